Context: an optimization exercise on an open-source flow, tuned for small area. The choices shown serve that exercise and are no tape-out recipe.
Function was checked by simulation only, so behaviour that the tests miss may differ from the original.
The runs stand in the order in which they began. Some may have run side by side, so a run need not build on the results above it, and the first need not be the original design.
Some runs may be left out. An edit can pass the tests and still lose a function that they never use.

[design/flow/design.v]
module ilog2_32(
	input 	[31:0]	data_in,
	output 	[4:0]	pos_out
);
wire [4:0]  data_chk;
wire [15:0] data_1;	
wire [7:0]  data_2;
wire [3:0]  data_3;
wire [1:0]  data_4;
assign data_chk[4] = |data_in[31:16]; 
assign data_chk[3] = |data_1[15:8];
assign data_chk[2] = |data_2[7:4];
assign data_chk[1] = |data_3[3:2];
assign data_chk[0] = |data_4[1]; 
assign	data_1	= (data_chk[4]) ? data_in[31:16] : data_in[15:0];  
assign	data_2 	= (data_chk[3]) ? data_1[15:8] 	: data_1[7:0];		 
assign	data_3 	= (data_chk[2]) ? data_2[7:4] : data_2[3:0];		 
assign	data_4 	= (data_chk[1]) ? data_3[3:2] : data_3[1:0];		 
assign 	pos_out = data_chk;
endmodule
module compute_sc(
    input   clock,
    input   resetn,
    input   ivalid,
    output  oready,
    output reg  ovalid,
    input   iready,
    input   [63:0]  a_x,
    input   [31:0]  a_y,
    input   [63:0]  ri,
    input   [31:0]  qi,
	input	[31:0]  q_span,
    input   [31:0]  avg_qspan,
    input   [31:0]  max_dist_x,
    input   [31:0]  max_dist_y,
    input   [31:0]  bw,
    output reg [31:0]  data_return
);
wire    [63:0]  dr;
wire    [31:0]  dq;
wire    [31:0]  dd_pre;
wire    [31:0]  dd;
wire direct_return;
wire direct_return_0, direct_return_1, direct_return_2;
wire branch_extra;
wire    [31:0]  min_d;
wire    [31:0]  sc;
wire    [4:0]   c_log;
wire    [15:0]  c_lin;
wire    [31:0]  c_lin_pre;
wire	  [31:0]	 c_lin_final;
wire	  			 c_lin_round;
wire    [31:0]  branch_data_part;
wire    [31:0]  branch_data;
reg     [31:0]  dr_stage_0;
reg     [31:0]  dq_stage_0;
reg     [31:0]  max_dist_x_stage_0;
reg     [31:0]  max_dist_y_stage_0;
reg     [31:0]  bw_stage_0;
reg     [7:0]   n_segs_stage_0;
reg     [7:0]   q_span_stage_0;
reg     [31:0]  avg_qspan_stage_0;
reg             data_valid_stage_0;
reg				 branch_extra_stage_0;
reg     [31:0]  dd_stage_1;
reg             direct_return_0_stage_1;
reg             direct_return_1_stage_1;
reg     [31:0]  min_d_stage_1;
reg     [31:0]  bw_stage_1;
reg     [7:0]   q_span_stage_1;
reg     [31:0]  avg_qspan_stage_1;
reg             data_valid_stage_1;
reg     [31:0]  sc_stage_2;
reg             direct_return_stage_2;
reg     [4:0]   c_log_stage_2;
reg     [31:0]  c_lin_pre_stage_2;
reg             data_valid_stage_2;
reg     [31:0]  sc_stage_3;
reg     [31:0]  branch_data_part_stage_3;
reg             direct_return_stage_3;
reg             data_valid_stage_3;
assign dr = ri - a_x;   
assign dq = qi - a_y;  
assign branch_extra = (ri > (a_x + max_dist_x));
always @(posedge clock or negedge resetn) begin
    if(~resetn)begin
        dr_stage_0 <= 32'b0;
        dq_stage_0 <= 32'b0;
        max_dist_x_stage_0 <= 32'b0;
        max_dist_y_stage_0 <= 32'b0;
        bw_stage_0 <= 32'b0;
        q_span_stage_0 <= 8'b0;
        avg_qspan_stage_0 <= 32'b0;
        data_valid_stage_0 <= 1'b0;
		  branch_extra_stage_0 <= 1'b0;
    end
    else begin
        dr_stage_0 <= dr[31:0];
        dq_stage_0 <= dq;
        max_dist_x_stage_0 <= max_dist_x;
        max_dist_y_stage_0 <= max_dist_y;
        bw_stage_0 <= bw;
        q_span_stage_0 <= q_span[7:0];
        avg_qspan_stage_0 <= avg_qspan;
        data_valid_stage_0 <= ivalid;
		  branch_extra_stage_0 <= branch_extra;
    end
end
assign dd_pre = dr_stage_0[31:0] - dq_stage_0;
assign dd = dd_pre[31]?((~dd_pre)+1):dd_pre; 
assign direct_return_0 = ((dr_stage_0[31]!=1) && (dr_stage_0[31:0]>max_dist_y_stage_0)) || (|(dr_stage_0)==1'b0) || branch_extra_stage_0;
assign direct_return_1 = (dq_stage_0[31]==1 || |(dq_stage_0)==0  || dq_stage_0 > max_dist_x_stage_0 || (dq_stage_0 > max_dist_y_stage_0));
assign min_d = dd_pre[31]?dr_stage_0[31:0]:dq_stage_0;
always @(posedge clock or negedge resetn) begin
    if(~resetn)begin
        dd_stage_1 <= 32'b0;
        direct_return_0_stage_1 <= 1'b0;
        direct_return_1_stage_1 <= 1'b0;
        min_d_stage_1 <= 32'b0;
        bw_stage_1 <= 32'b0;
        q_span_stage_1 <= 8'b0;
        avg_qspan_stage_1 <= 32'b0;
        data_valid_stage_1 <= 1'b0;
    end
    else begin
        dd_stage_1 <= dd;
        direct_return_0_stage_1 <= direct_return_0;
        direct_return_1_stage_1 <= direct_return_1;
        min_d_stage_1 <= min_d;
        bw_stage_1 <= bw_stage_0;
        q_span_stage_1 <= q_span_stage_0;
        avg_qspan_stage_1 <= avg_qspan_stage_0;
        data_valid_stage_1 <= data_valid_stage_0;
    end
end
assign direct_return_2 =  (dd_stage_1>bw_stage_1);
assign direct_return = direct_return_0_stage_1 | direct_return_1_stage_1 |direct_return_2;
assign sc = (q_span_stage_1 > min_d_stage_1)||min_d_stage_1[31]?min_d_stage_1:q_span_stage_1;
ilog2_32 u_ilog2(dd_stage_1,c_log);
assign c_lin_pre = (dd_stage_1[17:0] * avg_qspan_stage_1[17:0]);  
always @(posedge clock or negedge resetn) begin
    if(!resetn)begin
        sc_stage_2 <= 32'b0;
        direct_return_stage_2 <= 1'b0;
        c_log_stage_2 <= 5'b0;
        c_lin_pre_stage_2 <= 32'b0;
        data_valid_stage_2 <= 1'b0;
    end
    else begin
        sc_stage_2 <= sc;
        direct_return_stage_2 <= direct_return;
        c_log_stage_2 <= c_log;
        c_lin_pre_stage_2 <= c_lin_pre;
        data_valid_stage_2 <= data_valid_stage_1;
    end
end
assign c_lin = c_lin_pre_stage_2[31:19];
assign c_lin_round = (&c_lin_pre_stage_2[18:7]);					 
assign c_lin_final = c_lin + c_lin_round;
assign branch_data_part = c_lin_final + (c_log_stage_2>>1);
always @(posedge clock or negedge resetn) begin
    if(~resetn)begin
        sc_stage_3 <= 32'b0;
        branch_data_part_stage_3 <= 32'b0;
        direct_return_stage_3 <= 1'b0;
        data_valid_stage_3 <= 1'b0;
    end
    else begin
        sc_stage_3 <= sc_stage_2;
        branch_data_part_stage_3 <= branch_data_part;
        direct_return_stage_3 <= direct_return_stage_2;
        data_valid_stage_3 <= data_valid_stage_2;
    end
end
assign branch_data = sc_stage_3 - branch_data_part_stage_3;
always @(posedge clock or negedge resetn) begin
    if(~resetn)begin
        data_return <= 32'b0;
    end
    else begin
        if(direct_return_stage_3)begin
            data_return <= 32'h80000001;
        end
        else begin
            data_return <= branch_data;
        end
    end
end
always @(posedge clock or negedge resetn) begin
    if(~resetn)begin
        ovalid <= 1'b0;
    end
    else begin
        ovalid <= data_valid_stage_3;
    end
end
assign oready=1;
endmodule
[design/flow/constraint.sdc]
create_clock -name core_clock -period 7.0 [get_ports {clock}]
set_input_delay 1.4000 -clock core_clock [delete_from_list [all_inputs] [get_ports {clock}]]
set_output_delay 1.4000 -clock core_clock [all_outputs]
set_load 0.01 [all_outputs]
[design/flow/run.sh]
#!/bin/bash
# synth_recipe.tcl (not shown) runs the flow's synth.tcl, then flattens the netlist and writes it again
# the make line also repeats each setting of config.mk as NAME=value (left out here)
make -C /OpenROAD-flow-scripts/flow DESIGN_CONFIG=/design/flow/config.mk WORK_HOME=/design/flow/orfs CLKGATE_MAP_FILE= SYNTH_SCRIPT=/design/flow/synth_recipe.tcl finish
[design/flow/config.mk]
export PLATFORM = sky130hd
export DESIGN_NAME = compute_sc
export DESIGN_NICKNAME = compute_sc
export VERILOG_FILES = /design/flow/design.v
export SDC_FILE = /design/flow/constraint.sdc
export NUM_CORES = 4
export LEC_CHECK = 0
export CAP_MARGIN = 20
export CORE_MARGIN = 2
export CORE_UTILIZATION = 40
export SLEW_MARGIN = 20
==> run summary, run 1 <==
EDFF count, synth=0; root buffer cell=clkbuf_16; synth unique cells=82; first-pass GRT wire length=160000 um; CP Launch Type=register; Hold WC Path Type=reg -> reg; crit end category=register; layout cell share with drive strength beyond 1=4.54%; Max Used Layer=met5; DRT Wirelength=102000 um; setup TNS=0 ps; Post-Syn Area=0.0367 sq mm; vias per std cell=5.14; DRC violations left=0; core area=0.0912 sq mm; clock tree from TritonCTS=built; Synth async-reset ratio=100%; Tmin final=6550 ps; Fillers=8591; area grow syn2layout=18.9%; Starting DRT DRC Count=1594; gr usage total=21.9%; setup slack, reg-to-reg=450 ps; antenna violations before repair=12; Synth top area share=31.2%; kind of critical path=reg -> reg; CP Launch Point=avg_qspan_stage_1[7]; die width=307 um; Initial DRT Pass Iterations=5; via count=27962; Synth Instances=3850; Rows=111; Final Hold Fails=0; top cells by count, synth=inv_1 (594), dfrtp_1 (457), ha_1 (429); clk sink count=457; Slew @ Worst Pin=932 ps; Post-DRT Antenna Nets=0; Syn. warnings=1; # hold bufs at CTS=0; Critical Path AT=7040 ps; area occupied by multi-input gates=0.0226 sq mm; Design Area, Final=0.0436 sq mm; total CTS buffers=51; Avg Inst Size Synth=9.52 sq um; top-count cell post-synth=inv_1; global placer's final weighted congestion=0.924; area leader, netlist=dfrtp_1; Clock transition at path regs=70 ps; critical path required time=7490 ps; H-tree levels=2; starting density of the core=40.2%; max-cap viol count=0; synthesized flop and latch total=457; worst reg2reg path depth=22; Max Fclk=153 MHz; fin. max-slew vios=0; sequential area share after synthesis=31.2%; dominant synthesized flop cell=dfrtp_1; critical-path maximum fanout=18; Clock Latency Late Sink=640 ps; Critical Path End=c_lin_pre_stage_2[31]; Slew headroom=37.1%; Clock Path Buffers=3; DRT met1 WL=43300 um; num ports=390; Routed met3 length=5190 um; top post-synthesis cells by area=dfrtp_1 (31%), ha_1 (15%), fa_1 (14%); routed wl met2=48900 um; routed length per instance=18.7 um; Final #Nets=5250; Post-DP Area=0.0417 sq mm; fin crit share=93.6%; status=no timing/DRC/antenna violations; Seq. cell area=0.0114 sq mm; post-DP HPWL=83600 um; port bufs=349; final setup violation count=0; terminus of the critical flop-to-flop path=c_lin_pre_stage_2[31]; HP Start=sc_stage_2[0]; reg2reg start=avg_qspan_stage_1[7]; DIE AREA=0.0941 sq mm; die height=307 um; Worst Clk Skew=31.8 ps; total global routing overflow=0; RSZ-0062 raised after global routing=false; largest net degree at the start of global routing=177; vias in the first global route=28791
## through the flow
stage	cells	hold WS [ps]	setup slack, ps	utilization, %
after CTS	5436	338	341	47.8
after global routing	5437	349	11.2	47.8
final	5439	341	450	47.8
after floorplan	3850	331	804	-
after global placement	5342	333	95.7	45.7
after detailed placement	5342	335	40.1	45.7
## layer usage
metal | GRT usage (%) | up-vias
li1 | - | 13521
met3 | 3.35 | 175
met2 | 37.7 | 753
met4 | 8.03 | 12
met1 | 27.9 | 13501
met5 | 0 | -
## flip-flops by register name, summed over array words and instances, names as in the netlist, 8 cells and up
signal	cells
dq_stage_0	32
sc_stage_2	32
avg_qspan_stage_1	18
bw_stage_0	32
max_dist_y_stage_0	32
min_d_stage_1	32
q_span_stage_0	8
dd_stage_1	32
max_dist_x_stage_0	32
sc_stage_3	32
branch_data_part_stage_3	14
q_span_stage_1	8
dr_stage_0	32
c_lin_pre_stage_2	25
avg_qspan_stage_0	18
bw_stage_1	32
data_return	32
## critical path: stages, from the launching register on
cell	delay [ps]
dfrtp_1	600
and2_1	300
fa_1	500
inv_1	50
fa_1	510
fa_1	520
inv_1	50
fa_1	460
fa_1	540
inv_1	60
fa_1	530
inv_1	40
ha_1	330
a21o_1	180
a21oi_1	130
o21ai_0	120
nor3_1	140
a21oi_1	100
buf_4	160
a21o_1	220
a2111o_1	410
a2111oi_0	380
nor4bb_1	100
## cell type report
class | count | share of cell area [%]
multi-input combinational | 2701 | 51.9
timing repair buffer | 404 | 9.09
clock inverter | 29 | 0.942
clock buffer | 65 | 3.28
antenna | 3 | 0.0172
tap | 1186 | 3.40
sequential | 457 | 26.2
inverter | 594 | 5.12
## logic make-up (layout without fill, tap and decap cells)
group,after synthesis,in the layout,share of synthesized area [%]
and+or+nand+nor,1076,1076,14.9
AOI/OAI and AO/OA,701,701,12.4
buffers and inverters,692,1092,7.11
adders and majority gates,685,685,28.6
DFF,457,457,31.2
xor gates and xnor gates,221,221,5.28
muxes,17,17,0.508
other,1,4,0.0102
## timing repair
item                                    CTS  global route
buffers inserted                          0             0
resized for setup                         0             4
endpoints found under the setup margin    0             1
## cell usage in the layout (no fill, tap or decap), types with 26 or more instances in the layout
| master | netlist | layout |
|---|---|---|
| dfrtp_1 | 457 | 453 |
| nand2_1 | 328 | 327 |
| clkdlybuf4s50_1 | 0 | 348 |
| nor4_1 | 38 | 38 |
| nor2b_1 | 46 | 46 |
| fa_1 | 256 | 256 |
| nor3_1 | 57 | 57 |
| nand3_1 | 60 | 60 |
| xnor2_1 | 141 | 141 |
| o21ai_0 | 162 | 162 |
| and3_1 | 26 | 26 |
| inv_1 | 594 | 594 |
| clkbuf_16 | 0 | 51 |
| ha_1 | 429 | 429 |
| xor2_1 | 80 | 80 |
| nor2_1 | 167 | 167 |
| nand4_1 | 75 | 75 |
| a21oi_1 | 174 | 174 |
| buf_4 | 2 | 51 |
| and2_1 | 173 | 173 |
| o21a_1 | 52 | 52 |
| nand2b_1 | 41 | 41 |
| a21o_1 | 141 | 141 |
## how the worst min path moves through the flow
stage | end | slack (ps) | depth (start not counted)
floorplan | avg_qspan_stage_1[0] | 330 | 0
global placement | ovalid | 330 | 0
detailed placement | bw_stage_1[28] | 330 | 0
CTS | sc_stage_3[0] | 340 | 0
global route | avg_qspan_stage_1[9] | 350 | 0
finish | sc_stage_3[0] | 340 | 0
Power of run 1 is left out: the tool's default activity adds up to more than one toggle a clock period on the data nets, which glitch-free logic cannot reach.
## Run 2: large edit since run 1, in outline
design/flow/design.v: 198 -> 2231 lines; modules unchanged: 1
  compute_sc: edited, 178 -> 2203 lines, shown in part
  fa_cell: new, 4 lines
  ha_cell: new, 4 lines
==> module compute_sc as of run 2, first 85 of 2203 lines <==
module compute_sc(
    input   clock,
    input   resetn,
    input   ivalid,
    output  oready,
    output  ovalid,
    input   iready,
    input   [63:0]  a_x,
    input   [31:0]  a_y,
    input   [63:0]  ri,
    input   [31:0]  qi,
    input   [31:0]  q_span,
    input   [31:0]  avg_qspan,
    input   [31:0]  max_dist_x,
    input   [31:0]  max_dist_y,
    input   [31:0]  bw,
    output  [31:0]  data_return
);
wire [31:0] nax = ~a_x[31:0];
wire [31:0] nqi = ~qi;
wire [32:0] dr_full = {1'b0, ri[31:0]} + {1'b0, nax} + 33'd1;
wire [31:0] dr = dr_full[31:0];
wire c_lo = dr_full[32];                  
wire [31:0] dq = qi - a_y;
wire [31:0] csa_s, csa_c;
wire a1_s, a1_c;
wire a2_s, a2_c;
wire a3_s, a3_c;
wire a4_s, a4_c;
wire a5_s, a5_c;
wire a6_s, a6_c;
wire a7_s, a7_c;
wire a8_s, a8_c;
wire a9_s, a9_c;
wire a10_s, a10_c;
wire a11_s, a11_c;
wire a12_s, a12_c;
wire a13_s, a13_c;
wire a14_s, a14_c;
wire a15_s, a15_c;
wire a16_s, a16_c;
wire a17_s, a17_c;
wire a18_s, a18_c;
wire a19_s, a19_c;
wire a20_s, a20_c;
wire a21_s, a21_c;
wire a22_s, a22_c;
wire a23_s, a23_c;
wire a24_s, a24_c;
wire a25_s, a25_c;
wire a26_s, a26_c;
wire a27_s, a27_c;
wire a28_s, a28_c;
wire a29_s, a29_c;
wire a30_s, a30_c;
wire a31_s, a31_c;
wire a32_s, a32_c;
wire a33_s, a33_c;
wire a34_s, a34_c;
wire a35_s, a35_c;
wire a36_s, a36_c;
wire a37_s, a37_c;
wire a38_s, a38_c;
wire a39_s, a39_c;
wire a40_s, a40_c;
wire a41_s, a41_c;
wire a42_s, a42_c;
wire a43_s, a43_c;
wire a44_s, a44_c;
wire a45_s, a45_c;
wire a46_s, a46_c;
wire a47_s, a47_c;
wire a48_s, a48_c;
wire a49_s, a49_c;
wire a50_s, a50_c;
wire a51_s, a51_c;
wire a52_s, a52_c;
wire a53_s, a53_c;
wire a54_s, a54_c;
wire a55_s, a55_c;
wire a56_s, a56_c;
wire a57_s, a57_c;
wire a58_s, a58_c;
wire a59_s, a59_c;
wire a60_s, a60_c;
==> module fa_cell as of run 2 <==
module fa_cell(input a, input b, input c, output s, output co);
assign s = a ^ b ^ c;
assign co = (a & b) | (a & c) | (b & c);
endmodule
==> module ha_cell as of run 2 <==
module ha_cell(input a, input b, output s, output co);
assign s = a ^ b;
assign co = a & b;
endmodule
--- a/design/flow/config.mk
+++ b/design/flow/config.mk
@@ -9,3 +9,5 @@
 export CORE_MARGIN = 2
 export CORE_UTILIZATION = 40
 export SLEW_MARGIN = 20
+export SYNTH_HIERARCHICAL = 1
+export SYNTH_MINIMUM_KEEP_SIZE = 0
==> run summary, run 2 <==
status=no timing/DRC/antenna violations; CP most frequent cell=buf_4; clock tree from TritonCTS=built; clk sink count=123 (-73%); layout cell share with drive strength beyond 1=14.0% (+9.5 points); die width=257 um (-16%); DRC violations left=0 (unchanged); post-route insts no fill=4590 (-16%); Critical Path AT=7210 ps (+170 ps); core area=0.0632 sq mm (-31%); area grow syn2layout=30.6%; Avg Inst Size Synth=8.30 sq um (-13%); Initial DRT Pass Iterations=6 (+1); top-count cell post-synth=nand2_1; DIE AREA=0.0660 sq mm (-30%); # hold bufs at CTS=0 (unchanged); hold path depth=0 (unchanged); Clock Latency Late Sink=440 ps (-200 ps); reg2reg start=dd_r[1]; Post-DRT Antenna Nets=0 (unchanged); top cells by count, synth=nand2_1 (422), fa_1 (322), inv_1 (322); Max stage delay cell, worst path=fa_1; Final #Nets=4642 (-12%); synthesized flop and latch total=123 (-73%); vias per std cell=5.60 (+8.9%); Slew headroom=38.0% (+0.96 points); total CTS buffers=17 (-67%); total global routing overflow=0 (unchanged); starting density of the core=40.5% (+0.30 points); die height=257 um (-16%); Largest Register=sc_r; first-pass GRT wire length=149000 um (-7.0%); HP Start=sc_r[31]; Worst Clk Skew=6.98 ps (-24.8 ps); dominant synthesized flop cell=dfxtp_1; fin crit share=98.2% (+4.6 points); Fillers=5939 (-31%); Hold WS=322 ps (-19.2 ps); Final Hold Fails=0 (unchanged); fin. max-slew vios=0 (unchanged); Synth Instances=3082 (-20%); Rows=92 (-17%); dpl cells=4546 (-15%); commonest non-fill, non-tap cell in the layout=nand2_1; gr usage total=28.8% (+6.9 points); setup slack, reg-to-reg=740 ps (+290 ps); critical path required time=7340 ps (-150 ps); Slew @ Worst Pin=923 ps (-9.19 ps); crit end category=register; terminus of the critical flop-to-flop path=clin_r2[12]; final setup violation count=0 (unchanged); num ports=390 (unchanged); Syn. warnings=7 (+6); Max Fclk=145 MHz (-4.7%); commonest cells after routing, fill and taps aside=nand2_1 (421), buf_4 (382), clkdlybuf4s50_1 (347); setup TNS=0 ps (unchanged); via count=25686 (-8.1%); DRT Wirelength=95900 um (-5.6%); port bufs=349 (unchanged); Synth top area share=25.2% (-6.0 points); Synth async-reset ratio=1.63% (-98 points); H-tree levels=4 (+2); post-DP HPWL=84100 um (+0.58%); fin util=52.9% (+5.1 points); EDFF count, synth=0 (unchanged); root buffer cell=clkbuf_16; Clock Path Buffers=2 (-1); Hold WC Path Type=reg -> reg; Starting DRT DRC Count=2004 (+26%); CP peak stage delay=530 ps (-70 ps); critical-path maximum fanout=5 (-13); sequential area share after synthesis=9.66% (-22 points); routed length per instance=20.9 um (+12%); RSZ-0062 raised after global routing=true; synth unique cells=120 (+46%); antenna violations before repair=7 (-5); CP Launch Type=input pin; Clock transition at path regs=70 ps (about the same); largest net degree at the start of global routing=33 (-81%); Tmin final=6870 ps (+325 ps); Endpoint, Worst Hold=hi_r2[17]; top post-synthesis cells by area=fa_1 (25%), ha_1 (12%), dfxtp_1 (9.5%); max-cap viol count=0 (unchanged); max reg flops=32; Post-Syn Area=0.0256 sq mm (-30%); kind of critical path=in -> reg; global placer's final weighted congestion=0.963 (+4.3%); area leader, netlist=fa_1; worst reg2reg path depth=22 (unchanged); vias in the first global route=26535 (-7.8%)
run 2: changes by cell type after synthesis, moves of 93 or more:
cell / change
and2_1: -121
nand2_1: +94
inv_1: -272
ha_1: -191
dfxtp_1: +121
dfrtp_1: -455
a21o_1: -93
run 2: cell type report:
class	count	area, sq um	share of cell area (%)
Antenna cell	5	12.5	0.0374
Clock buffer	17	425	1.27
Clock inverter	15	173	0.517
Inverter	322	1210	3.62
Multi-Input combinational cell	2531	21700	64.9
Sequential cell	123	2470	7.40
Tap cell	846	1060	3.17
Timing Repair Buffer	731	6370	19.1
run 2: timing repair:
item                                   in CTS  in global routing
pin swaps                                   0                 13
endpoints found under the hold margin       0                  0
setup endpoints to repair                   1                 15
buffers inserted                            1                  6
resized for setup                           2                 42
run 2: how the worst max path moves through the flow:
stage / cells past startpoint / start / to
final: 26 / a_x[1] / rej_r
after CTS: 25 / a_x[4] / rej_r
after global routing: 25 / a_x[1] / rej_r
after detailed placement: 24 / a_x[1] / rej_r
after global placement: 24 / a_x[1] / rej_r
after floorplan: 22 / a_x[0] / rej_r
run 2: routing by layer:
| layer | vias up | track usage (%) | part of all wire, % | wire [um] |
|---|---|---|---|---|
| met2 | 1003 | 48.8 | 47 | 45500 |
| met3 | 128 | 4.37 | 7.2 | 6870 |
| li1 | 11953 | - | - | - |
| met1 | 12600 | 38.1 | 43 | 40900 |
| met4 | 2 | 7.99 | 2.7 | 2550 |
| met5 | - | 0 | 0.010 | 10 |
run 2: critical path, delay by kind of cell:
kind / cells / cell delay [ps]
adder cells (fa/ha/maj): 4 / 1680
AND/OR/NAND/NOR: 2 / 410
AO/OA/AOI/OAI: 13 / 2350
buffers and inverters: 7 / 1360
run 2: logic make-up (layout without fill, tap and decap cells):
group                      count (synthesis)  in the layout  share of synthesized area (%)
buffers and inverters                    429           1085                           6.43
adders and majority gates                615            615                           39.0
xor gates and xnor gates                 177            177                           6.19
AOI/OAI and AO/OA                        697            697                           19.1
muxes                                      9              9                          0.357
and+or+nand+nor                         1031           1031                           19.2
other                                      1              7                         0.0147
DFF                                      123            123                           9.66
run 2: metrics by stage:
step	cell area (sq um)	setup WS (ps)
after floorplan	25600	483
after global placement	32500	-557
after detailed placement	32500	-586
after CTS	33100	15.9
after global routing	33400	-127
final	33400	125
run 2: per-module statistics from Yosys, one instance, submodules excluded:
module	cells	copies in the design	flip-flops and latches	cell area [sq um]
compute_sc	2766	1	123	19300
fa_cell	1	316	0	20.0
Power of run 2 is left out for the same reason.
==> run 3: changes to the inputs <==
--- a/design/flow/design.v
+++ b/design/flow/design.v
@@ -957,8 +957,7 @@
 wire ov = (&ah) & ovc;             
 wire extra = ov ? (c64 | dgtm) : (c64 & dgtm);
 wire rej = (~dr[31] & gt_dr_mdy) | (dr == 32'd0) | extra |
-           dq[31] | (dq == 32'd0) | gt_dq_mdx | gt_dq_mdy |
-           gt_dd_bw;
+           dq[31] | (dq == 32'd0) | gt_dq_mdx | gt_dq_mdy;
 wire [7:0] qs = q_span[7:0];
 wire big = s & dr[31];
 wire k_r = dr[31] | ((dr[30:8] == 23'd0) & (qs > dr[7:0]));
@@ -976,6 +975,7 @@
 reg [31:0] sc_r;
 reg [3:0]  lgh_r;
 reg        rej_r;
+reg        rbw_r;               
 reg        v_r;
 always @(posedge clock) begin
     dd_r  <= dd[17:0];
@@ -983,6 +983,7 @@
     sc_r  <= sc;
     lgh_r <= lgh;
     rej_r <= rej;
+    rbw_r <= gt_dd_bw;
 end
 always @(posedge clock or negedge resetn)
     if (!resetn) v_r <= 1'b0; else v_r <= ivalid;
@@ -2211,7 +2212,7 @@
     r_r2    <= r;
     w_r2    <= w;
     hi_r2   <= sc_r[31:14];
-    rej_r2  <= rej_r;
+    rej_r2  <= rej_r | rbw_r;
 end
 always @(posedge clock or negedge resetn)
     if (!resetn) v_r2 <= 1'b0; else v_r2 <= v_r;
--- a/design/flow/config.mk
+++ b/design/flow/config.mk
@@ -5,9 +5,11 @@
 export SDC_FILE = /design/flow/constraint.sdc
 export NUM_CORES = 4
 export LEC_CHECK = 0
+export ABC_AREA = 1
 export CAP_MARGIN = 20
 export CORE_MARGIN = 2
 export CORE_UTILIZATION = 40
+export GPL_TIMING_DRIVEN = 0
 export SLEW_MARGIN = 20
 export SYNTH_HIERARCHICAL = 1
 export SYNTH_MINIMUM_KEEP_SIZE = 0
==> run summary, run 3 <==
status=no timing/DRC/antenna violations; Post-DRT Antenna Nets=0 (unchanged); vias per std cell=5.18 (-7.5%); layout cell share with drive strength beyond 1=3.86% (-10 points); global placer's final weighted congestion=0.967 (+0.35%); Synth top area share=25.4% (+0.23 points); gr busiest metal=met2; post-DP HPWL=77500 um (-7.9%); DRT Wirelength=88400 um (-7.8%); commonest cells after routing, fill and taps aside=nand2_1 (900), inv_1 (590), clkdlybuf4s50_1 (343); Clock transition at path regs=60 ps (about the same); routed length per instance=18.4 um (-12%); kind of cell adding the most delay to the critical path=simple AND/OR/NAND/NOR gates; CP most frequent cell=inv_1; clk sink count=124 (+0.81%); Clock Path Buffers=2 (unchanged); Synth async-reset ratio=1.61% (-0.013 points); first-pass GRT wire length=137000 um (-8.1%); synth unique cells=69 (-43%); Fillers=6495 (+9.4%); Max Fclk=153 MHz (+5.2%); DRC violations left=0 (unchanged); die width=256 um (-0.44%); largest net degree at the start of global routing=17 (-48%); fin crit share=93.4% (-4.8 points); max reg flops=32 (unchanged); Hold WS=323 ps (+0.814 ps); Worst Slack Setup Final=464 ps (+339 ps); setup slack, reg-to-reg=550 ps (-190 ps); H-tree levels=4 (unchanged); final setup violation count=0 (unchanged); critical-path maximum fanout=3 (-2); die height=256 um (-0.44%); Place WS=118 ps (+704 ps); Final #Nets=4844 (+4.4%); Avg Inst Size Synth=7.12 sq um (-14%); Post-Syn Area=0.0254 sq mm (-0.89%); total global routing overflow=0 (unchanged); Rows=92 (unchanged); critical path required time=5600 ps (-1740 ps); Slew @ Worst Pin=972 ps (+48.9 ps); Syn. warnings=7 (unchanged); DIE AREA=0.0654 sq mm (-0.88%); top post-synthesis cells by area=fa_1 (25%), nand2_1 (13%), ha_1 (12%); port bufs=347 (-0.57%); Clock Latency Late Sink=460 ps (+20 ps); total CTS buffers=17 (unchanged); Tmin final=6540 ps (-339 ps); starting density of the core=40.3% (-0.14 points); Critical Path AT=5140 ps (-2070 ps); CP Launch Type=register; area occupied by multi-input gates=0.0204 sq mm (-6.1%); dominant synthesized flop cell=dfxtp_1; synthesized flop and latch total=124 (+0.81%); Worst Clk Skew=16.4 ps (+9.38 ps); Critical path buffers and inverters=11 (+4); CP peak stage delay=310 ps (-220 ps); antenna violations before repair=10 (+3); RSZ-0062 raised after global routing=true; Final Hold Fails=0 (unchanged); top-count cell post-synth=nand2_1; # hold bufs at CTS=0 (unchanged); area grow syn2layout=20.7%; gr usage total=26.8% (-2.0 points); met1 GRT Util=33.1% (-5.0 points); fin. max-slew vios=0 (unchanged); met2 Use GR=48.1% (-0.75 points); EDFF count, synth=0 (unchanged); area leader, netlist=fa_1; core area=0.0629 sq mm (-0.55%); top cells by count, synth=nand2_1 (902), inv_1 (590), fa_1 (322); num ports=390 (unchanged); Slew headroom=33.5% (-4.5 points); Max stage delay cell, worst path=dfxtp_1; Hold WC Path Type=reg -> reg; sequential area share after synthesis=9.83% (+0.17 points); Synth Instances=3560 (+16%); GR Layer Usage met3=4.05% (-0.32 points); kind of critical path=reg -> out; crit end category=output port; root buffer cell=clkbuf_16; Initial DRT Pass Iterations=6 (unchanged); vias in the first global route=24716 (-6.9%); Starting DRT DRC Count=1692 (-16%); Largest Register=sc_r; clock tree from TritonCTS=built; max-cap viol count=0 (unchanged); via count=24826 (-3.3%); Seq. cell area=0.00249 sq mm (+0.76%); commonest non-fill, non-tap cell in the layout=nand2_1
==> run 3: changes by cell type in the layout (fill, tap and decap cells not counted), moves of 27 or more <==
cell | before | now
nand2b_1 | 33 | 0
a21oi_1 | 133 | 204
nand2_1 | 421 | 900
o21ai_0 | 103 | 161
maj3_1 | 49 | 1
nor2_1 | 190 | 248
inv_1 | 322 | 590
a22oi_1 | 27 | 0
a21o_1 | 48 | 14
clkbuf_1 | 0 | 73
xnor2_1 | 72 | 34
buf_4 | 382 | 3
nand3_1 | 55 | 137
and2_1 | 52 | 2
==> run 3: per-module statistics from Yosys, one instance, submodules excluded <==
module,cell area [sq um],copies in the design
fa_cell,20.0,316
compute_sc,19000,1
==> run 3: layout make-up <==
cell class,count,area share (%)
clock inverters,15,0.548
flip-flops and latches,124,8.15
diodes,7,0.0573
multi-input cells,2754,66.6
repair buffers,348,11.3
inverters,597,7.32
plain buffers,86,1.13
clock buffers,17,1.39
well taps,846,3.46
==> run 3: repair_timing <==
item                                    CTS  global route
gates resized for setup                   6            27
endpoints found under the setup margin    4             8
setup buffers                             0             1
pin swaps                                 0             8
==> run 3: final timing paths <==
kind,start,endpoint,cells past startpoint
max in group asynchronous,resetn,v_r,1
hold / removal,sc_r[19],hi_r2[5],0
min in group asynchronous,resetn,v_r2,1
hold reg to reg,sc_r[19],hi_r2[5],0
setup reg to reg,avg_r[7],clin_r2[11],19
setup / recovery,clin_r2[1],data_return[30],43
==> run 3: cell families (layout without fill, tap and decap cells) <==
group / Yosys count / count (layout) / share of synthesized area, %
xor+xnor: 114 / 114 / 3.97
simple gates: 1513 / 1513 / 25.6
other cells: 1 / 9 / 0.0148
fa+ha+maj: 561 / 561 / 37.2
flops: 124 / 124 / 9.83
buf+inv: 683 / 1063 / 10.2
compound gates: 564 / 564 / 13.1
==> run 3: metal layers <==
metal  routed length (um)  vias up
met2                43900      756
met5                   52        -
met4                 2430       10
met1                36300    11766
li1                     -    12164
met3                 5670      130
==> run 3: per-stage QoR <==
stage                     cells  utilization, %  cell area, sq um  TNS, ps
final                      4794            48.7             30600        0
after global routing       4790            48.7             30600     -138
after CTS                  4786            48.5             30500        0
after detailed placement   4754            47.6             29900        0
after global placement     4754            47.6             29900        0
after floorplan            3561               -             25400        0
Power of run 3 is left out for the same reason.
==> run 4: changes to the inputs <==
--- a/design/flow/design.v
+++ b/design/flow/design.v
@@ -42,138 +42,7 @@
 wire [31:0] dr = dr_full[31:0];
 wire c_lo = dr_full[32];                  
 wire [31:0] dq = qi - a_y;
-wire [31:0] csa_s, csa_c;
-wire a1_s, a1_c;
-wire a2_s, a2_c;
-wire a3_s, a3_c;
-wire a4_s, a4_c;
-wire a5_s, a5_c;
-wire a6_s, a6_c;
-wire a7_s, a7_c;
-wire a8_s, a8_c;
-wire a9_s, a9_c;
-wire a10_s, a10_c;
-wire a11_s, a11_c;
-wire a12_s, a12_c;
-wire a13_s, a13_c;
-wire a14_s, a14_c;
-wire a15_s, a15_c;
-wire a16_s, a16_c;
-wire a17_s, a17_c;
-wire a18_s, a18_c;
-wire a19_s, a19_c;
-wire a20_s, a20_c;
-wire a21_s, a21_c;
-wire a22_s, a22_c;
-wire a23_s, a23_c;
-wire a24_s, a24_c;
-wire a25_s, a25_c;
-wire a26_s, a26_c;
-wire a27_s, a27_c;
-wire a28_s, a28_c;
-wire a29_s, a29_c;
-wire a30_s, a30_c;
-wire a31_s, a31_c;
-wire a32_s, a32_c;
-wire a33_s, a33_c;
-wire a34_s, a34_c;
-wire a35_s, a35_c;
-wire a36_s, a36_c;
-wire a37_s, a37_c;
-wire a38_s, a38_c;
-wire a39_s, a39_c;
-wire a40_s, a40_c;
-wire a41_s, a41_c;
-wire a42_s, a42_c;
-wire a43_s, a43_c;
-wire a44_s, a44_c;
-wire a45_s, a45_c;
-wire a46_s, a46_c;
-wire a47_s, a47_c;
-wire a48_s, a48_c;
-wire a49_s, a49_c;
-wire a50_s, a50_c;
-wire a51_s, a51_c;
-wire a52_s, a52_c;
-wire a53_s, a53_c;
-wire a54_s, a54_c;
-wire a55_s, a55_c;
-wire a56_s, a56_c;
-wire a57_s, a57_c;
-wire a58_s, a58_c;
-wire a59_s, a59_c;
-wire a60_s, a60_c;
-wire a61_s, a61_c;
-wire a62_s, a62_c;
-wire a63_s, a63_c;
-wire a64_s, a64_c;
-fa_cell ua1 (.a(ri[0]), .b(nax[0]), .c(a_y[0]), .s(a1_s), .co(a1_c));
-fa_cell ua2 (.a(ri[1]), .b(nax[1]), .c(a_y[1]), .s(a2_s), .co(a2_c));
-fa_cell ua3 (.a(ri[2]), .b(nax[2]), .c(a_y[2]), .s(a3_s), .co(a3_c));
-fa_cell ua4 (.a(ri[3]), .b(nax[3]), .c(a_y[3]), .s(a4_s), .co(a4_c));
-fa_cell ua5 (.a(ri[4]), .b(nax[4]), .c(a_y[4]), .s(a5_s), .co(a5_c));
-fa_cell ua6 (.a(ri[5]), .b(nax[5]), .c(a_y[5]), .s(a6_s), .co(a6_c));
-fa_cell ua7 (.a(ri[6]), .b(nax[6]), .c(a_y[6]), .s(a7_s), .co(a7_c));
-fa_cell ua8 (.a(ri[7]), .b(nax[7]), .c(a_y[7]), .s(a8_s), .co(a8_c));
-fa_cell ua9 (.a(ri[8]), .b(nax[8]), .c(a_y[8]), .s(a9_s), .co(a9_c));
-fa_cell ua10 (.a(ri[9]), .b(nax[9]), .c(a_y[9]), .s(a10_s), .co(a10_c));
-fa_cell ua11 (.a(ri[10]), .b(nax[10]), .c(a_y[10]), .s(a11_s), .co(a11_c));
-fa_cell ua12 (.a(ri[11]), .b(nax[11]), .c(a_y[11]), .s(a12_s), .co(a12_c));
-fa_cell ua13 (.a(ri[12]), .b(nax[12]), .c(a_y[12]), .s(a13_s), .co(a13_c));
-fa_cell ua14 (.a(ri[13]), .b(nax[13]), .c(a_y[13]), .s(a14_s), .co(a14_c));
-fa_cell ua15 (.a(ri[14]), .b(nax[14]), .c(a_y[14]), .s(a15_s), .co(a15_c));
-fa_cell ua16 (.a(ri[15]), .b(nax[15]), .c(a_y[15]), .s(a16_s), .co(a16_c));
-fa_cell ua17 (.a(ri[16]), .b(nax[16]), .c(a_y[16]), .s(a17_s), .co(a17_c));
-fa_cell ua18 (.a(ri[17]), .b(nax[17]), .c(a_y[17]), .s(a18_s), .co(a18_c));
-fa_cell ua19 (.a(ri[18]), .b(nax[18]), .c(a_y[18]), .s(a19_s), .co(a19_c));
-fa_cell ua20 (.a(ri[19]), .b(nax[19]), .c(a_y[19]), .s(a20_s), .co(a20_c));
-fa_cell ua21 (.a(ri[20]), .b(nax[20]), .c(a_y[20]), .s(a21_s), .co(a21_c));
-fa_cell ua22 (.a(ri[21]), .b(nax[21]), .c(a_y[21]), .s(a22_s), .co(a22_c));
-fa_cell ua23 (.a(ri[22]), .b(nax[22]), .c(a_y[22]), .s(a23_s), .co(a23_c));
-fa_cell ua24 (.a(ri[23]), .b(nax[23]), .c(a_y[23]), .s(a24_s), .co(a24_c));
-fa_cell ua25 (.a(ri[24]), .b(nax[24]), .c(a_y[24]), .s(a25_s), .co(a25_c));
-fa_cell ua26 (.a(ri[25]), .b(nax[25]), .c(a_y[25]), .s(a26_s), .co(a26_c));
-fa_cell ua27 (.a(ri[26]), .b(nax[26]), .c(a_y[26]), .s(a27_s), .co(a27_c));
-fa_cell ua28 (.a(ri[27]), .b(nax[27]), .c(a_y[27]), .s(a28_s), .co(a28_c));
-fa_cell ua29 (.a(ri[28]), .b(nax[28]), .c(a_y[28]), .s(a29_s), .co(a29_c));
-fa_cell ua30 (.a(ri[29]), .b(nax[29]), .c(a_y[29]), .s(a30_s), .co(a30_c));
-fa_cell ua31 (.a(ri[30]), .b(nax[30]), .c(a_y[30]), .s(a31_s), .co(a31_c));
-fa_cell ua32 (.a(ri[31]), .b(nax[31]), .c(a_y[31]), .s(a32_s), .co(a32_c));
-fa_cell ua33 (.a(a1_s), .b(1'b1), .c(nqi[0]), .s(a33_s), .co(a33_c));
-fa_cell ua34 (.a(a2_s), .b(a1_c), .c(nqi[1]), .s(a34_s), .co(a34_c));
-fa_cell ua35 (.a(a3_s), .b(a2_c), .c(nqi[2]), .s(a35_s), .co(a35_c));
-fa_cell ua36 (.a(a4_s), .b(a3_c), .c(nqi[3]), .s(a36_s), .co(a36_c));
-fa_cell ua37 (.a(a5_s), .b(a4_c), .c(nqi[4]), .s(a37_s), .co(a37_c));
-fa_cell ua38 (.a(a6_s), .b(a5_c), .c(nqi[5]), .s(a38_s), .co(a38_c));
-fa_cell ua39 (.a(a7_s), .b(a6_c), .c(nqi[6]), .s(a39_s), .co(a39_c));
-fa_cell ua40 (.a(a8_s), .b(a7_c), .c(nqi[7]), .s(a40_s), .co(a40_c));
-fa_cell ua41 (.a(a9_s), .b(a8_c), .c(nqi[8]), .s(a41_s), .co(a41_c));
-fa_cell ua42 (.a(a10_s), .b(a9_c), .c(nqi[9]), .s(a42_s), .co(a42_c));
-fa_cell ua43 (.a(a11_s), .b(a10_c), .c(nqi[10]), .s(a43_s), .co(a43_c));
-fa_cell ua44 (.a(a12_s), .b(a11_c), .c(nqi[11]), .s(a44_s), .co(a44_c));
-fa_cell ua45 (.a(a13_s), .b(a12_c), .c(nqi[12]), .s(a45_s), .co(a45_c));
-fa_cell ua46 (.a(a14_s), .b(a13_c), .c(nqi[13]), .s(a46_s), .co(a46_c));
-fa_cell ua47 (.a(a15_s), .b(a14_c), .c(nqi[14]), .s(a47_s), .co(a47_c));
-fa_cell ua48 (.a(a16_s), .b(a15_c), .c(nqi[15]), .s(a48_s), .co(a48_c));
-fa_cell ua49 (.a(a17_s), .b(a16_c), .c(nqi[16]), .s(a49_s), .co(a49_c));
-fa_cell ua50 (.a(a18_s), .b(a17_c), .c(nqi[17]), .s(a50_s), .co(a50_c));
-fa_cell ua51 (.a(a19_s), .b(a18_c), .c(nqi[18]), .s(a51_s), .co(a51_c));
-fa_cell ua52 (.a(a20_s), .b(a19_c), .c(nqi[19]), .s(a52_s), .co(a52_c));
-fa_cell ua53 (.a(a21_s), .b(a20_c), .c(nqi[20]), .s(a53_s), .co(a53_c));
-fa_cell ua54 (.a(a22_s), .b(a21_c), .c(nqi[21]), .s(a54_s), .co(a54_c));
-fa_cell ua55 (.a(a23_s), .b(a22_c), .c(nqi[22]), .s(a55_s), .co(a55_c));
-fa_cell ua56 (.a(a24_s), .b(a23_c), .c(nqi[23]), .s(a56_s), .co(a56_c));
-fa_cell ua57 (.a(a25_s), .b(a24_c), .c(nqi[24]), .s(a57_s), .co(a57_c));
-fa_cell ua58 (.a(a26_s), .b(a25_c), .c(nqi[25]), .s(a58_s), .co(a58_c));
-fa_cell ua59 (.a(a27_s), .b(a26_c), .c(nqi[26]), .s(a59_s), .co(a59_c));
-fa_cell ua60 (.a(a28_s), .b(a27_c), .c(nqi[27]), .s(a60_s), .co(a60_c));
-fa_cell ua61 (.a(a29_s), .b(a28_c), .c(nqi[28]), .s(a61_s), .co(a61_c));
-fa_cell ua62 (.a(a30_s), .b(a29_c), .c(nqi[29]), .s(a62_s), .co(a62_c));
-fa_cell ua63 (.a(a31_s), .b(a30_c), .c(nqi[30]), .s(a63_s), .co(a63_c));
-fa_cell ua64 (.a(a32_s), .b(a31_c), .c(nqi[31]), .s(a64_s), .co(a64_c));
-assign csa_s = {a64_s, a63_s, a62_s, a61_s, a60_s, a59_s, a58_s, a57_s, a56_s, a55_s, a54_s, a53_s, a52_s, a51_s, a50_s, a49_s, a48_s, a47_s, a46_s, a45_s, a44_s, a43_s, a42_s, a41_s, a40_s, a39_s, a38_s, a37_s, a36_s, a35_s, a34_s, a33_s};
-assign csa_c = {a63_c, a62_c, a61_c, a60_c, a59_c, a58_c, a57_c, a56_c, a55_c, a54_c, a53_c, a52_c, a51_c, a50_c, a49_c, a48_c, a47_c, a46_c, a45_c, a44_c, a43_c, a42_c, a41_c, a40_c, a39_c, a38_c, a37_c, a36_c, a35_c, a34_c, a33_c, 1'b1};
-wire [31:0] ddp = csa_s + csa_c;           
+wire [31:0] ddp = dr - dq;
 wire s = ddp[31];
 wire [31:0] por;
 assign por[0] = 1'b0;
@@ -183,7 +52,7 @@
 end endgenerate
 wire [31:0] dd = ddp ^ ({32{s}} & por);
 wire [31:0] rh = ri[63:32], ah = a_x[63:32];
-wire gt_dr_mdx, gt_dr_mdy, gt_dq_mdx, gt_dq_mdy, gt_dd_bw, gt_hi, ovc;
+wire gt_dr_mdx, gt_dr_mdy, gt_dq_mdx, gt_dq_mdy, gt_p_bw, gt_bw_np, ovc;
 wire cm1;
 wire cm2;
 wire cm3;
@@ -778,46 +647,46 @@
 assign cm214 = cm210 & cm208;
 assign cm215 = cm213 | (cm214 & cm211);
 assign cm216 = cm214 & cm212;
-assign cm217 = dd[0] & ~bw[0];
-assign cm218 = (dd[1] & ~bw[1]) | ((dd[1] | ~bw[1]) & cm217);
-assign cm219 = (dd[2] & ~bw[2]) | ((dd[2] | ~bw[2]) & cm218);
-assign cm220 = (dd[3] & ~bw[3]) | ((dd[3] | ~bw[3]) & cm219);
-assign cm221 = (dd[0] | ~bw[0]) & (dd[1] | ~bw[1]) & (dd[2] | ~bw[2]) & (dd[3] | ~bw[3]);
-assign cm222 = dd[4] & ~bw[4];
-assign cm223 = (dd[5] & ~bw[5]) | ((dd[5] | ~bw[5]) & cm222);
-assign cm224 = (dd[6] & ~bw[6]) | ((dd[6] | ~bw[6]) & cm223);
-assign cm225 = (dd[7] & ~bw[7]) | ((dd[7] | ~bw[7]) & cm224);
-assign cm226 = (dd[4] | ~bw[4]) & (dd[5] | ~bw[5]) & (dd[6] | ~bw[6]) & (dd[7] | ~bw[7]);
-assign cm227 = dd[8] & ~bw[8];
-assign cm228 = (dd[9] & ~bw[9]) | ((dd[9] | ~bw[9]) & cm227);
-assign cm229 = (dd[10] & ~bw[10]) | ((dd[10] | ~bw[10]) & cm228);
-assign cm230 = (dd[11] & ~bw[11]) | ((dd[11] | ~bw[11]) & cm229);
-assign cm231 = (dd[8] | ~bw[8]) & (dd[9] | ~bw[9]) & (dd[10] | ~bw[10]) & (dd[11] | ~bw[11]);
-assign cm232 = dd[12] & ~bw[12];
-assign cm233 = (dd[13] & ~bw[13]) | ((dd[13] | ~bw[13]) & cm232);
-assign cm234 = (dd[14] & ~bw[14]) | ((dd[14] | ~bw[14]) & cm233);
-assign cm235 = (dd[15] & ~bw[15]) | ((dd[15] | ~bw[15]) & cm234);
-assign cm236 = (dd[12] | ~bw[12]) & (dd[13] | ~bw[13]) & (dd[14] | ~bw[14]) & (dd[15] | ~bw[15]);
-assign cm237 = dd[16] & ~bw[16];
-assign cm238 = (dd[17] & ~bw[17]) | ((dd[17] | ~bw[17]) & cm237);
-assign cm239 = (dd[18] & ~bw[18]) | ((dd[18] | ~bw[18]) & cm238);
-assign cm240 = (dd[19] & ~bw[19]) | ((dd[19] | ~bw[19]) & cm239);
-assign cm241 = (dd[16] | ~bw[16]) & (dd[17] | ~bw[17]) & (dd[18] | ~bw[18]) & (dd[19] | ~bw[19]);
-assign cm242 = dd[20] & ~bw[20];
-assign cm243 = (dd[21] & ~bw[21]) | ((dd[21] | ~bw[21]) & cm242);
-assign cm244 = (dd[22] & ~bw[22]) | ((dd[22] | ~bw[22]) & cm243);
-assign cm245 = (dd[23] & ~bw[23]) | ((dd[23] | ~bw[23]) & cm244);
-assign cm246 = (dd[20] | ~bw[20]) & (dd[21] | ~bw[21]) & (dd[22] | ~bw[22]) & (dd[23] | ~bw[23]);
-assign cm247 = dd[24] & ~bw[24];
-assign cm248 = (dd[25] & ~bw[25]) | ((dd[25] | ~bw[25]) & cm247);
-assign cm249 = (dd[26] & ~bw[26]) | ((dd[26] | ~bw[26]) & cm248);
-assign cm250 = (dd[27] & ~bw[27]) | ((dd[27] | ~bw[27]) & cm249);
-assign cm251 = (dd[24] | ~bw[24]) & (dd[25] | ~bw[25]) & (dd[26] | ~bw[26]) & (dd[27] | ~bw[27]);
-assign cm252 = dd[28] & ~bw[28];
-assign cm253 = (dd[29] & ~bw[29]) | ((dd[29] | ~bw[29]) & cm252);
-assign cm254 = (dd[30] & ~bw[30]) | ((dd[30] | ~bw[30]) & cm253);
-assign cm255 = (dd[31] & ~bw[31]) | ((dd[31] | ~bw[31]) & cm254);
-assign cm256 = (dd[28] | ~bw[28]) & (dd[29] | ~bw[29]) & (dd[30] | ~bw[30]) & (dd[31] | ~bw[31]);
+assign cm217 = ddp[0] & ~bw[0];
+assign cm218 = (ddp[1] & ~bw[1]) | ((ddp[1] | ~bw[1]) & cm217);
+assign cm219 = (ddp[2] & ~bw[2]) | ((ddp[2] | ~bw[2]) & cm218);
+assign cm220 = (ddp[3] & ~bw[3]) | ((ddp[3] | ~bw[3]) & cm219);
+assign cm221 = (ddp[0] | ~bw[0]) & (ddp[1] | ~bw[1]) & (ddp[2] | ~bw[2]) & (ddp[3] | ~bw[3]);
+assign cm222 = ddp[4] & ~bw[4];
+assign cm223 = (ddp[5] & ~bw[5]) | ((ddp[5] | ~bw[5]) & cm222);
+assign cm224 = (ddp[6] & ~bw[6]) | ((ddp[6] | ~bw[6]) & cm223);
+assign cm225 = (ddp[7] & ~bw[7]) | ((ddp[7] | ~bw[7]) & cm224);
+assign cm226 = (ddp[4] | ~bw[4]) & (ddp[5] | ~bw[5]) & (ddp[6] | ~bw[6]) & (ddp[7] | ~bw[7]);
+assign cm227 = ddp[8] & ~bw[8];
+assign cm228 = (ddp[9] & ~bw[9]) | ((ddp[9] | ~bw[9]) & cm227);
+assign cm229 = (ddp[10] & ~bw[10]) | ((ddp[10] | ~bw[10]) & cm228);
+assign cm230 = (ddp[11] & ~bw[11]) | ((ddp[11] | ~bw[11]) & cm229);
+assign cm231 = (ddp[8] | ~bw[8]) & (ddp[9] | ~bw[9]) & (ddp[10] | ~bw[10]) & (ddp[11] | ~bw[11]);
+assign cm232 = ddp[12] & ~bw[12];
+assign cm233 = (ddp[13] & ~bw[13]) | ((ddp[13] | ~bw[13]) & cm232);
+assign cm234 = (ddp[14] & ~bw[14]) | ((ddp[14] | ~bw[14]) & cm233);
+assign cm235 = (ddp[15] & ~bw[15]) | ((ddp[15] | ~bw[15]) & cm234);
+assign cm236 = (ddp[12] | ~bw[12]) & (ddp[13] | ~bw[13]) & (ddp[14] | ~bw[14]) & (ddp[15] | ~bw[15]);
+assign cm237 = ddp[16] & ~bw[16];
+assign cm238 = (ddp[17] & ~bw[17]) | ((ddp[17] | ~bw[17]) & cm237);
+assign cm239 = (ddp[18] & ~bw[18]) | ((ddp[18] | ~bw[18]) & cm238);
+assign cm240 = (ddp[19] & ~bw[19]) | ((ddp[19] | ~bw[19]) & cm239);
+assign cm241 = (ddp[16] | ~bw[16]) & (ddp[17] | ~bw[17]) & (ddp[18] | ~bw[18]) & (ddp[19] | ~bw[19]);
+assign cm242 = ddp[20] & ~bw[20];
+assign cm243 = (ddp[21] & ~bw[21]) | ((ddp[21] | ~bw[21]) & cm242);
+assign cm244 = (ddp[22] & ~bw[22]) | ((ddp[22] | ~bw[22]) & cm243);
+assign cm245 = (ddp[23] & ~bw[23]) | ((ddp[23] | ~bw[23]) & cm244);
+assign cm246 = (ddp[20] | ~bw[20]) & (ddp[21] | ~bw[21]) & (ddp[22] | ~bw[22]) & (ddp[23] | ~bw[23]);
+assign cm247 = ddp[24] & ~bw[24];
+assign cm248 = (ddp[25] & ~bw[25]) | ((ddp[25] | ~bw[25]) & cm247);
+assign cm249 = (ddp[26] & ~bw[26]) | ((ddp[26] | ~bw[26]) & cm248);
+assign cm250 = (ddp[27] & ~bw[27]) | ((ddp[27] | ~bw[27]) & cm249);
+assign cm251 = (ddp[24] | ~bw[24]) & (ddp[25] | ~bw[25]) & (ddp[26] | ~bw[26]) & (ddp[27] | ~bw[27]);
+assign cm252 = ddp[28] & ~bw[28];
+assign cm253 = (ddp[29] & ~bw[29]) | ((ddp[29] | ~bw[29]) & cm252);
+assign cm254 = (ddp[30] & ~bw[30]) | ((ddp[30] | ~bw[30]) & cm253);
+assign cm255 = (ddp[31] & ~bw[31]) | ((ddp[31] | ~bw[31]) & cm254);
+assign cm256 = (ddp[28] | ~bw[28]) & (ddp[29] | ~bw[29]) & (ddp[30] | ~bw[30]) & (ddp[31] | ~bw[31]);
 assign cm257 = cm225 | (cm226 & cm220);
 assign cm258 = cm226 & cm221;
 assign cm259 = cm235 | (cm236 & cm230);
@@ -832,46 +701,46 @@
 assign cm268 = cm264 & cm262;
 assign cm269 = cm267 | (cm268 & cm265);
 assign cm270 = cm268 & cm266;
-assign cm271 = ri[32] & ~a_x[32];
-assign cm272 = (ri[33] & ~a_x[33]) | ((ri[33] | ~a_x[33]) & cm271);
-assign cm273 = (ri[34] & ~a_x[34]) | ((ri[34] | ~a_x[34]) & cm272);
-assign cm274 = (ri[35] & ~a_x[35]) | ((ri[35] | ~a_x[35]) & cm273);
-assign cm275 = (ri[32] | ~a_x[32]) & (ri[33] | ~a_x[33]) & (ri[34] | ~a_x[34]) & (ri[35] | ~a_x[35]);
-assign cm276 = ri[36] & ~a_x[36];
-assign cm277 = (ri[37] & ~a_x[37]) | ((ri[37] | ~a_x[37]) & cm276);
-assign cm278 = (ri[38] & ~a_x[38]) | ((ri[38] | ~a_x[38]) & cm277);
-assign cm279 = (ri[39] & ~a_x[39]) | ((ri[39] | ~a_x[39]) & cm278);
-assign cm280 = (ri[36] | ~a_x[36]) & (ri[37] | ~a_x[37]) & (ri[38] | ~a_x[38]) & (ri[39] | ~a_x[39]);
-assign cm281 = ri[40] & ~a_x[40];
-assign cm282 = (ri[41] & ~a_x[41]) | ((ri[41] | ~a_x[41]) & cm281);
-assign cm283 = (ri[42] & ~a_x[42]) | ((ri[42] | ~a_x[42]) & cm282);
-assign cm284 = (ri[43] & ~a_x[43]) | ((ri[43] | ~a_x[43]) & cm283);
-assign cm285 = (ri[40] | ~a_x[40]) & (ri[41] | ~a_x[41]) & (ri[42] | ~a_x[42]) & (ri[43] | ~a_x[43]);
-assign cm286 = ri[44] & ~a_x[44];
-assign cm287 = (ri[45] & ~a_x[45]) | ((ri[45] | ~a_x[45]) & cm286);
-assign cm288 = (ri[46] & ~a_x[46]) | ((ri[46] | ~a_x[46]) & cm287);
-assign cm289 = (ri[47] & ~a_x[47]) | ((ri[47] | ~a_x[47]) & cm288);
-assign cm290 = (ri[44] | ~a_x[44]) & (ri[45] | ~a_x[45]) & (ri[46] | ~a_x[46]) & (ri[47] | ~a_x[47]);
-assign cm291 = ri[48] & ~a_x[48];
-assign cm292 = (ri[49] & ~a_x[49]) | ((ri[49] | ~a_x[49]) & cm291);
-assign cm293 = (ri[50] & ~a_x[50]) | ((ri[50] | ~a_x[50]) & cm292);
-assign cm294 = (ri[51] & ~a_x[51]) | ((ri[51] | ~a_x[51]) & cm293);
-assign cm295 = (ri[48] | ~a_x[48]) & (ri[49] | ~a_x[49]) & (ri[50] | ~a_x[50]) & (ri[51] | ~a_x[51]);
-assign cm296 = ri[52] & ~a_x[52];
-assign cm297 = (ri[53] & ~a_x[53]) | ((ri[53] | ~a_x[53]) & cm296);
-assign cm298 = (ri[54] & ~a_x[54]) | ((ri[54] | ~a_x[54]) & cm297);
-assign cm299 = (ri[55] & ~a_x[55]) | ((ri[55] | ~a_x[55]) & cm298);
-assign cm300 = (ri[52] | ~a_x[52]) & (ri[53] | ~a_x[53]) & (ri[54] | ~a_x[54]) & (ri[55] | ~a_x[55]);
-assign cm301 = ri[56] & ~a_x[56];
-assign cm302 = (ri[57] & ~a_x[57]) | ((ri[57] | ~a_x[57]) & cm301);
-assign cm303 = (ri[58] & ~a_x[58]) | ((ri[58] | ~a_x[58]) & cm302);
-assign cm304 = (ri[59] & ~a_x[59]) | ((ri[59] | ~a_x[59]) & cm303);
-assign cm305 = (ri[56] | ~a_x[56]) & (ri[57] | ~a_x[57]) & (ri[58] | ~a_x[58]) & (ri[59] | ~a_x[59]);
-assign cm306 = ri[60] & ~a_x[60];
-assign cm307 = (ri[61] & ~a_x[61]) | ((ri[61] | ~a_x[61]) & cm306);
-assign cm308 = (ri[62] & ~a_x[62]) | ((ri[62] | ~a_x[62]) & cm307);
-assign cm309 = (ri[63] & ~a_x[63]) | ((ri[63] | ~a_x[63]) & cm308);
-assign cm310 = (ri[60] | ~a_x[60]) & (ri[61] | ~a_x[61]) & (ri[62] | ~a_x[62]) & (ri[63] | ~a_x[63]);
+assign cm271 = bw[0] & ~~ddp[0];
+assign cm272 = (bw[1] & ~~ddp[1]) | ((bw[1] | ~~ddp[1]) & cm271);
+assign cm273 = (bw[2] & ~~ddp[2]) | ((bw[2] | ~~ddp[2]) & cm272);
+assign cm274 = (bw[3] & ~~ddp[3]) | ((bw[3] | ~~ddp[3]) & cm273);
+assign cm275 = (bw[0] | ~~ddp[0]) & (bw[1] | ~~ddp[1]) & (bw[2] | ~~ddp[2]) & (bw[3] | ~~ddp[3]);
+assign cm276 = bw[4] & ~~ddp[4];
+assign cm277 = (bw[5] & ~~ddp[5]) | ((bw[5] | ~~ddp[5]) & cm276);
+assign cm278 = (bw[6] & ~~ddp[6]) | ((bw[6] | ~~ddp[6]) & cm277);
+assign cm279 = (bw[7] & ~~ddp[7]) | ((bw[7] | ~~ddp[7]) & cm278);
+assign cm280 = (bw[4] | ~~ddp[4]) & (bw[5] | ~~ddp[5]) & (bw[6] | ~~ddp[6]) & (bw[7] | ~~ddp[7]);
+assign cm281 = bw[8] & ~~ddp[8];
+assign cm282 = (bw[9] & ~~ddp[9]) | ((bw[9] | ~~ddp[9]) & cm281);
+assign cm283 = (bw[10] & ~~ddp[10]) | ((bw[10] | ~~ddp[10]) & cm282);
+assign cm284 = (bw[11] & ~~ddp[11]) | ((bw[11] | ~~ddp[11]) & cm283);
+assign cm285 = (bw[8] | ~~ddp[8]) & (bw[9] | ~~ddp[9]) & (bw[10] | ~~ddp[10]) & (bw[11] | ~~ddp[11]);
+assign cm286 = bw[12] & ~~ddp[12];
+assign cm287 = (bw[13] & ~~ddp[13]) | ((bw[13] | ~~ddp[13]) & cm286);
+assign cm288 = (bw[14] & ~~ddp[14]) | ((bw[14] | ~~ddp[14]) & cm287);
+assign cm289 = (bw[15] & ~~ddp[15]) | ((bw[15] | ~~ddp[15]) & cm288);
+assign cm290 = (bw[12] | ~~ddp[12]) & (bw[13] | ~~ddp[13]) & (bw[14] | ~~ddp[14]) & (bw[15] | ~~ddp[15]);
+assign cm291 = bw[16] & ~~ddp[16];
+assign cm292 = (bw[17] & ~~ddp[17]) | ((bw[17] | ~~ddp[17]) & cm291);
+assign cm293 = (bw[18] & ~~ddp[18]) | ((bw[18] | ~~ddp[18]) & cm292);
+assign cm294 = (bw[19] & ~~ddp[19]) | ((bw[19] | ~~ddp[19]) & cm293);
+assign cm295 = (bw[16] | ~~ddp[16]) & (bw[17] | ~~ddp[17]) & (bw[18] | ~~ddp[18]) & (bw[19] | ~~ddp[19]);
+assign cm296 = bw[20] & ~~ddp[20];
+assign cm297 = (bw[21] & ~~ddp[21]) | ((bw[21] | ~~ddp[21]) & cm296);
+assign cm298 = (bw[22] & ~~ddp[22]) | ((bw[22] | ~~ddp[22]) & cm297);
+assign cm299 = (bw[23] & ~~ddp[23]) | ((bw[23] | ~~ddp[23]) & cm298);
+assign cm300 = (bw[20] | ~~ddp[20]) & (bw[21] | ~~ddp[21]) & (bw[22] | ~~ddp[22]) & (bw[23] | ~~ddp[23]);
+assign cm301 = bw[24] & ~~ddp[24];
+assign cm302 = (bw[25] & ~~ddp[25]) | ((bw[25] | ~~ddp[25]) & cm301);
+assign cm303 = (bw[26] & ~~ddp[26]) | ((bw[26] | ~~ddp[26]) & cm302);
+assign cm304 = (bw[27] & ~~ddp[27]) | ((bw[27] | ~~ddp[27]) & cm303);
+assign cm305 = (bw[24] | ~~ddp[24]) & (bw[25] | ~~ddp[25]) & (bw[26] | ~~ddp[26]) & (bw[27] | ~~ddp[27]);
+assign cm306 = bw[28] & ~~ddp[28];
+assign cm307 = (bw[29] & ~~ddp[29]) | ((bw[29] | ~~ddp[29]) & cm306);
+assign cm308 = (bw[30] & ~~ddp[30]) | ((bw[30] | ~~ddp[30]) & cm307);
+assign cm309 = (bw[31] & ~~ddp[31]) | ((bw[31] | ~~ddp[31]) & cm308);
+assign cm310 = (bw[28] | ~~ddp[28]) & (bw[29] | ~~ddp[29]) & (bw[30] | ~~ddp[30]) & (bw[31] | ~~ddp[31]);
 assign cm311 = cm279 | (cm280 & cm274);
 assign cm312 = cm280 & cm275;
 assign cm313 = cm289 | (cm290 & cm284);
@@ -944,13 +813,14 @@
 assign gt_dr_mdy = cm107;
 assign gt_dq_mdx = cm161;
 assign gt_dq_mdy = cm215;
-assign gt_dd_bw = cm269;
-assign gt_hi = cm323;
+assign gt_p_bw = cm269;
+assign gt_bw_np = cm323;
 assign ovc = cm377;
-wire [31:0] e_hi = ~(rh ^ ah);
-wire eq_hi = &e_hi;
-wire [31:0] o_hi = rh | ~ah;
-wire eq1_hi = ~e_hi[0] & (&(e_hi[31:1] ~^ o_hi[30:0]));
+wire gt_dd_bw = s ? ~gt_bw_np : gt_p_bw;
+wire [32:0] t_hi = {1'b0, rh} + {1'b0, ~ah};
+wire gt_hi = t_hi[32];
+wire eq_hi = &t_hi[31:0];
+wire eq1_hi = ~|t_hi[31:0];
 wire c64 = gt_hi | (eq_hi & c_lo);                
 wire z_hi = c_lo ? eq_hi : eq1_hi;                
 wire dgtm = ~z_hi | gt_dr_mdx;            
@@ -964,29 +834,28 @@
 wire k_q = (dq[31:8] == 24'd0) & (qs > dq[7:0]);
 wire [7:0] sc_lo = s ? (k_r ? dr[7:0] : qs) : (k_q ? dq[7:0] : qs);
 wire [31:0] sc = {dr[31:8] & {24{big}}, sc_lo};
-reg [3:0] lgh;
-integer k;
-always @(*) begin
-    lgh = 4'd0;
-    for (k = 0; k < 16; k = k + 1)
-        if (dd[2*k] | dd[2*k+1]) lgh = k;
-end
-reg [17:0] dd_r, avg_r;
+reg [31:0] dd_r;
+reg [17:0] avg_r;
 reg [31:0] sc_r;
-reg [3:0]  lgh_r;
 reg        rej_r;
 reg        rbw_r;               
 reg        v_r;
 always @(posedge clock) begin
-    dd_r  <= dd[17:0];
+    dd_r  <= dd;
     avg_r <= avg_qspan[17:0];
     sc_r  <= sc;
-    lgh_r <= lgh;
     rej_r <= rej;
     rbw_r <= gt_dd_bw;
 end
 always @(posedge clock or negedge resetn)
     if (!resetn) v_r <= 1'b0; else v_r <= ivalid;
+reg [3:0] lgh;
+integer k;
+always @(*) begin
+    lgh = 4'd0;
+    for (k = 0; k < 16; k = k + 1)
+        if (dd_r[2*k] | dd_r[2*k+1]) lgh = k;
+end
 wire [31:0] mA, mB;
 wire b1;
 wire b2;
@@ -2200,7 +2069,7 @@
 assign mB = {b604_s, b603_s, b602_s, b601_s, b600_s, b599_s, b598_s, b597_s, b596_s, b595_s, b594_s, b593_s, b592_s, b591_s, b590_s, b589_s, b588_s, b587_s, b586_s, b585_s, b584_s, b583_s, b582_s, b581_s, b580_s, b579_s, b578_s, b577_s, b576_s, b37, b19, 1'b1};
 wire [31:0] p = ~(mA + mB + 32'd1);
 wire r = &p[18:7];
-wire [14:0] w = {1'b0, sc_r[13:0]} - {11'd0, lgh_r};
+wire [14:0] w = {1'b0, sc_r[13:0]} - {11'd0, lgh};
 reg [12:0] clin_r2;
 reg        r_r2;
 reg [14:0] w_r2;
==> design/flow/flow/run.sh (new file) <==
#!/bin/bash
# Standard ORFS layout (standard.sh), with two changes:
#  - ports get buf_1 buffers instead of the default port buffer cell;
#  - Yosys's ABC mapping uses flow/abc_area.script (area-only mapping) in place of ORFS's.
# Everything else, including the synthesis script, is ORFS's own, run from a local copy.
set -e
rm -rf scripts_local
cp -r "$FLOW_HOME/scripts" scripts_local
cp flow/abc_area.script scripts_local/abc_area.script
export SCRIPTS_DIR="$PWD/scripts_local"
export BUFFER_PORTS_ARGS="-buffer_cell sky130_fd_sc_hd__buf_1"
echo "export BUFFER_PORTS_ARGS = -buffer_cell sky130_fd_sc_hd__buf_1" >> config.mk
bash standard.sh > standard.log 2>&1
==> design/flow/flow/abc_area.script (new file) <==
strash
dch
map -a
topo
stime -c
upsize -c
dnsize -c
==> design/flow/standard.sh (new file) <==
#!/bin/bash
# synth_recipe.tcl (not shown) runs the flow's synth.tcl, then flattens the netlist and writes it again
# the make line also repeats each setting of config.mk as NAME=value (left out here)
make -C /OpenROAD-flow-scripts/flow DESIGN_CONFIG=/design/flow/config.mk WORK_HOME=/design/flow/orfs CLKGATE_MAP_FILE= SYNTH_SCRIPT=/design/flow/synth_recipe.tcl "${@:-finish}"
--- a/design/flow/config.mk
+++ b/design/flow/config.mk
@@ -9,7 +9,10 @@
 export CAP_MARGIN = 20
 export CORE_MARGIN = 2
 export CORE_UTILIZATION = 40
+export GPL_ROUTABILITY_DRIVEN = 0
 export GPL_TIMING_DRIVEN = 0
+export PLACE_DENSITY = 0.75
 export SLEW_MARGIN = 20
 export SYNTH_HIERARCHICAL = 1
 export SYNTH_MINIMUM_KEEP_SIZE = 0
+export BUFFER_PORTS_ARGS = -buffer_cell sky130_fd_sc_hd__buf_1
removed: design/flow/run.sh
==> run summary, run 4 <==
status=no timing/DRC/antenna violations; Endpoint, Worst Hold=hi_r2[11]; EDFF count, synth=0 (unchanged); crit end category=register; Initial DRT Pass Iterations=6 (unchanged); Clock Path Buffers=2 (unchanged); Clock transition at path regs=70 ps (about the same); num ports=390 (unchanged); DRT Wirelength=70500 um (-20%); commonest cells after routing, fill and taps aside=nand2_1 (602), clkinv_1 (476), buf_1 (346); gr usage total=23.9% (-2.8 points); total CTS buffers=17 (unchanged); Post-DRT Antenna Nets=0 (unchanged); Tmin final=6650 ps (+110 ps); Max stage delay cell, worst path=a2111o_1; reg2reg start=avg_r[8]; Post-Syn Area=0.0224 sq mm (-12%); Worst Clk Skew=10.7 ps (-5.64 ps); met1 GRT Util=29.4% (-3.7 points); root buffer cell=clkbuf_16; dpl cells=4170 (-12%); synthesized flop and latch total=134 (+8.1%); Critical path buffers and inverters=5 (-6); Synth top area share=23.1% (-2.3 points); HP Start=sc_r[25]; routed length per instance=16.6 um (-9.8%); Syn. warnings=7 (unchanged); first-pass GRT wire length=110000 um (-19%); Largest regs=dd_r: 32 flops, sc_r: 32 flops; clk sink count=134 (+8.1%); CP most frequent cell=nand2_1; hold path depth=0 (unchanged); Starting DRT DRC Count=1518 (-10%); kind of critical path=in -> reg; area leader, netlist=fa_1; top-count cell post-synth=nand2_1; post-route insts no fill=4241 (-12%); DIE AREA=0.0579 sq mm (-11%); Final #Nets=4283 (-12%); GR Layer Usage met3=4.13% (+0.079 points); Slew @ Worst Pin=1060 ps (+85.3 ps); kind of cell adding the most delay to the critical path=compound AO/OA/AOI/OAI gates; terminus of the critical flop-to-flop path=clin_r2[9]; top post-synthesis cells by area=fa_1 (23%), dfxtp_1 (12%), ha_1 (11%); area grow syn2layout=16.6%; # hold bufs at CTS=0 (unchanged); Slew headroom=29.4% (-4.1 points); met2 Use GR=41.6% (-6.5 points); layout cell share with drive strength beyond 1=8.21% (+4.3 points); antenna violations before repair=8 (-2); Avg Inst Size Synth=7.29 sq um (+2.4%); Rows=86 (-6.5%); Final Hold Fails=0 (unchanged); critical-path maximum fanout=6 (+3); Synth Instances=3073 (-14%); setup slack, reg-to-reg=420 ps (-130 ps); top cells by count, synth=nand2_1 (612), clkinv_1 (502), nor2_1 (285); largest net degree at the start of global routing=24 (+7); commonest non-fill, non-tap cell in the layout=nand2_1; dominant synthesized flop cell=dfxtp_1; vias in the first global route=22085 (-11%); vias per std cell=5.36 (+3.4%); via count=22716 (-8.5%); DRC violations left=0 (unchanged); critical path required time=7370 ps (+1770 ps); final setup violation count=0 (unchanged); sequential area share after synthesis=12.0% (+2.2 points); synth unique cells=70 (+1.4%); Synth async-reset ratio=1.49% (-0.12 points); Critical Path AT=7020 ps (+1880 ps); CP peak stage delay=420 ps (+110 ps); die height=241 um (-5.9%); gr busiest metal=met2; die width=241 um (-5.9%); fin crit share=95.0% (+1.6 points); CP Launch Type=input pin; post-DP HPWL=57700 um (-26%); Hold WC Path Type=reg -> reg; core area=0.0552 sq mm (-12%); fin. max-slew vios=0 (unchanged); port bufs=349 (+0.58%); Max Fclk=150 MHz (-1.7%); RSZ-0062 raised after global routing=true; max-cap viol count=0 (unchanged); clock tree from TritonCTS=built; H-tree levels=4 (unchanged); Fillers=5403 (-17%); starting density of the core=40.6% (+0.25 points); worst reg2reg path depth=25 (+6); Clock Latency Late Sink=440 ps (-20 ps); total global routing overflow=0 (unchanged)
run 4: cell count changes in the layout (fill, tap and decap cells not counted), sizes merged, moves of 71 or more:
| cell | before | now |
|---|---|---|
| inv | 608 | 74 |
| clkdlybuf4s50 | 343 | 0 |
| clkinv | 1 | 479 |
| nand2 | 928 | 623 |
| clkbuf | 91 | 20 |
| buf | 15 | 380 |
run 4: cell families after synthesis:
family,share of synthesized area [%]
AO/OA/AOI/OAI,16.9
XOR/XNOR,5.53
adder cells (fa/ha/maj),34.0
buffers and inverters,9.16
flip-flops,12.0
other,0.0167
AND/OR/NAND/NOR,22.3
run 4: metal layers:
metal | up-vias | share of wire [%] | routed length [um]
met1 | 10682 | 41 | 28600
met3 | 191 | 6.9 | 4840
li1 | 11016 | - | -
met5 | - | 0.069 | 49
met2 | 819 | 49 | 34500
met4 | 8 | 3.6 | 2540
run 4: cell type report:
class	instances	area [sq um]	share of cell area [%]
repair buffers	380	1570	5.99
well taps	748	936	3.58
flip-flops and latches	134	2720	10.4
plain buffers	1	7.51	0.0287
clock inverters	12	109	0.417
multi-input cells	2394	18200	69.8
inverters	545	2070	7.93
clock buffers	19	453	1.73
diodes	8	20.0	0.0766
run 4: how the worst max path moves through the flow:
stage | cells after the start | from | to | slack [ps]
after floorplan | 43 | qi[0] | rbw_r | 60
after global placement | 44 | qi[0] | rbw_r | -1220
after detailed placement | 44 | qi[0] | rbw_r | -1280
after CTS | 31 | avg_r[5] | clin_r2[9] | 2
after global routing | 44 | a_y[1] | rbw_r | -200
final | 38 | ri[0] | rbw_r | 350
run 4: per-stage QoR:
step                      utilization (%)  area, sq um  worst slack [ps]  hold WS (ps)  TNS (ps)
after floorplan                         -        22400              61.1           310         0
after global placement               44.7        24700             -1220           312    -50090
after detailed placement             44.7        24700             -1280           312    -53480
after CTS                            46.1        25400              1.99           313         0
after global routing                 47.3        26100              -196           327      -798
final                                47.3        26100               353           319         0
run 4: modules after synthesis, one instance, submodules excluded:
module	cell area [sq um]	flops+latches	cells
fa_cell	20.0	0	1
compute_sc	17400	134	2821
run 4: what timing repair did:
| action | CTS | global route |
|---|---|---|
| buffers inserted | 2 | 29 |
| cloned | 1 | 0 |
| resized for setup | 44 | 111 |
| endpoints found under the setup margin | 72 | 77 |
| pin swaps | 3 | 35 |
Power of run 4 is left out for the same reason.
==> run 5: changes to the inputs <==
--- a/design/flow/config.mk
+++ b/design/flow/config.mk
@@ -12,6 +12,7 @@
 export GPL_ROUTABILITY_DRIVEN = 0
 export GPL_TIMING_DRIVEN = 0
 export PLACE_DENSITY = 0.75
+export SETUP_SLACK_MARGIN = -0.1
 export SLEW_MARGIN = 20
 export SYNTH_HIERARCHICAL = 1
 export SYNTH_MINIMUM_KEEP_SIZE = 0
==> run summary, run 5 <==
kind of critical path=in -> reg; Slew headroom=30.7% (+1.2 points); largest net degree at the start of global routing=33 (+38%); total CTS buffers=17 (unchanged); total global routing overflow=0 (unchanged); area leader, netlist=fa_1; clock tree from TritonCTS=built; Critical Path AT=7070 ps (+50 ps); Final Hold Fails=0 (unchanged); sequential area share after synthesis=12.0% (unchanged); status=no timing/DRC/antenna violations; DIE AREA=0.0579 sq mm (unchanged); clk sink count=134 (unchanged); EDFF count, synth=0 (unchanged); DRT Wirelength=70200 um (-0.41%); Post-DP Area=0.0247 sq mm (unchanged); vias per std cell=5.36 (about the same); Synth async-reset ratio=1.49% (unchanged); Critical path buffers and inverters=10 (+5); crit end category=register; port bufs=349 (unchanged); Rows=86 (unchanged); Post-DRT Antenna Nets=0 (unchanged); final setup violation count=0 (unchanged); gr usage total=23.8% (-0.15 points); Design Area, Final=0.0260 sq mm (-0.50%); H-tree levels=4 (unchanged); num ports=390 (unchanged); largest family of logic cells by synthesized area=adder cells; post-DP HPWL=57700 um (unchanged); # hold bufs at CTS=0 (unchanged); critical-path maximum fanout=14 (+8); Synth top area share=23.1% (unchanged); area grow syn2layout=16.0%; via count=22687 (-0.13%); post-synthesis simple-gate area fraction=22.3% (unchanged); Slew @ Worst Pin=1040 ps (-18.4 ps); dpl cells=4170 (unchanged); fin crit share=96.2% (+1.2 points); layout cell share with drive strength beyond 1=7.58% (-0.62 points); Clock transition at path regs=70 ps (about the same); Initial DRT Pass Iterations=5 (-1); dominant synthesized flop cell=dfxtp_1; fin. max-slew vios=0 (unchanged); antenna violations before repair=7 (-1); Avg Inst Size Synth=7.29 sq um (unchanged); Post-Syn Area=0.0224 sq mm (unchanged); Post-Synth Adder-Cell Area=34.0% (unchanged); Synth Instances=3073 (unchanged); max-cap viol count=0 (unchanged); CP peak stage delay=360 ps (-60 ps); first-pass GRT wire length=110000 um (-0.50%); Syn. warnings=7 (unchanged); RSZ-0062 raised after global routing=true; setup slack, reg-to-reg=340 ps (-80 ps); Largest regs=dd_r: 32 flops, sc_r: 32 flops; Max stage delay cell, worst path=o41ai_2; post-synthesis xor/xnor area fraction=5.53% (unchanged); DRC violations left=0 (unchanged); Clock Path Buffers=2 (unchanged); starting density of the core=40.6% (unchanged); kind of cell adding the most delay to the critical path=compound AO/OA/AOI/OAI gates; Hold WC Path Type=reg -> reg; Tmin final=6730 ps (+85.7 ps); Final #Nets=4279 (-0.093%); die height=241 um (unchanged); post-route insts no fill=4235 (-0.14%); top post-synthesis cells by area=fa_1 (23%), dfxtp_1 (12%), ha_1 (11%); commonest cells after routing, fill and taps aside=nand2_1 (603), clkinv_1 (480), buf_1 (346); Max Fclk=149 MHz (-1.3%); vias in the first global route=22029 (-0.25%); CP Launch Type=input pin; routed length per instance=16.6 um (-0.27%); core area=0.0552 sq mm (unchanged); critical path required time=7340 ps (-30 ps); root buffer cell=clkbuf_16; die width=241 um (unchanged); Worst Clk Skew=13.7 ps (+2.96 ps); top-count cell post-synth=nand2_1; Compound-Gate Fraction of Synth Area=16.9% (unchanged); commonest non-fill, non-tap cell in the layout=nand2_1; synthesized flop and latch total=134 (unchanged); Starting DRT DRC Count=1579 (+4.0%); synth unique cells=70 (unchanged); post-synthesis mux area share=0% (unchanged); Clock Latency Late Sink=450 ps (about the same); top cells by count, synth=nand2_1 (612), clkinv_1 (502), nor2_1 (285)
-- run 5: cell type report --
cell class                 instances  area (sq um)
antenna                            6          15.0
buffer                             1          7.51
clock buffer                      19           453
clock inverter                    12           109
fill                            5415         29200
inverter                         545          2070
multi-input combinational       2394         18200
sequential                       134          2720
tap                              748           936
timing repair buffer             376          1530
-- run 5: through the flow --
| step | hold slack [ps] | setup slack [ps] | utilization, % | setup TNS [ps] |
|---|---|---|---|---|
| floorplan | 310 | 61.1 | - | 0 |
| global placement | 312 | -1220 | 44.7 | -50090 |
| detailed placement | 312 | -1280 | 44.7 | -53480 |
| CTS | 313 | -97.2 | 45.9 | -279 |
| global route | 327 | -322 | 47.1 | -3090 |
| finish | 319 | 268 | 47.1 | 0 |
-- run 5: modules after synthesis (local to each module, per instance) --
| module | times used | cells inside | cell area, sq um |
|---|---|---|---|
| compute_sc | 1 | 2821 | 17400 |
| fa_cell | 252 | 1 | 20.0 |
-- run 5: final timing paths --
check,from,endpoint,cells past startpoint
worst max-delay path,qi[0],sc_r[7],38
worst min-delay path,sc_r[25],hi_r2[11],0
max in group asynchronous,resetn,v_r,1
min in group asynchronous,resetn,v_r2,1
worst max register to register,avg_r[4],clin_r2[9],29
worst min register to register,sc_r[25],hi_r2[11],0
-- run 5: logic make-up (layout without fill, tap and decap cells) --
| family | Yosys count | after routing |
|---|---|---|
| compound gates | 623 | 623 |
| xor+xnor | 135 | 135 |
| fa+ha+maj | 454 | 454 |
| flops | 134 | 134 |
| simple gates | 1180 | 1181 |
| other cells | 1 | 7 |
| buf+inv | 546 | 953 |
-- run 5: repair_timing --
action | in CTS | in global routing
gates resized for setup | 30 | 104
pin swaps | 2 | 23
setup buffers | 0 | 27
gates cloned | 0 | 1
endpoints found under the setup margin | 61 | 77
-- run 5: metal layers --
metal / wire [um] / up-vias / GRT usage (%) / part of all wire, %
met5: 49 / - / 0 / 0.070
met4: 2650 / 8 / 9.60 / 3.8
met3: 5150 / 190 / 4.20 / 7.3
met2: 34200 / 886 / 41.3 / 49
met1: 28200 / 10598 / 29.2 / 40
li1: - / 11005 / - / -
-- run 5: worst register-to-register path, delay by kind of cell, from the launching register on --
kind	cells	cell delay (ps)
flops	1	610
buf+inv	7	940
fa+ha+maj	5	1960
simple gates	4	610
compound gates	12	2320
xor+xnor	1	120
Power of run 5 is left out for the same reason.
==> run 6: changes to the inputs <==
--- a/design/flow/design.v
+++ b/design/flow/design.v
@@ -44,13 +44,6 @@
 wire [31:0] dq = qi - a_y;
 wire [31:0] ddp = dr - dq;
 wire s = ddp[31];
-wire [31:0] por;
-assign por[0] = 1'b0;
-genvar gi;
-generate for (gi = 1; gi < 32; gi = gi + 1) begin : g_por
-    assign por[gi] = por[gi-1] | ddp[gi-1];
-end endgenerate
-wire [31:0] dd = ddp ^ ({32{s}} & por);
 wire [31:0] rh = ri[63:32], ah = a_x[63:32];
 wire gt_dr_mdx, gt_dr_mdy, gt_dq_mdx, gt_dq_mdy, gt_p_bw, gt_bw_np, ovc;
 wire cm1;
@@ -816,7 +809,6 @@
 assign gt_p_bw = cm269;
 assign gt_bw_np = cm323;
 assign ovc = cm377;
-wire gt_dd_bw = s ? ~gt_bw_np : gt_p_bw;
 wire [32:0] t_hi = {1'b0, rh} + {1'b0, ~ah};
 wire gt_hi = t_hi[32];
 wire eq_hi = &t_hi[31:0];
@@ -829,32 +821,46 @@
 wire rej = (~dr[31] & gt_dr_mdy) | (dr == 32'd0) | extra |
            dq[31] | (dq == 32'd0) | gt_dq_mdx | gt_dq_mdy;
 wire [7:0] qs = q_span[7:0];
-wire big = s & dr[31];
 wire k_r = dr[31] | ((dr[30:8] == 23'd0) & (qs > dr[7:0]));
 wire k_q = (dq[31:8] == 24'd0) & (qs > dq[7:0]);
-wire [7:0] sc_lo = s ? (k_r ? dr[7:0] : qs) : (k_q ? dq[7:0] : qs);
-wire [31:0] sc = {dr[31:8] & {24{big}}, sc_lo};
-reg [31:0] dd_r;
+wire [7:0] scr = k_r ? dr[7:0] : qs;      
+wire [7:0] scq = k_q ? dq[7:0] : qs;      
+reg [31:0] ddp_r;
 reg [17:0] avg_r;
-reg [31:0] sc_r;
+reg [31:8] dr_r;
+reg [7:0]  scr_r, scq_r;
 reg        rej_r;
-reg        rbw_r;               
+reg        gpb_r, gbn_r;        
 reg        v_r;
 always @(posedge clock) begin
-    dd_r  <= dd;
+    ddp_r <= ddp;
     avg_r <= avg_qspan[17:0];
-    sc_r  <= sc;
+    dr_r  <= dr[31:8];
+    scr_r <= scr;
+    scq_r <= scq;
     rej_r <= rej;
-    rbw_r <= gt_dd_bw;
+    gpb_r <= gt_p_bw;
+    gbn_r <= gt_bw_np;
 end
 always @(posedge clock or negedge resetn)
     if (!resetn) v_r <= 1'b0; else v_r <= ivalid;
+wire sb = ddp_r[31];
+wire [31:0] por;
+assign por[0] = 1'b0;
+genvar gi;
+generate for (gi = 1; gi < 32; gi = gi + 1) begin : g_por
+    assign por[gi] = por[gi-1] | ddp_r[gi-1];
+end endgenerate
+wire [31:0] ddb = ddp_r ^ ({32{sb}} & por);
+wire rbw = sb ? ~gbn_r : gpb_r;
+wire big = sb & dr_r[31];
+wire [31:0] sc_r = {dr_r[31:8] & {24{big}}, sb ? scr_r : scq_r};
 reg [3:0] lgh;
 integer k;
 always @(*) begin
     lgh = 4'd0;
     for (k = 0; k < 16; k = k + 1)
-        if (dd_r[2*k] | dd_r[2*k+1]) lgh = k;
+        if (ddb[2*k] | ddb[2*k+1]) lgh = k;
 end
 wire [31:0] mA, mB;
 wire b1;
@@ -1461,324 +1467,324 @@
 wire b602_s, b602_c;
 wire b603_s, b603_c;
 wire b604_s, b604_c;
-assign b1 = ~(dd_r[0] & avg_r[0]);
-assign b2 = ~(dd_r[0] & avg_r[1]);
-assign b3 = ~(dd_r[0] & avg_r[2]);
-assign b4 = ~(dd_r[0] & avg_r[3]);
-assign b5 = ~(dd_r[0] & avg_r[4]);
-assign b6 = ~(dd_r[0] & avg_r[5]);
-assign b7 = ~(dd_r[0] & avg_r[6]);
-assign b8 = ~(dd_r[0] & avg_r[7]);
-assign b9 = ~(dd_r[0] & avg_r[8]);
-assign b10 = ~(dd_r[0] & avg_r[9]);
-assign b11 = ~(dd_r[0] & avg_r[10]);
-assign b12 = ~(dd_r[0] & avg_r[11]);
-assign b13 = ~(dd_r[0] & avg_r[12]);
-assign b14 = ~(dd_r[0] & avg_r[13]);
-assign b15 = ~(dd_r[0] & avg_r[14]);
-assign b16 = ~(dd_r[0] & avg_r[15]);
-assign b17 = ~(dd_r[0] & avg_r[16]);
-assign b18 = ~(dd_r[0] & avg_r[17]);
-assign b19 = ~(dd_r[1] & avg_r[0]);
-assign b20 = ~(dd_r[1] & avg_r[1]);
-assign b21 = ~(dd_r[1] & avg_r[2]);
-assign b22 = ~(dd_r[1] & avg_r[3]);
-assign b23 = ~(dd_r[1] & avg_r[4]);
-assign b24 = ~(dd_r[1] & avg_r[5]);
-assign b25 = ~(dd_r[1] & avg_r[6]);
-assign b26 = ~(dd_r[1] & avg_r[7]);
-assign b27 = ~(dd_r[1] & avg_r[8]);
-assign b28 = ~(dd_r[1] & avg_r[9]);
-assign b29 = ~(dd_r[1] & avg_r[10]);
-assign b30 = ~(dd_r[1] & avg_r[11]);
-assign b31 = ~(dd_r[1] & avg_r[12]);
-assign b32 = ~(dd_r[1] & avg_r[13]);
-assign b33 = ~(dd_r[1] & avg_r[14]);
-assign b34 = ~(dd_r[1] & avg_r[15]);
-assign b35 = ~(dd_r[1] & avg_r[16]);
-assign b36 = ~(dd_r[1] & avg_r[17]);
-assign b37 = ~(dd_r[2] & avg_r[0]);
-assign b38 = ~(dd_r[2] & avg_r[1]);
-assign b39 = ~(dd_r[2] & avg_r[2]);
-assign b40 = ~(dd_r[2] & avg_r[3]);
-assign b41 = ~(dd_r[2] & avg_r[4]);
-assign b42 = ~(dd_r[2] & avg_r[5]);
-assign b43 = ~(dd_r[2] & avg_r[6]);
-assign b44 = ~(dd_r[2] & avg_r[7]);
-assign b45 = ~(dd_r[2] & avg_r[8]);
-assign b46 = ~(dd_r[2] & avg_r[9]);
-assign b47 = ~(dd_r[2] & avg_r[10]);
-assign b48 = ~(dd_r[2] & avg_r[11]);
-assign b49 = ~(dd_r[2] & avg_r[12]);
-assign b50 = ~(dd_r[2] & avg_r[13]);
-assign b51 = ~(dd_r[2] & avg_r[14]);
-assign b52 = ~(dd_r[2] & avg_r[15]);
-assign b53 = ~(dd_r[2] & avg_r[16]);
-assign b54 = ~(dd_r[2] & avg_r[17]);
-assign b55 = ~(dd_r[3] & avg_r[0]);
-assign b56 = ~(dd_r[3] & avg_r[1]);
-assign b57 = ~(dd_r[3] & avg_r[2]);
-assign b58 = ~(dd_r[3] & avg_r[3]);
-assign b59 = ~(dd_r[3] & avg_r[4]);
-assign b60 = ~(dd_r[3] & avg_r[5]);
-assign b61 = ~(dd_r[3] & avg_r[6]);
-assign b62 = ~(dd_r[3] & avg_r[7]);
-assign b63 = ~(dd_r[3] & avg_r[8]);
-assign b64 = ~(dd_r[3] & avg_r[9]);
-assign b65 = ~(dd_r[3] & avg_r[10]);
-assign b66 = ~(dd_r[3] & avg_r[11]);
-assign b67 = ~(dd_r[3] & avg_r[12]);
-assign b68 = ~(dd_r[3] & avg_r[13]);
-assign b69 = ~(dd_r[3] & avg_r[14]);
-assign b70 = ~(dd_r[3] & avg_r[15]);
-assign b71 = ~(dd_r[3] & avg_r[16]);
-assign b72 = ~(dd_r[3] & avg_r[17]);
-assign b73 = ~(dd_r[4] & avg_r[0]);
-assign b74 = ~(dd_r[4] & avg_r[1]);
-assign b75 = ~(dd_r[4] & avg_r[2]);
-assign b76 = ~(dd_r[4] & avg_r[3]);
-assign b77 = ~(dd_r[4] & avg_r[4]);
-assign b78 = ~(dd_r[4] & avg_r[5]);
-assign b79 = ~(dd_r[4] & avg_r[6]);
-assign b80 = ~(dd_r[4] & avg_r[7]);
-assign b81 = ~(dd_r[4] & avg_r[8]);
-assign b82 = ~(dd_r[4] & avg_r[9]);
-assign b83 = ~(dd_r[4] & avg_r[10]);
-assign b84 = ~(dd_r[4] & avg_r[11]);
-assign b85 = ~(dd_r[4] & avg_r[12]);
-assign b86 = ~(dd_r[4] & avg_r[13]);
-assign b87 = ~(dd_r[4] & avg_r[14]);
-assign b88 = ~(dd_r[4] & avg_r[15]);
-assign b89 = ~(dd_r[4] & avg_r[16]);
-assign b90 = ~(dd_r[4] & avg_r[17]);
-assign b91 = ~(dd_r[5] & avg_r[0]);
-assign b92 = ~(dd_r[5] & avg_r[1]);
-assign b93 = ~(dd_r[5] & avg_r[2]);
-assign b94 = ~(dd_r[5] & avg_r[3]);
-assign b95 = ~(dd_r[5] & avg_r[4]);
-assign b96 = ~(dd_r[5] & avg_r[5]);
-assign b97 = ~(dd_r[5] & avg_r[6]);
-assign b98 = ~(dd_r[5] & avg_r[7]);
-assign b99 = ~(dd_r[5] & avg_r[8]);
-assign b100 = ~(dd_r[5] & avg_r[9]);
-assign b101 = ~(dd_r[5] & avg_r[10]);
-assign b102 = ~(dd_r[5] & avg_r[11]);
-assign b103 = ~(dd_r[5] & avg_r[12]);
-assign b104 = ~(dd_r[5] & avg_r[13]);
-assign b105 = ~(dd_r[5] & avg_r[14]);
-assign b106 = ~(dd_r[5] & avg_r[15]);
-assign b107 = ~(dd_r[5] & avg_r[16]);
-assign b108 = ~(dd_r[5] & avg_r[17]);
-assign b109 = ~(dd_r[6] & avg_r[0]);
-assign b110 = ~(dd_r[6] & avg_r[1]);
-assign b111 = ~(dd_r[6] & avg_r[2]);
-assign b112 = ~(dd_r[6] & avg_r[3]);
-assign b113 = ~(dd_r[6] & avg_r[4]);
-assign b114 = ~(dd_r[6] & avg_r[5]);
-assign b115 = ~(dd_r[6] & avg_r[6]);
-assign b116 = ~(dd_r[6] & avg_r[7]);
-assign b117 = ~(dd_r[6] & avg_r[8]);
-assign b118 = ~(dd_r[6] & avg_r[9]);
-assign b119 = ~(dd_r[6] & avg_r[10]);
-assign b120 = ~(dd_r[6] & avg_r[11]);
-assign b121 = ~(dd_r[6] & avg_r[12]);
-assign b122 = ~(dd_r[6] & avg_r[13]);
-assign b123 = ~(dd_r[6] & avg_r[14]);
-assign b124 = ~(dd_r[6] & avg_r[15]);
-assign b125 = ~(dd_r[6] & avg_r[16]);
-assign b126 = ~(dd_r[6] & avg_r[17]);
-assign b127 = ~(dd_r[7] & avg_r[0]);
-assign b128 = ~(dd_r[7] & avg_r[1]);
-assign b129 = ~(dd_r[7] & avg_r[2]);
-assign b130 = ~(dd_r[7] & avg_r[3]);
-assign b131 = ~(dd_r[7] & avg_r[4]);
-assign b132 = ~(dd_r[7] & avg_r[5]);
-assign b133 = ~(dd_r[7] & avg_r[6]);
-assign b134 = ~(dd_r[7] & avg_r[7]);
-assign b135 = ~(dd_r[7] & avg_r[8]);
-assign b136 = ~(dd_r[7] & avg_r[9]);
-assign b137 = ~(dd_r[7] & avg_r[10]);
-assign b138 = ~(dd_r[7] & avg_r[11]);
-assign b139 = ~(dd_r[7] & avg_r[12]);
-assign b140 = ~(dd_r[7] & avg_r[13]);
-assign b141 = ~(dd_r[7] & avg_r[14]);
-assign b142 = ~(dd_r[7] & avg_r[15]);
-assign b143 = ~(dd_r[7] & avg_r[16]);
-assign b144 = ~(dd_r[7] & avg_r[17]);
-assign b145 = ~(dd_r[8] & avg_r[0]);
-assign b146 = ~(dd_r[8] & avg_r[1]);
-assign b147 = ~(dd_r[8] & avg_r[2]);
-assign b148 = ~(dd_r[8] & avg_r[3]);
-assign b149 = ~(dd_r[8] & avg_r[4]);
-assign b150 = ~(dd_r[8] & avg_r[5]);
-assign b151 = ~(dd_r[8] & avg_r[6]);
-assign b152 = ~(dd_r[8] & avg_r[7]);
-assign b153 = ~(dd_r[8] & avg_r[8]);
-assign b154 = ~(dd_r[8] & avg_r[9]);
-assign b155 = ~(dd_r[8] & avg_r[10]);
-assign b156 = ~(dd_r[8] & avg_r[11]);
-assign b157 = ~(dd_r[8] & avg_r[12]);
-assign b158 = ~(dd_r[8] & avg_r[13]);
-assign b159 = ~(dd_r[8] & avg_r[14]);
-assign b160 = ~(dd_r[8] & avg_r[15]);
-assign b161 = ~(dd_r[8] & avg_r[16]);
-assign b162 = ~(dd_r[8] & avg_r[17]);
-assign b163 = ~(dd_r[9] & avg_r[0]);
-assign b164 = ~(dd_r[9] & avg_r[1]);
-assign b165 = ~(dd_r[9] & avg_r[2]);
-assign b166 = ~(dd_r[9] & avg_r[3]);
-assign b167 = ~(dd_r[9] & avg_r[4]);
-assign b168 = ~(dd_r[9] & avg_r[5]);
-assign b169 = ~(dd_r[9] & avg_r[6]);
-assign b170 = ~(dd_r[9] & avg_r[7]);
-assign b171 = ~(dd_r[9] & avg_r[8]);
-assign b172 = ~(dd_r[9] & avg_r[9]);
-assign b173 = ~(dd_r[9] & avg_r[10]);
-assign b174 = ~(dd_r[9] & avg_r[11]);
-assign b175 = ~(dd_r[9] & avg_r[12]);
-assign b176 = ~(dd_r[9] & avg_r[13]);
-assign b177 = ~(dd_r[9] & avg_r[14]);
-assign b178 = ~(dd_r[9] & avg_r[15]);
-assign b179 = ~(dd_r[9] & avg_r[16]);
-assign b180 = ~(dd_r[9] & avg_r[17]);
-assign b181 = ~(dd_r[10] & avg_r[0]);
-assign b182 = ~(dd_r[10] & avg_r[1]);
-assign b183 = ~(dd_r[10] & avg_r[2]);
-assign b184 = ~(dd_r[10] & avg_r[3]);
-assign b185 = ~(dd_r[10] & avg_r[4]);
-assign b186 = ~(dd_r[10] & avg_r[5]);
-assign b187 = ~(dd_r[10] & avg_r[6]);
-assign b188 = ~(dd_r[10] & avg_r[7]);
-assign b189 = ~(dd_r[10] & avg_r[8]);
-assign b190 = ~(dd_r[10] & avg_r[9]);
-assign b191 = ~(dd_r[10] & avg_r[10]);
-assign b192 = ~(dd_r[10] & avg_r[11]);
-assign b193 = ~(dd_r[10] & avg_r[12]);
-assign b194 = ~(dd_r[10] & avg_r[13]);
-assign b195 = ~(dd_r[10] & avg_r[14]);
-assign b196 = ~(dd_r[10] & avg_r[15]);
-assign b197 = ~(dd_r[10] & avg_r[16]);
-assign b198 = ~(dd_r[10] & avg_r[17]);
-assign b199 = ~(dd_r[11] & avg_r[0]);
-assign b200 = ~(dd_r[11] & avg_r[1]);
-assign b201 = ~(dd_r[11] & avg_r[2]);
-assign b202 = ~(dd_r[11] & avg_r[3]);
-assign b203 = ~(dd_r[11] & avg_r[4]);
-assign b204 = ~(dd_r[11] & avg_r[5]);
-assign b205 = ~(dd_r[11] & avg_r[6]);
-assign b206 = ~(dd_r[11] & avg_r[7]);
-assign b207 = ~(dd_r[11] & avg_r[8]);
-assign b208 = ~(dd_r[11] & avg_r[9]);
-assign b209 = ~(dd_r[11] & avg_r[10]);
-assign b210 = ~(dd_r[11] & avg_r[11]);
-assign b211 = ~(dd_r[11] & avg_r[12]);
-assign b212 = ~(dd_r[11] & avg_r[13]);
-assign b213 = ~(dd_r[11] & avg_r[14]);
-assign b214 = ~(dd_r[11] & avg_r[15]);
-assign b215 = ~(dd_r[11] & avg_r[16]);
-assign b216 = ~(dd_r[11] & avg_r[17]);
-assign b217 = ~(dd_r[12] & avg_r[0]);
-assign b218 = ~(dd_r[12] & avg_r[1]);
-assign b219 = ~(dd_r[12] & avg_r[2]);
-assign b220 = ~(dd_r[12] & avg_r[3]);
-assign b221 = ~(dd_r[12] & avg_r[4]);
-assign b222 = ~(dd_r[12] & avg_r[5]);
-assign b223 = ~(dd_r[12] & avg_r[6]);
-assign b224 = ~(dd_r[12] & avg_r[7]);
-assign b225 = ~(dd_r[12] & avg_r[8]);
-assign b226 = ~(dd_r[12] & avg_r[9]);
-assign b227 = ~(dd_r[12] & avg_r[10]);
-assign b228 = ~(dd_r[12] & avg_r[11]);
-assign b229 = ~(dd_r[12] & avg_r[12]);
-assign b230 = ~(dd_r[12] & avg_r[13]);
-assign b231 = ~(dd_r[12] & avg_r[14]);
-assign b232 = ~(dd_r[12] & avg_r[15]);
-assign b233 = ~(dd_r[12] & avg_r[16]);
-assign b234 = ~(dd_r[12] & avg_r[17]);
-assign b235 = ~(dd_r[13] & avg_r[0]);
-assign b236 = ~(dd_r[13] & avg_r[1]);
-assign b237 = ~(dd_r[13] & avg_r[2]);
-assign b238 = ~(dd_r[13] & avg_r[3]);
-assign b239 = ~(dd_r[13] & avg_r[4]);
-assign b240 = ~(dd_r[13] & avg_r[5]);
-assign b241 = ~(dd_r[13] & avg_r[6]);
-assign b242 = ~(dd_r[13] & avg_r[7]);
-assign b243 = ~(dd_r[13] & avg_r[8]);
-assign b244 = ~(dd_r[13] & avg_r[9]);
-assign b245 = ~(dd_r[13] & avg_r[10]);
-assign b246 = ~(dd_r[13] & avg_r[11]);
-assign b247 = ~(dd_r[13] & avg_r[12]);
-assign b248 = ~(dd_r[13] & avg_r[13]);
-assign b249 = ~(dd_r[13] & avg_r[14]);
-assign b250 = ~(dd_r[13] & avg_r[15]);
-assign b251 = ~(dd_r[13] & avg_r[16]);
-assign b252 = ~(dd_r[13] & avg_r[17]);
-assign b253 = ~(dd_r[14] & avg_r[0]);
-assign b254 = ~(dd_r[14] & avg_r[1]);
-assign b255 = ~(dd_r[14] & avg_r[2]);
-assign b256 = ~(dd_r[14] & avg_r[3]);
-assign b257 = ~(dd_r[14] & avg_r[4]);
-assign b258 = ~(dd_r[14] & avg_r[5]);
-assign b259 = ~(dd_r[14] & avg_r[6]);
-assign b260 = ~(dd_r[14] & avg_r[7]);
-assign b261 = ~(dd_r[14] & avg_r[8]);
-assign b262 = ~(dd_r[14] & avg_r[9]);
-assign b263 = ~(dd_r[14] & avg_r[10]);
-assign b264 = ~(dd_r[14] & avg_r[11]);
-assign b265 = ~(dd_r[14] & avg_r[12]);
-assign b266 = ~(dd_r[14] & avg_r[13]);
-assign b267 = ~(dd_r[14] & avg_r[14]);
-assign b268 = ~(dd_r[14] & avg_r[15]);
-assign b269 = ~(dd_r[14] & avg_r[16]);
-assign b270 = ~(dd_r[14] & avg_r[17]);
-assign b271 = ~(dd_r[15] & avg_r[0]);
-assign b272 = ~(dd_r[15] & avg_r[1]);
-assign b273 = ~(dd_r[15] & avg_r[2]);
-assign b274 = ~(dd_r[15] & avg_r[3]);
-assign b275 = ~(dd_r[15] & avg_r[4]);
-assign b276 = ~(dd_r[15] & avg_r[5]);
-assign b277 = ~(dd_r[15] & avg_r[6]);
-assign b278 = ~(dd_r[15] & avg_r[7]);
-assign b279 = ~(dd_r[15] & avg_r[8]);
-assign b280 = ~(dd_r[15] & avg_r[9]);
-assign b281 = ~(dd_r[15] & avg_r[10]);
-assign b282 = ~(dd_r[15] & avg_r[11]);
-assign b283 = ~(dd_r[15] & avg_r[12]);
-assign b284 = ~(dd_r[15] & avg_r[13]);
-assign b285 = ~(dd_r[15] & avg_r[14]);
-assign b286 = ~(dd_r[15] & avg_r[15]);
-assign b287 = ~(dd_r[15] & avg_r[16]);
-assign b288 = ~(dd_r[16] & avg_r[0]);
-assign b289 = ~(dd_r[16] & avg_r[1]);
-assign b290 = ~(dd_r[16] & avg_r[2]);
-assign b291 = ~(dd_r[16] & avg_r[3]);
-assign b292 = ~(dd_r[16] & avg_r[4]);
-assign b293 = ~(dd_r[16] & avg_r[5]);
-assign b294 = ~(dd_r[16] & avg_r[6]);
-assign b295 = ~(dd_r[16] & avg_r[7]);
-assign b296 = ~(dd_r[16] & avg_r[8]);
-assign b297 = ~(dd_r[16] & avg_r[9]);
-assign b298 = ~(dd_r[16] & avg_r[10]);
-assign b299 = ~(dd_r[16] & avg_r[11]);
-assign b300 = ~(dd_r[16] & avg_r[12]);
-assign b301 = ~(dd_r[16] & avg_r[13]);
-assign b302 = ~(dd_r[16] & avg_r[14]);
-assign b303 = ~(dd_r[16] & avg_r[15]);
-assign b304 = ~(dd_r[17] & avg_r[0]);
-assign b305 = ~(dd_r[17] & avg_r[1]);
-assign b306 = ~(dd_r[17] & avg_r[2]);
-assign b307 = ~(dd_r[17] & avg_r[3]);
-assign b308 = ~(dd_r[17] & avg_r[4]);
-assign b309 = ~(dd_r[17] & avg_r[5]);
-assign b310 = ~(dd_r[17] & avg_r[6]);
-assign b311 = ~(dd_r[17] & avg_r[7]);
-assign b312 = ~(dd_r[17] & avg_r[8]);
-assign b313 = ~(dd_r[17] & avg_r[9]);
-assign b314 = ~(dd_r[17] & avg_r[10]);
-assign b315 = ~(dd_r[17] & avg_r[11]);
-assign b316 = ~(dd_r[17] & avg_r[12]);
-assign b317 = ~(dd_r[17] & avg_r[13]);
-assign b318 = ~(dd_r[17] & avg_r[14]);
+assign b1 = ~(ddb[0] & avg_r[0]);
+assign b2 = ~(ddb[0] & avg_r[1]);
+assign b3 = ~(ddb[0] & avg_r[2]);
+assign b4 = ~(ddb[0] & avg_r[3]);
+assign b5 = ~(ddb[0] & avg_r[4]);
+assign b6 = ~(ddb[0] & avg_r[5]);
+assign b7 = ~(ddb[0] & avg_r[6]);
+assign b8 = ~(ddb[0] & avg_r[7]);
+assign b9 = ~(ddb[0] & avg_r[8]);
+assign b10 = ~(ddb[0] & avg_r[9]);
+assign b11 = ~(ddb[0] & avg_r[10]);
+assign b12 = ~(ddb[0] & avg_r[11]);
+assign b13 = ~(ddb[0] & avg_r[12]);
+assign b14 = ~(ddb[0] & avg_r[13]);
+assign b15 = ~(ddb[0] & avg_r[14]);
+assign b16 = ~(ddb[0] & avg_r[15]);
+assign b17 = ~(ddb[0] & avg_r[16]);
+assign b18 = ~(ddb[0] & avg_r[17]);
+assign b19 = ~(ddb[1] & avg_r[0]);
+assign b20 = ~(ddb[1] & avg_r[1]);
+assign b21 = ~(ddb[1] & avg_r[2]);
+assign b22 = ~(ddb[1] & avg_r[3]);
+assign b23 = ~(ddb[1] & avg_r[4]);
+assign b24 = ~(ddb[1] & avg_r[5]);
+assign b25 = ~(ddb[1] & avg_r[6]);
+assign b26 = ~(ddb[1] & avg_r[7]);
+assign b27 = ~(ddb[1] & avg_r[8]);
+assign b28 = ~(ddb[1] & avg_r[9]);
+assign b29 = ~(ddb[1] & avg_r[10]);
+assign b30 = ~(ddb[1] & avg_r[11]);
+assign b31 = ~(ddb[1] & avg_r[12]);
+assign b32 = ~(ddb[1] & avg_r[13]);
+assign b33 = ~(ddb[1] & avg_r[14]);
+assign b34 = ~(ddb[1] & avg_r[15]);
+assign b35 = ~(ddb[1] & avg_r[16]);
+assign b36 = ~(ddb[1] & avg_r[17]);
+assign b37 = ~(ddb[2] & avg_r[0]);
+assign b38 = ~(ddb[2] & avg_r[1]);
+assign b39 = ~(ddb[2] & avg_r[2]);
+assign b40 = ~(ddb[2] & avg_r[3]);
+assign b41 = ~(ddb[2] & avg_r[4]);
+assign b42 = ~(ddb[2] & avg_r[5]);
+assign b43 = ~(ddb[2] & avg_r[6]);
+assign b44 = ~(ddb[2] & avg_r[7]);
+assign b45 = ~(ddb[2] & avg_r[8]);
+assign b46 = ~(ddb[2] & avg_r[9]);
+assign b47 = ~(ddb[2] & avg_r[10]);
+assign b48 = ~(ddb[2] & avg_r[11]);
+assign b49 = ~(ddb[2] & avg_r[12]);
+assign b50 = ~(ddb[2] & avg_r[13]);
+assign b51 = ~(ddb[2] & avg_r[14]);
+assign b52 = ~(ddb[2] & avg_r[15]);
+assign b53 = ~(ddb[2] & avg_r[16]);
+assign b54 = ~(ddb[2] & avg_r[17]);
+assign b55 = ~(ddb[3] & avg_r[0]);
+assign b56 = ~(ddb[3] & avg_r[1]);
+assign b57 = ~(ddb[3] & avg_r[2]);
+assign b58 = ~(ddb[3] & avg_r[3]);
+assign b59 = ~(ddb[3] & avg_r[4]);
+assign b60 = ~(ddb[3] & avg_r[5]);
+assign b61 = ~(ddb[3] & avg_r[6]);
+assign b62 = ~(ddb[3] & avg_r[7]);
+assign b63 = ~(ddb[3] & avg_r[8]);
+assign b64 = ~(ddb[3] & avg_r[9]);
+assign b65 = ~(ddb[3] & avg_r[10]);
+assign b66 = ~(ddb[3] & avg_r[11]);
+assign b67 = ~(ddb[3] & avg_r[12]);
+assign b68 = ~(ddb[3] & avg_r[13]);
+assign b69 = ~(ddb[3] & avg_r[14]);
+assign b70 = ~(ddb[3] & avg_r[15]);
+assign b71 = ~(ddb[3] & avg_r[16]);
+assign b72 = ~(ddb[3] & avg_r[17]);
+assign b73 = ~(ddb[4] & avg_r[0]);
+assign b74 = ~(ddb[4] & avg_r[1]);
+assign b75 = ~(ddb[4] & avg_r[2]);
+assign b76 = ~(ddb[4] & avg_r[3]);
+assign b77 = ~(ddb[4] & avg_r[4]);
+assign b78 = ~(ddb[4] & avg_r[5]);
+assign b79 = ~(ddb[4] & avg_r[6]);
+assign b80 = ~(ddb[4] & avg_r[7]);
+assign b81 = ~(ddb[4] & avg_r[8]);
+assign b82 = ~(ddb[4] & avg_r[9]);
+assign b83 = ~(ddb[4] & avg_r[10]);
+assign b84 = ~(ddb[4] & avg_r[11]);
+assign b85 = ~(ddb[4] & avg_r[12]);
+assign b86 = ~(ddb[4] & avg_r[13]);
+assign b87 = ~(ddb[4] & avg_r[14]);
+assign b88 = ~(ddb[4] & avg_r[15]);
+assign b89 = ~(ddb[4] & avg_r[16]);
+assign b90 = ~(ddb[4] & avg_r[17]);
+assign b91 = ~(ddb[5] & avg_r[0]);
+assign b92 = ~(ddb[5] & avg_r[1]);
+assign b93 = ~(ddb[5] & avg_r[2]);
+assign b94 = ~(ddb[5] & avg_r[3]);
+assign b95 = ~(ddb[5] & avg_r[4]);
+assign b96 = ~(ddb[5] & avg_r[5]);
+assign b97 = ~(ddb[5] & avg_r[6]);
+assign b98 = ~(ddb[5] & avg_r[7]);
+assign b99 = ~(ddb[5] & avg_r[8]);
+assign b100 = ~(ddb[5] & avg_r[9]);
+assign b101 = ~(ddb[5] & avg_r[10]);
+assign b102 = ~(ddb[5] & avg_r[11]);
+assign b103 = ~(ddb[5] & avg_r[12]);
+assign b104 = ~(ddb[5] & avg_r[13]);
+assign b105 = ~(ddb[5] & avg_r[14]);
+assign b106 = ~(ddb[5] & avg_r[15]);
+assign b107 = ~(ddb[5] & avg_r[16]);
+assign b108 = ~(ddb[5] & avg_r[17]);
+assign b109 = ~(ddb[6] & avg_r[0]);
+assign b110 = ~(ddb[6] & avg_r[1]);
+assign b111 = ~(ddb[6] & avg_r[2]);
+assign b112 = ~(ddb[6] & avg_r[3]);
+assign b113 = ~(ddb[6] & avg_r[4]);
+assign b114 = ~(ddb[6] & avg_r[5]);
+assign b115 = ~(ddb[6] & avg_r[6]);
+assign b116 = ~(ddb[6] & avg_r[7]);
+assign b117 = ~(ddb[6] & avg_r[8]);
+assign b118 = ~(ddb[6] & avg_r[9]);
+assign b119 = ~(ddb[6] & avg_r[10]);
+assign b120 = ~(ddb[6] & avg_r[11]);
+assign b121 = ~(ddb[6] & avg_r[12]);
+assign b122 = ~(ddb[6] & avg_r[13]);
+assign b123 = ~(ddb[6] & avg_r[14]);
+assign b124 = ~(ddb[6] & avg_r[15]);
+assign b125 = ~(ddb[6] & avg_r[16]);
+assign b126 = ~(ddb[6] & avg_r[17]);
+assign b127 = ~(ddb[7] & avg_r[0]);
+assign b128 = ~(ddb[7] & avg_r[1]);
+assign b129 = ~(ddb[7] & avg_r[2]);
+assign b130 = ~(ddb[7] & avg_r[3]);
+assign b131 = ~(ddb[7] & avg_r[4]);
+assign b132 = ~(ddb[7] & avg_r[5]);
+assign b133 = ~(ddb[7] & avg_r[6]);
+assign b134 = ~(ddb[7] & avg_r[7]);
+assign b135 = ~(ddb[7] & avg_r[8]);
+assign b136 = ~(ddb[7] & avg_r[9]);
+assign b137 = ~(ddb[7] & avg_r[10]);
+assign b138 = ~(ddb[7] & avg_r[11]);
+assign b139 = ~(ddb[7] & avg_r[12]);
+assign b140 = ~(ddb[7] & avg_r[13]);
+assign b141 = ~(ddb[7] & avg_r[14]);
+assign b142 = ~(ddb[7] & avg_r[15]);
+assign b143 = ~(ddb[7] & avg_r[16]);
+assign b144 = ~(ddb[7] & avg_r[17]);
+assign b145 = ~(ddb[8] & avg_r[0]);
+assign b146 = ~(ddb[8] & avg_r[1]);
+assign b147 = ~(ddb[8] & avg_r[2]);
+assign b148 = ~(ddb[8] & avg_r[3]);
+assign b149 = ~(ddb[8] & avg_r[4]);
+assign b150 = ~(ddb[8] & avg_r[5]);
+assign b151 = ~(ddb[8] & avg_r[6]);
+assign b152 = ~(ddb[8] & avg_r[7]);
+assign b153 = ~(ddb[8] & avg_r[8]);
+assign b154 = ~(ddb[8] & avg_r[9]);
+assign b155 = ~(ddb[8] & avg_r[10]);
+assign b156 = ~(ddb[8] & avg_r[11]);
+assign b157 = ~(ddb[8] & avg_r[12]);
+assign b158 = ~(ddb[8] & avg_r[13]);
+assign b159 = ~(ddb[8] & avg_r[14]);
+assign b160 = ~(ddb[8] & avg_r[15]);
+assign b161 = ~(ddb[8] & avg_r[16]);
+assign b162 = ~(ddb[8] & avg_r[17]);
+assign b163 = ~(ddb[9] & avg_r[0]);
+assign b164 = ~(ddb[9] & avg_r[1]);
+assign b165 = ~(ddb[9] & avg_r[2]);
+assign b166 = ~(ddb[9] & avg_r[3]);
+assign b167 = ~(ddb[9] & avg_r[4]);
+assign b168 = ~(ddb[9] & avg_r[5]);
+assign b169 = ~(ddb[9] & avg_r[6]);
+assign b170 = ~(ddb[9] & avg_r[7]);
+assign b171 = ~(ddb[9] & avg_r[8]);
+assign b172 = ~(ddb[9] & avg_r[9]);
+assign b173 = ~(ddb[9] & avg_r[10]);
+assign b174 = ~(ddb[9] & avg_r[11]);
+assign b175 = ~(ddb[9] & avg_r[12]);
+assign b176 = ~(ddb[9] & avg_r[13]);
+assign b177 = ~(ddb[9] & avg_r[14]);
+assign b178 = ~(ddb[9] & avg_r[15]);
+assign b179 = ~(ddb[9] & avg_r[16]);
+assign b180 = ~(ddb[9] & avg_r[17]);
+assign b181 = ~(ddb[10] & avg_r[0]);
+assign b182 = ~(ddb[10] & avg_r[1]);
+assign b183 = ~(ddb[10] & avg_r[2]);
+assign b184 = ~(ddb[10] & avg_r[3]);
+assign b185 = ~(ddb[10] & avg_r[4]);
+assign b186 = ~(ddb[10] & avg_r[5]);
+assign b187 = ~(ddb[10] & avg_r[6]);
+assign b188 = ~(ddb[10] & avg_r[7]);
+assign b189 = ~(ddb[10] & avg_r[8]);
+assign b190 = ~(ddb[10] & avg_r[9]);
+assign b191 = ~(ddb[10] & avg_r[10]);
+assign b192 = ~(ddb[10] & avg_r[11]);
+assign b193 = ~(ddb[10] & avg_r[12]);
+assign b194 = ~(ddb[10] & avg_r[13]);
+assign b195 = ~(ddb[10] & avg_r[14]);
+assign b196 = ~(ddb[10] & avg_r[15]);
+assign b197 = ~(ddb[10] & avg_r[16]);
+assign b198 = ~(ddb[10] & avg_r[17]);
+assign b199 = ~(ddb[11] & avg_r[0]);
+assign b200 = ~(ddb[11] & avg_r[1]);
+assign b201 = ~(ddb[11] & avg_r[2]);
+assign b202 = ~(ddb[11] & avg_r[3]);
+assign b203 = ~(ddb[11] & avg_r[4]);
+assign b204 = ~(ddb[11] & avg_r[5]);
+assign b205 = ~(ddb[11] & avg_r[6]);
+assign b206 = ~(ddb[11] & avg_r[7]);
+assign b207 = ~(ddb[11] & avg_r[8]);
+assign b208 = ~(ddb[11] & avg_r[9]);
+assign b209 = ~(ddb[11] & avg_r[10]);
+assign b210 = ~(ddb[11] & avg_r[11]);
+assign b211 = ~(ddb[11] & avg_r[12]);
+assign b212 = ~(ddb[11] & avg_r[13]);
+assign b213 = ~(ddb[11] & avg_r[14]);
+assign b214 = ~(ddb[11] & avg_r[15]);
+assign b215 = ~(ddb[11] & avg_r[16]);
+assign b216 = ~(ddb[11] & avg_r[17]);
+assign b217 = ~(ddb[12] & avg_r[0]);
+assign b218 = ~(ddb[12] & avg_r[1]);
+assign b219 = ~(ddb[12] & avg_r[2]);
+assign b220 = ~(ddb[12] & avg_r[3]);
+assign b221 = ~(ddb[12] & avg_r[4]);
+assign b222 = ~(ddb[12] & avg_r[5]);
+assign b223 = ~(ddb[12] & avg_r[6]);
+assign b224 = ~(ddb[12] & avg_r[7]);
+assign b225 = ~(ddb[12] & avg_r[8]);
+assign b226 = ~(ddb[12] & avg_r[9]);
+assign b227 = ~(ddb[12] & avg_r[10]);
+assign b228 = ~(ddb[12] & avg_r[11]);
+assign b229 = ~(ddb[12] & avg_r[12]);
+assign b230 = ~(ddb[12] & avg_r[13]);
+assign b231 = ~(ddb[12] & avg_r[14]);
+assign b232 = ~(ddb[12] & avg_r[15]);
+assign b233 = ~(ddb[12] & avg_r[16]);
+assign b234 = ~(ddb[12] & avg_r[17]);
+assign b235 = ~(ddb[13] & avg_r[0]);
+assign b236 = ~(ddb[13] & avg_r[1]);
+assign b237 = ~(ddb[13] & avg_r[2]);
+assign b238 = ~(ddb[13] & avg_r[3]);
+assign b239 = ~(ddb[13] & avg_r[4]);
+assign b240 = ~(ddb[13] & avg_r[5]);
+assign b241 = ~(ddb[13] & avg_r[6]);
+assign b242 = ~(ddb[13] & avg_r[7]);
+assign b243 = ~(ddb[13] & avg_r[8]);
+assign b244 = ~(ddb[13] & avg_r[9]);
+assign b245 = ~(ddb[13] & avg_r[10]);
+assign b246 = ~(ddb[13] & avg_r[11]);
+assign b247 = ~(ddb[13] & avg_r[12]);
+assign b248 = ~(ddb[13] & avg_r[13]);
+assign b249 = ~(ddb[13] & avg_r[14]);
+assign b250 = ~(ddb[13] & avg_r[15]);
+assign b251 = ~(ddb[13] & avg_r[16]);
+assign b252 = ~(ddb[13] & avg_r[17]);
+assign b253 = ~(ddb[14] & avg_r[0]);
+assign b254 = ~(ddb[14] & avg_r[1]);
+assign b255 = ~(ddb[14] & avg_r[2]);
+assign b256 = ~(ddb[14] & avg_r[3]);
+assign b257 = ~(ddb[14] & avg_r[4]);
+assign b258 = ~(ddb[14] & avg_r[5]);
+assign b259 = ~(ddb[14] & avg_r[6]);
+assign b260 = ~(ddb[14] & avg_r[7]);
+assign b261 = ~(ddb[14] & avg_r[8]);
+assign b262 = ~(ddb[14] & avg_r[9]);
+assign b263 = ~(ddb[14] & avg_r[10]);
+assign b264 = ~(ddb[14] & avg_r[11]);
+assign b265 = ~(ddb[14] & avg_r[12]);
+assign b266 = ~(ddb[14] & avg_r[13]);
+assign b267 = ~(ddb[14] & avg_r[14]);
+assign b268 = ~(ddb[14] & avg_r[15]);
+assign b269 = ~(ddb[14] & avg_r[16]);
+assign b270 = ~(ddb[14] & avg_r[17]);
+assign b271 = ~(ddb[15] & avg_r[0]);
+assign b272 = ~(ddb[15] & avg_r[1]);
+assign b273 = ~(ddb[15] & avg_r[2]);
+assign b274 = ~(ddb[15] & avg_r[3]);
+assign b275 = ~(ddb[15] & avg_r[4]);
+assign b276 = ~(ddb[15] & avg_r[5]);
+assign b277 = ~(ddb[15] & avg_r[6]);
+assign b278 = ~(ddb[15] & avg_r[7]);
+assign b279 = ~(ddb[15] & avg_r[8]);
+assign b280 = ~(ddb[15] & avg_r[9]);
+assign b281 = ~(ddb[15] & avg_r[10]);
+assign b282 = ~(ddb[15] & avg_r[11]);
+assign b283 = ~(ddb[15] & avg_r[12]);
+assign b284 = ~(ddb[15] & avg_r[13]);
+assign b285 = ~(ddb[15] & avg_r[14]);
+assign b286 = ~(ddb[15] & avg_r[15]);
+assign b287 = ~(ddb[15] & avg_r[16]);
+assign b288 = ~(ddb[16] & avg_r[0]);
+assign b289 = ~(ddb[16] & avg_r[1]);
+assign b290 = ~(ddb[16] & avg_r[2]);
+assign b291 = ~(ddb[16] & avg_r[3]);
+assign b292 = ~(ddb[16] & avg_r[4]);
+assign b293 = ~(ddb[16] & avg_r[5]);
+assign b294 = ~(ddb[16] & avg_r[6]);
+assign b295 = ~(ddb[16] & avg_r[7]);
+assign b296 = ~(ddb[16] & avg_r[8]);
+assign b297 = ~(ddb[16] & avg_r[9]);
+assign b298 = ~(ddb[16] & avg_r[10]);
+assign b299 = ~(ddb[16] & avg_r[11]);
+assign b300 = ~(ddb[16] & avg_r[12]);
+assign b301 = ~(ddb[16] & avg_r[13]);
+assign b302 = ~(ddb[16] & avg_r[14]);
+assign b303 = ~(ddb[16] & avg_r[15]);
+assign b304 = ~(ddb[17] & avg_r[0]);
+assign b305 = ~(ddb[17] & avg_r[1]);
+assign b306 = ~(ddb[17] & avg_r[2]);
+assign b307 = ~(ddb[17] & avg_r[3]);
+assign b308 = ~(ddb[17] & avg_r[4]);
+assign b309 = ~(ddb[17] & avg_r[5]);
+assign b310 = ~(ddb[17] & avg_r[6]);
+assign b311 = ~(ddb[17] & avg_r[7]);
+assign b312 = ~(ddb[17] & avg_r[8]);
+assign b313 = ~(ddb[17] & avg_r[9]);
+assign b314 = ~(ddb[17] & avg_r[10]);
+assign b315 = ~(ddb[17] & avg_r[11]);
+assign b316 = ~(ddb[17] & avg_r[12]);
+assign b317 = ~(ddb[17] & avg_r[13]);
+assign b318 = ~(ddb[17] & avg_r[14]);
 assign b319 = ~(b14 ^ b31);
 assign b320 = b14 | b31;
 fa_cell ub321 (.a(b15), .b(b32), .c(b49), .s(b321_s), .co(b321_c));
@@ -2081,7 +2087,7 @@
     r_r2    <= r;
     w_r2    <= w;
     hi_r2   <= sc_r[31:14];
-    rej_r2  <= rej_r | rbw_r;
+    rej_r2  <= rej_r | rbw;
 end
 always @(posedge clock or negedge resetn)
     if (!resetn) v_r2 <= 1'b0; else v_r2 <= v_r;
--- a/design/flow/flow/run.sh
+++ b/design/flow/flow/run.sh
@@ -1,7 +1,7 @@
 #!/bin/bash
 # Standard ORFS layout (standard.sh), with two changes:
 #  - ports get buf_1 buffers instead of the default port buffer cell;
-#  - Yosys's ABC mapping uses flow/abc_area.script (area-only mapping) in place of ORFS's.
+#  - Yosys's ABC mapping uses flow/abc_area.script (area-oriented &nf mapping) in place of ORFS's.
 # Everything else, including the synthesis script, is ORFS's own, run from a local copy.
 set -e
 rm -rf scripts_local
==> design/flow/flow/abc_area.script (replaced) <==
strash
&get -n
&st
&dch
&nf -R 1000 -p -F 8 -A 4 -a
&put
topo
stime -c
upsize -c
dnsize -c
--- a/design/flow/config.mk
+++ b/design/flow/config.mk
@@ -12,7 +12,6 @@
 export GPL_ROUTABILITY_DRIVEN = 0
 export GPL_TIMING_DRIVEN = 0
 export PLACE_DENSITY = 0.75
-export SETUP_SLACK_MARGIN = -0.1
 export SLEW_MARGIN = 20
 export SYNTH_HIERARCHICAL = 1
 export SYNTH_MINIMUM_KEEP_SIZE = 0
==> run summary, run 6 <==
max reg flops=32; RSZ-0062 raised after global routing=true; DRT Wirelength=77800 um (+11%); Critical path buffers and inverters=1 (-9); clock tree from TritonCTS=built; critical-path maximum fanout=6 (-8); Max stage delay cell, worst path=or4_4; Hold WC Path Type=reg -> reg; Post-DP Area=0.0249 sq mm (+1.1%); kind of critical path=reg -> reg; CP peak stage delay=570 ps (+210 ps); top cells by count, synth=nand2_1 (562), fa_1 (259), clkinv_1 (231); Post-Syn Area=0.0223 sq mm (-0.31%); fin. max-slew vios=0 (unchanged); setup TNS=-123 ps (-123 ps); setup slack, reg-to-reg=-80 ps (-420 ps); root buffer cell=clkbuf_16; terminus of the critical flop-to-flop path=clin_r2[11]; clk sink count=143 (+6.7%); Largest regs=ddp_r: 32 flops, dr_r: 24 flops; routed length per instance=19.5 um (+17%); Fillers=5103 (-5.8%); Critical Path AT=7410 ps (+340 ps); starting density of the core=40.5% (-0.13 points); gr usage total=25.8% (+2.0 points); dominant synthesized flop cell=dfxtp_1; num ports=390 (unchanged); first-pass GRT wire length=117000 um (+6.4%); Endpoint, Worst Hold=v_r2; hold path depth=0 (unchanged); sequential area share after synthesis=12.9% (+0.84 points); Final #Nets=4042 (-5.5%); Clock Latency Late Sink=460 ps (about the same); Tmin final=7080 ps (+344 ps); dpl cells=3877 (-7.0%); die height=240 um (-0.15%); via count=23209 (+2.3%); H-tree levels=4 (unchanged); Worst path depth=22 (-42%); Final Hold Fails=0 (unchanged); crit end category=register; HP Start=v_r; Failing Checks=setup timing; EDFF count, synth=0 (unchanged); # hold bufs at CTS=0 (unchanged); vias per std cell=5.81 (+8.5%); Clock transition at path regs=70 ps (about the same); antenna violations before repair=19 (+12); critical-path cell list=or4_4 -> nor4_4 -> nand2b_4 -> or4_4 -> or4_4 -> o21ai_4 -> xnor2_4 -> buf_6 -> nand2_4 -> fa_2 -> fa_2 -> fa_1 -> fa_1 -> fa_2 -> ha_4 -> nand2_4 -> o21ai_4 -> a21oi_4 -> o31ai_4 -> a21oi_2 -> o31ai_2 -> xnor2_1; Post-DRT Antenna Nets=0 (unchanged); post-route insts no fill=3992 (-5.7%); Synth top area share=23.2% (+0.073 points); fin util=49.3% (+2.2 points); area leader, netlist=fa_1; commonest cells after routing, fill and taps aside=nand2_1 (553), buf_1 (348), fa_1 (237); Design Area, Final=0.0272 sq mm (+4.6%); Max Fclk=141 MHz (-4.9%); total CTS buffers=17 (unchanged); final setup violation count=3 (+3); commonest non-fill, non-tap cell in the layout=nand2_1; reg2reg start=ddp_r[0]; DRC violations left=0 (unchanged); status=finished with violations; worst reg2reg path depth=22 (-24%); Syn. warnings=7 (unchanged); layout cell share with drive strength beyond 1=10.1% (+2.5 points); Synth async-reset ratio=1.40% (-0.094 points); fin crit share=101% (+4.9 points); critical path required time=7340 ps (about the same); synth unique cells=84 (+20%); die width=240 um (-0.15%); port bufs=349 (unchanged); Clock Path Buffers=2 (unchanged); Slew @ Worst Pin=1050 ps (+12.6 ps); top post-synthesis cells by area=fa_1 (23%), dfxtp_1 (13%), ha_1 (12%); total global routing overflow=0 (unchanged); vias in the first global route=22426 (+1.8%); Synth Instances=2763 (-10%); top-count cell post-synth=nand2_1; post-DP HPWL=62800 um (+9.0%); synthesized flop and latch total=143 (+6.7%); core area=0.0552 sq mm (unchanged); Avg Inst Size Synth=8.08 sq um (+11%); max-cap viol count=0 (unchanged); Worst Slack Setup Final=-76.4 ps (-344 ps); Initial DRT Pass Iterations=6 (+1); largest net degree at the start of global routing=39 (+18%); CP Launch Type=register; Rows=86 (unchanged); Worst Clk Skew=11.4 ps (-2.33 ps); area grow syn2layout=21.7%; Largest Register=ddp_r; DIE AREA=0.0577 sq mm (-0.31%); kind of cell adding the most delay to the critical path=adder cells; Starting DRT DRC Count=1927 (+22%); Slew headroom=29.6% (-1.1 points)
## run 6: changes by cell type after synthesis, moves of 42 or more
cell      change
a21oi_1      -42
clkinv_1    -271
nand2_1      -50
nand3_1      -72
nor2_1      -131
o21ai_0      +52
xnor2_1      +83
## run 6: repair_timing
action	4_1_cts	5_1_grt
pin swaps	5	70
setup buffers	3	67
gates resized for setup	38	182
cloned	0	2
endpoints found under the setup margin	16	22
## run 6: how the worst max path moves through the flow
stage                     startpoint     endpoint
after floorplan            ddp_r[31]  clin_r2[11]
after global placement     ddp_r[31]  clin_r2[11]
after detailed placement      a_x[0]        gpb_r
after CTS                   ddp_r[0]  clin_r2[11]
after global routing        ddp_r[0]  clin_r2[11]
final                       ddp_r[0]  clin_r2[11]
## run 6: area by class of cell
cell class                      count  area [sq um]  area share, %
Sequential cell                   143          2880           10.6
Timing Repair Buffer              439          2100           7.71
Clock inverter                     12           149          0.548
Multi-Input combinational cell   2387         19800           72.8
Tap cell                          748           936           3.44
Inverter                          232           871           3.20
Antenna cell                       11          27.5          0.101
Buffer                              1          7.51         0.0276
Clock buffer                       19           443           1.63
## run 6: cells by family after synthesis
logic type | after synthesis | share of synthesized area, %
buffers and inverters | 233 | 3.93
other | 1 | 0.0168
DFF | 143 | 12.9
and+or+nand+nor | 994 | 19.9
xor gates and xnor gates | 197 | 7.76
adders and majority gates | 482 | 35.5
muxes | 8 | 0.375
AOI/OAI and AO/OA | 705 | 19.7
## run 6: per-layer routing
metal / share of wire [%] / GRT usage [%] / wire, um
met5: 0.12 / 0 / 92
met4: 5.5 / 12.6 / 4280
met3: 9.3 / 5.03 / 7270
met2: 49 / 44.9 / 37900
met1: 36 / 30.3 / 28300
## run 6: stage by stage
step / setup slack (ps) / hold slack [ps]
floorplan: 131 / 331
global placement: -1730 / 343
detailed placement: -897 / 344
CTS: -0.158 / 366
global route: -239 / 378
finish: -76.4 / 362
## run 6: modules after synthesis (local to each module, per instance)
| module | flops+latches | cell area, sq um |
|---|---|---|
| compute_sc | 143 | 17300 |
| fa_cell | 0 | 20.0 |
Power of run 6 is left out for the same reason.
==> run 7: changes to the inputs <==
--- a/design/flow/design.v
+++ b/design/flow/design.v
@@ -44,8 +44,15 @@
 wire [31:0] dq = qi - a_y;
 wire [31:0] ddp = dr - dq;
 wire s = ddp[31];
+wire [31:0] por;
+assign por[0] = 1'b0;
+genvar gi;
+generate for (gi = 1; gi < 32; gi = gi + 1) begin : g_por
+    assign por[gi] = por[gi-1] | ddp[gi-1];
+end endgenerate
+wire [31:0] dd = ddp ^ ({32{s}} & por);
 wire [31:0] rh = ri[63:32], ah = a_x[63:32];
-wire gt_dr_mdx, gt_dr_mdy, gt_dq_mdx, gt_dq_mdy, gt_p_bw, gt_bw_np, ovc;
+wire gt_dr_mdx, gt_dr_mdy, gt_dq_mdx, gt_dq_mdy, gt_p_bw, gt_bw_np, gt_hi, ovc;
 wire cm1;
 wire cm2;
 wire cm3;
@@ -424,6 +431,60 @@
 wire cm376;
 wire cm377;
 wire cm378;
+wire cm379;
+wire cm380;
+wire cm381;
+wire cm382;
+wire cm383;
+wire cm384;
+wire cm385;
+wire cm386;
+wire cm387;
+wire cm388;
+wire cm389;
+wire cm390;
+wire cm391;
+wire cm392;
+wire cm393;
+wire cm394;
+wire cm395;
+wire cm396;
+wire cm397;
+wire cm398;
+wire cm399;
+wire cm400;
+wire cm401;
+wire cm402;
+wire cm403;
+wire cm404;
+wire cm405;
+wire cm406;
+wire cm407;
+wire cm408;
+wire cm409;
+wire cm410;
+wire cm411;
+wire cm412;
+wire cm413;
+wire cm414;
+wire cm415;
+wire cm416;
+wire cm417;
+wire cm418;
+wire cm419;
+wire cm420;
+wire cm421;
+wire cm422;
+wire cm423;
+wire cm424;
+wire cm425;
+wire cm426;
+wire cm427;
+wire cm428;
+wire cm429;
+wire cm430;
+wire cm431;
+wire cm432;
 assign cm1 = dr[0] & ~max_dist_x[0];
 assign cm2 = (dr[1] & ~max_dist_x[1]) | ((dr[1] | ~max_dist_x[1]) & cm1);
 assign cm3 = (dr[2] & ~max_dist_x[2]) | ((dr[2] | ~max_dist_x[2]) & cm2);
@@ -748,46 +809,46 @@
 assign cm322 = cm318 & cm316;
 assign cm323 = cm321 | (cm322 & cm319);
 assign cm324 = cm322 & cm320;
-assign cm325 = max_dist_x[0] & ~~a_x[0];
-assign cm326 = (max_dist_x[1] & ~~a_x[1]) | ((max_dist_x[1] | ~~a_x[1]) & cm325);
-assign cm327 = (max_dist_x[2] & ~~a_x[2]) | ((max_dist_x[2] | ~~a_x[2]) & cm326);
-assign cm328 = (max_dist_x[3] & ~~a_x[3]) | ((max_dist_x[3] | ~~a_x[3]) & cm327);
-assign cm329 = (max_dist_x[0] | ~~a_x[0]) & (max_dist_x[1] | ~~a_x[1]) & (max_dist_x[2] | ~~a_x[2]) & (max_dist_x[3] | ~~a_x[3]);
-assign cm330 = max_dist_x[4] & ~~a_x[4];
-assign cm331 = (max_dist_x[5] & ~~a_x[5]) | ((max_dist_x[5] | ~~a_x[5]) & cm330);
-assign cm332 = (max_dist_x[6] & ~~a_x[6]) | ((max_dist_x[6] | ~~a_x[6]) & cm331);
-assign cm333 = (max_dist_x[7] & ~~a_x[7]) | ((max_dist_x[7] | ~~a_x[7]) & cm332);
-assign cm334 = (max_dist_x[4] | ~~a_x[4]) & (max_dist_x[5] | ~~a_x[5]) & (max_dist_x[6] | ~~a_x[6]) & (max_dist_x[7] | ~~a_x[7]);
-assign cm335 = max_dist_x[8] & ~~a_x[8];
-assign cm336 = (max_dist_x[9] & ~~a_x[9]) | ((max_dist_x[9] | ~~a_x[9]) & cm335);
-assign cm337 = (max_dist_x[10] & ~~a_x[10]) | ((max_dist_x[10] | ~~a_x[10]) & cm336);
-assign cm338 = (max_dist_x[11] & ~~a_x[11]) | ((max_dist_x[11] | ~~a_x[11]) & cm337);
-assign cm339 = (max_dist_x[8] | ~~a_x[8]) & (max_dist_x[9] | ~~a_x[9]) & (max_dist_x[10] | ~~a_x[10]) & (max_dist_x[11] | ~~a_x[11]);
-assign cm340 = max_dist_x[12] & ~~a_x[12];
-assign cm341 = (max_dist_x[13] & ~~a_x[13]) | ((max_dist_x[13] | ~~a_x[13]) & cm340);
-assign cm342 = (max_dist_x[14] & ~~a_x[14]) | ((max_dist_x[14] | ~~a_x[14]) & cm341);
-assign cm343 = (max_dist_x[15] & ~~a_x[15]) | ((max_dist_x[15] | ~~a_x[15]) & cm342);
-assign cm344 = (max_dist_x[12] | ~~a_x[12]) & (max_dist_x[13] | ~~a_x[13]) & (max_dist_x[14] | ~~a_x[14]) & (max_dist_x[15] | ~~a_x[15]);
-assign cm345 = max_dist_x[16] & ~~a_x[16];
-assign cm346 = (max_dist_x[17] & ~~a_x[17]) | ((max_dist_x[17] | ~~a_x[17]) & cm345);
-assign cm347 = (max_dist_x[18] & ~~a_x[18]) | ((max_dist_x[18] | ~~a_x[18]) & cm346);
-assign cm348 = (max_dist_x[19] & ~~a_x[19]) | ((max_dist_x[19] | ~~a_x[19]) & cm347);
-assign cm349 = (max_dist_x[16] | ~~a_x[16]) & (max_dist_x[17] | ~~a_x[17]) & (max_dist_x[18] | ~~a_x[18]) & (max_dist_x[19] | ~~a_x[19]);
-assign cm350 = max_dist_x[20] & ~~a_x[20];
-assign cm351 = (max_dist_x[21] & ~~a_x[21]) | ((max_dist_x[21] | ~~a_x[21]) & cm350);
-assign cm352 = (max_dist_x[22] & ~~a_x[22]) | ((max_dist_x[22] | ~~a_x[22]) & cm351);
-assign cm353 = (max_dist_x[23] & ~~a_x[23]) | ((max_dist_x[23] | ~~a_x[23]) & cm352);
-assign cm354 = (max_dist_x[20] | ~~a_x[20]) & (max_dist_x[21] | ~~a_x[21]) & (max_dist_x[22] | ~~a_x[22]) & (max_dist_x[23] | ~~a_x[23]);
-assign cm355 = max_dist_x[24] & ~~a_x[24];
-assign cm356 = (max_dist_x[25] & ~~a_x[25]) | ((max_dist_x[25] | ~~a_x[25]) & cm355);
-assign cm357 = (max_dist_x[26] & ~~a_x[26]) | ((max_dist_x[26] | ~~a_x[26]) & cm356);
-assign cm358 = (max_dist_x[27] & ~~a_x[27]) | ((max_dist_x[27] | ~~a_x[27]) & cm357);
-assign cm359 = (max_dist_x[24] | ~~a_x[24]) & (max_dist_x[25] | ~~a_x[25]) & (max_dist_x[26] | ~~a_x[26]) & (max_dist_x[27] | ~~a_x[27]);
-assign cm360 = max_dist_x[28] & ~~a_x[28];
-assign cm361 = (max_dist_x[29] & ~~a_x[29]) | ((max_dist_x[29] | ~~a_x[29]) & cm360);
-assign cm362 = (max_dist_x[30] & ~~a_x[30]) | ((max_dist_x[30] | ~~a_x[30]) & cm361);
-assign cm363 = (max_dist_x[31] & ~~a_x[31]) | ((max_dist_x[31] | ~~a_x[31]) & cm362);
-assign cm364 = (max_dist_x[28] | ~~a_x[28]) & (max_dist_x[29] | ~~a_x[29]) & (max_dist_x[30] | ~~a_x[30]) & (max_dist_x[31] | ~~a_x[31]);
+assign cm325 = ri[32] & ~a_x[32];
+assign cm326 = (ri[33] & ~a_x[33]) | ((ri[33] | ~a_x[33]) & cm325);
+assign cm327 = (ri[34] & ~a_x[34]) | ((ri[34] | ~a_x[34]) & cm326);
+assign cm328 = (ri[35] & ~a_x[35]) | ((ri[35] | ~a_x[35]) & cm327);
+assign cm329 = (ri[32] | ~a_x[32]) & (ri[33] | ~a_x[33]) & (ri[34] | ~a_x[34]) & (ri[35] | ~a_x[35]);
+assign cm330 = ri[36] & ~a_x[36];
+assign cm331 = (ri[37] & ~a_x[37]) | ((ri[37] | ~a_x[37]) & cm330);
+assign cm332 = (ri[38] & ~a_x[38]) | ((ri[38] | ~a_x[38]) & cm331);
+assign cm333 = (ri[39] & ~a_x[39]) | ((ri[39] | ~a_x[39]) & cm332);
+assign cm334 = (ri[36] | ~a_x[36]) & (ri[37] | ~a_x[37]) & (ri[38] | ~a_x[38]) & (ri[39] | ~a_x[39]);
+assign cm335 = ri[40] & ~a_x[40];
+assign cm336 = (ri[41] & ~a_x[41]) | ((ri[41] | ~a_x[41]) & cm335);
+assign cm337 = (ri[42] & ~a_x[42]) | ((ri[42] | ~a_x[42]) & cm336);
+assign cm338 = (ri[43] & ~a_x[43]) | ((ri[43] | ~a_x[43]) & cm337);
+assign cm339 = (ri[40] | ~a_x[40]) & (ri[41] | ~a_x[41]) & (ri[42] | ~a_x[42]) & (ri[43] | ~a_x[43]);
+assign cm340 = ri[44] & ~a_x[44];
+assign cm341 = (ri[45] & ~a_x[45]) | ((ri[45] | ~a_x[45]) & cm340);
+assign cm342 = (ri[46] & ~a_x[46]) | ((ri[46] | ~a_x[46]) & cm341);
+assign cm343 = (ri[47] & ~a_x[47]) | ((ri[47] | ~a_x[47]) & cm342);
+assign cm344 = (ri[44] | ~a_x[44]) & (ri[45] | ~a_x[45]) & (ri[46] | ~a_x[46]) & (ri[47] | ~a_x[47]);
+assign cm345 = ri[48] & ~a_x[48];
+assign cm346 = (ri[49] & ~a_x[49]) | ((ri[49] | ~a_x[49]) & cm345);
+assign cm347 = (ri[50] & ~a_x[50]) | ((ri[50] | ~a_x[50]) & cm346);
+assign cm348 = (ri[51] & ~a_x[51]) | ((ri[51] | ~a_x[51]) & cm347);
+assign cm349 = (ri[48] | ~a_x[48]) & (ri[49] | ~a_x[49]) & (ri[50] | ~a_x[50]) & (ri[51] | ~a_x[51]);
+assign cm350 = ri[52] & ~a_x[52];
+assign cm351 = (ri[53] & ~a_x[53]) | ((ri[53] | ~a_x[53]) & cm350);
+assign cm352 = (ri[54] & ~a_x[54]) | ((ri[54] | ~a_x[54]) & cm351);
+assign cm353 = (ri[55] & ~a_x[55]) | ((ri[55] | ~a_x[55]) & cm352);
+assign cm354 = (ri[52] | ~a_x[52]) & (ri[53] | ~a_x[53]) & (ri[54] | ~a_x[54]) & (ri[55] | ~a_x[55]);
+assign cm355 = ri[56] & ~a_x[56];
+assign cm356 = (ri[57] & ~a_x[57]) | ((ri[57] | ~a_x[57]) & cm355);
+assign cm357 = (ri[58] & ~a_x[58]) | ((ri[58] | ~a_x[58]) & cm356);
+assign cm358 = (ri[59] & ~a_x[59]) | ((ri[59] | ~a_x[59]) & cm357);
+assign cm359 = (ri[56] | ~a_x[56]) & (ri[57] | ~a_x[57]) & (ri[58] | ~a_x[58]) & (ri[59] | ~a_x[59]);
+assign cm360 = ri[60] & ~a_x[60];
+assign cm361 = (ri[61] & ~a_x[61]) | ((ri[61] | ~a_x[61]) & cm360);
+assign cm362 = (ri[62] & ~a_x[62]) | ((ri[62] | ~a_x[62]) & cm361);
+assign cm363 = (ri[63] & ~a_x[63]) | ((ri[63] | ~a_x[63]) & cm362);
+assign cm364 = (ri[60] | ~a_x[60]) & (ri[61] | ~a_x[61]) & (ri[62] | ~a_x[62]) & (ri[63] | ~a_x[63]);
 assign cm365 = cm333 | (cm334 & cm328);
 assign cm366 = cm334 & cm329;
 assign cm367 = cm343 | (cm344 & cm338);
@@ -802,17 +863,73 @@
 assign cm376 = cm372 & cm370;
 assign cm377 = cm375 | (cm376 & cm373);
 assign cm378 = cm376 & cm374;
+assign cm379 = max_dist_x[0] & ~~a_x[0];
+assign cm380 = (max_dist_x[1] & ~~a_x[1]) | ((max_dist_x[1] | ~~a_x[1]) & cm379);
+assign cm381 = (max_dist_x[2] & ~~a_x[2]) | ((max_dist_x[2] | ~~a_x[2]) & cm380);
+assign cm382 = (max_dist_x[3] & ~~a_x[3]) | ((max_dist_x[3] | ~~a_x[3]) & cm381);
+assign cm383 = (max_dist_x[0] | ~~a_x[0]) & (max_dist_x[1] | ~~a_x[1]) & (max_dist_x[2] | ~~a_x[2]) & (max_dist_x[3] | ~~a_x[3]);
+assign cm384 = max_dist_x[4] & ~~a_x[4];
+assign cm385 = (max_dist_x[5] & ~~a_x[5]) | ((max_dist_x[5] | ~~a_x[5]) & cm384);
+assign cm386 = (max_dist_x[6] & ~~a_x[6]) | ((max_dist_x[6] | ~~a_x[6]) & cm385);
+assign cm387 = (max_dist_x[7] & ~~a_x[7]) | ((max_dist_x[7] | ~~a_x[7]) & cm386);
+assign cm388 = (max_dist_x[4] | ~~a_x[4]) & (max_dist_x[5] | ~~a_x[5]) & (max_dist_x[6] | ~~a_x[6]) & (max_dist_x[7] | ~~a_x[7]);
+assign cm389 = max_dist_x[8] & ~~a_x[8];
+assign cm390 = (max_dist_x[9] & ~~a_x[9]) | ((max_dist_x[9] | ~~a_x[9]) & cm389);
+assign cm391 = (max_dist_x[10] & ~~a_x[10]) | ((max_dist_x[10] | ~~a_x[10]) & cm390);
+assign cm392 = (max_dist_x[11] & ~~a_x[11]) | ((max_dist_x[11] | ~~a_x[11]) & cm391);
+assign cm393 = (max_dist_x[8] | ~~a_x[8]) & (max_dist_x[9] | ~~a_x[9]) & (max_dist_x[10] | ~~a_x[10]) & (max_dist_x[11] | ~~a_x[11]);
+assign cm394 = max_dist_x[12] & ~~a_x[12];
+assign cm395 = (max_dist_x[13] & ~~a_x[13]) | ((max_dist_x[13] | ~~a_x[13]) & cm394);
+assign cm396 = (max_dist_x[14] & ~~a_x[14]) | ((max_dist_x[14] | ~~a_x[14]) & cm395);
+assign cm397 = (max_dist_x[15] & ~~a_x[15]) | ((max_dist_x[15] | ~~a_x[15]) & cm396);
+assign cm398 = (max_dist_x[12] | ~~a_x[12]) & (max_dist_x[13] | ~~a_x[13]) & (max_dist_x[14] | ~~a_x[14]) & (max_dist_x[15] | ~~a_x[15]);
+assign cm399 = max_dist_x[16] & ~~a_x[16];
+assign cm400 = (max_dist_x[17] & ~~a_x[17]) | ((max_dist_x[17] | ~~a_x[17]) & cm399);
+assign cm401 = (max_dist_x[18] & ~~a_x[18]) | ((max_dist_x[18] | ~~a_x[18]) & cm400);
+assign cm402 = (max_dist_x[19] & ~~a_x[19]) | ((max_dist_x[19] | ~~a_x[19]) & cm401);
+assign cm403 = (max_dist_x[16] | ~~a_x[16]) & (max_dist_x[17] | ~~a_x[17]) & (max_dist_x[18] | ~~a_x[18]) & (max_dist_x[19] | ~~a_x[19]);
+assign cm404 = max_dist_x[20] & ~~a_x[20];
+assign cm405 = (max_dist_x[21] & ~~a_x[21]) | ((max_dist_x[21] | ~~a_x[21]) & cm404);
+assign cm406 = (max_dist_x[22] & ~~a_x[22]) | ((max_dist_x[22] | ~~a_x[22]) & cm405);
+assign cm407 = (max_dist_x[23] & ~~a_x[23]) | ((max_dist_x[23] | ~~a_x[23]) & cm406);
+assign cm408 = (max_dist_x[20] | ~~a_x[20]) & (max_dist_x[21] | ~~a_x[21]) & (max_dist_x[22] | ~~a_x[22]) & (max_dist_x[23] | ~~a_x[23]);
+assign cm409 = max_dist_x[24] & ~~a_x[24];
+assign cm410 = (max_dist_x[25] & ~~a_x[25]) | ((max_dist_x[25] | ~~a_x[25]) & cm409);
+assign cm411 = (max_dist_x[26] & ~~a_x[26]) | ((max_dist_x[26] | ~~a_x[26]) & cm410);
+assign cm412 = (max_dist_x[27] & ~~a_x[27]) | ((max_dist_x[27] | ~~a_x[27]) & cm411);
+assign cm413 = (max_dist_x[24] | ~~a_x[24]) & (max_dist_x[25] | ~~a_x[25]) & (max_dist_x[26] | ~~a_x[26]) & (max_dist_x[27] | ~~a_x[27]);
+assign cm414 = max_dist_x[28] & ~~a_x[28];
+assign cm415 = (max_dist_x[29] & ~~a_x[29]) | ((max_dist_x[29] | ~~a_x[29]) & cm414);
+assign cm416 = (max_dist_x[30] & ~~a_x[30]) | ((max_dist_x[30] | ~~a_x[30]) & cm415);
+assign cm417 = (max_dist_x[31] & ~~a_x[31]) | ((max_dist_x[31] | ~~a_x[31]) & cm416);
+assign cm418 = (max_dist_x[28] | ~~a_x[28]) & (max_dist_x[29] | ~~a_x[29]) & (max_dist_x[30] | ~~a_x[30]) & (max_dist_x[31] | ~~a_x[31]);
+assign cm419 = cm387 | (cm388 & cm382);
+assign cm420 = cm388 & cm383;
+assign cm421 = cm397 | (cm398 & cm392);
+assign cm422 = cm398 & cm393;
+assign cm423 = cm407 | (cm408 & cm402);
+assign cm424 = cm408 & cm403;
+assign cm425 = cm417 | (cm418 & cm412);
+assign cm426 = cm418 & cm413;
+assign cm427 = cm421 | (cm422 & cm419);
+assign cm428 = cm422 & cm420;
+assign cm429 = cm425 | (cm426 & cm423);
+assign cm430 = cm426 & cm424;
+assign cm431 = cm429 | (cm430 & cm427);
+assign cm432 = cm430 & cm428;
 assign gt_dr_mdx = cm53;
 assign gt_dr_mdy = cm107;
 assign gt_dq_mdx = cm161;
 assign gt_dq_mdy = cm215;
 assign gt_p_bw = cm269;
 assign gt_bw_np = cm323;
-assign ovc = cm377;
-wire [32:0] t_hi = {1'b0, rh} + {1'b0, ~ah};
-wire gt_hi = t_hi[32];
-wire eq_hi = &t_hi[31:0];
-wire eq1_hi = ~|t_hi[31:0];
+assign gt_hi = cm377;
+assign ovc = cm431;
+wire gt_dd_bw = s ? ~gt_bw_np : gt_p_bw;
+wire [31:0] e_hi = ~(rh ^ ah);
+wire eq_hi = &e_hi;
+wire [31:0] o_hi = rh | ~ah;
+wire eq1_hi = ~e_hi[0] & (&(e_hi[31:1] ~^ o_hi[30:0]));
 wire c64 = gt_hi | (eq_hi & c_lo);                
 wire z_hi = c_lo ? eq_hi : eq1_hi;                
 wire dgtm = ~z_hi | gt_dr_mdx;            
@@ -821,46 +938,32 @@
 wire rej = (~dr[31] & gt_dr_mdy) | (dr == 32'd0) | extra |
            dq[31] | (dq == 32'd0) | gt_dq_mdx | gt_dq_mdy;
 wire [7:0] qs = q_span[7:0];
+wire big = s & dr[31];
 wire k_r = dr[31] | ((dr[30:8] == 23'd0) & (qs > dr[7:0]));
 wire k_q = (dq[31:8] == 24'd0) & (qs > dq[7:0]);
-wire [7:0] scr = k_r ? dr[7:0] : qs;      
-wire [7:0] scq = k_q ? dq[7:0] : qs;      
-reg [31:0] ddp_r;
+wire [7:0] sc_lo = s ? (k_r ? dr[7:0] : qs) : (k_q ? dq[7:0] : qs);
+wire [31:0] sc = {dr[31:8] & {24{big}}, sc_lo};
+reg [31:0] dd_r;
 reg [17:0] avg_r;
-reg [31:8] dr_r;
-reg [7:0]  scr_r, scq_r;
+reg [31:0] sc_r;
 reg        rej_r;
-reg        gpb_r, gbn_r;        
+reg        rbw_r;               
 reg        v_r;
 always @(posedge clock) begin
-    ddp_r <= ddp;
+    dd_r  <= dd;
     avg_r <= avg_qspan[17:0];
-    dr_r  <= dr[31:8];
-    scr_r <= scr;
-    scq_r <= scq;
+    sc_r  <= sc;
     rej_r <= rej;
-    gpb_r <= gt_p_bw;
-    gbn_r <= gt_bw_np;
+    rbw_r <= gt_dd_bw;
 end
 always @(posedge clock or negedge resetn)
     if (!resetn) v_r <= 1'b0; else v_r <= ivalid;
-wire sb = ddp_r[31];
-wire [31:0] por;
-assign por[0] = 1'b0;
-genvar gi;
-generate for (gi = 1; gi < 32; gi = gi + 1) begin : g_por
-    assign por[gi] = por[gi-1] | ddp_r[gi-1];
-end endgenerate
-wire [31:0] ddb = ddp_r ^ ({32{sb}} & por);
-wire rbw = sb ? ~gbn_r : gpb_r;
-wire big = sb & dr_r[31];
-wire [31:0] sc_r = {dr_r[31:8] & {24{big}}, sb ? scr_r : scq_r};
 reg [3:0] lgh;
 integer k;
 always @(*) begin
     lgh = 4'd0;
     for (k = 0; k < 16; k = k + 1)
-        if (ddb[2*k] | ddb[2*k+1]) lgh = k;
+        if (dd_r[2*k] | dd_r[2*k+1]) lgh = k;
 end
 wire [31:0] mA, mB;
 wire b1;
@@ -1467,324 +1570,324 @@
 wire b602_s, b602_c;
 wire b603_s, b603_c;
 wire b604_s, b604_c;
-assign b1 = ~(ddb[0] & avg_r[0]);
-assign b2 = ~(ddb[0] & avg_r[1]);
-assign b3 = ~(ddb[0] & avg_r[2]);
-assign b4 = ~(ddb[0] & avg_r[3]);
-assign b5 = ~(ddb[0] & avg_r[4]);
-assign b6 = ~(ddb[0] & avg_r[5]);
-assign b7 = ~(ddb[0] & avg_r[6]);
-assign b8 = ~(ddb[0] & avg_r[7]);
-assign b9 = ~(ddb[0] & avg_r[8]);
-assign b10 = ~(ddb[0] & avg_r[9]);
-assign b11 = ~(ddb[0] & avg_r[10]);
-assign b12 = ~(ddb[0] & avg_r[11]);
-assign b13 = ~(ddb[0] & avg_r[12]);
-assign b14 = ~(ddb[0] & avg_r[13]);
-assign b15 = ~(ddb[0] & avg_r[14]);
-assign b16 = ~(ddb[0] & avg_r[15]);
-assign b17 = ~(ddb[0] & avg_r[16]);
-assign b18 = ~(ddb[0] & avg_r[17]);
-assign b19 = ~(ddb[1] & avg_r[0]);
-assign b20 = ~(ddb[1] & avg_r[1]);
-assign b21 = ~(ddb[1] & avg_r[2]);
-assign b22 = ~(ddb[1] & avg_r[3]);
-assign b23 = ~(ddb[1] & avg_r[4]);
-assign b24 = ~(ddb[1] & avg_r[5]);
-assign b25 = ~(ddb[1] & avg_r[6]);
-assign b26 = ~(ddb[1] & avg_r[7]);
-assign b27 = ~(ddb[1] & avg_r[8]);
-assign b28 = ~(ddb[1] & avg_r[9]);
-assign b29 = ~(ddb[1] & avg_r[10]);
-assign b30 = ~(ddb[1] & avg_r[11]);
-assign b31 = ~(ddb[1] & avg_r[12]);
-assign b32 = ~(ddb[1] & avg_r[13]);
-assign b33 = ~(ddb[1] & avg_r[14]);
-assign b34 = ~(ddb[1] & avg_r[15]);
-assign b35 = ~(ddb[1] & avg_r[16]);
-assign b36 = ~(ddb[1] & avg_r[17]);
-assign b37 = ~(ddb[2] & avg_r[0]);
-assign b38 = ~(ddb[2] & avg_r[1]);
-assign b39 = ~(ddb[2] & avg_r[2]);
-assign b40 = ~(ddb[2] & avg_r[3]);
-assign b41 = ~(ddb[2] & avg_r[4]);
-assign b42 = ~(ddb[2] & avg_r[5]);
-assign b43 = ~(ddb[2] & avg_r[6]);
-assign b44 = ~(ddb[2] & avg_r[7]);
-assign b45 = ~(ddb[2] & avg_r[8]);
-assign b46 = ~(ddb[2] & avg_r[9]);
-assign b47 = ~(ddb[2] & avg_r[10]);
-assign b48 = ~(ddb[2] & avg_r[11]);
-assign b49 = ~(ddb[2] & avg_r[12]);
-assign b50 = ~(ddb[2] & avg_r[13]);
-assign b51 = ~(ddb[2] & avg_r[14]);
-assign b52 = ~(ddb[2] & avg_r[15]);
-assign b53 = ~(ddb[2] & avg_r[16]);
-assign b54 = ~(ddb[2] & avg_r[17]);
-assign b55 = ~(ddb[3] & avg_r[0]);
-assign b56 = ~(ddb[3] & avg_r[1]);
-assign b57 = ~(ddb[3] & avg_r[2]);
-assign b58 = ~(ddb[3] & avg_r[3]);
-assign b59 = ~(ddb[3] & avg_r[4]);
-assign b60 = ~(ddb[3] & avg_r[5]);
-assign b61 = ~(ddb[3] & avg_r[6]);
-assign b62 = ~(ddb[3] & avg_r[7]);
-assign b63 = ~(ddb[3] & avg_r[8]);
-assign b64 = ~(ddb[3] & avg_r[9]);
-assign b65 = ~(ddb[3] & avg_r[10]);
-assign b66 = ~(ddb[3] & avg_r[11]);
-assign b67 = ~(ddb[3] & avg_r[12]);
-assign b68 = ~(ddb[3] & avg_r[13]);
-assign b69 = ~(ddb[3] & avg_r[14]);
-assign b70 = ~(ddb[3] & avg_r[15]);
-assign b71 = ~(ddb[3] & avg_r[16]);
-assign b72 = ~(ddb[3] & avg_r[17]);
-assign b73 = ~(ddb[4] & avg_r[0]);
-assign b74 = ~(ddb[4] & avg_r[1]);
-assign b75 = ~(ddb[4] & avg_r[2]);
-assign b76 = ~(ddb[4] & avg_r[3]);
-assign b77 = ~(ddb[4] & avg_r[4]);
-assign b78 = ~(ddb[4] & avg_r[5]);
-assign b79 = ~(ddb[4] & avg_r[6]);
-assign b80 = ~(ddb[4] & avg_r[7]);
-assign b81 = ~(ddb[4] & avg_r[8]);
-assign b82 = ~(ddb[4] & avg_r[9]);
-assign b83 = ~(ddb[4] & avg_r[10]);
-assign b84 = ~(ddb[4] & avg_r[11]);
-assign b85 = ~(ddb[4] & avg_r[12]);
-assign b86 = ~(ddb[4] & avg_r[13]);
-assign b87 = ~(ddb[4] & avg_r[14]);
-assign b88 = ~(ddb[4] & avg_r[15]);
-assign b89 = ~(ddb[4] & avg_r[16]);
-assign b90 = ~(ddb[4] & avg_r[17]);
-assign b91 = ~(ddb[5] & avg_r[0]);
-assign b92 = ~(ddb[5] & avg_r[1]);
-assign b93 = ~(ddb[5] & avg_r[2]);
-assign b94 = ~(ddb[5] & avg_r[3]);
-assign b95 = ~(ddb[5] & avg_r[4]);
-assign b96 = ~(ddb[5] & avg_r[5]);
-assign b97 = ~(ddb[5] & avg_r[6]);
-assign b98 = ~(ddb[5] & avg_r[7]);
-assign b99 = ~(ddb[5] & avg_r[8]);
-assign b100 = ~(ddb[5] & avg_r[9]);
-assign b101 = ~(ddb[5] & avg_r[10]);
-assign b102 = ~(ddb[5] & avg_r[11]);
-assign b103 = ~(ddb[5] & avg_r[12]);
-assign b104 = ~(ddb[5] & avg_r[13]);
-assign b105 = ~(ddb[5] & avg_r[14]);
-assign b106 = ~(ddb[5] & avg_r[15]);
-assign b107 = ~(ddb[5] & avg_r[16]);
-assign b108 = ~(ddb[5] & avg_r[17]);
-assign b109 = ~(ddb[6] & avg_r[0]);
-assign b110 = ~(ddb[6] & avg_r[1]);
-assign b111 = ~(ddb[6] & avg_r[2]);
-assign b112 = ~(ddb[6] & avg_r[3]);
-assign b113 = ~(ddb[6] & avg_r[4]);
-assign b114 = ~(ddb[6] & avg_r[5]);
-assign b115 = ~(ddb[6] & avg_r[6]);
-assign b116 = ~(ddb[6] & avg_r[7]);
-assign b117 = ~(ddb[6] & avg_r[8]);
-assign b118 = ~(ddb[6] & avg_r[9]);
-assign b119 = ~(ddb[6] & avg_r[10]);
-assign b120 = ~(ddb[6] & avg_r[11]);
-assign b121 = ~(ddb[6] & avg_r[12]);
-assign b122 = ~(ddb[6] & avg_r[13]);
-assign b123 = ~(ddb[6] & avg_r[14]);
-assign b124 = ~(ddb[6] & avg_r[15]);
-assign b125 = ~(ddb[6] & avg_r[16]);
-assign b126 = ~(ddb[6] & avg_r[17]);
-assign b127 = ~(ddb[7] & avg_r[0]);
-assign b128 = ~(ddb[7] & avg_r[1]);
-assign b129 = ~(ddb[7] & avg_r[2]);
-assign b130 = ~(ddb[7] & avg_r[3]);
-assign b131 = ~(ddb[7] & avg_r[4]);
-assign b132 = ~(ddb[7] & avg_r[5]);
-assign b133 = ~(ddb[7] & avg_r[6]);
-assign b134 = ~(ddb[7] & avg_r[7]);
-assign b135 = ~(ddb[7] & avg_r[8]);
-assign b136 = ~(ddb[7] & avg_r[9]);
-assign b137 = ~(ddb[7] & avg_r[10]);
-assign b138 = ~(ddb[7] & avg_r[11]);
-assign b139 = ~(ddb[7] & avg_r[12]);
-assign b140 = ~(ddb[7] & avg_r[13]);
-assign b141 = ~(ddb[7] & avg_r[14]);
-assign b142 = ~(ddb[7] & avg_r[15]);
-assign b143 = ~(ddb[7] & avg_r[16]);
-assign b144 = ~(ddb[7] & avg_r[17]);
-assign b145 = ~(ddb[8] & avg_r[0]);
-assign b146 = ~(ddb[8] & avg_r[1]);
-assign b147 = ~(ddb[8] & avg_r[2]);
-assign b148 = ~(ddb[8] & avg_r[3]);
-assign b149 = ~(ddb[8] & avg_r[4]);
-assign b150 = ~(ddb[8] & avg_r[5]);
-assign b151 = ~(ddb[8] & avg_r[6]);
-assign b152 = ~(ddb[8] & avg_r[7]);
-assign b153 = ~(ddb[8] & avg_r[8]);
-assign b154 = ~(ddb[8] & avg_r[9]);
-assign b155 = ~(ddb[8] & avg_r[10]);
-assign b156 = ~(ddb[8] & avg_r[11]);
-assign b157 = ~(ddb[8] & avg_r[12]);
-assign b158 = ~(ddb[8] & avg_r[13]);
-assign b159 = ~(ddb[8] & avg_r[14]);
-assign b160 = ~(ddb[8] & avg_r[15]);
-assign b161 = ~(ddb[8] & avg_r[16]);
-assign b162 = ~(ddb[8] & avg_r[17]);
-assign b163 = ~(ddb[9] & avg_r[0]);
-assign b164 = ~(ddb[9] & avg_r[1]);
-assign b165 = ~(ddb[9] & avg_r[2]);
-assign b166 = ~(ddb[9] & avg_r[3]);
-assign b167 = ~(ddb[9] & avg_r[4]);
-assign b168 = ~(ddb[9] & avg_r[5]);
-assign b169 = ~(ddb[9] & avg_r[6]);
-assign b170 = ~(ddb[9] & avg_r[7]);
-assign b171 = ~(ddb[9] & avg_r[8]);
-assign b172 = ~(ddb[9] & avg_r[9]);
-assign b173 = ~(ddb[9] & avg_r[10]);
-assign b174 = ~(ddb[9] & avg_r[11]);
-assign b175 = ~(ddb[9] & avg_r[12]);
-assign b176 = ~(ddb[9] & avg_r[13]);
-assign b177 = ~(ddb[9] & avg_r[14]);
-assign b178 = ~(ddb[9] & avg_r[15]);
-assign b179 = ~(ddb[9] & avg_r[16]);
-assign b180 = ~(ddb[9] & avg_r[17]);
-assign b181 = ~(ddb[10] & avg_r[0]);
-assign b182 = ~(ddb[10] & avg_r[1]);
-assign b183 = ~(ddb[10] & avg_r[2]);
-assign b184 = ~(ddb[10] & avg_r[3]);
-assign b185 = ~(ddb[10] & avg_r[4]);
-assign b186 = ~(ddb[10] & avg_r[5]);
-assign b187 = ~(ddb[10] & avg_r[6]);
-assign b188 = ~(ddb[10] & avg_r[7]);
-assign b189 = ~(ddb[10] & avg_r[8]);
-assign b190 = ~(ddb[10] & avg_r[9]);
-assign b191 = ~(ddb[10] & avg_r[10]);
-assign b192 = ~(ddb[10] & avg_r[11]);
-assign b193 = ~(ddb[10] & avg_r[12]);
-assign b194 = ~(ddb[10] & avg_r[13]);
-assign b195 = ~(ddb[10] & avg_r[14]);
-assign b196 = ~(ddb[10] & avg_r[15]);
-assign b197 = ~(ddb[10] & avg_r[16]);
-assign b198 = ~(ddb[10] & avg_r[17]);
-assign b199 = ~(ddb[11] & avg_r[0]);
-assign b200 = ~(ddb[11] & avg_r[1]);
-assign b201 = ~(ddb[11] & avg_r[2]);
-assign b202 = ~(ddb[11] & avg_r[3]);
-assign b203 = ~(ddb[11] & avg_r[4]);
-assign b204 = ~(ddb[11] & avg_r[5]);
-assign b205 = ~(ddb[11] & avg_r[6]);
-assign b206 = ~(ddb[11] & avg_r[7]);
-assign b207 = ~(ddb[11] & avg_r[8]);
-assign b208 = ~(ddb[11] & avg_r[9]);
-assign b209 = ~(ddb[11] & avg_r[10]);
-assign b210 = ~(ddb[11] & avg_r[11]);
-assign b211 = ~(ddb[11] & avg_r[12]);
-assign b212 = ~(ddb[11] & avg_r[13]);
-assign b213 = ~(ddb[11] & avg_r[14]);
-assign b214 = ~(ddb[11] & avg_r[15]);
-assign b215 = ~(ddb[11] & avg_r[16]);
-assign b216 = ~(ddb[11] & avg_r[17]);
-assign b217 = ~(ddb[12] & avg_r[0]);
-assign b218 = ~(ddb[12] & avg_r[1]);
-assign b219 = ~(ddb[12] & avg_r[2]);
-assign b220 = ~(ddb[12] & avg_r[3]);
-assign b221 = ~(ddb[12] & avg_r[4]);
-assign b222 = ~(ddb[12] & avg_r[5]);
-assign b223 = ~(ddb[12] & avg_r[6]);
-assign b224 = ~(ddb[12] & avg_r[7]);
-assign b225 = ~(ddb[12] & avg_r[8]);
-assign b226 = ~(ddb[12] & avg_r[9]);
-assign b227 = ~(ddb[12] & avg_r[10]);
-assign b228 = ~(ddb[12] & avg_r[11]);
-assign b229 = ~(ddb[12] & avg_r[12]);
-assign b230 = ~(ddb[12] & avg_r[13]);
-assign b231 = ~(ddb[12] & avg_r[14]);
-assign b232 = ~(ddb[12] & avg_r[15]);
-assign b233 = ~(ddb[12] & avg_r[16]);
-assign b234 = ~(ddb[12] & avg_r[17]);
-assign b235 = ~(ddb[13] & avg_r[0]);
-assign b236 = ~(ddb[13] & avg_r[1]);
-assign b237 = ~(ddb[13] & avg_r[2]);
-assign b238 = ~(ddb[13] & avg_r[3]);
-assign b239 = ~(ddb[13] & avg_r[4]);
-assign b240 = ~(ddb[13] & avg_r[5]);
-assign b241 = ~(ddb[13] & avg_r[6]);
-assign b242 = ~(ddb[13] & avg_r[7]);
-assign b243 = ~(ddb[13] & avg_r[8]);
-assign b244 = ~(ddb[13] & avg_r[9]);
-assign b245 = ~(ddb[13] & avg_r[10]);
-assign b246 = ~(ddb[13] & avg_r[11]);
-assign b247 = ~(ddb[13] & avg_r[12]);
-assign b248 = ~(ddb[13] & avg_r[13]);
-assign b249 = ~(ddb[13] & avg_r[14]);
-assign b250 = ~(ddb[13] & avg_r[15]);
-assign b251 = ~(ddb[13] & avg_r[16]);
-assign b252 = ~(ddb[13] & avg_r[17]);
-assign b253 = ~(ddb[14] & avg_r[0]);
-assign b254 = ~(ddb[14] & avg_r[1]);
-assign b255 = ~(ddb[14] & avg_r[2]);
-assign b256 = ~(ddb[14] & avg_r[3]);
-assign b257 = ~(ddb[14] & avg_r[4]);
-assign b258 = ~(ddb[14] & avg_r[5]);
-assign b259 = ~(ddb[14] & avg_r[6]);
-assign b260 = ~(ddb[14] & avg_r[7]);
-assign b261 = ~(ddb[14] & avg_r[8]);
-assign b262 = ~(ddb[14] & avg_r[9]);
-assign b263 = ~(ddb[14] & avg_r[10]);
-assign b264 = ~(ddb[14] & avg_r[11]);
-assign b265 = ~(ddb[14] & avg_r[12]);
-assign b266 = ~(ddb[14] & avg_r[13]);
-assign b267 = ~(ddb[14] & avg_r[14]);
-assign b268 = ~(ddb[14] & avg_r[15]);
-assign b269 = ~(ddb[14] & avg_r[16]);
-assign b270 = ~(ddb[14] & avg_r[17]);
-assign b271 = ~(ddb[15] & avg_r[0]);
-assign b272 = ~(ddb[15] & avg_r[1]);
-assign b273 = ~(ddb[15] & avg_r[2]);
-assign b274 = ~(ddb[15] & avg_r[3]);
-assign b275 = ~(ddb[15] & avg_r[4]);
-assign b276 = ~(ddb[15] & avg_r[5]);
-assign b277 = ~(ddb[15] & avg_r[6]);
-assign b278 = ~(ddb[15] & avg_r[7]);
-assign b279 = ~(ddb[15] & avg_r[8]);
-assign b280 = ~(ddb[15] & avg_r[9]);
-assign b281 = ~(ddb[15] & avg_r[10]);
-assign b282 = ~(ddb[15] & avg_r[11]);
-assign b283 = ~(ddb[15] & avg_r[12]);
-assign b284 = ~(ddb[15] & avg_r[13]);
-assign b285 = ~(ddb[15] & avg_r[14]);
-assign b286 = ~(ddb[15] & avg_r[15]);
-assign b287 = ~(ddb[15] & avg_r[16]);
-assign b288 = ~(ddb[16] & avg_r[0]);
-assign b289 = ~(ddb[16] & avg_r[1]);
-assign b290 = ~(ddb[16] & avg_r[2]);
-assign b291 = ~(ddb[16] & avg_r[3]);
-assign b292 = ~(ddb[16] & avg_r[4]);
-assign b293 = ~(ddb[16] & avg_r[5]);
-assign b294 = ~(ddb[16] & avg_r[6]);
-assign b295 = ~(ddb[16] & avg_r[7]);
-assign b296 = ~(ddb[16] & avg_r[8]);
-assign b297 = ~(ddb[16] & avg_r[9]);
-assign b298 = ~(ddb[16] & avg_r[10]);
-assign b299 = ~(ddb[16] & avg_r[11]);
-assign b300 = ~(ddb[16] & avg_r[12]);
-assign b301 = ~(ddb[16] & avg_r[13]);
-assign b302 = ~(ddb[16] & avg_r[14]);
-assign b303 = ~(ddb[16] & avg_r[15]);
-assign b304 = ~(ddb[17] & avg_r[0]);
-assign b305 = ~(ddb[17] & avg_r[1]);
-assign b306 = ~(ddb[17] & avg_r[2]);
-assign b307 = ~(ddb[17] & avg_r[3]);
-assign b308 = ~(ddb[17] & avg_r[4]);
-assign b309 = ~(ddb[17] & avg_r[5]);
-assign b310 = ~(ddb[17] & avg_r[6]);
-assign b311 = ~(ddb[17] & avg_r[7]);
-assign b312 = ~(ddb[17] & avg_r[8]);
-assign b313 = ~(ddb[17] & avg_r[9]);
-assign b314 = ~(ddb[17] & avg_r[10]);
-assign b315 = ~(ddb[17] & avg_r[11]);
-assign b316 = ~(ddb[17] & avg_r[12]);
-assign b317 = ~(ddb[17] & avg_r[13]);
-assign b318 = ~(ddb[17] & avg_r[14]);
+assign b1 = ~(dd_r[0] & avg_r[0]);
+assign b2 = ~(dd_r[0] & avg_r[1]);
+assign b3 = ~(dd_r[0] & avg_r[2]);
+assign b4 = ~(dd_r[0] & avg_r[3]);
+assign b5 = ~(dd_r[0] & avg_r[4]);
+assign b6 = ~(dd_r[0] & avg_r[5]);
+assign b7 = ~(dd_r[0] & avg_r[6]);
+assign b8 = ~(dd_r[0] & avg_r[7]);
+assign b9 = ~(dd_r[0] & avg_r[8]);
+assign b10 = ~(dd_r[0] & avg_r[9]);
+assign b11 = ~(dd_r[0] & avg_r[10]);
+assign b12 = ~(dd_r[0] & avg_r[11]);
+assign b13 = ~(dd_r[0] & avg_r[12]);
+assign b14 = ~(dd_r[0] & avg_r[13]);
+assign b15 = ~(dd_r[0] & avg_r[14]);
+assign b16 = ~(dd_r[0] & avg_r[15]);
+assign b17 = ~(dd_r[0] & avg_r[16]);
+assign b18 = ~(dd_r[0] & avg_r[17]);
+assign b19 = ~(dd_r[1] & avg_r[0]);
+assign b20 = ~(dd_r[1] & avg_r[1]);
+assign b21 = ~(dd_r[1] & avg_r[2]);
+assign b22 = ~(dd_r[1] & avg_r[3]);
+assign b23 = ~(dd_r[1] & avg_r[4]);
+assign b24 = ~(dd_r[1] & avg_r[5]);
+assign b25 = ~(dd_r[1] & avg_r[6]);
+assign b26 = ~(dd_r[1] & avg_r[7]);
+assign b27 = ~(dd_r[1] & avg_r[8]);
+assign b28 = ~(dd_r[1] & avg_r[9]);
+assign b29 = ~(dd_r[1] & avg_r[10]);
+assign b30 = ~(dd_r[1] & avg_r[11]);
+assign b31 = ~(dd_r[1] & avg_r[12]);
+assign b32 = ~(dd_r[1] & avg_r[13]);
+assign b33 = ~(dd_r[1] & avg_r[14]);
+assign b34 = ~(dd_r[1] & avg_r[15]);
+assign b35 = ~(dd_r[1] & avg_r[16]);
+assign b36 = ~(dd_r[1] & avg_r[17]);
+assign b37 = ~(dd_r[2] & avg_r[0]);
+assign b38 = ~(dd_r[2] & avg_r[1]);
+assign b39 = ~(dd_r[2] & avg_r[2]);
+assign b40 = ~(dd_r[2] & avg_r[3]);
+assign b41 = ~(dd_r[2] & avg_r[4]);
+assign b42 = ~(dd_r[2] & avg_r[5]);
+assign b43 = ~(dd_r[2] & avg_r[6]);
+assign b44 = ~(dd_r[2] & avg_r[7]);
+assign b45 = ~(dd_r[2] & avg_r[8]);
+assign b46 = ~(dd_r[2] & avg_r[9]);
+assign b47 = ~(dd_r[2] & avg_r[10]);
+assign b48 = ~(dd_r[2] & avg_r[11]);
+assign b49 = ~(dd_r[2] & avg_r[12]);
+assign b50 = ~(dd_r[2] & avg_r[13]);
+assign b51 = ~(dd_r[2] & avg_r[14]);
+assign b52 = ~(dd_r[2] & avg_r[15]);
+assign b53 = ~(dd_r[2] & avg_r[16]);
+assign b54 = ~(dd_r[2] & avg_r[17]);
+assign b55 = ~(dd_r[3] & avg_r[0]);
+assign b56 = ~(dd_r[3] & avg_r[1]);
+assign b57 = ~(dd_r[3] & avg_r[2]);
+assign b58 = ~(dd_r[3] & avg_r[3]);
+assign b59 = ~(dd_r[3] & avg_r[4]);
+assign b60 = ~(dd_r[3] & avg_r[5]);
+assign b61 = ~(dd_r[3] & avg_r[6]);
+assign b62 = ~(dd_r[3] & avg_r[7]);
+assign b63 = ~(dd_r[3] & avg_r[8]);
+assign b64 = ~(dd_r[3] & avg_r[9]);
+assign b65 = ~(dd_r[3] & avg_r[10]);
+assign b66 = ~(dd_r[3] & avg_r[11]);
+assign b67 = ~(dd_r[3] & avg_r[12]);
+assign b68 = ~(dd_r[3] & avg_r[13]);
+assign b69 = ~(dd_r[3] & avg_r[14]);
+assign b70 = ~(dd_r[3] & avg_r[15]);
+assign b71 = ~(dd_r[3] & avg_r[16]);
+assign b72 = ~(dd_r[3] & avg_r[17]);
+assign b73 = ~(dd_r[4] & avg_r[0]);
+assign b74 = ~(dd_r[4] & avg_r[1]);
+assign b75 = ~(dd_r[4] & avg_r[2]);
+assign b76 = ~(dd_r[4] & avg_r[3]);
+assign b77 = ~(dd_r[4] & avg_r[4]);
+assign b78 = ~(dd_r[4] & avg_r[5]);
+assign b79 = ~(dd_r[4] & avg_r[6]);
+assign b80 = ~(dd_r[4] & avg_r[7]);
+assign b81 = ~(dd_r[4] & avg_r[8]);
+assign b82 = ~(dd_r[4] & avg_r[9]);
+assign b83 = ~(dd_r[4] & avg_r[10]);
+assign b84 = ~(dd_r[4] & avg_r[11]);
+assign b85 = ~(dd_r[4] & avg_r[12]);
+assign b86 = ~(dd_r[4] & avg_r[13]);
+assign b87 = ~(dd_r[4] & avg_r[14]);
+assign b88 = ~(dd_r[4] & avg_r[15]);
+assign b89 = ~(dd_r[4] & avg_r[16]);
+assign b90 = ~(dd_r[4] & avg_r[17]);
+assign b91 = ~(dd_r[5] & avg_r[0]);
+assign b92 = ~(dd_r[5] & avg_r[1]);
+assign b93 = ~(dd_r[5] & avg_r[2]);
+assign b94 = ~(dd_r[5] & avg_r[3]);
+assign b95 = ~(dd_r[5] & avg_r[4]);
+assign b96 = ~(dd_r[5] & avg_r[5]);
+assign b97 = ~(dd_r[5] & avg_r[6]);
+assign b98 = ~(dd_r[5] & avg_r[7]);
+assign b99 = ~(dd_r[5] & avg_r[8]);
+assign b100 = ~(dd_r[5] & avg_r[9]);
+assign b101 = ~(dd_r[5] & avg_r[10]);
+assign b102 = ~(dd_r[5] & avg_r[11]);
+assign b103 = ~(dd_r[5] & avg_r[12]);
+assign b104 = ~(dd_r[5] & avg_r[13]);
+assign b105 = ~(dd_r[5] & avg_r[14]);
+assign b106 = ~(dd_r[5] & avg_r[15]);
+assign b107 = ~(dd_r[5] & avg_r[16]);
+assign b108 = ~(dd_r[5] & avg_r[17]);
+assign b109 = ~(dd_r[6] & avg_r[0]);
+assign b110 = ~(dd_r[6] & avg_r[1]);
+assign b111 = ~(dd_r[6] & avg_r[2]);
+assign b112 = ~(dd_r[6] & avg_r[3]);
+assign b113 = ~(dd_r[6] & avg_r[4]);
+assign b114 = ~(dd_r[6] & avg_r[5]);
+assign b115 = ~(dd_r[6] & avg_r[6]);
+assign b116 = ~(dd_r[6] & avg_r[7]);
+assign b117 = ~(dd_r[6] & avg_r[8]);
+assign b118 = ~(dd_r[6] & avg_r[9]);
+assign b119 = ~(dd_r[6] & avg_r[10]);
+assign b120 = ~(dd_r[6] & avg_r[11]);
+assign b121 = ~(dd_r[6] & avg_r[12]);
+assign b122 = ~(dd_r[6] & avg_r[13]);
+assign b123 = ~(dd_r[6] & avg_r[14]);
+assign b124 = ~(dd_r[6] & avg_r[15]);
+assign b125 = ~(dd_r[6] & avg_r[16]);
+assign b126 = ~(dd_r[6] & avg_r[17]);
+assign b127 = ~(dd_r[7] & avg_r[0]);
+assign b128 = ~(dd_r[7] & avg_r[1]);
+assign b129 = ~(dd_r[7] & avg_r[2]);
+assign b130 = ~(dd_r[7] & avg_r[3]);
+assign b131 = ~(dd_r[7] & avg_r[4]);
+assign b132 = ~(dd_r[7] & avg_r[5]);
+assign b133 = ~(dd_r[7] & avg_r[6]);
+assign b134 = ~(dd_r[7] & avg_r[7]);
+assign b135 = ~(dd_r[7] & avg_r[8]);
+assign b136 = ~(dd_r[7] & avg_r[9]);
+assign b137 = ~(dd_r[7] & avg_r[10]);
+assign b138 = ~(dd_r[7] & avg_r[11]);
+assign b139 = ~(dd_r[7] & avg_r[12]);
+assign b140 = ~(dd_r[7] & avg_r[13]);
+assign b141 = ~(dd_r[7] & avg_r[14]);
+assign b142 = ~(dd_r[7] & avg_r[15]);
+assign b143 = ~(dd_r[7] & avg_r[16]);
+assign b144 = ~(dd_r[7] & avg_r[17]);
+assign b145 = ~(dd_r[8] & avg_r[0]);
+assign b146 = ~(dd_r[8] & avg_r[1]);
+assign b147 = ~(dd_r[8] & avg_r[2]);
+assign b148 = ~(dd_r[8] & avg_r[3]);
+assign b149 = ~(dd_r[8] & avg_r[4]);
+assign b150 = ~(dd_r[8] & avg_r[5]);
+assign b151 = ~(dd_r[8] & avg_r[6]);
+assign b152 = ~(dd_r[8] & avg_r[7]);
+assign b153 = ~(dd_r[8] & avg_r[8]);
+assign b154 = ~(dd_r[8] & avg_r[9]);
+assign b155 = ~(dd_r[8] & avg_r[10]);
+assign b156 = ~(dd_r[8] & avg_r[11]);
+assign b157 = ~(dd_r[8] & avg_r[12]);
+assign b158 = ~(dd_r[8] & avg_r[13]);
+assign b159 = ~(dd_r[8] & avg_r[14]);
+assign b160 = ~(dd_r[8] & avg_r[15]);
+assign b161 = ~(dd_r[8] & avg_r[16]);
+assign b162 = ~(dd_r[8] & avg_r[17]);
+assign b163 = ~(dd_r[9] & avg_r[0]);
+assign b164 = ~(dd_r[9] & avg_r[1]);
+assign b165 = ~(dd_r[9] & avg_r[2]);
+assign b166 = ~(dd_r[9] & avg_r[3]);
+assign b167 = ~(dd_r[9] & avg_r[4]);
+assign b168 = ~(dd_r[9] & avg_r[5]);
+assign b169 = ~(dd_r[9] & avg_r[6]);
+assign b170 = ~(dd_r[9] & avg_r[7]);
+assign b171 = ~(dd_r[9] & avg_r[8]);
+assign b172 = ~(dd_r[9] & avg_r[9]);
+assign b173 = ~(dd_r[9] & avg_r[10]);
+assign b174 = ~(dd_r[9] & avg_r[11]);
+assign b175 = ~(dd_r[9] & avg_r[12]);
+assign b176 = ~(dd_r[9] & avg_r[13]);
+assign b177 = ~(dd_r[9] & avg_r[14]);
+assign b178 = ~(dd_r[9] & avg_r[15]);
+assign b179 = ~(dd_r[9] & avg_r[16]);
+assign b180 = ~(dd_r[9] & avg_r[17]);
+assign b181 = ~(dd_r[10] & avg_r[0]);
+assign b182 = ~(dd_r[10] & avg_r[1]);
+assign b183 = ~(dd_r[10] & avg_r[2]);
+assign b184 = ~(dd_r[10] & avg_r[3]);
+assign b185 = ~(dd_r[10] & avg_r[4]);
+assign b186 = ~(dd_r[10] & avg_r[5]);
+assign b187 = ~(dd_r[10] & avg_r[6]);
+assign b188 = ~(dd_r[10] & avg_r[7]);
+assign b189 = ~(dd_r[10] & avg_r[8]);
+assign b190 = ~(dd_r[10] & avg_r[9]);
+assign b191 = ~(dd_r[10] & avg_r[10]);
+assign b192 = ~(dd_r[10] & avg_r[11]);
+assign b193 = ~(dd_r[10] & avg_r[12]);
+assign b194 = ~(dd_r[10] & avg_r[13]);
+assign b195 = ~(dd_r[10] & avg_r[14]);
+assign b196 = ~(dd_r[10] & avg_r[15]);
+assign b197 = ~(dd_r[10] & avg_r[16]);
+assign b198 = ~(dd_r[10] & avg_r[17]);
+assign b199 = ~(dd_r[11] & avg_r[0]);
+assign b200 = ~(dd_r[11] & avg_r[1]);
+assign b201 = ~(dd_r[11] & avg_r[2]);
+assign b202 = ~(dd_r[11] & avg_r[3]);
+assign b203 = ~(dd_r[11] & avg_r[4]);
+assign b204 = ~(dd_r[11] & avg_r[5]);
+assign b205 = ~(dd_r[11] & avg_r[6]);
+assign b206 = ~(dd_r[11] & avg_r[7]);
+assign b207 = ~(dd_r[11] & avg_r[8]);
+assign b208 = ~(dd_r[11] & avg_r[9]);
+assign b209 = ~(dd_r[11] & avg_r[10]);
+assign b210 = ~(dd_r[11] & avg_r[11]);
+assign b211 = ~(dd_r[11] & avg_r[12]);
+assign b212 = ~(dd_r[11] & avg_r[13]);
+assign b213 = ~(dd_r[11] & avg_r[14]);
+assign b214 = ~(dd_r[11] & avg_r[15]);
+assign b215 = ~(dd_r[11] & avg_r[16]);
+assign b216 = ~(dd_r[11] & avg_r[17]);
+assign b217 = ~(dd_r[12] & avg_r[0]);
+assign b218 = ~(dd_r[12] & avg_r[1]);
+assign b219 = ~(dd_r[12] & avg_r[2]);
+assign b220 = ~(dd_r[12] & avg_r[3]);
+assign b221 = ~(dd_r[12] & avg_r[4]);
+assign b222 = ~(dd_r[12] & avg_r[5]);
+assign b223 = ~(dd_r[12] & avg_r[6]);
+assign b224 = ~(dd_r[12] & avg_r[7]);
+assign b225 = ~(dd_r[12] & avg_r[8]);
+assign b226 = ~(dd_r[12] & avg_r[9]);
+assign b227 = ~(dd_r[12] & avg_r[10]);
+assign b228 = ~(dd_r[12] & avg_r[11]);
+assign b229 = ~(dd_r[12] & avg_r[12]);
+assign b230 = ~(dd_r[12] & avg_r[13]);
+assign b231 = ~(dd_r[12] & avg_r[14]);
+assign b232 = ~(dd_r[12] & avg_r[15]);
+assign b233 = ~(dd_r[12] & avg_r[16]);
+assign b234 = ~(dd_r[12] & avg_r[17]);
+assign b235 = ~(dd_r[13] & avg_r[0]);
+assign b236 = ~(dd_r[13] & avg_r[1]);
+assign b237 = ~(dd_r[13] & avg_r[2]);
+assign b238 = ~(dd_r[13] & avg_r[3]);
+assign b239 = ~(dd_r[13] & avg_r[4]);
+assign b240 = ~(dd_r[13] & avg_r[5]);
+assign b241 = ~(dd_r[13] & avg_r[6]);
+assign b242 = ~(dd_r[13] & avg_r[7]);
+assign b243 = ~(dd_r[13] & avg_r[8]);
+assign b244 = ~(dd_r[13] & avg_r[9]);
+assign b245 = ~(dd_r[13] & avg_r[10]);
+assign b246 = ~(dd_r[13] & avg_r[11]);
+assign b247 = ~(dd_r[13] & avg_r[12]);
+assign b248 = ~(dd_r[13] & avg_r[13]);
+assign b249 = ~(dd_r[13] & avg_r[14]);
+assign b250 = ~(dd_r[13] & avg_r[15]);
+assign b251 = ~(dd_r[13] & avg_r[16]);
+assign b252 = ~(dd_r[13] & avg_r[17]);
+assign b253 = ~(dd_r[14] & avg_r[0]);
+assign b254 = ~(dd_r[14] & avg_r[1]);
+assign b255 = ~(dd_r[14] & avg_r[2]);
+assign b256 = ~(dd_r[14] & avg_r[3]);
+assign b257 = ~(dd_r[14] & avg_r[4]);
+assign b258 = ~(dd_r[14] & avg_r[5]);
+assign b259 = ~(dd_r[14] & avg_r[6]);
+assign b260 = ~(dd_r[14] & avg_r[7]);
+assign b261 = ~(dd_r[14] & avg_r[8]);
+assign b262 = ~(dd_r[14] & avg_r[9]);
+assign b263 = ~(dd_r[14] & avg_r[10]);
+assign b264 = ~(dd_r[14] & avg_r[11]);
+assign b265 = ~(dd_r[14] & avg_r[12]);
+assign b266 = ~(dd_r[14] & avg_r[13]);
+assign b267 = ~(dd_r[14] & avg_r[14]);
+assign b268 = ~(dd_r[14] & avg_r[15]);
+assign b269 = ~(dd_r[14] & avg_r[16]);
+assign b270 = ~(dd_r[14] & avg_r[17]);
+assign b271 = ~(dd_r[15] & avg_r[0]);
+assign b272 = ~(dd_r[15] & avg_r[1]);
+assign b273 = ~(dd_r[15] & avg_r[2]);
+assign b274 = ~(dd_r[15] & avg_r[3]);
+assign b275 = ~(dd_r[15] & avg_r[4]);
+assign b276 = ~(dd_r[15] & avg_r[5]);
+assign b277 = ~(dd_r[15] & avg_r[6]);
+assign b278 = ~(dd_r[15] & avg_r[7]);
+assign b279 = ~(dd_r[15] & avg_r[8]);
+assign b280 = ~(dd_r[15] & avg_r[9]);
+assign b281 = ~(dd_r[15] & avg_r[10]);
+assign b282 = ~(dd_r[15] & avg_r[11]);
+assign b283 = ~(dd_r[15] & avg_r[12]);
+assign b284 = ~(dd_r[15] & avg_r[13]);
+assign b285 = ~(dd_r[15] & avg_r[14]);
+assign b286 = ~(dd_r[15] & avg_r[15]);
+assign b287 = ~(dd_r[15] & avg_r[16]);
+assign b288 = ~(dd_r[16] & avg_r[0]);
+assign b289 = ~(dd_r[16] & avg_r[1]);
+assign b290 = ~(dd_r[16] & avg_r[2]);
+assign b291 = ~(dd_r[16] & avg_r[3]);
+assign b292 = ~(dd_r[16] & avg_r[4]);
+assign b293 = ~(dd_r[16] & avg_r[5]);
+assign b294 = ~(dd_r[16] & avg_r[6]);
+assign b295 = ~(dd_r[16] & avg_r[7]);
+assign b296 = ~(dd_r[16] & avg_r[8]);
+assign b297 = ~(dd_r[16] & avg_r[9]);
+assign b298 = ~(dd_r[16] & avg_r[10]);
+assign b299 = ~(dd_r[16] & avg_r[11]);
+assign b300 = ~(dd_r[16] & avg_r[12]);
+assign b301 = ~(dd_r[16] & avg_r[13]);
+assign b302 = ~(dd_r[16] & avg_r[14]);
+assign b303 = ~(dd_r[16] & avg_r[15]);
+assign b304 = ~(dd_r[17] & avg_r[0]);
+assign b305 = ~(dd_r[17] & avg_r[1]);
+assign b306 = ~(dd_r[17] & avg_r[2]);
+assign b307 = ~(dd_r[17] & avg_r[3]);
+assign b308 = ~(dd_r[17] & avg_r[4]);
+assign b309 = ~(dd_r[17] & avg_r[5]);
+assign b310 = ~(dd_r[17] & avg_r[6]);
+assign b311 = ~(dd_r[17] & avg_r[7]);
+assign b312 = ~(dd_r[17] & avg_r[8]);
+assign b313 = ~(dd_r[17] & avg_r[9]);
+assign b314 = ~(dd_r[17] & avg_r[10]);
+assign b315 = ~(dd_r[17] & avg_r[11]);
+assign b316 = ~(dd_r[17] & avg_r[12]);
+assign b317 = ~(dd_r[17] & avg_r[13]);
+assign b318 = ~(dd_r[17] & avg_r[14]);
 assign b319 = ~(b14 ^ b31);
 assign b320 = b14 | b31;
 fa_cell ub321 (.a(b15), .b(b32), .c(b49), .s(b321_s), .co(b321_c));
@@ -2087,7 +2190,7 @@
     r_r2    <= r;
     w_r2    <= w;
     hi_r2   <= sc_r[31:14];
-    rej_r2  <= rej_r | rbw;
+    rej_r2  <= rej_r | rbw_r;
 end
 always @(posedge clock or negedge resetn)
     if (!resetn) v_r2 <= 1'b0; else v_r2 <= v_r;
--- a/design/flow/flow/run.sh
+++ b/design/flow/flow/run.sh
@@ -1,7 +1,7 @@
 #!/bin/bash
 # Standard ORFS layout (standard.sh), with two changes:
 #  - ports get buf_1 buffers instead of the default port buffer cell;
-#  - Yosys's ABC mapping uses flow/abc_area.script (area-oriented &nf mapping) in place of ORFS's.
+#  - Yosys's ABC mapping uses flow/abc_area.script (area-only mapping) in place of ORFS's.
 # Everything else, including the synthesis script, is ORFS's own, run from a local copy.
 set -e
 rm -rf scripts_local
==> design/flow/flow/abc_area.script (replaced) <==
strash
dch
map -a
topo
stime -c
upsize -c
dnsize -c
--- a/design/flow/config.mk
+++ b/design/flow/config.mk
@@ -12,6 +12,7 @@
 export GPL_ROUTABILITY_DRIVEN = 0
 export GPL_TIMING_DRIVEN = 0
 export PLACE_DENSITY = 0.75
+export SETUP_SLACK_MARGIN = -0.1
 export SLEW_MARGIN = 20
 export SYNTH_HIERARCHICAL = 1
 export SYNTH_MINIMUM_KEEP_SIZE = 0
==> run summary, run 7 <==
Post-Syn Area=0.0225 sq mm (+0.92%); post-synthesis mux area share=0.0444% (-0.33 points); commonest cells after routing, fill and taps aside=nand2_1 (554), clkinv_1 (485), buf_1 (347); Final #Nets=4281 (+5.9%); Clock Path Buffers=2 (unchanged); Worst Clk Skew=16.8 ps (+5.40 ps); Design Area, Final=0.0260 sq mm (-4.3%); Final Hold Fails=0 (unchanged); HP Start=sc_r[31]; Synth async-reset ratio=1.49% (+0.094 points); Max stage delay cell, worst path=dfxtp_2; setup slack, reg-to-reg=290 ps (+370 ps); synthesized flop and latch total=134 (-6.3%); largest net degree at the start of global routing=33 (-15%); num ports=390 (unchanged); post-synthesis xor/xnor area fraction=4.57% (-3.2 points); Clock transition at path regs=70 ps (about the same); die height=241 um (+0.45%); H-tree levels=4 (unchanged); worst reg2reg path depth=21 (-4.5%); Critical Path AT=5400 ps (-2010 ps); max-cap viol count=0 (unchanged); RSZ-0062 raised after global routing=true; Rows=87 (+1.2%); sequential area share after synthesis=11.9% (-0.92 points); top post-synthesis cells by area=fa_1 (23%), ha_1 (13%), dfxtp_1 (12%); Synth top area share=22.9% (-0.30 points); Post-DP Area=0.0248 sq mm (-0.49%); Starting DRT DRC Count=1696 (-12%); Compound-Gate Fraction of Synth Area=17.4% (-2.3 points); post-DP HPWL=60300 um (-4.0%); crit end category=output port; CP peak stage delay=340 ps (-230 ps); critical-path maximum fanout=3 (-3); core area=0.0561 sq mm (+1.6%); first-pass GRT wire length=116000 um (-0.36%); fin crit share=97.2% (-3.9 points); largest family of logic cells by synthesized area=adder cells; top-count cell post-synth=nand2_1; top cells by count, synth=nand2_1 (561), clkinv_1 (507), nor2_1 (303); Place WS=-838 ps (+59.8 ps); critical path required time=5600 ps (-1740 ps); total CTS buffers=17 (unchanged); Tmin final=6800 ps (-275 ps); status=no timing/DRC/antenna violations; Slew headroom=12.1% (-17 points); Avg Inst Size Synth=7.40 sq um (-8.5%); root buffer cell=clkbuf_16; final setup violation count=0 (-3); total global routing overflow=0 (unchanged); Endpoint, Worst Hold=hi_r2[17]; Clock Latency Late Sink=450 ps (about the same); port bufs=349 (unchanged); CP most frequent cell=inv_2; fin. max-slew vios=0 (unchanged); vias per std cell=5.40 (-7.1%); dominant synthesized flop cell=dfxtp_1; die width=241 um (+0.45%); starting density of the core=40.2% (-0.25 points); reg2reg start=avg_r[13]; vias in the first global route=22624 (+0.88%); antenna violations before repair=16 (-3); Worst Slack Setup Final=198 ps (+275 ps); Largest regs=dd_r: 32 flops, sc_r: 32 flops; DIE AREA=0.0583 sq mm (+0.91%); synth unique cells=68 (-19%); Post-DRT Antenna Nets=0 (unchanged); Synth Instances=3047 (+10%); clk sink count=134 (-6.3%); Initial DRT Pass Iterations=6 (unchanged); post-synthesis simple-gate area fraction=21.1% (+1.3 points); fin util=46.4% (-2.8 points); area leader, netlist=fa_1; Post-Synth Adder-Cell Area=35.6% (+0.041 points); terminus of the critical flop-to-flop path=clin_r2[11]; DRT Wirelength=74400 um (-4.4%); gr usage total=25.4% (-0.40 points); DRC violations left=0 (unchanged); Slew @ Worst Pin=1310 ps (+255 ps); kind of critical path=reg -> out; layout cell share with drive strength beyond 1=7.56% (-2.5 points); via count=22774 (-1.9%); clock tree from TritonCTS=built; Syn. warnings=7 (unchanged); hold path depth=0 (unchanged); commonest non-fill, non-tap cell in the layout=nand2_1; Hold WC Path Type=reg -> reg; EDFF count, synth=0 (unchanged); area grow syn2layout=15.4%; Max Fclk=147 MHz (+4.0%); routed length per instance=17.6 um (-9.5%); CP Launch Type=register
==> run 7: modules after synthesis, one instance, submodules excluded <==
module / times used / flops+latches / cell area [sq um]
fa_cell: 252 / 0 / 20.0
compute_sc: 1 / 134 / 17500
==> run 7: cell type report <==
class | count | area [sq um]
inverter | 557 | 2120
multi-input combinational | 2356 | 18100
timing repair buffer | 373 | 1490
tap | 756 | 946
antenna | 8 | 20.0
fill | 5570 | 30000
clock inverter | 15 | 161
clock buffer | 17 | 425
buffer | 1 | 7.51
sequential | 134 | 2710
==> run 7: worst max-delay path by stage <==
stage | slack [ps] | from | endpoint
floorplan | 560 | qi[0] | dd_r[14]
global placement | -950 | a_x[0] | sc_r[1]
detailed placement | -840 | qi[0] | sc_r[5]
CTS | -90 | clin_r2[2] | data_return[30]
global route | -310 | clin_r2[1] | data_return[30]
finish | 200 | clin_r2[1] | data_return[30]
==> run 7: cells by family (layout without fill, tap and decap cells) <==
kind of cell | count (synthesis) | count (layout)
simple gates | 1117 | 1118
fa+ha+maj | 486 | 486
other cells | 1 | 9
mux | 1 | 1
xor+xnor | 116 | 116
compound gates | 634 | 634
flops | 134 | 134
buf+inv | 558 | 963
==> run 7: critical path: cells and delay by family (launching register included) <==
family / cells / cell delay [ps]
and+or+nand+nor: 22 / 2720
adders and majority gates: 3 / 520
DFF: 1 / 340
buffers and inverters: 10 / 510
AOI/OAI and AO/OA: 7 / 850
==> run 7: metrics by stage <==
step / TNS, ps / std cells / hold WS (ps)
finish: 0 / 4217 / 326
global placement: -29120 / 4152 / 312
detailed placement: -32050 / 4152 / 313
CTS: -351 / 4185 / 325
floorplan: 0 / 3047 / 310
global route: -6860 / 4214 / 331
==> run 7: timing repair <==
| item | CTS | global route |
|---|---|---|
| endpoints found under the hold margin | 0 | 0 |
| hold buffers | 0 | 0 |
| gates cloned | 0 | 1 |
| pin swaps | 2 | 45 |
| setup buffers | 1 | 23 |
| setup endpoints to repair | 44 | 73 |
| gates resized for setup | 15 | 106 |
==> run 7: metal layers <==
metal / global-route usage, % / wire, um
met1: 29.8 / 28500
met2: 44.0 / 35800
met3: 5.82 / 6280
met4: 11.7 / 3660
met5: 0 / 99
Power of run 7 is left out for the same reason.
==> run 8: changes to the inputs <==
==> design/flow/design.v: back to that of run 4 <==
--- a/design/flow/config.mk
+++ b/design/flow/config.mk
@@ -12,7 +12,7 @@
 export GPL_ROUTABILITY_DRIVEN = 0
 export GPL_TIMING_DRIVEN = 0
 export PLACE_DENSITY = 0.75
-export SETUP_SLACK_MARGIN = -0.1
+export SETUP_SLACK_MARGIN = -0.2
 export SLEW_MARGIN = 20
 export SYNTH_HIERARCHICAL = 1
 export SYNTH_MINIMUM_KEEP_SIZE = 0
==> run summary, run 8 <==
H-tree levels=4 (unchanged); layout cell share with drive strength beyond 1=6.71% (-0.84 points); commonest cells after routing, fill and taps aside=nand2_1 (603), clkinv_1 (485), buf_1 (346); top cells by count, synth=nand2_1 (612), clkinv_1 (502), nor2_1 (285); area grow syn2layout=15.3%; Tmin final=6800 ps (+2.36 ps); Syn. warnings=7 (unchanged); Worst Slack Setup Final=196 ps (-2.36 ps); Rows=86 (-1.1%); total CTS buffers=17 (unchanged); Final #Nets=4268 (-0.30%); Post-DRT Antenna Nets=0 (unchanged); Starting DRT DRC Count=1462 (-14%); first-pass GRT wire length=110000 um (-5.7%); via count=22564 (-0.92%); Max stage delay cell, worst path=o41ai_2; crit end category=register; Fillers=5433 (-2.5%); status=no timing/DRC/antenna violations; root buffer cell=clkbuf_16; Slew @ Worst Pin=1060 ps (-243 ps); die height=241 um (-0.30%); Synth Instances=3073 (+0.85%); top post-synthesis cells by area=fa_1 (23%), dfxtp_1 (12%), ha_1 (11%); RSZ-0062 raised after global routing=true; Avg Inst Size Synth=7.29 sq um (-1.4%); Clock Path Buffers=2 (unchanged); post-DP HPWL=57700 um (-4.4%); final setup violation count=0 (unchanged); Initial DRT Pass Iterations=7 (+1); gr usage total=23.8% (-1.6 points); CP Launch Type=input pin; num ports=390 (unchanged); critical-path maximum fanout=23 (+20); area leader, netlist=fa_1; fin util=46.8% (+0.37 points); clk sink count=134 (unchanged); Synth async-reset ratio=1.49% (unchanged); EDFF count, synth=0 (unchanged); kind of critical path=in -> reg; Max Fclk=147 MHz (about the same); core area=0.0552 sq mm (-1.5%); clock tree from TritonCTS=built; max-cap viol count=0 (unchanged); top-count cell post-synth=nand2_1; DRT Wirelength=70000 um (-5.9%); dominant synthesized flop cell=dfxtp_1; synth unique cells=70 (+2.9%); starting density of the core=40.6% (+0.38 points); CP most frequent cell=inv_2; Slew headroom=29.1% (+17 points); vias in the first global route=22025 (-2.6%); Final Hold Fails=0 (unchanged); fin. max-slew vios=0 (unchanged); Largest regs=dd_r: 32 flops, sc_r: 32 flops; CP peak stage delay=370 ps (+30 ps); Hold WS=319 ps (-6.72 ps); DIE AREA=0.0579 sq mm (-0.60%); hold path depth=0 (unchanged); DRC violations left=0 (unchanged); Post-Syn Area=0.0224 sq mm (-0.61%); die width=241 um (-0.30%); fin crit share=97.2% (about the same); critical path required time=7290 ps (+1690 ps); Place WS=-1280 ps (-447 ps); Clock Latency Late Sink=440 ps (about the same); port bufs=349 (unchanged); Worst Clk Skew=10.9 ps (-5.90 ps); sequential area share after synthesis=12.0% (+0.073 points); Synth top area share=23.1% (+0.23 points); vias per std cell=5.34 (-1.1%); routed length per instance=16.6 um (-6.1%); post-route insts no fill=4224 (+0.17%); worst reg2reg path depth=29 (+38%); Clock transition at path regs=70 ps (about the same); Hold WC Path Type=reg -> reg; Critical Path AT=7090 ps (+1690 ps); largest net degree at the start of global routing=33 (unchanged); antenna violations before repair=7 (-9); synthesized flop and latch total=134 (unchanged); dpl cells=4170 (+0.43%); commonest non-fill, non-tap cell in the layout=nand2_1; total global routing overflow=0 (unchanged)
-- run 8: cell count changes after synthesis, moves of 9 or more --
| cell | previous run | this run |
|---|---|---|
| nand2_1 | 561 | 612 |
| ha_1 | 227 | 195 |
| xor2_1 | 86 | 111 |
| nor4_1 | 30 | 21 |
| nand3_1 | 96 | 114 |
| a21oi_1 | 238 | 256 |
| a221oi_1 | 24 | 14 |
| nor3_1 | 39 | 54 |
| a211oi_1 | 22 | 11 |
| nor2_1 | 303 | 285 |
| o21ai_0 | 118 | 99 |
| xnor2_1 | 28 | 18 |
-- run 8: kinds of logic after synthesis --
group | share of synthesized area (%)
adders and majority gates | 34.0
buffers and inverters | 9.16
and+or+nand+nor | 22.3
AOI/OAI and AO/OA | 16.9
other | 0.0167
xor gates and xnor gates | 5.53
DFF | 12.0
-- run 8: path summary, 6_finish.rpt --
kind | slack [ps] | startpoint | to
max in group asynchronous | 6150 | resetn | v_r
min | 320 | sc_r[25] | hi_r2[11]
min reg2reg | 320 | sc_r[25] | hi_r2[11]
max | 200 | qi[0] | sc_r[17]
max reg2reg | 280 | avg_r[3] | clin_r2[9]
min in group asynchronous | 720 | resetn | v_r2
-- run 8: area by class of cell --
type / instances / area (sq um) / area share (%)
Clock inverter: 12 / 109 / 0.422
Sequential cell: 134 / 2720 / 10.5
Buffer: 1 / 7.51 / 0.0291
Antenna cell: 6 / 15.0 / 0.0581
Timing Repair Buffer: 365 / 1430 / 5.55
Inverter: 545 / 2070 / 8.01
Multi-Input combinational cell: 2394 / 18100 / 70.0
Clock buffer: 19 / 453 / 1.75
Tap cell: 748 / 936 / 3.62
-- run 8: worst max-delay path: cells and delay by family --
kind | cells | cell delay, ps
compound gates | 8 | 1810
xor+xnor | 1 | 300
fa+ha+maj | 3 | 740
buf+inv | 10 | 950
simple gates | 16 | 1870
-- run 8: timing repair --
item | CTS | global route
cloned | 0 | 1
gates resized for setup | 18 | 94
pin swaps | 1 | 15
hold buffers | 0 | 0
endpoints found under the setup margin | 48 | 76
setup buffers | 0 | 16
-- run 8: per-module statistics from Yosys (local to each module, per instance) --
module | flops+latches | cell area, sq um
compute_sc | 134 | 17400
fa_cell | 0 | 20.0
-- run 8: through the flow --
stage          area, sq um  setup TNS (ps)
2_1_floorplan        22400               0
3_3_place_gp         24700          -50090
3_5_place_dp         24700          -53480
4_1_cts              25300           -1020
5_1_grt              25800           -5410
6_report             25800               0
-- run 8: layer usage --
metal | vias up | track usage (%) | wire length, um
met2 | 793 | 41.2 | 34100
li1 | 10993 | - | -
met1 | 10591 | 29.2 | 28500
met5 | - | 0 | 49
met4 | 8 | 9.58 | 2560
met3 | 179 | 4.16 | 4760
Power of run 8 is left out for the same reason.

[port drivers added, routing unchanged]
The flow's constraints put no driver on any port. The routed layouts listed below were extracted and timed again, unchanged, in two steps.
Step 1 (the two cells are an assumption about what drives the block):
set clk [get_ports {clock}]
set_driving_cell -lib_cell sky130_fd_sc_hd__clkbuf_16 $clk
set_driving_cell -lib_cell sky130_fd_sc_hd__buf_2 [delete_from_list [all_inputs] $clk]
Step 2, shift: input delay + t, output delay - t, t = (earliest + latest rising clock arrival at the registers) / 2. This alone moves slack from input paths to output paths.
Slacks: ideal ports / drivers / drivers and shift; pairs: ideal ports / drivers.
run | shift t [ns] | setup slack, ns | worst register clock-pin slew, ns | cell pins on the clock port's net
run 1 | 0.691 | 0.450 / 0.450 / 0.064 | 0.07 / 0.07 | 1
run 2 | 0.493 | 0.125 / 0.138 / -0.355 | 0.07 / 0.07 | 1
run 3 | 0.499 | 0.464 / 0.412 / 0.132 | 0.08 / 0.08 | 1
run 4 | 0.492 | 0.353 / 0.362 / -0.126 | 0.07 / 0.07 | 1
run 5 | 0.492 | 0.268 / 0.270 / -0.210 | 0.07 / 0.07 | 1
run 6 | 0.502 | -0.076 / -0.076 / -0.256 | 0.07 / 0.07 | 1
run 7 | 0.485 | 0.198 / 0.155 / -0.169 | 0.07 / 0.07 | 1
run 8 | 0.490 | 0.196 / 0.211 / -0.279 | 0.07 / 0.07 | 1
Met with ideal ports but missed after step 2: setup timing in 5 of these runs. For run 2, which loses most, drivers alone change the setup slack by +0.013 ns; drivers and shift together by -0.480 ns.
